Source: an optimization exercise on an open RTL-to-GDS flow (aim: small area). Production flows keep margins and buffers that such runs may drop.
Where RTL was checked, it was by simulation tests only, not by an equivalence proof against the original.
Runs are listed by start time; runs that overlapped did not see each other's results, and the first one shown may already differ from the original design.
Some runs may be left out. An edit can pass the tests and still lose a function that they never use.
Function not checked in run 1: the RTL went through the layout flow alone.
The clock input has no modelled driver; a real chip could not lean on it and would need a root buffer or a full tree.
No activity file was given, so power comes from the tool's default toggle rates.

==> flow/config.mk <==
export PLATFORM = sky130hd
export DESIGN_NAME = binaryDisplay
export DESIGN_NICKNAME = binaryDisplay
export VERILOG_FILES = /design/flow/design.v
export SDC_FILE = /design/flow/constraint.sdc
export NUM_CORES = 4
export LEC_CHECK = 0
export CAP_MARGIN = 20
export CORE_MARGIN = 2
export CORE_UTILIZATION = 40
export SLEW_MARGIN = 20
==> flow/design.v <==
`timescale 1ns / 1ps
module prescaler(
        clk,
        rst,
        clk_out
    );
    input wire clk;
    input rst;
    output wire clk_out;
    parameter integer FPGA_CLK = 100000000;
    parameter integer LIGHT_CLK = 1000;
    parameter integer clk_context = FPGA_CLK/LIGHT_CLK;
    integer clk_counter;
    reg temp_clk;
    assign clk_out = (clk_counter == (clk_context / 2) - 1) && !temp_clk;
    always @(posedge clk, posedge rst ) begin
        if (rst == 1) begin
            temp_clk <= 0;
            clk_counter <= 0;
        end
        else begin
            if (clk_counter == (clk_context / 2) - 1) begin
                clk_counter <= 0;
                temp_clk <= !temp_clk;
            end
            else 
                clk_counter <= clk_counter + 1;
        end
    end
endmodule
`timescale 1ns / 1ps
module binaryDisplay(
        SW,
        clk,
        reset,
        segmentDisplay,
        an,
        dp
    );
    input [12:0] SW;
    input wire clk;
    input reset;
    output reg [6:0] segmentDisplay;
    output reg [3:0] an;
    output reg dp;
    integer totalVal;
    wire clk_output;
    prescaler #(.LIGHT_CLK(5000000)) PRESCALER (.clk(clk), .rst(reset), .clk_out(clk_output));
    localparam STATE_RESET = 3'b000;
    localparam STATE_BIT_0 = 3'b001;
    localparam STATE_BIT_1 = 3'b010;
    localparam STATE_BIT_2 = 3'b011;
    localparam STATE_BIT_3 = 3'b100;
    localparam STATE_UNUSED_1 = 3'b101;
    localparam STATE_UNUSED_2 = 3'b110;
    localparam STATE_UNUSED_3 = 3'b111;
    reg[2:0] CurrentState;
    reg[2:0] NextState;
    integer onePos;
    integer tenPos;
    integer hundredPos;
    integer thousandPos;
    always @(*) begin
        totalVal = SW;
    end
    always @(posedge clk , posedge reset) begin
        if (reset == 1) begin
            CurrentState <= STATE_RESET;
        end else begin
            CurrentState <= NextState;
        end
    end
    always @(posedge clk, posedge reset) begin
        if (reset == 1) begin
            NextState <= STATE_RESET;
            dp <= 1'b0;
            an <= 4'b0000;
            segmentDisplay <= 7'b000_0000;
        end else if (clk_output) begin
            NextState <= CurrentState;
            case (CurrentState)
                STATE_RESET : begin
                    dp <= 1'b0;
                    an <= 4'b0000;
                    segmentDisplay <= 7'b000_0000;
                    NextState <= STATE_BIT_0;
                end
                STATE_BIT_0 : begin
                    onePos = totalVal % 10;
                    case (onePos)
                        'd0 : segmentDisplay <= 7'b100_0000;
                        'd1 : segmentDisplay <= 7'b111_1001;
                        'd2 : segmentDisplay <= 7'b010_0100;
                        'd3 : segmentDisplay <= 7'b011_0000;
                        'd4 : segmentDisplay <= 7'b001_1001;
                        'd5 : segmentDisplay <= 7'b001_0010;
                        'd6 : segmentDisplay <= 7'b000_0010;
                        'd7 : segmentDisplay <= 7'b111_1000;
                        'd8 : segmentDisplay <= 7'b000_0000;
                        'd9 : segmentDisplay <= 7'b001_0000;
                        default : segmentDisplay <= 7'b000_0000;
                    endcase
                    dp <= 1'b1;
                    an <= 4'b1110;
                    NextState <= STATE_BIT_1;
                end
                STATE_BIT_1 : begin
                    tenPos = (totalVal % 100) / 10;
                    case (tenPos)
                        'd0 : segmentDisplay <= 7'b100_0000;
                        'd1 : segmentDisplay <= 7'b111_1001;
                        'd2 : segmentDisplay <= 7'b010_0100;
                        'd3 : segmentDisplay <= 7'b011_0000;
                        'd4 : segmentDisplay <= 7'b001_1001;
                        'd5 : segmentDisplay <= 7'b001_0010;
                        'd6 : segmentDisplay <= 7'b000_0010;
                        'd7 : segmentDisplay <= 7'b111_1000;
                        'd8 : segmentDisplay <= 7'b000_0000;
                        'd9 : segmentDisplay <= 7'b001_0000;
                        default : segmentDisplay <= 7'b000_0000;
                    endcase
                    dp <= 1'b1;
                    an <= 4'b1101;
                    NextState <= STATE_BIT_2;
                end
                STATE_BIT_2 : begin
                    hundredPos = ((totalVal % 1000) - (totalVal % 100)) / 100;
                    case (hundredPos)
                        'd0 : segmentDisplay <= 7'b100_0000;
                        'd1 : segmentDisplay <= 7'b111_1001;
                        'd2 : segmentDisplay <= 7'b010_0100;
                        'd3 : segmentDisplay <= 7'b011_0000;
                        'd4 : segmentDisplay <= 7'b001_1001;
                        'd5 : segmentDisplay <= 7'b001_0010;
                        'd6 : segmentDisplay <= 7'b000_0010;
                        'd7 : segmentDisplay <= 7'b111_1000;
                        'd8 : segmentDisplay <= 7'b000_0000;
                        'd9 : segmentDisplay <= 7'b001_0000;
                        default : segmentDisplay <= 7'b000_0000;
                    endcase
                    dp <= 1'b1;
                    an <= 4'b1011;
                    NextState <= STATE_BIT_3;
                end
                STATE_BIT_3 : begin
                    thousandPos = (totalVal  - (totalVal % 1000)) / 1000;
                    case (thousandPos)
                        'd0 : segmentDisplay <= 7'b100_0000;
                        'd1 : segmentDisplay <= 7'b111_1001;
                        'd2 : segmentDisplay <= 7'b010_0100;
                        'd3 : segmentDisplay <= 7'b011_0000;
                        'd4 : segmentDisplay <= 7'b001_1001;
                        'd5 : segmentDisplay <= 7'b001_0010;
                        'd6 : segmentDisplay <= 7'b000_0010;
                        'd7 : segmentDisplay <= 7'b111_1000;
                        'd8 : segmentDisplay <= 7'b000_0000;
                        'd9 : segmentDisplay <= 7'b001_0000;
                        default : segmentDisplay <= 7'b000_0000;
                    endcase
                    dp <= 1'b1;
                    an <= 4'b0111;
                    NextState <= STATE_BIT_0;
                end
                STATE_UNUSED_1 : begin
                    NextState <= STATE_RESET;
                end
                STATE_UNUSED_2 : begin
                    NextState <= STATE_RESET;
                end
                STATE_UNUSED_3 : begin
                    NextState <= STATE_RESET;
                end
                default: begin
                    NextState <= STATE_RESET;
                end
            endcase
        end
    end 
endmodule
==> flow/run.sh <==
#!/bin/bash
# synth_recipe.tcl (not shown) runs the flow's synth.tcl, then flattens the netlist and writes it again
# the make line also repeats each setting of config.mk as NAME=value (left out here)
make -C /OpenROAD-flow-scripts/flow DESIGN_CONFIG=/design/flow/config.mk WORK_HOME=/design/flow/orfs CLKGATE_MAP_FILE= SYNTH_SCRIPT=/design/flow/synth_recipe.tcl finish
==> flow/constraint.sdc <==
create_clock -name core_clock -period 50.0 [get_ports {clk}]
set_input_delay 10.0000 -clock core_clock [delete_from_list [all_inputs] [get_ports {clk}]]
set_output_delay 10.0000 -clock core_clock [all_outputs]
set_load 0.01 [all_outputs]
==> results.txt, run 1 <==
By instance count, the cell type seen most on the critical path is sky130_fd_sc_hd__nand2_1. The proportion of layout cells with a drive suffix above 1 is 5.48%. Clock-pin slew was measured on the worst setup and hold paths at 0.07 ns. From synthesis to final layout, the design area changed by 4.82%. The repair_antennas step left the layout with diodes totalling 0. Setup repair after global routing left no endpoint under its margin. The share of synthesized flip-flops with an asynchronous set or reset is 100%. The launch instance of the worst register-to-register path is CurrentState[2]. The worst min-delay path category is reg2reg.

The fmax is 22.2 MHz. The vertical extent of the die came out at 210 um. The worst setup path is captured at a register. The count of buffers inserted at the top-level ports is 26. The launching element of the worst setup path is SW[9]. Dividing the detail-routed via count by the number of cells gives 6.27. The count of endpoints failing hold in the final timing report came out at 0. Among all stages on the critical path, the largest delay is contributed by sky130_fd_sc_hd__a2111oi_0. In this run, post-CTS repair resized a total of 0 instances. The simple logic cell fraction of the synthesized area is 28.5%. The first detailed-routing pass ran for 8 iterations. The detail route stage leaves a number of antenna-violating nets equal to 0. The required arrival time at the worst endpoint is 50.22 ns.

The minimum clock period after layout came out at 45.07 ns. The area fraction in compound gates after synthesis is 35.9%. The summed instance area of the synthesized netlist is 17,000 sq um. The die covers 44,100 sq um. The CTS sink count came out at 51. For this run, the register share of the synthesized area comes to 7.52%.

The via count of the first global-routing pass came out at 17,157. For this run, design rule violations remaining after detail routing come to 0. The synthesized design contains 0 enable-type register cells. Routability-driven placement finished with a final weighted congestion of 0.925. After detailed placement, the total cell area comes to 17,600 sq um. The adder-cell share of the synthesized area is 6.81%. After synthesis the netlist holds a flip-flop and latch count of 51.

Once the clock tree was built, the setup fixing pass inserted 0 buffers. The mean post-synth cell area is 6.81 sq um. The final-report setup violation count came out at 0. After synthesis, the largest family of logic cells by area is compound AO/OA/AOI/OAI gates. The worst clock skew came out at 0.00782 ns. The CTS tree is yes. The number of DRC markers after the initial detailed-route iteration came out at 1,406.

The tool flagged a number of max-cap violations equal to 0. In the final routed layout, each cell accounts on average for 17.2 um. The gate count after technology mapping came out at 2,490.

The sort of element at the start of the critical path is a primary input. The maximum buffer depth of the clock tree is 2. The final-report max-slew violation count is 0. After layout, the worst path uses 90.1% of the clock period.

The wire length of the first global-routing pass is 85.6 mm. The H-tree was split into 2 levels. The largest stage delay on the critical path came out at 0.93 ns.

The clock insertion delay at the later pin of the skew report came out at 0.29 ns. The final global-route overflow total came out at 0. The tightest hold margin came out at 0.374 ns. Clock tree synthesis selected as its root buffer the cell sky130_fd_sc_hd__clkbuf_16. The most used flip-flop cell after synthesis is sky130_fd_sc_hd__dfrtp_1.

The flow ran to the end and the layout has no timing, DRC or antenna violations. The slew at the pin with the worst max-slew slack came out at 1.06 ns. The HPWL after detailed placement is 40.7 mm. The total core area is 41,900 sq um. The total number of vias came out at 18,737. The cell area after layout is 17,800 sq um. The TritonCTS buffer count came out at 5.

The I/O pin total is 27. After the last flow step, the layout net total stands at 2,538. The biggest fanout along the worst timing path is 25. The launch point of the worst hold path is NextState[1]. The maximum number of pins on one net before global-route repair is 52. The effective utilization at floorplan came out at 40.5%. Row generation in the floorplan step produced 75 rows. The die is 210 um wide. The total negative slack came out at 0 ns.

The distinct cell type count after synthesis is 127. The mux share of post-synthesis cell area came out at 4.42%. The data arrival time at the worst-slack endpoint came out at 45.29 ns. The Yosys warning count is 2. The relative slew slack came out at 27.5%.

The critical path in this run is classified as in2reg. The area share of xor/xnor cells in the synthesized design is 12.2%. The number of antenna violations at the first check in global routing came out at 0.

The post-detailed-routing wire length is 51.4 mm. The total track usage is 22.4%. The total of hold buffers inserted after clock tree synthesis is 0.
-- state kept, by name, indices dropped and copies added, names as in the netlist --
signal and cells:
dp 1, segmentDisplay 7, CurrentState 3, an 4, NextState 3, PRESCALER.clk_counter 32, PRESCALER.temp_clk 1
-- layout make-up --
class | count | area (sq um)
Fill cell | 4346 | 24200
Multi-Input combinational cell | 2242 | 14900
Sequential cell | 51 | 1280
Tap cell | 539 | 674
Inverter | 108 | 407
Timing Repair Buffer | 38 | 348
Clock buffer | 6 | 129
Clock inverter | 2 | 12.5
-- cells in the final DEF, fill, tap and decap left out, drive strengths merged, types with 11 or more instances in the layout --
cell type	synthesis	routed
a2111oi	11	11
a31o	11	11
a32oi	12	12
a221oi	16	16
maj3	19	19
and4	13	13
ha	77	77
buf	23	12
dfrtp	51	51
and3	23	23
a22oi	17	17
nand2b	34	34
o21ai	184	184
nor3	80	80
or2	28	28
xnor2	162	162
and2	37	37
a31oi	39	39
or3	28	28
clkdlybuf4s50	0	26
o22ai	28	28
nor4	29	29
o31ai	27	27
inv	106	105
nand3	90	90
a21oi	162	162
xor2	71	71
a21boi	13	13
nand4	30	30
a21o	46	46
nor2b	19	19
a211o	17	17
nand2	279	279
o21a	32	32
o211ai	41	41
mux2	19	19
mux2i	49	49
o2111ai	17	17
nor2	251	251
a211oi	35	35
-- path summary, 6_finish.rpt --
kind / to / slack [ns] / depth (start not counted)
setup / recovery: segmentDisplay[4] / 4.93 / 114
hold / removal: CurrentState[1] / 0.37 / 0
setup reg to reg: segmentDisplay[4] / 45.79 / 14
hold reg to reg: CurrentState[1] / 0.37 / 0
max in group asynchronous: PRESCALER.clk_counter[18] / 39.29 / 2
min in group asynchronous: an[3] / 10.19 / 2
-- critical path: cells and delay by family --
kind / cells / cell delay [ns]
multiplexers: 5 / 2.19
adder cells (fa/ha/maj): 6 / 1.86
AO/OA/AOI/OAI: 53 / 16.90
XOR/XNOR: 8 / 2.90
buffers and inverters: 2 / 1.09
AND/OR/NAND/NOR: 40 / 10.26
-- per-layer routing --
metal | share of wire, % | global-route usage (%) | vias to the layer above | wire (um)
met3 | 4.3 | 1.03 | 74 | 2190
met2 | 48 | 39.5 | 595 | 24600
met5 | 0 | 0 | - | 0
met4 | 2.1 | 5.33 | 0 | 1090
met1 | 46 | 30.2 | 8820 | 23500
li1 | - | - | 9248 | -
-- cells by family (layout without fill, tap and decap cells) --
family                     after synthesis  after routing
adders and majority gates               96             96
buffers and inverters                  203            154
DFF                                     51             51
xor gates and xnor gates               233            233
other                                    2              8
and+or+nand+nor                        991            991
muxes                                   69             69
AOI/OAI and AO/OA                      845            845
-- metrics by stage --
stage | util, % | setup WS, ns | cells
after floorplan | - | 12.05 | 2496
after global placement | 42.0 | 6.16 | 2977
after detailed placement | 42.0 | 5.41 | 2977
after CTS | 42.4 | 5.60 | 2985
after global routing | 42.4 | 1.67 | 2986
final | 42.4 | 4.93 | 2986
-- synthesized netlist by cell type, drive strengths merged, types with 23 or more instances --
cell,number,area [sq um]
and2,37,231
a21oi,162,826
and3,23,144
nand2b,34,213
o21ai,184,943
a31oi,39,272
xor2,71,644
ha,77,963
buf,23,111
or3,28,180
nor3,80,405
inv,106,398
xnor2,162,1430
clkbuf,72,270
dfrtp,51,1280
or2,28,175
o22ai,28,175
a21o,46,347
nor4,29,196
o21a,32,240
nand4,30,188
nand3,90,450
a211oi,35,268
nand2,279,1050
nor2,251,942
mux2i,49,514
o31ai,27,221
o211ai,41,327
Power of run 1 is not shown: default switching activity piles up to over one toggle a cycle in this logic, so the estimate is an artifact.
==> inputs of run 2 (changes only) <==
==> flow/design.v (replaced) <==
module prescaler(
        input wire clk,
        input wire rst,
        output wire clk_out
    );
    reg [4:0] cnt;
    assign clk_out = &cnt;
    always @(posedge clk, posedge rst) begin
        if (rst)
            cnt <= 5'd2;
        else if (clk_out)
            cnt <= 5'd12;
        else
            cnt <= cnt + 5'd1;
    end
endmodule
module binaryDisplay(
        input [12:0] SW,
        input wire clk,
        input reset,
        output [6:0] segmentDisplay,
        output reg [3:0] an,
        output dp
    );
    wire en;
    prescaler PRESCALER (.clk(clk), .rst(reset), .clk_out(en));
    reg [3:0] digit;
    wire [1:0] sel = (an == 4'b1110) ? 2'd1 :
                     (an == 4'b1101) ? 2'd2 :
                     (an == 4'b1011) ? 2'd3 : 2'd0;
    wire [3:0] nd;
    bcd_digit EXT (.SW(SW), .sel(sel), .d(nd));
    always @(posedge clk, posedge reset) begin
        if (reset) begin
            an <= 4'b0000;
            digit <= 4'd8;
        end else if (en) begin
            an <= {an[2] | ~an[3], an[1] | ~an[2], an[0] | ~an[1], an[3]};
            digit <= nd;
        end
    end
    assign dp = an[0] | an[1];
    reg [6:0] seg;
    always @(*) begin
        case (digit)
            4'd0: seg = 7'b100_0000;
            4'd1: seg = 7'b111_1001;
            4'd2: seg = 7'b010_0100;
            4'd3: seg = 7'b011_0000;
            4'd4: seg = 7'b001_1001;
            4'd5: seg = 7'b001_0010;
            4'd6: seg = 7'b000_0010;
            4'd7: seg = 7'b111_1000;
            4'd9: seg = 7'b001_0000;
            default: seg = 7'b000_0000;
        endcase
    end
    assign segmentDisplay = seg;
endmodule
module bcd_digit(input wire [12:0] SW, input wire [1:0] sel, output wire [3:0] d);
  wire new_n20, new_n21, new_n22, new_n23, new_n24, new_n25, new_n26, new_n27, new_n28, new_n29, new_n30, new_n31, new_n32, new_n33, new_n34, new_n35, new_n36, new_n37, new_n38, new_n39, new_n40, new_n41, new_n42, new_n43, new_n44, new_n45, new_n46, new_n47, new_n48, new_n49, new_n50, new_n51, new_n52, new_n53, new_n54, new_n55, new_n56, new_n57, new_n58, new_n59, new_n60, new_n61, new_n62, new_n63, new_n64, new_n65, new_n66, new_n67, new_n68, new_n69, new_n70, new_n71, new_n72, new_n73, new_n74, new_n75, new_n76, new_n77, new_n78, new_n79, new_n80, new_n81, new_n82, new_n83, new_n84, new_n85, new_n86, new_n87, new_n88, new_n89, new_n90, new_n91, new_n92, new_n93, new_n94, new_n95, new_n96, new_n97, new_n98, new_n99, new_n100, new_n101, new_n102, new_n103, new_n104, new_n105, new_n106, new_n107, new_n108, new_n109, new_n110, new_n111, new_n112, new_n113, new_n114, new_n115, new_n116, new_n117, new_n118, new_n119, new_n120, new_n121, new_n122, new_n123, new_n124, new_n125, new_n126, new_n127, new_n128, new_n129, new_n130, new_n131, new_n132, new_n133, new_n134, new_n135, new_n136, new_n137, new_n138, new_n139, new_n140, new_n141, new_n142, new_n143, new_n144, new_n145, new_n146, new_n147, new_n148, new_n149, new_n150, new_n151, new_n152, new_n153, new_n154, new_n155, new_n156, new_n157, new_n158, new_n159, new_n160, new_n161, new_n162, new_n163, new_n164, new_n165, new_n166, new_n167, new_n168, new_n169, new_n170, new_n171, new_n172, new_n173, new_n174, new_n175, new_n176, new_n177, new_n178, new_n179, new_n180, new_n181, new_n182, new_n183, new_n184, new_n185, new_n186, new_n187, new_n188, new_n189, new_n190, new_n191, new_n192, new_n193, new_n194, new_n195, new_n196, new_n197, new_n198, new_n199, new_n200, new_n201, new_n202, new_n203, new_n204, new_n205, new_n206, new_n207, new_n208, new_n209, new_n210, new_n211, new_n212, new_n213, new_n214, new_n215, new_n216, new_n217, new_n218, new_n219, new_n220, new_n221, new_n222, new_n223, new_n224, new_n225, new_n226, new_n228, new_n229, new_n230, new_n231, new_n232, new_n233, new_n234, new_n235, new_n236, new_n237, new_n238, new_n239, new_n240, new_n242, new_n243, new_n244, new_n245, new_n246, new_n247, new_n248, new_n250, new_n251, new_n252, new_n253, new_n254, new_n255, new_n256;
  assign new_n20 = ~SW[2];
  assign new_n21 = ~SW[3];
  assign new_n22 = ~SW[4];
  assign new_n23 = ~SW[10];
  assign new_n24 = ~SW[11];
  assign new_n25 = ~new_n24 & (~new_n23 | ~SW[12]);
  assign new_n26 = ~SW[12]& ~new_n23;
  assign new_n27 = ~new_n25 | (~SW[9]& ~new_n26);
  assign new_n28 = ~new_n27;
  assign new_n29 = ~SW[12];
  assign new_n30 = ~new_n29 & ~SW[10]& ~SW[11];
  assign new_n31 = ~new_n25 & (~new_n30 | ~SW[9]);
  assign new_n32 = ~new_n31 & ~new_n28;
  assign new_n33 = ~SW[8];
  assign new_n34 = ~new_n30 & ~new_n28;
  assign new_n35 = ~SW[9]& ~new_n34;
  assign new_n36 = ~SW[9];
  assign new_n37 = ~new_n28 & ~new_n36 & ~new_n30;
  assign new_n38 = ~new_n37 & ~new_n35;
  assign new_n39 = ~new_n38 | ~new_n33;
  assign new_n40 = ~new_n30 | ~new_n36;
  assign new_n41 = ~new_n29 & (~new_n23 | ~new_n24);
  assign new_n42 = ~new_n26 & (~new_n41 | ~new_n23);
  assign new_n43 = ~new_n40 | (~new_n42 & ~new_n35);
  assign new_n44 = ~new_n39 | ~new_n43;
  assign new_n45 = ~new_n44;
  assign new_n46 = ~new_n32 & ~new_n45;
  assign new_n47 = ~SW[8]& ~new_n46;
  assign new_n48 = ~new_n46;
  assign new_n49 = ~new_n33 & ~new_n48;
  assign new_n50 = ~new_n47 & ~new_n49;
  assign new_n51 = ~new_n50;
  assign new_n52 = ~SW[7]& ~new_n51;
  assign new_n53 = ~new_n52;
  assign new_n54 = ~new_n32;
  assign new_n55 = (~new_n54 & ~new_n39) | (~new_n38 & ~new_n47);
  assign new_n56 = ~new_n53 | ~new_n55;
  assign new_n57 = ~new_n56;
  assign new_n58 = ~new_n54 & (~new_n38 | ~new_n33);
  assign new_n59 = ~new_n44 | (~new_n43 & ~new_n58);
  assign new_n60 = ~new_n59;
  assign new_n61 = ~new_n60 & ~new_n57;
  assign new_n62 = SW[7]| new_n61;
  assign new_n63 = ~new_n61 | ~SW[7];
  assign new_n64 = ~new_n62 | ~new_n63;
  assign new_n65 = ~SW[6]& ~new_n64;
  assign new_n66 = ~new_n65;
  assign new_n67 = ~new_n62 | ~new_n51;
  assign new_n68 = ~new_n67 | (~new_n53 & ~new_n59);
  assign new_n69 = ~new_n66 | ~new_n68;
  assign new_n70 = ~new_n59 & ~new_n52;
  assign new_n71 = ~new_n56 | (~new_n55 & ~new_n70);
  assign new_n72 = ~new_n69 | ~new_n71;
  assign new_n73 = ~new_n72;
  assign new_n74 = SW[6]| new_n73;
  assign new_n75 = ~new_n73 | ~SW[6];
  assign new_n76 = ~new_n74 | ~new_n75;
  assign new_n77 = ~SW[5]& ~new_n76;
  assign new_n78 = ~new_n77;
  assign new_n79 = ~new_n74 | ~new_n64;
  assign new_n80 = ~new_n79 | (~new_n66 & ~new_n71);
  assign new_n81 = ~new_n78 | ~new_n80;
  assign new_n82 = ~new_n71 & ~new_n65;
  assign new_n83 = ~new_n69 | (~new_n68 & ~new_n82);
  assign new_n84 = ~new_n81 | ~new_n83;
  assign new_n85 = ~SW[5]^ new_n84;
  assign new_n86 = ~new_n85 | ~new_n22;
  assign new_n87 = ~new_n84;
  assign new_n88 = ~new_n76 | (~SW[5]& ~new_n87);
  assign new_n89 = ~new_n88 | (~new_n78 & ~new_n83);
  assign new_n90 = ~new_n86 | ~new_n89;
  assign new_n91 = ~new_n83 & ~new_n77;
  assign new_n92 = ~new_n81 | (~new_n80 & ~new_n91);
  assign new_n93 = ~new_n90 | ~new_n92;
  assign new_n94 = ~new_n93;
  assign new_n95 = ~SW[4]& ~new_n94;
  assign new_n96 = ~new_n22 & ~new_n93;
  assign new_n97 = ~new_n96 & ~new_n95;
  assign new_n98 = ~new_n97 | ~new_n21;
  assign new_n99 = (~new_n86 & ~new_n92) | (~new_n85 & ~new_n95);
  assign new_n100 = ~new_n98 | ~new_n99;
  assign new_n101 = ~new_n92 & (~new_n85 | ~new_n22);
  assign new_n102 = ~new_n90 | (~new_n89 & ~new_n101);
  assign new_n103 = ~new_n100 | ~new_n102;
  assign new_n104 = ~new_n103;
  assign new_n105 = ~SW[3]& ~new_n104;
  assign new_n106 = ~new_n21 & ~new_n103;
  assign new_n107 = ~new_n106 & ~new_n105;
  assign new_n108 = ~new_n107 | ~new_n20;
  assign new_n109 = (~new_n98 & ~new_n102) | (~new_n97 & ~new_n105);
  assign new_n110 = ~new_n108 | ~new_n109;
  assign new_n111 = ~new_n102 & (~new_n97 | ~new_n21);
  assign new_n112 = ~new_n100 | (~new_n99 & ~new_n111);
  assign new_n113 = ~new_n110 | ~new_n112;
  assign new_n114 = ~new_n113;
  assign new_n115 = ~SW[2]& ~new_n114;
  assign new_n116 = ~new_n20 & ~new_n113;
  assign new_n117 = ~new_n116 & ~new_n115;
  assign new_n118 = ~new_n117;
  assign new_n119 = ~SW[1]& ~new_n118;
  assign new_n120 = ~new_n119;
  assign new_n121 = (~new_n108 & ~new_n112) | (~new_n107 & ~new_n115);
  assign new_n122 = ~new_n120 | ~new_n121;
  assign new_n123 = ~new_n112 & (~new_n107 | ~new_n20);
  assign new_n124 = ~new_n110 | (~new_n109 & ~new_n123);
  assign new_n125 = ~new_n122 | ~new_n124;
  assign new_n126 = ~sel[0];
  assign new_n127 = ~sel[1]& ~new_n126;
  assign new_n128 = ~new_n125 | ~new_n127;
  assign new_n129 = ~new_n61;
  assign new_n130 = ~new_n41;
  assign new_n131 = ~new_n46 | ~new_n130;
  assign new_n132 = ~new_n131 | (~new_n130 & ~new_n28);
  assign new_n133 = ~new_n61 | ~new_n132;
  assign new_n134 = ~new_n133;
  assign new_n135 = ~new_n41 & ~new_n134;
  assign new_n136 = ~new_n135;
  assign new_n137 = ~new_n31 | ~new_n44 | ~new_n41;
  assign new_n138 = ~new_n137 | (~new_n34 & ~new_n136);
  assign new_n139 = ~new_n138;
  assign new_n140 = ~new_n129 & ~new_n139;
  assign new_n141 = ~new_n61 & ~new_n138;
  assign new_n142 = ~new_n141 & ~new_n140;
  assign new_n143 = ~new_n142 | ~new_n73;
  assign new_n144 = (~new_n129 & ~new_n137) | (~new_n132 & ~new_n140);
  assign new_n145 = ~new_n143 | ~new_n144;
  assign new_n146 = ~new_n145;
  assign new_n147 = ~new_n134 | ~new_n34;
  assign new_n148 = ~new_n130 & (~new_n44 | ~new_n31);
  assign new_n149 = ~new_n148;
  assign new_n150 = ~new_n149 | ~new_n136 | ~new_n147;
  assign new_n151 = ~new_n150;
  assign new_n152 = ~new_n151 & ~new_n146;
  assign new_n153 = ~new_n72 & ~new_n152;
  assign new_n154 = ~new_n146 & ~new_n73 & ~new_n151;
  assign new_n155 = ~new_n154 & ~new_n153;
  assign new_n156 = ~new_n87 | ~new_n155;
  assign new_n157 = (~new_n143 & ~new_n150) | (~new_n142 & ~new_n153);
  assign new_n158 = ~new_n156 | ~new_n157;
  assign new_n159 = ~new_n144 & (~new_n143 | ~new_n151);
  assign new_n160 = ~new_n159 & ~new_n146;
  assign new_n161 = ~new_n160;
  assign new_n162 = ~new_n158 | ~new_n161;
  assign new_n163 = ~new_n162;
  assign new_n164 = ~new_n84 & ~new_n163;
  assign new_n165 = ~new_n87 & ~new_n162;
  assign new_n166 = ~new_n165 & ~new_n164;
  assign new_n167 = ~new_n166 | ~new_n94;
  assign new_n168 = ~new_n157 & (~new_n156 | ~new_n160);
  assign new_n169 = ~new_n168 & (~new_n156 | ~new_n157);
  assign new_n170 = ~new_n169;
  assign new_n171 = (~new_n156 & ~new_n161) | (~new_n155 & ~new_n164);
  assign new_n172 = ~new_n167 | ~new_n171;
  assign new_n173 = ~new_n172 | ~new_n170;
  assign new_n174 = ~new_n173;
  assign new_n175 = ~new_n93 & ~new_n174;
  assign new_n176 = (~new_n167 & ~new_n170) | (~new_n166 & ~new_n175);
  assign new_n177 = ~new_n94 & ~new_n173;
  assign new_n178 = ~new_n177 & ~new_n175;
  assign new_n179 = ~new_n178;
  assign new_n180 = ~new_n103 & ~new_n179;
  assign new_n181 = ~new_n180;
  assign new_n182 = ~new_n181 | ~new_n176;
  assign new_n183 = ~new_n170 & (~new_n166 | ~new_n94);
  assign new_n184 = ~new_n172 | (~new_n171 & ~new_n183);
  assign new_n185 = ~new_n184 & ~new_n180;
  assign new_n186 = ~new_n182 | (~new_n176 & ~new_n185);
  assign new_n187 = ~new_n182 | ~new_n184;
  assign new_n188 = ~new_n187;
  assign new_n189 = ~new_n103 & ~new_n188;
  assign new_n190 = ~new_n104 & ~new_n187;
  assign new_n191 = ~new_n190 & ~new_n189;
  assign new_n192 = ~new_n191 | ~new_n114;
  assign new_n193 = (~new_n181 & ~new_n184) | (~new_n178 & ~new_n189);
  assign new_n194 = ~new_n192 | ~new_n193;
  assign new_n195 = ~new_n194 | ~new_n186;
  assign new_n196 = ~sel[1];
  assign new_n197 = ~sel[0]& ~new_n196;
  assign new_n198 = ~new_n195 | ~new_n197;
  assign new_n199 = ~new_n148 & ~new_n152;
  assign new_n200 = ~new_n138 | (~new_n199 & ~new_n162);
  assign new_n201 = ~new_n149 & ~new_n146;
  assign new_n202 = ~new_n201;
  assign new_n203 = ~new_n202 & ~new_n163;
  assign new_n204 = ~new_n200 | (~new_n138 & ~new_n203);
  assign new_n205 = ~new_n200 | ~new_n202;
  assign new_n206 = new_n163 ^ new_n205;
  assign new_n207 = ~new_n174 | ~new_n206;
  assign new_n208 = ~new_n204;
  assign new_n209 = ~new_n205;
  assign new_n210 = ~new_n199 | (~new_n162 & ~new_n209);
  assign new_n211 = ~new_n210 | (~new_n162 & ~new_n202);
  assign new_n212 = ~new_n207 | ~new_n211;
  assign new_n213 = ~new_n212;
  assign new_n214 = ~new_n208 & ~new_n213;
  assign new_n215 = ~new_n173 & ~new_n214;
  assign new_n216 = (~new_n204 & ~new_n207) | (~new_n206 & ~new_n215);
  assign new_n217 = new_n174 ^ new_n214;
  assign new_n218 = new_n217 | new_n187;
  assign new_n219 = ~new_n218 | ~new_n216;
  assign new_n220 = ~new_n211 & (~new_n207 | ~new_n208);
  assign new_n221 = ~new_n220 & ~new_n213;
  assign new_n222 = ~new_n221;
  assign new_n223 = ~new_n219 | ~new_n222;
  assign new_n224 = ~new_n126 & ~new_n196;
  assign new_n225 = ~sel[0]& ~sel[1];
  assign new_n226 = (~SW[0]| ~new_n225) & (~new_n223 | ~new_n224);
  assign d[0]= ~new_n226 | ~new_n128 | ~new_n198;
  assign new_n228 = ~new_n224;
  assign new_n229 = ~SW[1];
  assign new_n230 = ~new_n125 | ~new_n229;
  assign new_n231 = ~new_n230;
  assign new_n232 = ~new_n229 & ~new_n125;
  assign new_n233 = ~new_n225 | (~new_n232 & ~new_n231);
  assign new_n234 = ~new_n113 & (~new_n194 | ~new_n186);
  assign new_n235 = ~new_n114 & ~new_n195;
  assign new_n236 = ~new_n127 | (~new_n234 & ~new_n235);
  assign new_n237 = ~new_n223 | ~new_n188;
  assign new_n238 = ~new_n222 | ~new_n219 | ~new_n187;
  assign new_n239 = ~new_n237 | ~new_n238;
  assign new_n240 = ~new_n239 | ~new_n197;
  assign d[1]= ~new_n236 | ~new_n240 | ~new_n233 | (~new_n214 & ~new_n228);
  assign new_n242 = (~new_n120 & ~new_n124) | (~new_n117 & ~new_n231);
  assign new_n243 = ~new_n242 | ~new_n225;
  assign new_n244 = (~new_n186 & ~new_n192) | (~new_n191 & ~new_n234);
  assign new_n245 = ~new_n244 | ~new_n127;
  assign new_n246 = ~new_n237 | ~new_n217;
  assign new_n247 = ~new_n246 | (~new_n218 & ~new_n222);
  assign new_n248 = (~new_n205 | ~new_n224) & (~new_n247 | ~new_n197);
  assign d[2]= ~new_n248 | ~new_n243 | ~new_n245;
  assign new_n250 = ~new_n124 & ~new_n119;
  assign new_n251 = ~new_n225 | ~new_n122 | (~new_n121 & ~new_n250);
  assign new_n252 = ~new_n186 & (~new_n191 | ~new_n114);
  assign new_n253 = ~new_n127 | ~new_n194 | (~new_n193 & ~new_n252);
  assign new_n254 = ~new_n216 & (~new_n218 | ~new_n221);
  assign new_n255 = ~new_n219 | ~new_n197;
  assign new_n256 = ~new_n224 | ~new_n146 | ~new_n148;
  assign d[3]= ~new_n253 | ~new_n256 | ~new_n251 | (~new_n254 & ~new_n255);
endmodule
--- a/flow/config.mk
+++ b/flow/config.mk
@@ -5,6 +5,8 @@
 export SDC_FILE = /design/flow/constraint.sdc
 export NUM_CORES = 4
 export LEC_CHECK = 0
+export ABC_AREA = 1
+export ABC_CLOCK_PERIOD_IN_PS = 50000
 export CAP_MARGIN = 20
 export CORE_MARGIN = 2
 export CORE_UTILIZATION = 40
==> run 2 against run 1 <==
- highest routed layer unchanged
- die area fell by 86%
- worst setup slack improved by 29 ns
- fmax rose to 2.7 times the previous value
- via count fell by 89%
- global-route usage fell by 7.0 points
- still clean
- wire length fell by 92%
- critical endpoint is now digit[2]
- final cell count fell by 85%
- clock skew fell by 0.0045 ns
- flip-flop and latch count fell by 38
- synthesized cell count fell by 86%
==> results.txt, run 2 <==
The final period utilization is 33.0%. STA classifies the critical path startpoint as a primary input. The DRC violations left is 0. The post-synthesis to final-layout area growth came out at 17.4%. Data on the critical path is required at its endpoint by 50.14 ns. The leading cell type in the layout, fill and taps excluded is sky130_fd_sc_hd__nand2_1. The proportion of layout cells with a drive suffix above 1 is 24.1%. The combined buffer and inverter count along the critical path is 10.

The count of cells in the finished layout, fillers not included, comes to 450. The gate count after technology mapping came out at 349. The CTS sink count came out at 13. The final global-route overflow total is 0.

The share of synthesized flip-flops with an asynchronous set or reset came out at 100%. The endpoint class of the critical path is a register. The fmax is 60.5 MHz.

Ranked by total cell area, the synthesized netlist is headed by sky130_fd_sc_hd__nand2_1, sky130_fd_sc_hd__ha_1, sky130_fd_sc_hd__dfrtp_1, sky130_fd_sc_hd__inv_1, sky130_fd_sc_hd__nand2_2. The floorplan step defined a die boundary enclosing 6250 sq um. The residual antenna-violating net count after detailed routing is 0. After detailed routing, the total wire length is 4.32 mm. Max-cap violations in this run came to 0.

The worst clock skew is 0.00328 ns. The worst-case IR drop observed on VDD is 0.0267 mV. The count of buffers inserted at the top-level ports is 26. The kind of cell adding the most delay to the critical path is simple AND/OR/NAND/NOR gates. The number of flip-flops and latches in the synthesized netlist is 13.

The number of cells after detailed placement is 446. The maximum buffer depth of the clock tree is 2. The largest single stage delay on the critical path is 0.54 ns. The number of different library cells used by synthesis comes to 36. The critical path is of the in2reg type.

The vias per cell came out at 4.67. The static leakage power is 1.45 nW. The slowest cell on the critical path is sky130_fd_sc_hd__clkdlybuf4s50_1. The effective utilization at floorplan came out at 41.2%. The post-layout utilization of the core is 48.3%.

The final-report max-slew violation count is 0. The count of endpoints failing hold in the final timing report came out at 0. The die is 79.1 um tall. The wire length of the first global-routing pass came out at 8.19 mm.

The detailed router placed 2,103 vias in this run. 27 I/O pins were placed. Detailed placement finished with a half-perimeter wire length of 3.67 mm.

The summed instance area of the synthesized netlist came out at 2250 sq um. The number of flip-flops in the largest register is 5. The clock insertion delay at the later pin of the skew report came out at 0.24 ns.

At the end of routability-driven placement, the weighted congestion stood at 0.813. The initialized floorplan defines 27 standard-cell rows. In the synthesized netlist the dominant register cell turns out to be sky130_fd_sc_hd__dfrtp_1. The total negative slack came out at 0 ns. The largest registers in the layout are PRESCALER.cnt (5), an (4), digit (4). The TritonCTS buffer count is 3.

The mean post-synth cell area is 6.46 sq um. The total track usage came out at 15.4%. The Yosys warning count is 2.

Setup repair after global routing left no endpoint under its margin. The number of antenna violations at the first check in global routing came out at 0. 0 antenna diodes ended up in the layout. In this run, the number of DRC markers left after iteration 0 of detailed routing was 45. PRESCALER.cnt holds more flip-flops than any other register. The commonest cells after synthesis are sky130_fd_sc_hd__nand2_1, sky130_fd_sc_hd__inv_1, sky130_fd_sc_hd__nand2_2. The data arrival time at the worst-slack endpoint is 16.66 ns. The library cells used most frequently in the layout, excluding fill and tap cells, are sky130_fd_sc_hd__nand2_1, sky130_fd_sc_hd__inv_1, sky130_fd_sc_hd__nand2_2, sky130_fd_sc_hd__clkdlybuf4s50_1, sky130_fd_sc_hd__nand3_1.

Of all cell types, the one taking the most synthesized area is sky130_fd_sc_hd__nand2_1. The fraction of the yosys area taken by sequential cells is 14.5%. The layout net count came out at 417.

The total power of the final layout came out at 152 uW. The total core area came out at 5470 sq um. The horizontal die dimension is 79.1 um. Dividing total power by cell area gives a power density of 57.6 nW/um^2.

The tree is rooted in a sky130_fd_sc_hd__clkbuf_8. The run finished with no timing, DRC or antenna violations. At the pin with the least slew margin, the transition time is 0.492 ns. The top cell type's share of synthesized area came out at 14.0%.

The total of hold buffers inserted after clock tree synthesis came out at 0. The min-delay analysis places its worst path in the category reg2reg. The count of flip-flops with a built-in enable after synthesis came out at 0. The most common cell in the synthesized netlist is sky130_fd_sc_hd__nand2_1. The number of gates resized after CTS was 0. After clock tree synthesis, the clock-pin slew on the worst setup and hold paths is 0.05 ns. The relative slew slack is 67.2%.

TritonCTS built the clock tree. The maximum number of pins on one net before global-route repair is 15. After layout, the minimum clock period comes to 16.52 ns.

The H-tree level count came out at 1. The tightest hold margin came out at 0.448 ns. Setup violations remaining at the end of the flow were counted as 0. The via count of the first global-routing pass came to 2,090. The biggest fanout along the worst timing path came out at 5.

The post-detailed-route wirelength per cell is 9.60 um. The number of buffers inserted by post-CTS setup repair is 0. The length of the first detailed-routing pass in iterations is 4.
-- run 2: power by group --
group          leakage, nW  total (mW)  switching, mW  internal, mW
Sequential           0.133      0.0138        0.00166        0.0121
Clock               0.0228     0.00918        0.00356       0.00562
Combinational         1.29       0.130         0.0755        0.0540
-- run 2: cells by family (layout without fill, tap and decap cells) --
family                     after synthesis  after routing  share of synthesized area, %
and+or+nand+nor                        198            198                          47.9
buffers and inverters                   74            103                          12.3
AOI/OAI and AO/OA                       40             40                          12.0
adders and majority gates               23             23                          12.8
DFF                                     13             13                          14.5
xor gates and xnor gates                 1              1                         0.389
-- run 2: worst paths after layout --
| path | from | to | slack, ns | cells past startpoint |
|---|---|---|---|---|
| worst max-delay path | SW[12] | digit[2] | 33.48 | 54 |
| worst min-delay path | PRESCALER.cnt[0] | PRESCALER.cnt[0] | 0.45 | 1 |
| worst max register to register | PRESCALER.cnt[1] | digit[3] | 48.13 | 8 |
| worst min register to register | PRESCALER.cnt[0] | PRESCALER.cnt[0] | 0.45 | 1 |
| max in group asynchronous | reset | PRESCALER.cnt[1] | 39.57 | 2 |
| min in group asynchronous | reset | PRESCALER.cnt[4] | 10.08 | 2 |
-- run 2: final cells by class --
class                   instances  area, sq um
fillers                       576         2830
multi-input cells             262         1650
flip-flops and latches         13          328
inverters                      73          274
repair buffers                 26          260
well taps                      72         90.1
clock buffers                   4         45.0
-- run 2: routing by layer --
| layer | track usage [%] | vias up | wire [um] |
|---|---|---|---|
| met3 | 2.16 | 2 | 117 |
| met4 | 1.72 | 0 | 9 |
| met5 | 0 | - | 0 |
| met2 | 29.4 | 20 | 2120 |
| li1 | - | 1157 | - |
| met1 | 18.7 | 924 | 2070 |
-- run 2: per-stage QoR --
stage                     setup slack (ns)  cell area, sq um
final                                33.48              2650
after global routing                 32.68              2650
after CTS                            33.42              2650
after detailed placement             33.18              2600
after global placement               33.31              2600
after floorplan                      34.39              2250
==> inputs of run 3 (changes only) <==
==> flow/flow/run.sh (new file) <==
#!/bin/bash
# Own layout flow: the standard ORFS flow, with two synthesis changes and
# smaller port buffers.
#  - synthesis is ORFS's synth.tcl (through synth_recipe.tcl, so the registers,
#    their names and cells are the standard synthesis's), but the final ABC
#    mapping uses flow/area.abc (area-oriented restructuring and mapping,
#    no gate upsizing), and the full-adder extraction is off;
#  - the ports are buffered with sky130_fd_sc_hd__buf_1.
set -euo pipefail
W=$PWD
sed "s#\$::env(SCRIPTS_DIR)/synth.tcl#$W/my_synth.tcl#" synth_recipe.tcl > my_synth_recipe.tcl
awk -v s="$W/flow/area.abc" '{print} /synth_preamble.tcl/ {print "set abc_args [lreplace $abc_args 1 1 " s "]"}' \
    "$FLOW_HOME/scripts/synth.tcl" > my_synth.tcl
grep -q "lreplace \$abc_args 1 1" my_synth.tcl
bash standard.sh SYNTH_SCRIPT=$W/my_synth_recipe.tcl ADDER_MAP_FILE= \
    "BUFFER_PORTS_ARGS=-buffer_cell sky130_fd_sc_hd__buf_1" finish > standard.log 2>&1
==> flow/flow/area.abc (new file) <==
strash
dc2
balance
rewrite
refactor
balance
rewrite
rewrite -z
balance
refactor -z
rewrite -z
balance
dc2
dch
map -a
topo
==> flow/standard.sh (new file) <==
#!/bin/bash
# synth_recipe.tcl (not shown) runs the flow's synth.tcl, then flattens the netlist and writes it again
# the make line also repeats each setting of config.mk as NAME=value (left out here)
make -C /OpenROAD-flow-scripts/flow DESIGN_CONFIG=/design/flow/config.mk WORK_HOME=/design/flow/orfs CLKGATE_MAP_FILE= SYNTH_SCRIPT=/design/flow/synth_recipe.tcl "${@:-finish}"
removed: flow/run.sh
==> run 3 against run 2 <==
- still clean
- final cell count down 16%
- sequential share of layout area increased by 5.9 points
- clock skew increased by 0.00076 ns
- synthesized cell count shrank 14%
- critical path type unchanged
- largest power group unchanged
==> results.txt, run 3 <==
The number of flip-flops and latches in the synthesized netlist came out at 13. The DRC violations left came out at 0. The depth of the worst hold-timing path is 1. The final-report setup violation count is 0. The number of rows created at floorplan came out at 22.

By instance count, the leading cell after synthesis is sky130_fd_sc_hd__nor2_1. The biggest fanout along the worst timing path came out at 6. The distinct cell type count after synthesis is 21. The overall die area came out at 4510 sq um. After synthesis the cells add up to 1590 sq um. The setup slack after layout came out at 33.66 ns. The library cells used most frequently in the layout, excluding fill and tap cells, are sky130_fd_sc_hd__nor2_1, sky130_fd_sc_hd__nand2_1, sky130_fd_sc_hd__clkinv_1, sky130_fd_sc_hd__o21ai_0, sky130_fd_sc_hd__buf_1. The number of clock buffers added by TritonCTS is 3. The via count of the first global-routing pass is 1,635. The top cell type's share of synthesized area came out at 17.3%.

Dividing total power by cell area gives a power density of 51.6 nW/um^2. CTS built an H-tree with a depth of 1. Setup repair after global routing left no endpoint under its margin. VDD sags by at most 0.0167 mV. TritonCTS built the clock tree. The placement-stage worst setup slack is 33.41 ns. The register with the most flip-flops in the final layout is PRESCALER.cnt.

The minimum clock period after layout is 16.34 ns. The fmax came out at 61.2 MHz. The number of antenna violations at the first check in global routing was 0. Across every metal layer, demand over resource in global routing totals 17.2%.

The count of endpoints failing hold in the final timing report came out at 0. The share of synthesized flip-flops with an asynchronous set or reset came out at 100%. Clock latency on the worst-skew pair, taken at its later pin, is 0.25 ns.

The total negative slack came out at 0 ns. The leading cell type in the layout, fill and taps excluded is sky130_fd_sc_hd__nor2_1. The vertical extent of the die came out at 67.1 um. The number of cell instances on the worst register-to-register path is 7.

After filler insertion, the fill cell instance count of the layout stands at 445. Across the run, the number of max-cap violations was 0. The last weighted congestion value of the routability-driven placer came out at 0.826. The final-report max-slew violation count is 0. In this run the most critical hold path is launched from PRESCALER.cnt[4].

The residual antenna-violating net count after detailed routing is 0. The number of diodes added for antenna fixing came out at 0. The met2 wire length came out at 1.58 mm. At the pin with the least slew margin, the transition time is 0.801 ns. The I/O pin total is 27. In the final layout, the registers with the most flip-flops are PRESCALER.cnt (5), an (4), digit (4).

For the worst setup path, the data arrival time is 16.50 ns. The fraction of the yosys area taken by sequential cells came out at 20.6%. In this run the horizontal extent of the chip is 67.1 um. The required arrival time at the worst endpoint came out at 50.16 ns. The post-synthesis to final-layout area growth is 12.7%. The final period utilization is 32.7%.

The static leakage power came out at 0.718 nW. After detailed routing, the total wire length is 3.51 mm. The count of flip-flops with a built-in enable after synthesis came out at 0. The number of flip-flops in the largest register came out at 5.

The detailed-routed wire length on met3 is 92 um. The met1 wire length came out at 1.79 mm. In this design, the stage delay of the slowest critical-path cell is 0.31 ns. STA classifies the critical path endpoint as a register. Entering global routing, the biggest net connects 14 pins. The worst register-to-register path begins at PRESCALER.cnt[1].

By startpoint and endpoint, the worst setup path is classified as in2reg. Summed over all instances, the cell type with the most area after synthesis is sky130_fd_sc_hd__dfrtp_1. The gate count after technology mapping is 299. The HPWL after detailed placement is 2.95 mm. The maximum buffer depth of the clock tree came out at 2. The initial utilization of the core area, before any placement, comes to 42.6%. The min-delay analysis places its worst path in the category reg2reg. The run finished with no timing, DRC or antenna violations.

The CTS sink count is 13. The terminating pin of the worst hold path is PRESCALER.cnt[4]. The layout net count came out at 345. For the final database, setup skew stands at 0.00404 ns. For this design, the CTS-stage hold fixing added 0 buffers. The clock slew at the register clock pins of the worst setup and hold paths came out at 0.05 ns. The total overflow left after global routing is 0. The most used flip-flop cell after synthesis is sky130_fd_sc_hd__dfrtp_1. The commonest cells after synthesis are sky130_fd_sc_hd__nor2_1, sky130_fd_sc_hd__nand2_1, sky130_fd_sc_hd__clkinv_1. The wire length of the first global-routing pass is 6.20 mm. Dividing the detail-routed wire length by the instance count gives 9.31 um.

The worst setup path is launched from a primary input. The post-CTS resize count is 0. The length of the first detailed-routing pass in iterations is 4. Summing over every cut layer, the via total after detailed routing is 1,875.

The detailed router finished its first iteration with 74 violations. The number of buffers inserted by post-CTS setup repair is 0. The count of buffers inserted at the top-level ports came out at 26. The setup check on the worst reg-to-reg path leaves a slack of 47.61 ns.

The proportion of layout cells with a drive suffix above 1 is 2.43%. The worst flop-to-flop path endpoint is digit[3]. The Yosys warning count came out at 2.

Ranked by total cell area, the synthesized netlist is headed by sky130_fd_sc_hd__dfrtp_1, sky130_fd_sc_hd__nor2_1, sky130_fd_sc_hd__nand2_1, sky130_fd_sc_hd__clkinv_1, sky130_fd_sc_hd__o21ai_0. The slowest stage of the critical path is the sky130_fd_sc_hd__o21ai_0 cell. In the routed layout, each cell is associated on average with a via count of 4.97. In this run the mean area of a mapped cell was 5.33 sq um. In this run the tightest slew margin relative to its limit is 46.1%. The core region is 3740 sq um. By instance count, the cell type seen most on the critical path is sky130_fd_sc_hd__nor2_1. In this run the top signal layer used is met4.

In this run the clock root is driven by a sky130_fd_sc_hd__clkbuf_8.
[run 3: changes by cell type in the layout (fill, tap and decap cells not counted), sizes merged, moves of 8 or more]
cell	change
a21oi	+8
buf	+26
clkdlybuf4s50	-26
clkinv	+58
ha	-23
inv	-73
nand2	-62
nand3	-31
nor2	+53
o21ai	+13
o22ai	+9
[run 3: cell families after synthesis]
group | synth area share [%]
AND/OR/NAND/NOR | 36.9
AO/OA/AOI/OAI | 26.7
buffers and inverters | 13.7
flip-flops | 20.6
XOR/XNOR | 2.20
[run 3: how the worst max path moves through the flow]
stage          slack, ns  depth (start not counted)        to    from
6_report           33.66                         58  digit[2]  SW[12]
4_1_cts            33.64                         62  digit[2]  SW[12]
3_3_place_gp       33.46                         62  digit[2]  SW[12]
3_5_place_dp       33.41                         62  digit[2]  SW[12]
2_1_floorplan      34.45                         61  digit[2]  SW[12]
5_1_grt            32.34                         61  digit[1]  SW[12]
[run 3: layer usage]
layer	global-route usage, %	vias to the layer above
li1	-	1051
met2	30.2	20
met3	3.38	7
met4	4.08	0
met5	0	-
met1	21.4	797
[run 3: worst max-delay path, delay by kind of cell]
kind | cells | cell delay [ns]
simple gates | 38 | 4.12
buf+inv | 14 | 1.43
compound gates | 6 | 0.95
[run 3: stage by stage]
stage / total power [mW] / utilization [%] / instance area [sq um] / std cells / hold slack (ns)
finish: 0.0927 / 48.0 / 1800 / 377 / 0.473
global route: 0.105 / 48.0 / 1800 / 377 / 0.496
CTS: 0.0927 / 48.0 / 1800 / 377 / 0.475
detailed placement: 0.0830 / 46.8 / 1750 / 373 / 0.464
global placement: 0.0830 / 46.8 / 1750 / 373 / 0.463
floorplan: 0.0700 / - / 1590 / 299 / 0.449
[run 3: report_power, final]
part / switching [mW] / internal [mW] / leakage, nW / total, mW
logic: 0.0465 / 0.0230 / 0.562 / 0.0695
registers: 0.00177 / 0.0121 / 0.133 / 0.0139
clock network: 0.00369 / 0.00563 / 0.0228 / 0.00932
[run 3: layout make-up]
class | instances | area [sq um] | area share (%)
clock buffers | 4 | 45.0 | 2.51
inverters | 58 | 218 | 12.1
multi-input cells | 228 | 1050 | 58.4
flip-flops and latches | 13 | 328 | 18.2
well taps | 48 | 60.1 | 3.34
repair buffers | 26 | 97.6 | 5.43
==> inputs of run 4 (changes only) <==
--- a/flow/config.mk
+++ b/flow/config.mk
@@ -10,4 +10,5 @@
 export CAP_MARGIN = 20
 export CORE_MARGIN = 2
 export CORE_UTILIZATION = 40
+export CTS_BUF_LIST = sky130_fd_sc_hd__clkbuf_2
 export SLEW_MARGIN = 20
==> run 4 against run 3 <==
- hold slack better by 0.0097 ns
- via count is 0.53% lower
- combinational power hardly changed
- critical path type unchanged
- flip-flop and latch count stayed put
- largest cell class unchanged
- still clean on timing, DRC and antenna
- clock power is 42% lower
- wire length is 0.60% lower
==> results.txt, run 4 <==
The smallest clock period supported by the final layout is computed as 16.31 ns. The worst hold path belongs to the class reg2reg. The flow ran to the end and the layout has no timing, DRC or antenna violations. The number of flip-flops in the largest register is 5. The largest registers in the layout are PRESCALER.cnt (5), an (4), digit (4).

Counting flops with an async set or reset pin after synthesis yields a share of 100%. The dominant cell type by area after synthesis is sky130_fd_sc_hd__dfrtp_1. The total core area is 3740 sq um. The number of antenna violations at the first check in global routing is 0.

The distinct cell type count after synthesis is 21. The die covers 4510 sq um. The effective utilization at floorplan came out at 42.6%.

The final global-route overflow total came out at 0. Global routing used 17.1% of the available tracks across all layers. From bottom edge to top edge, the die measures 67.1 um. The number of rows created at floorplan is 22. The design internal power came out at 37.1 uW. The post-detailed-routing wire length came out at 3.49 mm.

For the pin with the worst max-slew slack, the measured transition is 0.803 ns. The library cell used most frequently in the layout, excluding fill and tap cells, is sky130_fd_sc_hd__nor2_1. The critical path contains buffers and inverters numbering 14 combined. The post-CTS resize count came out at 0. The final-report max-slew violation count is 0. The count of endpoints failing hold in the final timing report is 0. The Yosys warning count came out at 2. Setup repair after global routing left no endpoint under its margin.

The fmax came out at 61.3 MHz. The total negative slack is 0 ns. The H-tree level count is 1.

The number of setup buffers added after CTS is 0. The static leakage power is 0.712 nW. Entering global routing, the biggest net connects 14 pins.

Among all stages on the critical path, the largest delay is contributed by sky130_fd_sc_hd__o21ai_0. Pin placement for this block handled 27 I/O pins. In this run the clock root is driven by a sky130_fd_sc_hd__clkbuf_2. The gate count after technology mapping came out at 299. Measured along the x axis, the die boundary spans 67.1 um. In this run the deepest clock path goes through 2 buffers. The average instance in the mapped netlist occupies 5.33 sq um. The highest layer used for signal routing is met4. The switching component of the power is 51.6 uW. The HPWL after detailed placement is 2.95 mm. The worst setup path is launched from a primary input. The sequential fraction of design power came out at 15.6%. After detailed routing, the average wire length per cell comes to 9.25 um.

The CTS tree is yes. The TritonCTS buffer count came out at 3. The critical path is of the in2reg type. The top cell type's share of synthesized area is 17.3%. The area after detailed placement is 1750 sq um. The clock power share came out at 6.1%. The final period utilization came out at 32.6%.

The relative slew slack is 46.0%. The areal power density over the cells came out at 50.1 nW/um^2. The wire length of the first global-routing pass is 6.22 mm. The cell area after layout came out at 1770 sq um. The worst clock skew is 0.00442 ns. The last weighted congestion value of the routability-driven placer came out at 0.826. STA classifies the critical path endpoint as a register. The final-report setup violation count came out at 0. Once layout is complete, the utilization of the core stands at 47.3%. By instance count, the cell type seen most on the critical path is sky130_fd_sc_hd__nor2_1. The number of fill cells in the layout came out at 449. The kind of cell adding the most delay to the critical path is simple AND/OR/NAND/NOR gates. The count of max-cap constraint violations came out at 0.

The number of DRC markers after the initial detailed-route iteration is 75. Of all nets on the critical path, the largest fanout is 6. The via count of the first global-routing pass is 1,648. Leaving out fill and tap cells, the most frequent cells in the layout are sky130_fd_sc_hd__nor2_1, sky130_fd_sc_hd__nand2_1, sky130_fd_sc_hd__clkinv_1, sky130_fd_sc_hd__o21ai_0, sky130_fd_sc_hd__buf_1. The proportion of layout cells with a drive suffix above 1 is 2.74%. The relative contribution of combinational cells to total power came out at 78.3%. The fraction of the yosys area taken by sequential cells came out at 20.6%. The switching share of power came out at 58.1%. The summed instance area of the synthesized netlist is 1590 sq um. The met2 wire length came out at 1.59 mm. For this run, the detailed router's first-pass iteration total came to 4. Data on the critical path is required at its endpoint by 50.19 ns. The CTS sink count is 13. Among all flip-flop cells after synthesis, the most frequent one is sky130_fd_sc_hd__dfrtp_1.

In the post-synthesis netlist, the cell with the most instances is sky130_fd_sc_hd__nor2_1. By area the synthesized netlist is led by sky130_fd_sc_hd__dfrtp_1, sky130_fd_sc_hd__nor2_1, sky130_fd_sc_hd__nand2_1, sky130_fd_sc_hd__clkinv_1, sky130_fd_sc_hd__o21ai_0. The met1 wire length came out at 1.81 mm.

The residual antenna-violating net count after detailed routing came out at 0. The number of flip-flops and latches in the synthesized netlist is 13. For the worst setup path, the data arrival time is 16.51 ns. The commonest cells after synthesis are sky130_fd_sc_hd__nor2_1, sky130_fd_sc_hd__nand2_1, sky130_fd_sc_hd__clkinv_1. Summing over every cut layer, the via total after detailed routing is 1,865. After clock tree synthesis, the clock-pin slew on the worst setup and hold paths is 0.12 ns. The highest ir drop seen on vdd is 0.0167 mV. The number of diodes added for antenna fixing is 0. The clock insertion delay at the later pin of the skew report came out at 0.27 ns. For this run, design rule violations remaining after detail routing come to 0. Detailed routing placed a total of 78 um of wire on met3. The count of buffers inserted at the top-level ports is 26.

Counting flops with a built-in enable in the synthesized netlist gives 0. The layout net count came out at 345. The total of hold buffers inserted after clock tree synthesis is 0.

The largest stage delay on the critical path came out at 0.31 ns. After detailed routing, the number of vias per cell comes to 4.95. The post-synthesis to final-layout area growth is 11.1%. The register with the highest flop count is PRESCALER.cnt.
[run 4: path summary, 6_finish.rpt]
check                                  from               end  slack (ns)  cells after the start
max                                  SW[12]          digit[2]       33.69                     58
min                        PRESCALER.cnt[4]  PRESCALER.cnt[4]        0.48                      1
max reg2reg                PRESCALER.cnt[1]          digit[3]       47.60                      7
min reg2reg                PRESCALER.cnt[4]  PRESCALER.cnt[4]        0.48                      1
max in group asynchronous             reset  PRESCALER.cnt[1]       40.08                      2
min in group asynchronous             reset          digit[0]        9.63                      2
[run 4: power groups by stage]
stage | logic [mW] | registers (mW) | clock network, mW
global placement | 0.0690 | 0.0140 | 0
finish | 0.0695 | 0.0138 | 0.00539
global route | 0.0812 | 0.0140 | 0.00612
floorplan | 0.0564 | 0.0136 | 0
detailed placement | 0.0691 | 0.0140 | 0
CTS | 0.0694 | 0.0137 | 0.00567
[run 4: cell type report]
cell class / count / area [sq um] / area share (%)
clock buffer: 4 / 20.0 / 1.13
inverter: 58 / 218 / 12.3
multi-input combinational: 228 / 1050 / 59.2
sequential: 13 / 328 / 18.5
tap: 48 / 60.1 / 3.39
timing repair buffer: 26 / 97.6 / 5.51
[run 4: cells by family after synthesis]
logic type / Yosys count / synth area share, %
xor+xnor: 4 / 2.20
buf+inv: 58 / 13.7
compound gates: 75 / 26.7
flops: 13 / 20.6
simple gates: 149 / 36.9
[run 4: per-layer routing]
layer  vias up  track usage, %
li1       1051               -
met1       793            21.5
met2        19            30.4
met3         2            3.38
met4         0            2.55
met5         -               0
[run 4: stage by stage]
stage | hold slack [ns] | std cells | total power [mW] | worst slack (ns)
detailed placement | 0.464 | 373 | 0.0830 | 33.41
finish | 0.483 | 377 | 0.0887 | 33.69
global placement | 0.463 | 373 | 0.0830 | 33.46
global route | 0.507 | 377 | 0.101 | 32.40
CTS | 0.485 | 377 | 0.0888 | 33.68
floorplan | 0.449 | 299 | 0.0700 | 34.45
==> inputs of run 5 (changes only) <==
--- a/flow/config.mk
+++ b/flow/config.mk
@@ -10,5 +10,5 @@
 export CAP_MARGIN = 20
 export CORE_MARGIN = 2
 export CORE_UTILIZATION = 40
-export CTS_BUF_LIST = sky130_fd_sc_hd__clkbuf_2
+export CTS_BUF_LIST = sky130_fd_sc_hd__clkbuf_4
 export SLEW_MARGIN = 20
==> run 5 against run 4 <==
- sequential power is essentially flat
- worst setup slack improved by 0.0064 ns
- fmax about the same
- critical path type unchanged
- still clean
- clock power is 28% higher
- clock skew down 0.00095 ns
- sequential share of layout area shrank 0.10 points
- combinational power is essentially flat
- power grew 1.7%
- synthesized cell count unchanged
- final area up 0.56%
- critical endpoint unchanged
==> results.txt, run 5 <==
The run finished with no timing, DRC or antenna violations. Once layout is complete, the cells apart from fillers number 377. The type of the worst setup path is in2reg. Relative to the synthesized area, the layout overhead comes to 11.8%. The last weighted congestion value of the routability-driven placer is 0.826. The via count of the first global-routing pass came out at 1,636. The mean post-synth cell area is 5.33 sq um. Summing every instance area after synthesis gives 1590 sq um.

Measured along the x axis, the die boundary spans 67.1 um. The final global-route overflow total came out at 0. The depth of the worst hold-timing path came out at 1. Summed over all nets, the half-perimeter wirelength after detailed placement is 2.95 mm. The sort of element at the start of the critical path is a primary input. The post-layout utilization of the core came out at 47.6%.

The maximum number of pins on one net before global-route repair came out at 14. The leading cell type in the layout, fill and taps excluded is sky130_fd_sc_hd__nor2_1. The die covers 4510 sq um. After the first detailed-routing iteration, the DRC count stood at 68. Of the cells placed in the final design, the portion with a size suffix greater than 1 is 2.74%.

The vertical extent of the die came out at 67.1 um. Summed over all cells, the static leakage comes to 0.714 nW. The CTS sink count came out at 13.

CTS placed an instance of sky130_fd_sc_hd__clkbuf_4 at the clock tree root. The share of synthesized flip-flops with an asynchronous set or reset is 100%. The routed layout has 1,875 vias.

In the routed design, unresolved DRC markers number 0. The final-report max-slew violation count came out at 0. The worst clock skew is 0.00347 ns. Setup repair after global routing left no endpoint under its margin. After synthesis, the largest area contributor takes up 17.3% of total cell area.

The areal power density over the cells came out at 50.7 nW/um^2. The fraction of the yosys area taken by sequential cells is 20.6%. The layout has 447 filler cells.

The clock slew at the register clock pins of the worst setup and hold paths is 0.08 ns. The slew at the pin with the worst max-slew slack came out at 0.802 ns. The count of endpoints failing hold in the final timing report came out at 0. The fmax came out at 61.3 MHz.

The count of max-cap constraint violations is 0. The length of the first detailed-routing pass in iterations came out at 4. Counting I/O delays and the setup requirement, the final critical path takes 16.31 ns. The gate count after technology mapping came out at 299. The placement-stage worst setup slack came out at 33.41 ns.

The number of buffers inserted by post-CTS setup repair is 0. In this run, post-CTS hold repair placed 0 buffers. The TritonCTS buffer count came out at 3. The highest ir drop seen on vdd came out at 0.0167 mV.

The I/O pin total came out at 27. After synthesis, the most frequently instantiated cells are sky130_fd_sc_hd__nor2_1, sky130_fd_sc_hd__nand2_1, sky130_fd_sc_hd__clkinv_1. The H-tree level count is 1.

After floorplanning, the core was divided into 22 placement rows. The maximum buffer depth of the clock tree came out at 2. The total negative slack came out at 0 ns. The layout net count came out at 345. The number of cells after detailed placement is 373. In the layout the commonest cells are sky130_fd_sc_hd__nor2_1, sky130_fd_sc_hd__nand2_1, sky130_fd_sc_hd__clkinv_1, sky130_fd_sc_hd__o21ai_0, sky130_fd_sc_hd__buf_1.

The distinct cell type count after synthesis is 21. The required arrival time at the worst endpoint came out at 50.19 ns. Counting flops per register, the top entry is PRESCALER.cnt. Among the stages of the critical path, the cell type that occurs most often is sky130_fd_sc_hd__nor2_1. The repair_antennas step left the layout with diodes totalling 0.

For this block, the routed nets add up to 3.48 mm of wire. The count of flip-flops with a built-in enable after synthesis came out at 0. The largest stage delay on the critical path came out at 0.31 ns.

The first global-routing pass estimated 6.16 mm of wire. For the worst setup path, the data arrival time is 16.50 ns. The Yosys warning count is 2.

The total track usage is 16.8%. Headroom to the max-slew limit came out at 46.0%. For this run, the leading register cell type out of synthesis is sky130_fd_sc_hd__dfrtp_1. The slowest cell on the critical path is sky130_fd_sc_hd__o21ai_0. The final period utilization came out at 32.6%.

The clock insertion delay at the later pin of the skew report came out at 0.27 ns. By area the synthesized netlist is led by sky130_fd_sc_hd__dfrtp_1, sky130_fd_sc_hd__nor2_1, sky130_fd_sc_hd__nand2_1, sky130_fd_sc_hd__clkinv_1, sky130_fd_sc_hd__o21ai_0. The effective utilization at floorplan is 42.6%. The total core area came out at 3740 sq um. In this run the worst path has a maximum fanout of 6. The total power of the final layout is 90.3 uW. Dividing the detail-routed wire length by the instance count gives 9.23 um. The largest registers in the layout are PRESCALER.cnt (5), an (4), digit (4). In this run the tool buffered the top-level ports with 26 buffer cells. Summed over all instances, the cell type with the most area after synthesis is sky130_fd_sc_hd__dfrtp_1.

In this run, post-CTS repair resized a total of 0 instances. The residual antenna-violating net count after detailed routing is 0. The number of flip-flops and latches in the synthesized netlist is 13. The CTS tree is yes.

The number of cell instances on the worst register-to-register path is 7. The final-report setup violation count came out at 0. The vias per cell came out at 4.97. The worst min-delay path category is reg2reg. The number of flip-flops in the largest register came out at 5. The worst setup path is captured at a register. The setup slack after layout is 33.69 ns.

The number of antenna violations at the first check in global routing came out at 0. In the post-synthesis netlist, the cell with the most instances is sky130_fd_sc_hd__nor2_1.
-- run 5: path summary, 6_finish.rpt --
kind                       slack [ns]               end        startpoint
min in group asynchronous        9.64          digit[0]             reset
min                              0.48  PRESCALER.cnt[4]  PRESCALER.cnt[4]
max reg2reg                     47.62          digit[3]  PRESCALER.cnt[1]
max                             33.69          digit[2]            SW[12]
min reg2reg                      0.48  PRESCALER.cnt[4]  PRESCALER.cnt[4]
max in group asynchronous       40.07  PRESCALER.cnt[1]             reset
-- run 5: where the power goes --
| part | internal [mW] | switching [mW] | leakage [nW] |
|---|---|---|---|
| logic | 0.0230 | 0.0465 | 0.562 |
| registers | 0.0121 | 0.00177 | 0.133 |
| clock network | 0.00364 | 0.00329 | 0.0184 |
| total | 0.0387 | 0.0516 | 0.714 |
-- run 5: layout make-up --
| type | count | area [sq um] | share of cell area, % |
|---|---|---|---|
| Tap cell | 48 | 60.1 | 3.37 |
| Sequential cell | 13 | 328 | 18.4 |
| Clock buffer | 4 | 30.0 | 1.69 |
| Inverter | 58 | 218 | 12.2 |
| Multi-Input combinational cell | 228 | 1050 | 58.8 |
| Timing Repair Buffer | 26 | 97.6 | 5.48 |
-- run 5: per-layer routing --
layer,GRT usage (%),part of all wire (%)
met1,21.4,51
met2,30.2,46
met3,3.38,2.4
met4,1.79,0.40
met5,0,0
-- run 5: cell families (layout without fill, tap and decap cells) --
| group | count (synthesis) | count (layout) | synth area share [%] |
|---|---|---|---|
| buffers and inverters | 58 | 88 | 13.7 |
| XOR/XNOR | 4 | 4 | 2.20 |
| AO/OA/AOI/OAI | 75 | 75 | 26.7 |
| AND/OR/NAND/NOR | 149 | 149 | 36.9 |
| flip-flops | 13 | 13 | 20.6 |
-- run 5: metrics by stage --
step	hold WS (ns)	instance area, sq um
after detailed placement	0.464	1750
after global placement	0.463	1750
final	0.476	1780
after global routing	0.500	1780
after floorplan	0.449	1590
after CTS	0.479	1780
-- run 5: worst max-delay path: cells and delay by family --
| family | cells | cell delay (ns) |
|---|---|---|
| and+or+nand+nor | 38 | 4.12 |
| buffers and inverters | 14 | 1.43 |
| AOI/OAI and AO/OA | 6 | 0.95 |
==> inputs of run 6 (changes only) <==
--- a/flow/design.v
+++ b/flow/design.v
@@ -3,15 +3,14 @@
         input wire rst,
         output wire clk_out
     );
-    reg [4:0] cnt;
-    assign clk_out = &cnt;
+    reg [4:0] sr;
+    wire fb = sr[4] ? ~sr[2] : (sr[2] & ~sr[3]);
+    assign clk_out = ~|sr[3:0];
     always @(posedge clk, posedge rst) begin
         if (rst)
-            cnt <= 5'd2;
-        else if (clk_out)
-            cnt <= 5'd12;
+            sr <= 5'b10001;
         else
-            cnt <= cnt + 5'd1;
+            sr <= {sr[3:0], fb};
     end
 endmodule
 module binaryDisplay(
@@ -19,43 +18,40 @@
         input wire clk,
         input reset,
         output [6:0] segmentDisplay,
-        output reg [3:0] an,
+        output [3:0] an,
         output dp
     );
     wire en;
     prescaler PRESCALER (.clk(clk), .rst(reset), .clk_out(en));
+    reg [1:0] sel;
+    reg on;
     reg [3:0] digit;
-    wire [1:0] sel = (an == 4'b1110) ? 2'd1 :
-                     (an == 4'b1101) ? 2'd2 :
-                     (an == 4'b1011) ? 2'd3 : 2'd0;
     wire [3:0] nd;
     bcd_digit EXT (.SW(SW), .sel(sel), .d(nd));
     always @(posedge clk, posedge reset) begin
         if (reset) begin
-            an <= 4'b0000;
-            digit <= 4'd8;
+            sel <= 2'd3;
+            on <= 1'b0;
         end else if (en) begin
-            an <= {an[2] | ~an[3], an[1] | ~an[2], an[0] | ~an[1], an[3]};
-            digit <= nd;
+            sel <= sel + 2'd1;
+            if (sel == 2'd0)
+                on <= 1'b1;
         end
     end
-    assign dp = an[0] | an[1];
-    reg [6:0] seg;
-    always @(*) begin
-        case (digit)
-            4'd0: seg = 7'b100_0000;
-            4'd1: seg = 7'b111_1001;
-            4'd2: seg = 7'b010_0100;
-            4'd3: seg = 7'b011_0000;
-            4'd4: seg = 7'b001_1001;
-            4'd5: seg = 7'b001_0010;
-            4'd6: seg = 7'b000_0010;
-            4'd7: seg = 7'b111_1000;
-            4'd9: seg = 7'b001_0000;
-            default: seg = 7'b000_0000;
-        endcase
+    always @(posedge clk) begin
+        if (en)
+            digit <= nd;
     end
-    assign segmentDisplay = seg;
+    assign dp = on;
+    assign an = {on & (sel != 2'd0), on & (sel != 2'd3),
+                 on & (sel != 2'd2), on & (sel != 2'd1)};
+    assign segmentDisplay[0] = on & ((digit == 4'd1) | (digit == 4'd4) | (digit == 4'd12));
+    assign segmentDisplay[1] = on & ((digit == 4'd5) | (digit == 4'd6) | (digit == 4'd13) | (digit == 4'd14));
+    assign segmentDisplay[2] = on & ((digit == 4'd2) | (digit == 4'd10));
+    assign segmentDisplay[3] = on & ((digit == 4'd1) | (digit == 4'd4) | (digit == 4'd7) | (digit == 4'd12) | (digit == 4'd15));
+    assign segmentDisplay[4] = on & ((digit == 4'd1) | (digit == 4'd3) | (digit == 4'd4) | (digit == 4'd5) | (digit == 4'd7) | (digit == 4'd9) | (digit == 4'd11) | (digit == 4'd12) | (digit == 4'd13) | (digit == 4'd15));
+    assign segmentDisplay[5] = on & ((digit == 4'd1) | (digit == 4'd2) | (digit == 4'd3) | (digit == 4'd7) | (digit == 4'd11) | (digit == 4'd15));
+    assign segmentDisplay[6] = on & ((digit == 4'd0) | (digit == 4'd1) | (digit == 4'd7) | (digit == 4'd10) | (digit == 4'd11) | (digit == 4'd15));
 endmodule
 module bcd_digit(input wire [12:0] SW, input wire [1:0] sel, output wire [3:0] d);
   wire new_n20, new_n21, new_n22, new_n23, new_n24, new_n25, new_n26, new_n27, new_n28, new_n29, new_n30, new_n31, new_n32, new_n33, new_n34, new_n35, new_n36, new_n37, new_n38, new_n39, new_n40, new_n41, new_n42, new_n43, new_n44, new_n45, new_n46, new_n47, new_n48, new_n49, new_n50, new_n51, new_n52, new_n53, new_n54, new_n55, new_n56, new_n57, new_n58, new_n59, new_n60, new_n61, new_n62, new_n63, new_n64, new_n65, new_n66, new_n67, new_n68, new_n69, new_n70, new_n71, new_n72, new_n73, new_n74, new_n75, new_n76, new_n77, new_n78, new_n79, new_n80, new_n81, new_n82, new_n83, new_n84, new_n85, new_n86, new_n87, new_n88, new_n89, new_n90, new_n91, new_n92, new_n93, new_n94, new_n95, new_n96, new_n97, new_n98, new_n99, new_n100, new_n101, new_n102, new_n103, new_n104, new_n105, new_n106, new_n107, new_n108, new_n109, new_n110, new_n111, new_n112, new_n113, new_n114, new_n115, new_n116, new_n117, new_n118, new_n119, new_n120, new_n121, new_n122, new_n123, new_n124, new_n125, new_n126, new_n127, new_n128, new_n129, new_n130, new_n131, new_n132, new_n133, new_n134, new_n135, new_n136, new_n137, new_n138, new_n139, new_n140, new_n141, new_n142, new_n143, new_n144, new_n145, new_n146, new_n147, new_n148, new_n149, new_n150, new_n151, new_n152, new_n153, new_n154, new_n155, new_n156, new_n157, new_n158, new_n159, new_n160, new_n161, new_n162, new_n163, new_n164, new_n165, new_n166, new_n167, new_n168, new_n169, new_n170, new_n171, new_n172, new_n173, new_n174, new_n175, new_n176, new_n177, new_n178, new_n179, new_n180, new_n181, new_n182, new_n183, new_n184, new_n185, new_n186, new_n187, new_n188, new_n189, new_n190, new_n191, new_n192, new_n193, new_n194, new_n195, new_n196, new_n197, new_n198, new_n199, new_n200, new_n201, new_n202, new_n203, new_n204, new_n205, new_n206, new_n207, new_n208, new_n209, new_n210, new_n211, new_n212, new_n213, new_n214, new_n215, new_n216, new_n217, new_n218, new_n219, new_n220, new_n221, new_n222, new_n223, new_n224, new_n225, new_n226, new_n228, new_n229, new_n230, new_n231, new_n232, new_n233, new_n234, new_n235, new_n236, new_n237, new_n238, new_n239, new_n240, new_n242, new_n243, new_n244, new_n245, new_n246, new_n247, new_n248, new_n250, new_n251, new_n252, new_n253, new_n254, new_n255, new_n256;
==> run 6 against run 5 <==
- hold slack got worse by 0.10 ns
- combinational power grew 5.0%
- via count is 6.2% lower
- synthesized cell count decreased by 4.3%
- global-route usage is 0.24 points lower
- die area decreased by 4.3%
- final cell count shrank 3.2%
- wire length fell by 5.0%
- largest cell class unchanged
==> results.txt, run 6 <==
The library cell used most frequently in the layout, excluding fill and tap cells, is sky130_fd_sc_hd__nor2_1. sky130_fd_sc_hd__nor2_1 is the most common cell in the netlist. The number of cells after detailed placement is 361. In the finished design, the share of the clock period the worst path needs comes to 33.3%.

In this run the cell area of the synthesized design comes to 1520 sq um. The CTS tree is yes. The biggest fanout along the worst timing path is 6.

The total of hold buffers inserted after clock tree synthesis is 0. The number of rows created at floorplan is 22. In the layout the commonest cells are sky130_fd_sc_hd__nor2_1, sky130_fd_sc_hd__nand2_1, sky130_fd_sc_hd__clkinv_1, sky130_fd_sc_hd__o21ai_0, sky130_fd_sc_hd__buf_1. The share of synthesized flip-flops with an asynchronous set or reset is 66.7%.

For the worst-skew pair, the clock arrives at the later sink with an insertion delay of 0.27 ns. VDD sags by at most 0.0161 mV. The critical path in this run is classified as in2reg. The area share of xor/xnor cells in the synthesized design is 1.73%. The areal power density over the cells is 54.4 nW/um^2. The flow ran to the end and the layout has no timing, DRC or antenna violations. A synthesized cell averages 5.32 sq um.

The register with the most flip-flops in the final layout is PRESCALER.sr. The sort of element at the start of the critical path is a primary input. At the worst endpoint, the arrival time is 16.65 ns. For the pin with the worst max-slew slack, the measured transition is 0.417 ns.

The worst min-delay path category is reg2reg. At the placement stage, the worst setup path has a slack of 33.07 ns. The final-report max-slew violation count came out at 0. The tightest hold margin came out at 0.374 ns. After synthesis, the most frequently instantiated cells are sky130_fd_sc_hd__nor2_1, sky130_fd_sc_hd__nand2_1, sky130_fd_sc_hd__clkinv_1. Synthesis produced a netlist whose cell count is 286.

Summing internal, switching and leakage power gives 93.2 uW. The count of max-cap constraint violations came out at 0. Summed over all instances, the cell type with the most area after synthesis is sky130_fd_sc_hd__nor2_1.

The largest registers in the layout are PRESCALER.sr (5), digit (4), sel (2). The die is 65.7 um tall. Setup violations remaining at the end of the flow were counted as 0. The Yosys step of the flow raised 2 warnings.

The post-CTS resize count came out at 0. Summed over all nets, the half-perimeter wirelength after detailed placement is 2.85 mm. For the finished layout, the period the worst path requires is 16.63 ns. The master cell of the clock root buffer is sky130_fd_sc_hd__clkbuf_4. The number of flip-flops and latches in the synthesized netlist came out at 12. The number of antenna violations at the first check in global routing is 0. STA classifies the critical path endpoint as a register. The H-tree level count is 1. Measured against its own limit, the worst slew margin works out to 71.9%.

The distinct cell type count after synthesis came out at 23. The number of DRC markers after the initial detailed-route iteration came out at 71. By instance count, the cell type seen most on the critical path is sky130_fd_sc_hd__nor2_1. The maximum buffer depth of the clock tree came out at 2. The clock arrives with 0.00507 ns of skew. Entering global routing, the biggest net connects 9 pins. The largest individual stage delay along the critical path comes from the cell sky130_fd_sc_hd__o21ai_0. The effective utilization at floorplan came out at 41.5%.

The TritonCTS buffer count is 3. Sorting the synthesized cells by area gives the leading types as sky130_fd_sc_hd__nor2_1, sky130_fd_sc_hd__nand2_1, sky130_fd_sc_hd__clkinv_1, sky130_fd_sc_hd__o21ai_0, sky130_fd_sc_hd__edfxtp_1. Among all flip-flop cells after synthesis, the most frequent one is sky130_fd_sc_hd__edfxtp_1. The total number of vias came out at 1,759. Relative to the synthesized area, the layout overhead comes to 12.6%. The number of standard cells in the final layout excluding fillers came out at 365. The layout net count came out at 333. The required arrival time at the worst endpoint is 50.01 ns.

The simple logic cell fraction of the synthesized area came out at 39.8%. The register with the most flip-flops in the layout has 5 of them. The top cell type's share of synthesized area is 18.8%. After detailed routing, the total wire length is 3.31 mm. The mux share of post-synthesis cell area came out at 0%.

Setup repair after global routing left no endpoint under its margin. Pin placement for this block handled 27 I/O pins. The DRC violations left came out at 0. The adder-cell share of the synthesized area came out at 0%.

The count of flip-flops with a built-in enable after synthesis is 4. The fmax came out at 60.1 MHz. In this run the remaining antenna-violating nets after routing total 0. The post-detailed-route wirelength per cell is 9.06 um. After synthesis, the largest family of logic cells by area is simple AND/OR/NAND/NOR gates. The static leakage power is 0.705 nW. The proportion of layout cells with a drive suffix above 1 is 4.10%. The wire length of the first global-routing pass came out at 5.88 mm.

The largest stage delay on the critical path came out at 0.35 ns. Measured along the x axis, the die boundary spans 65.7 um. The total negative slack came out at 0 ns. The layout has 428 filler cells. The share of the Yosys chip area taken by registers is 21.4%.

The final global-route overflow total is 0. The synthesized netlist devotes 23.5% of its cell area to compound gates. In this run the post-CTS setup repair buffer count came out at 0. The via count of the first global-routing pass came to 1,511. The last weighted congestion value of the routability-driven placer came out at 0.752. The total track usage is 16.6%. The overall die area came out at 4310 sq um.

The tree built by TritonCTS fans out to 12 sinks. The clock slew at the register clock pins of the worst setup and hold paths is 0.07 ns. The reg2reg setup slack is 48.48 ns. The setup slack after layout is 33.37 ns. The first detailed-routing pass ran for 4 iterations.

The count of buffers inserted at the top-level ports is 26. The repair_antennas step left the layout with diodes totalling 0. The floorplan step defined a core boundary enclosing 3660 sq um. The vias per cell came out at 4.82.

The count of endpoints failing hold in the final timing report came out at 0.
## run 6: worst max-delay path: cells and delay by family
family	cells	cell delay, ns
compound gates	6	0.88
buf+inv	16	1.60
simple gates	39	4.17
## run 6: layout make-up
cell class | instances | area (sq um) | area share (%)
multi-input cells | 219 | 988 | 57.7
repair buffers | 27 | 105 | 6.14
well taps | 48 | 60.1 | 3.51
flip-flops and latches | 12 | 325 | 19.0
clock inverters | 1 | 3.75 | 0.219
inverters | 55 | 206 | 12.1
clock buffers | 3 | 22.5 | 1.32
## run 6: routing by layer
metal	track usage (%)	share of wire [%]
met4	0.521	0.36
met5	0	0
met3	3.94	3.6
met2	29.9	46
met1	21.1	50
## run 6: power by group
group | switching [mW] | total, mW | internal [mW] | leakage (nW)
Sequential | 0.000982 | 0.0143 | 0.0133 | 0.136
Clock | 0.00301 | 0.00589 | 0.00289 | 0.0154
Combinational | 0.0473 | 0.0730 | 0.0257 | 0.554
## run 6: final timing paths
check,from,to,cells after the start
max in group asynchronous,reset,sel[0],2
min in group asynchronous,reset,on,2
worst max-delay path,SW[12],digit[2],61
worst min-delay path,PRESCALER.sr[1],PRESCALER.sr[2],0
worst min register to register,PRESCALER.sr[1],PRESCALER.sr[2],0
worst max register to register,sel[0],digit[0],4
## run 6: cell families (layout without fill, tap and decap cells)
group / count (synthesis) / after routing
AOI/OAI and AO/OA: 62 / 62
xor gates and xnor gates: 3 / 3
buffers and inverters: 55 / 86
DFF: 12 / 12
and+or+nand+nor: 154 / 154
## run 6: metrics by stage
step	utilization, %	instance area [sq um]
detailed placement	46.0	1690
finish	46.8	1710
global placement	46.0	1690
CTS	46.8	1710
floorplan	-	1520
global route	46.8	1710
==> inputs of run 7 (changes only) <==
--- a/flow/flow/area.abc
+++ b/flow/flow/area.abc
@@ -12,5 +12,5 @@
 balance
 dc2
 dch
-map -a
+amap
 topo
==> run 7 against run 6 <==
- hold slack gained 0.012 ns
- flip-flop and latch count unchanged
- power shrank 1.3%
- sequential power is essentially flat
- clock skew grew 0.0011 ns
- non-clock buffer count decreased by 1
- via count decreased by 6.1%
- clock-buffer cell count did not move
- core utilization shrank 0.54 points
- worst setup slack got worse by 0.62 ns
- wire length is 1.2% lower
- synthesized cell count decreased by 11%
- critical endpoint unchanged
- largest cell class unchanged
- highest routed layer unchanged
==> results.txt, run 7 <==
The final period utilization came out at 34.5%. In this run the biggest area consumer among cell types represents 24.6% of the synthesized area. The fmax is 58.0 MHz. The most used flip-flop cell after synthesis is sky130_fd_sc_hd__edfxtp_1. At the worst endpoint, the required time is 50.07 ns. The distinct cell type count after synthesis is 29. The tree is rooted in a sky130_fd_sc_hd__clkbuf_4. For this run, the detailed router's first-pass iteration total came to 4. In the post-synthesis netlist, the biggest area contributors are sky130_fd_sc_hd__nor2_1, sky130_fd_sc_hd__a21oi_1, sky130_fd_sc_hd__clkinv_1, sky130_fd_sc_hd__edfxtp_1, sky130_fd_sc_hd__dfstp_2.

The largest total area in the synthesized netlist belongs to sky130_fd_sc_hd__nor2_1. In the final layout, the share of cells above drive strength 1 is 2.46%. The number of rows created at floorplan came out at 22. The relative slew slack is 36.0%. The post-detailed-routing wire length is 3.27 mm. The slew at the pin with the worst max-slew slack is 0.952 ns. The cell count after synthesis came out at 255. The final-report max-slew violation count came out at 0. The data arrival time at the worst-slack endpoint came out at 17.32 ns. The flow ran to the end and the layout has no timing, DRC or antenna violations. The maximum number of pins on one net before global-route repair is 9. Setup repair after global routing left no endpoint under its margin. Counting stages on the worst path, the most repeated cell is sky130_fd_sc_hd__nor2_1. The largest stage delay on the critical path came out at 0.26 ns. For this design, the slowest cell found on the critical path is sky130_fd_sc_hd__nor2_1.

The static leakage power is 0.611 nW. In this run the post-CTS setup repair buffer count came out at 0. Post-CTS repair changed the size of 0 cells. The largest registers in the layout are PRESCALER.sr (5), digit (4), sel (2). Buffers inserted during clock tree synthesis total 3. The most instantiated library cell after synthesis is sky130_fd_sc_hd__nor2_1. The share of synthesized flip-flops with an asynchronous set or reset came out at 66.7%. Setup violations remaining at the end of the flow were counted as 0. The number of flip-flops and latches in the synthesized netlist came out at 12. In this design, the largest share of critical-path delay is due to simple AND/OR/NAND/NOR gates. The layout net count is 301. The wire length of the first global-routing pass came out at 5.55 mm.

The HPWL after detailed placement is 2.78 mm. On the final layout, the worst clock skew is 0.00612 ns. The number of diodes added for antenna fixing came out at 0. Counting I/O delays and the setup requirement, the final critical path takes 17.25 ns. The total negative slack came out at 0 ns. The floorplan step defined a die boundary enclosing 4210 sq um.

The register with the most flip-flops in the layout has 5 of them. The residual antenna-violating net count after detailed routing came out at 0. The clock insertion delay at the later pin of the skew report is 0.27 ns. The type of the worst setup path is in2reg.

After detailed routing, the average wire length per cell comes to 9.81 um. The last weighted congestion value of the routability-driven placer is 0.822. The Yosys step of the flow raised 2 warnings.

The summed instance area of the synthesized netlist is 1480 sq um. The die is 64.9 um tall. The mean post-synth cell area came out at 5.81 sq um. The sort of element at the start of the critical path is a primary input. The die is 64.9 um wide. For this configuration, the core starts out at a cell density of 41.1%.

The areal power density over the cells is 55.2 nW/um^2. The top cell types in the final layout, fill and taps aside, are sky130_fd_sc_hd__nor2_1, sky130_fd_sc_hd__a21oi_1, sky130_fd_sc_hd__clkinv_1, sky130_fd_sc_hd__buf_1. The commonest cells after synthesis are sky130_fd_sc_hd__nor2_1, sky130_fd_sc_hd__a21oi_1, sky130_fd_sc_hd__clkinv_1. The CTS sink count is 12. After detailed routing, the number of vias per cell comes to 4.96. Clock-pin slew was measured on the worst setup and hold paths at 0.07 ns. In this run, synthesis inferred 4 flip-flops with an integrated enable. After the first detailed-routing iteration, the DRC count stood at 66. Hold repair after CTS inserted 0 buffers. After routing the design area is 1670 sq um. The combined buffer and inverter count along the critical path is 2.

The via count of the first global-routing pass is 1,360. The tool flagged a number of max-cap violations equal to 0. The H-tree level count is 1. The worst min-delay path category is reg2reg.

More flip-flops sit in one register than any other, and that register is PRESCALER.sr. The maximum buffer depth of the clock tree is 2. The CTS tree is yes. The biggest fanout along the worst timing path is 5. The total number of vias came out at 1,651. The final global-route overflow total is 0. 27 I/O pins were placed. Leaving out fill and tap cells, the most frequent cell in the layout is sky130_fd_sc_hd__nor2_1. The area after detailed placement came out at 1640 sq um. The highest ir drop seen on vdd is 0.0290 mV. The area growth from synthesis to layout is 12.4%. The number of antenna violations at the first check in global routing is 0. For this run, the total global-route usage over all layers was measured as 15.6%.

The DRC violations left came out at 0. The fraction of the yosys area taken by sequential cells came out at 21.9%. The count of buffers inserted at the top-level ports is 26. The total core area is 3610 sq um. The count of endpoints failing hold in the final timing report came out at 0. STA classifies the critical path endpoint as a register.
-- run 7: cell type report --
cell class                      instances  area, sq um
Clock buffer                            3         22.5
Clock inverter                          1         3.75
Fill cell                             415         1940
Inverter                               33          124
Multi-Input combinational cell        210         1030
Sequential cell                        12          325
Tap cell                               48         60.1
Timing Repair Buffer                   26         97.6
-- run 7: metal layers --
| metal | part of all wire, % | track usage, % | vias to the layer above | wire length [um] |
|---|---|---|---|---|
| li1 | - | - | 935 | - |
| met1 | 54 | 23.5 | 683 | 1770 |
| met2 | 42 | 25.3 | 31 | 1370 |
| met3 | 3.2 | 0.521 | 2 | 106 |
| met4 | 0.43 | 2.39 | 0 | 14 |
| met5 | 0 | 0 | - | 0 |
-- run 7: cell families after synthesis --
group,count (synthesis),share of synthesized area [%]
AOI/OAI and AO/OA,76,32.0
DFF,12,21.9
and+or+nand+nor,134,37.7
buffers and inverters,33,8.35
-- run 7: where the power goes --
group | internal [mW] | switching, mW | leakage, nW | total, mW
sequential | 0.0133 | 0.00106 | 0.136 | 0.0143
clock | 0.00288 | 0.00293 | 0.0154 | 0.00581
combinational | 0.0258 | 0.0460 | 0.459 | 0.0718
-- run 7: through the flow --
step | instances | setup WS (ns) | hold slack, ns | total power, mW | util (%)
after detailed placement | 329 | 32.49 | 0.381 | 0.0860 | 45.5
after global routing | 333 | 31.57 | 0.411 | 0.104 | 46.2
after global placement | 329 | 32.56 | 0.359 | 0.0858 | 45.5
after CTS | 333 | 32.70 | 0.386 | 0.0921 | 46.2
final | 333 | 32.75 | 0.386 | 0.0919 | 46.2
after floorplan | 255 | 33.76 | 0.355 | 0.0722 | -
-- run 7: final timing paths --
path / from / to / slack, ns / cells past startpoint
hold reg to reg: PRESCALER.sr[1] / PRESCALER.sr[2] / 0.39 / 0
setup reg to reg: PRESCALER.sr[3] / sel[1] / 48.11 / 4
setup / recovery: SW[11] / digit[2] / 32.75 / 48
hold / removal: PRESCALER.sr[1] / PRESCALER.sr[2] / 0.39 / 0
min in group asynchronous: reset / PRESCALER.sr[3] / 9.60 / 2
max in group asynchronous: reset / sel[1] / 40.16 / 2
==> inputs of run 8 (changes only) <==
--- a/flow/config.mk
+++ b/flow/config.mk
@@ -11,4 +11,6 @@
 export CORE_MARGIN = 2
 export CORE_UTILIZATION = 40
 export CTS_BUF_LIST = sky130_fd_sc_hd__clkbuf_4
+export CTS_CLUSTER_DIAMETER = 200
+export CTS_CLUSTER_SIZE = 30
 export SLEW_MARGIN = 20
==> run 8 against run 7 <==
- still clean
- core utilization stayed put
- hold slack did not move
- critical path depth did not move
- clock power is essentially flat
- global-route usage unchanged
- fmax unchanged
- critical endpoint unchanged
- highest routed layer unchanged
==> results.txt, run 8 <==
The number of hold buffers added after CTS was 0. By area the synthesized netlist is led by sky130_fd_sc_hd__nor2_1, sky130_fd_sc_hd__a21oi_1, sky130_fd_sc_hd__clkinv_1, sky130_fd_sc_hd__edfxtp_1, sky130_fd_sc_hd__dfstp_2. Averaged over all synthesized cells, the footprint is 5.81 sq um. The Yosys warning count is 2. The worst clock skew is 0.00612 ns.

The number of antenna violations at the first check in global routing is 0. Sorting the synthesized cells by how often they occur yields sky130_fd_sc_hd__nor2_1, sky130_fd_sc_hd__a21oi_1, sky130_fd_sc_hd__clkinv_1. The proportion of layout cells with a drive suffix above 1 is 2.46%. The most frequent cell on the critical path is sky130_fd_sc_hd__nor2_1. The total power of the final layout is 91.9 uW. STA classifies the critical path endpoint as a register. In the layout the commonest cells are sky130_fd_sc_hd__nor2_1, sky130_fd_sc_hd__a21oi_1, sky130_fd_sc_hd__clkinv_1, sky130_fd_sc_hd__buf_1. The fmax came out at 58.0 MHz. Setup repair after global routing left no endpoint under its margin. The most common cell in the synthesized netlist is sky130_fd_sc_hd__nor2_1. The number of buffers inserted by post-CTS setup repair is 0. The largest registers in the layout are PRESCALER.sr (5), digit (4), sel (2). In this run the worst path has a maximum fanout of 5. The tightest min-delay check is of the reg2reg type. The combined buffer and inverter count along the critical path came out at 2. The top cell type's share of synthesized area is 24.6%. STA puts the critical path data required time at 50.07 ns.

The via count of the first global-routing pass is 1,360. STA puts the critical path data arrival time at 17.32 ns. The overall die area is 4210 sq um. The slew at the pin with the worst max-slew slack is 0.952 ns. Clock latency on the worst-skew pair, taken at its later pin, is 0.27 ns. The highest ir drop seen on vdd came out at 0.0290 mV. Leaving out fill and tap cells, the most frequent cell in the layout is sky130_fd_sc_hd__nor2_1. The maximum number of pins on one net before global-route repair came out at 9. Headroom to the max-slew limit came out at 36.0%.

The total core area is 3610 sq um. The summed instance area of the synthesized netlist is 1480 sq um. The post-detailed-routing wire length is 3.27 mm. The detailed router placed 1,651 vias in this run.

Dividing the detail-routed wire length by the instance count gives 9.81 um. The DRC violations left came out at 0. The run finished with no timing, DRC or antenna violations. The register with the most flip-flops in the layout has 5 of them.

The type of the worst setup path is in2reg. The share of synthesized flip-flops with an asynchronous set or reset came out at 66.7%. The count of max-cap constraint violations is 0. The number of DRC markers after the initial detailed-route iteration came out at 66.

The final layout contains 301 nets. The number of diodes added for antenna fixing came out at 0. The clock period could shrink to 17.25 ns. The synthesized design spends more area on one cell type than any other, namely sky130_fd_sc_hd__nor2_1. The horizontal die dimension is 64.9 um. OpenSTA, run right after detailed placement, puts the worst setup slack at 32.49 ns. The HPWL after detailed placement came out at 2.78 mm.

On the critical path, the stage with the largest delay is an instance of sky130_fd_sc_hd__nor2_1. The final-report setup violation count is 0. The number of standard cells in the final layout excluding fillers is 333.

The distinct cell type count after synthesis is 29. The final period utilization came out at 34.5%. The effective utilization at floorplan is 41.1%. The areal power density over the cells is 55.2 nW/um^2. The register with the highest flop count is PRESCALER.sr. The final-report max-slew violation count came out at 0.

For this run, the detailed router's first-pass iteration total came to 4. Summing the sequential cell areas from Yosys gives 21.9% of the chip area. The final global-route overflow total is 0. The count of endpoints failing hold in the final timing report is 0. The total track usage is 15.6%. The I/O pin total came out at 27. The post-CTS resize count is 0. Summed over all cells, the static leakage comes to 0.611 nW. The setup slack after layout came out at 32.75 ns. Clock-pin slew was measured on the worst setup and hold paths at 0.07 ns. The gate count after technology mapping came out at 255. After floorplanning, the core was divided into 22 placement rows. The clock net in this run drives a total of 12 sinks.

The largest stage delay on the critical path came out at 0.26 ns. The residual antenna-violating net count after detailed routing came out at 0. The root buffer cell chosen for the clock tree is sky130_fd_sc_hd__clkbuf_4. In this run, CTS created clock tree buffers numbering 3. The number of flip-flops and latches in the synthesized netlist is 12. The vertical extent of the die is 64.9 um. The wire length of the first global-routing pass is 5.55 mm. The total negative slack is 0 ns. The post-synthesis to final-layout area growth came out at 12.4%.

The number of cells after detailed placement came out at 329. STA classifies the critical path startpoint as a primary input. The kind of cell adding the most delay to the critical path is simple AND/OR/NAND/NOR gates. The count of buffers inserted at the top-level ports came out at 26.

TritonCTS built the clock tree. After detailed routing, the number of vias per cell comes to 4.96. The H-tree level count is 1. Counting along the longest clock path gives a buffer depth of 2. The most used flip-flop cell after synthesis is sky130_fd_sc_hd__edfxtp_1. The last weighted congestion value of the routability-driven placer came out at 0.822. The count of flip-flops with a built-in enable after synthesis came out at 4.
run 8: metal layers:
layer  global-route usage [%]  part of all wire, %  vias up  routed length (um)
li1                         -                    -      935                   -
met1                     23.5                   54      683                1770
met2                     25.3                   42       31                1370
met3                    0.521                  3.2        2                 106
met4                     2.39                 0.43        0                  14
met5                        0                    0        -                   0
run 8: cell families after synthesis:
family | share of synthesized area (%)
and+or+nand+nor | 37.7
AOI/OAI and AO/OA | 32.0
buffers and inverters | 8.35
DFF | 21.9
run 8: area by class of cell:
type                       instances  area, sq um
fill                             415         1940
multi-input combinational        210         1030
sequential                        12          325
inverter                          33          124
timing repair buffer              26         97.6
tap                               48         60.1
clock buffer                       3         22.5
clock inverter                     1         3.75
run 8: power breakdown:
part / total, mW / internal [mW] / switching (mW)
logic: 0.0718 / 0.0258 / 0.0460
clock network: 0.00581 / 0.00288 / 0.00293
registers: 0.0143 / 0.0133 / 0.00106
run 8: through the flow:
stage | util, % | cell area, sq um | hold slack, ns
global route | 46.2 | 1670 | 0.411
CTS | 46.2 | 1670 | 0.386
floorplan | - | 1480 | 0.355
finish | 46.2 | 1670 | 0.386
detailed placement | 45.5 | 1640 | 0.381
global placement | 45.5 | 1640 | 0.359
run 8: final timing paths:
path                                         to  cells after the start       startpoint  slack [ns]
worst max-delay path                   digit[2]                     48           SW[11]       32.75
worst min-delay path            PRESCALER.sr[2]                      0  PRESCALER.sr[1]        0.39
worst max register to register           sel[1]                      4  PRESCALER.sr[3]       48.11
worst min register to register  PRESCALER.sr[2]                      0  PRESCALER.sr[1]        0.39
max in group asynchronous                sel[1]                      2            reset       40.16
min in group asynchronous       PRESCALER.sr[3]                      2            reset        9.60
==> inputs of run 9 (changes only) <==
--- a/flow/config.mk
+++ b/flow/config.mk
@@ -10,7 +10,7 @@
 export CAP_MARGIN = 20
 export CORE_MARGIN = 2
 export CORE_UTILIZATION = 40
-export CTS_BUF_LIST = sky130_fd_sc_hd__clkbuf_4
+export CTS_BUF_LIST = sky130_fd_sc_hd__clkbuf_8
 export CTS_CLUSTER_DIAMETER = 200
 export CTS_CLUSTER_SIZE = 30
 export SLEW_MARGIN = 20
==> run 9 against run 8 <==
- die area is the same
- non-clock buffer count is the same
- final cell count is the same
- hold slack lost 0.0045 ns
- first-iteration DRC count is the same
- power grew 4.8%
- clock power grew 76%
- sequential share of layout area shrank 0.33 points
- critical path type unchanged
- largest power group unchanged
==> results.txt, run 9 <==
The run finished with no timing, DRC or antenna violations. The areal power density over the cells came out at 56.8 nW/um^2. sky130_fd_sc_hd__nor2_1 is the most common cell in the netlist. The combined buffer and inverter count along the critical path came out at 2. The worst-case IR drop observed on VDD is 0.0291 mV.

The total power of the final layout is 96.4 uW. The clock slew at the register clock pins of the worst setup and hold paths is 0.05 ns. The count of endpoints failing hold in the final timing report is 0. For this block, the initial DRC count from the detailed router was 66. TritonCTS built the clock tree. For this design the static power due to leakage is 0.624 nW. The last weighted congestion value of the routability-driven placer came out at 0.822. Hold timing on the final database bottoms out at a slack of 0.381 ns.

For this run, the share of the core covered by cells in the final layout is 47.0%. The minimum clock period after layout came out at 17.29 ns. The final-report max-slew violation count came to 0. The post-CTS resize count is 0. The number of hold buffers added after CTS was 0.

The count of buffers inserted at the top-level ports came out at 26. For this design the top-level I/O count stands at 27. The maximum buffer depth of the clock tree is 2.

The largest registers in the layout are PRESCALER.sr (5), digit (4), sel (2). The top cell types in the final layout, fill and taps aside, are sky130_fd_sc_hd__nor2_1, sky130_fd_sc_hd__a21oi_1, sky130_fd_sc_hd__clkinv_1, sky130_fd_sc_hd__buf_1. The synthesized design contains 12 register bits.

The horizontal die dimension is 64.9 um. The setup slack after layout is 32.71 ns. The slowest cell on the critical path is sky130_fd_sc_hd__nor2_1. The mean post-synth cell area is 5.81 sq um. Counting every sink on the clock net gives 12. The fmax came out at 57.9 MHz. The proportion of layout cells with a drive suffix above 1 came out at 2.81%. The worst clock skew came out at 0.00557 ns. The post-detailed-route wirelength per cell is 9.85 um. The worst min-delay path category is reg2reg.

The data arrival time at the worst-slack endpoint is 17.33 ns. The biggest fanout along the worst timing path came out at 5. The number of flip-flops in the largest register came out at 5. The length of the first detailed-routing pass in iterations is 4. The DRC violations left came out at 0. The total number of vias came out at 1,653. The initial utilization of the core area, before any placement, comes to 41.1%.

In the synthesized netlist the async set-or-reset flop fraction comes to 66.7%. The final period utilization is 34.6%. The top cell type's share of synthesized area is 24.6%. The number of rows created at floorplan came out at 22. The summed instance area of the synthesized netlist is 1480 sq um.

The total negative slack came out at 0 ns. After detailed routing, the total wire length is 3.28 mm. The number of diodes added for antenna fixing came out at 0. The clock insertion delay at the later pin of the skew report is 0.24 ns. The largest stage delay on the critical path came out at 0.26 ns.

The kind of cell adding the most delay to the critical path is simple AND/OR/NAND/NOR gates. The TritonCTS buffer count is 3. The maximum number of pins on one net before global-route repair is 9. After global routing the overflow that remains totals 0. For the worst setup path, the data required time is 50.04 ns. The core region is 3610 sq um. The count of nets left with antenna violations once routing finished came out at 0. The post-synthesis to final-layout area growth came out at 14.3%. The relative slew slack is 36.2%.

The H-tree level count came out at 1. Max-cap violations in this run came to 0. The number of buffers inserted by post-CTS setup repair is 0. The most frequent cell on the critical path is sky130_fd_sc_hd__nor2_1. Counting flops per register, the top entry is PRESCALER.sr. The number of antenna violations at the first check in global routing was 0. The total track usage came out at 15.8%.

In the synthesized netlist the dominant register cell turns out to be sky130_fd_sc_hd__edfxtp_1. The fraction of the yosys area taken by sequential cells came out at 21.9%. The critical path is of the in2reg type. OpenSTA, run right after detailed placement, puts the worst setup slack at 32.49 ns. The vertical extent of the die came out at 64.9 um. The layout net count came out at 301. The vias per cell is 4.96. STA classifies the critical path endpoint as a register. The slew at the pin with the worst max-slew slack is 0.948 ns. The Yosys warning count came out at 2.

STA classifies the critical path startpoint as a primary input. The number of fill cells in the layout is 410. Leaving out fill and tap cells, the most frequent cell in the layout is sky130_fd_sc_hd__nor2_1. Sorting the synthesized cells by area gives the leading types as sky130_fd_sc_hd__nor2_1, sky130_fd_sc_hd__a21oi_1, sky130_fd_sc_hd__clkinv_1, sky130_fd_sc_hd__edfxtp_1, sky130_fd_sc_hd__dfstp_2. The overall die area came out at 4210 sq um. The via count of the first global-routing pass is 1,357. The distinct cell type count after synthesis is 29. Synthesis produced 255 cells. The final-report setup violation count came out at 0.

The HPWL after detailed placement is 2.78 mm. In this run, synthesis inferred 4 flip-flops with an integrated enable. Setup repair after global routing left no endpoint under its margin. The dominant cell type by area after synthesis is sky130_fd_sc_hd__nor2_1. The master cell of the clock root buffer is sky130_fd_sc_hd__clkbuf_8. The wire length of the first global-routing pass is 5.56 mm. Counting instances in the post-synthesis netlist gives the leading cell types as sky130_fd_sc_hd__nor2_1, sky130_fd_sc_hd__a21oi_1, sky130_fd_sc_hd__clkinv_1.
[run 9: cell counts after synthesis]
Identical to the previous run, type by type.
[run 9: routing by layer]
| metal | vias to the layer above | track usage, % | routed length, um |
|---|---|---|---|
| met5 | - | 0 | 0 |
| met1 | 683 | 23.5 | 1780 |
| met2 | 33 | 25.3 | 1380 |
| li1 | 935 | - | - |
| met3 | 2 | 1.04 | 109 |
| met4 | 0 | 2.39 | 12 |
[run 9: layout make-up]
cell class | count | area, sq um | share of cell area, %
Multi-Input combinational cell | 210 | 1030 | 61.0
Clock buffer | 4 | 55.1 | 3.25
Inverter | 33 | 124 | 7.31
Timing Repair Buffer | 26 | 97.6 | 5.76
Tap cell | 48 | 60.1 | 3.54
Sequential cell | 12 | 325 | 19.2
[run 9: per-stage QoR]
| stage | cell area, sq um | instances |
|---|---|---|
| after floorplan | 1480 | 255 |
| after global placement | 1640 | 329 |
| after detailed placement | 1640 | 329 |
| after CTS | 1700 | 333 |
| after global routing | 1700 | 333 |
| final | 1700 | 333 |
[run 9: cell families (layout without fill, tap and decap cells)]
family	count (synthesis)	count (layout)	share of synthesized area (%)
AOI/OAI and AO/OA	76	76	32.0
buffers and inverters	33	63	8.35
DFF	12	12	21.9
and+or+nand+nor	134	134	37.7
[run 9: report_power, final]
part / switching (mW) / internal, mW / leakage, nW
Clock: 0.00324 / 0.00693 / 0.0288
Sequential: 0.00105 / 0.0133 / 0.136
Combinational: 0.0461 / 0.0258 / 0.459
[run 9: worst register-to-register path, delay by kind of cell (launching register included)]
family / cells / cell delay, ns
AOI/OAI and AO/OA: 1 / 0.09
buffers and inverters: 1 / 0.31
DFF: 1 / 0.39
and+or+nand+nor: 2 / 1.01
[run 9: worst paths after layout]
| check | start | to | slack (ns) | depth (start not counted) |
|---|---|---|---|---|
| max | SW[11] | digit[2] | 32.71 | 48 |
| min | PRESCALER.sr[1] | PRESCALER.sr[2] | 0.38 | 0 |
| max reg2reg | PRESCALER.sr[3] | sel[1] | 48.12 | 4 |
| min reg2reg | PRESCALER.sr[1] | PRESCALER.sr[2] | 0.38 | 0 |
| max in group asynchronous | reset | sel[1] | 40.12 | 2 |
| min in group asynchronous | reset | PRESCALER.sr[3] | 9.63 | 2 |
==> inputs of run 10 (changes only) <==
==> flow/design.v (replaced) <==
module prescaler(
        input wire clk,
        input wire rst,
        output wire clk_out
    );
    reg [4:0] sr;
    wire fb = sr[4] ? ~sr[2] : (sr[2] & ~sr[3]);
    assign clk_out = ~|sr[3:0];
    always @(posedge clk, posedge rst) begin
        if (rst)
            sr <= 5'b10001;
        else
            sr <= {sr[3:0], fb};
    end
endmodule
module binaryDisplay(
        input [12:0] SW,
        input wire clk,
        input reset,
        output [6:0] segmentDisplay,
        output [3:0] an,
        output dp
    );
    wire en;
    prescaler PRESCALER (.clk(clk), .rst(reset), .clk_out(en));
    reg [1:0] sel;
    reg on;
    reg [3:0] digit;
    wire [3:0] nd;
    bcd_digit EXT (.SW(SW), .sel(sel), .d(nd));
    always @(posedge clk, posedge reset) begin
        if (reset) begin
            sel <= 2'd3;
            on <= 1'b0;
        end else if (en) begin
            sel <= sel + 2'd1;
            if (sel == 2'd0)
                on <= 1'b1;
        end
    end
    always @(posedge clk) begin
        if (en)
            digit <= nd;
    end
    assign dp = on;
    assign an = {on & (sel != 2'd0), on & (sel != 2'd3),
                 on & (sel != 2'd2), on & (sel != 2'd1)};
    assign segmentDisplay[0] = on & ((digit == 4'd1) | (digit == 4'd4) | (digit == 4'd12));
    assign segmentDisplay[1] = on & ((digit == 4'd5) | (digit == 4'd6) | (digit == 4'd13) | (digit == 4'd14));
    assign segmentDisplay[2] = on & ((digit == 4'd2) | (digit == 4'd10));
    assign segmentDisplay[3] = on & ((digit == 4'd1) | (digit == 4'd4) | (digit == 4'd7) | (digit == 4'd12) | (digit == 4'd15));
    assign segmentDisplay[4] = on & ((digit == 4'd1) | (digit == 4'd3) | (digit == 4'd4) | (digit == 4'd5) | (digit == 4'd7) | (digit == 4'd9) | (digit == 4'd11) | (digit == 4'd12) | (digit == 4'd13) | (digit == 4'd15));
    assign segmentDisplay[5] = on & ((digit == 4'd1) | (digit == 4'd2) | (digit == 4'd3) | (digit == 4'd7) | (digit == 4'd11) | (digit == 4'd15));
    assign segmentDisplay[6] = on & ((digit == 4'd0) | (digit == 4'd1) | (digit == 4'd7) | (digit == 4'd10) | (digit == 4'd11) | (digit == 4'd15));
endmodule
module bcd_digit(input wire [12:0] SW, input wire [1:0] sel, output wire [3:0] d);
  wire new_n20, new_n21, new_n22, new_n23, new_n24, new_n25, new_n26, new_n27, new_n28, new_n29, new_n30, new_n31, new_n32, new_n33, new_n34, new_n35, new_n36, new_n37, new_n38, new_n39, new_n40, new_n41, new_n42, new_n43, new_n44, new_n45, new_n46, new_n47, new_n48, new_n49, new_n50, new_n51, new_n52, new_n53, new_n54, new_n55, new_n56, new_n57, new_n58, new_n59, new_n60, new_n61, new_n62, new_n63, new_n64, new_n65, new_n66, new_n67, new_n68, new_n69, new_n70, new_n71, new_n72, new_n73, new_n74, new_n75, new_n76, new_n77, new_n78, new_n79, new_n80, new_n81, new_n82, new_n83, new_n84, new_n85, new_n86, new_n87, new_n88, new_n89, new_n90, new_n91, new_n92, new_n93, new_n94, new_n95, new_n96, new_n97, new_n98, new_n99, new_n100, new_n101, new_n102, new_n103, new_n104, new_n105, new_n106, new_n107, new_n108, new_n109, new_n110, new_n111, new_n112, new_n113, new_n114, new_n115, new_n116, new_n117, new_n118, new_n119, new_n120, new_n121, new_n122, new_n123, new_n124, new_n125, new_n126, new_n127, new_n128, new_n129, new_n130, new_n131, new_n132, new_n133, new_n134, new_n135, new_n136, new_n137, new_n138, new_n139, new_n140, new_n141, new_n142, new_n143, new_n144, new_n145, new_n146, new_n147, new_n148, new_n149, new_n150, new_n151, new_n152, new_n153, new_n154, new_n155, new_n156, new_n157, new_n158, new_n159, new_n160, new_n161, new_n162, new_n163, new_n164, new_n165, new_n166, new_n168, new_n169, new_n170, new_n171, new_n172, new_n173, new_n174, new_n175, new_n177, new_n178, new_n179, new_n180, new_n181, new_n182, new_n183, new_n184, new_n185, new_n186, new_n187, new_n188, new_n189, new_n190, new_n192, new_n193, new_n194, new_n195, new_n196, new_n197, new_n198, new_n199, new_n200, new_n201;
  assign new_n20 = ~SW[2];
  assign new_n21 = ~SW[3];
  assign new_n22 = ~SW[4];
  assign new_n23 = ~SW[6];
  assign new_n24 = ~SW[9];
  assign new_n25 = ~SW[12];
  assign new_n26 = ~sel[0]| ~sel[1];
  assign new_n27 = ~SW[12]| (~SW[10]& ~SW[11]);
  assign new_n28 = ~new_n27;
  assign new_n29 = ~new_n25 & ~SW[10]& ~SW[11];
  assign new_n30 = SW[10]| ~new_n24;
  assign new_n31 = ~new_n29 & (~SW[11]| ~new_n25 | ~new_n30);
  assign new_n32 = ~new_n31;
  assign new_n33 = ~new_n28 & (~new_n24 | ~new_n32);
  assign new_n34 = ~SW[10]& ~new_n33;
  assign new_n35 = ~SW[12]| ~SW[9]| ~SW[10]| ~SW[11];
  assign new_n36 = ~new_n31 | ~new_n35;
  assign new_n37 = SW[11]& new_n31 & new_n35;
  assign new_n38 = (~SW[10]& ~new_n33) | (~new_n29 & ~new_n37);
  assign new_n39 = ~new_n34 & (~SW[10]| ~new_n33);
  assign new_n40 = (~SW[9]& ~new_n31) | (~new_n24 & ~new_n36);
  assign new_n41 = ~new_n40;
  assign new_n42 = ~SW[8]& ~new_n40;
  assign new_n43 = ~new_n38 | (~new_n39 & ~new_n42);
  assign new_n44 = ~new_n43;
  assign new_n45 = ~new_n36 & ~new_n27 & ~new_n43;
  assign new_n46 = ~new_n45;
  assign new_n47 = ~SW[7]& (~SW[8]| ~new_n39);
  assign new_n48 = ~SW[8]& ~new_n39;
  assign new_n49 = ~new_n47 & ~new_n41 & ~new_n48;
  assign new_n50 = ~new_n41 | ~new_n48;
  assign new_n51 = ~new_n38 | ~new_n50;
  assign new_n52 = ~new_n49 & ~new_n51;
  assign new_n53 = ~new_n52;
  assign new_n54 = ~new_n44 | (~SW[7]& ~new_n52);
  assign new_n55 = new_n54 & (SW[7]| new_n38);
  assign new_n56 = ~SW[8]| ~new_n55;
  assign new_n57 = ~new_n54 | ~new_n56;
  assign new_n58 = ~new_n41 & ~new_n53;
  assign new_n59 = ~new_n57 | (~new_n51 & ~new_n58);
  assign new_n60 = ~new_n56 | (~SW[8]& ~new_n55);
  assign new_n61 = ~SW[7]| ~new_n52;
  assign new_n62 = ~new_n61 | (~SW[7]& ~new_n52);
  assign new_n63 = ~SW[6]& ~new_n62;
  assign new_n64 = ~new_n59 | (~new_n60 & ~new_n63);
  assign new_n65 = ~new_n64;
  assign new_n66 = ~new_n35 | (~new_n28 & ~new_n44);
  assign new_n67 = ~new_n66;
  assign new_n68 = ~new_n66 | (~new_n53 & ~new_n64);
  assign new_n69 = ~new_n31 & (~new_n44 | ~new_n52);
  assign new_n70 = ~new_n69 & (~new_n31 | ~new_n68);
  assign new_n71 = ~new_n45 & ~new_n70;
  assign new_n72 = ~new_n64 | ~new_n66 | ~new_n32 | ~new_n53;
  assign new_n73 = ~new_n71 | ~new_n72;
  assign new_n74 = ~new_n27 & ~new_n68;
  assign new_n75 = ~new_n45 & ~new_n69;
  assign new_n76 = ~new_n75;
  assign new_n77 = ~new_n65 | (~new_n45 & ~new_n70);
  assign new_n78 = ~new_n75 | ~new_n77;
  assign new_n79 = ~new_n78 | (~new_n46 & ~new_n64);
  assign new_n80 = new_n79 | ~new_n53;
  assign new_n81 = ~new_n52 | ~new_n79;
  assign new_n82 = ~new_n80 | ~new_n81;
  assign new_n83 = ~new_n82;
  assign new_n84 = ~new_n23 & SW[5];
  assign new_n85 = ~new_n62 | (~SW[5]& ~SW[6]) | (~new_n60 & ~new_n84);
  assign new_n86 = ~new_n85 | ~new_n59 | (~SW[6]& ~new_n62 & ~new_n60);
  assign new_n87 = ~new_n86;
  assign new_n88 = ~new_n77 | (~new_n65 & ~new_n73);
  assign new_n89 = ~new_n88;
  assign new_n90 = ~new_n86 & ~new_n88;
  assign new_n91 = (~new_n78 | ~new_n80) & (~new_n67 | ~new_n71) & (~new_n66 | ~new_n73);
  assign new_n92 = ~new_n91;
  assign new_n93 = ~new_n92 | (~new_n82 & ~new_n90);
  assign new_n94 = ~new_n76 | ~new_n93;
  assign new_n95 = ~new_n74 & (~new_n27 | ~new_n72 | ~new_n94);
  assign new_n96 = ~new_n95;
  assign new_n97 = ~new_n93 & ~new_n96;
  assign new_n98 = ~new_n74 & ~new_n97;
  assign new_n99 = new_n73 | new_n98;
  assign new_n100 = ~new_n73 | ~new_n98;
  assign new_n101 = ~new_n99 | ~new_n100;
  assign new_n102 = ~SW[5]& ~new_n87;
  assign new_n103 = ~new_n64 & ~new_n102;
  assign new_n104 = (~new_n64 & ~new_n102) | (~SW[5]& ~new_n59);
  assign new_n105 = ~new_n23 & ~new_n104;
  assign new_n106 = ~new_n85 | (~new_n62 & ~new_n86) | (~new_n103 & ~new_n105);
  assign new_n107 = new_n105 | (new_n23 & new_n104);
  assign new_n108 = ~new_n102 & (~SW[5]| ~new_n87);
  assign new_n109 = ~new_n108;
  assign new_n110 = ~SW[4]& ~new_n109;
  assign new_n111 = ~new_n106 | (~new_n107 & ~new_n110);
  assign new_n112 = ~new_n111;
  assign new_n113 = ~new_n112 | (~new_n83 & ~new_n87);
  assign new_n114 = ~new_n113 | (~new_n82 & ~new_n86);
  assign new_n115 = ~new_n114;
  assign new_n116 = ~new_n91 & (~new_n83 | ~new_n87 | ~new_n89);
  assign new_n117 = ~new_n116 | (~new_n89 & ~new_n114);
  assign new_n118 = ~new_n117;
  assign new_n119 = ~new_n97 & (~new_n93 | ~new_n96);
  assign new_n120 = ~new_n119;
  assign new_n121 = new_n101 & (new_n117 | new_n120);
  assign new_n122 = ~new_n93 & (~new_n112 | ~new_n117);
  assign new_n123 = new_n122 | (~new_n92 & ~new_n111);
  assign new_n124 = ~new_n87 & ~new_n123;
  assign new_n125 = ~new_n116 | (~new_n89 & ~new_n115);
  assign new_n126 = ~new_n125 | (~new_n122 & ~new_n124);
  assign new_n127 = new_n124 | (new_n87 & new_n123);
  assign new_n128 = ~new_n106 | (~SW[4]& ~new_n109 & ~new_n107);
  assign new_n129 = ~new_n107 & (~SW[3]| ~SW[4]);
  assign new_n130 = ~new_n108 & ~new_n129 & (~new_n21 | ~new_n22);
  assign new_n131 = ~new_n128 & ~new_n130;
  assign new_n132 = ~new_n131;
  assign new_n133 = (~new_n111 & ~new_n118) | (~new_n112 & ~new_n117);
  assign new_n134 = ~new_n132 & ~new_n133;
  assign new_n135 = ~new_n126 | (~new_n127 & ~new_n134);
  assign new_n136 = ~new_n118 & ~new_n119;
  assign new_n137 = ~new_n101 & ~new_n136 & (~new_n120 | ~new_n135);
  assign new_n138 = ~new_n99 | (~new_n76 & ~new_n95) | (~new_n75 & ~new_n96);
  assign new_n139 = ~new_n138 | (~new_n121 & ~new_n137);
  assign new_n140 = ~new_n139 & (~new_n101 | ~new_n136 | ~new_n135);
  assign new_n141 = sel[0]| ~sel[1];
  assign new_n142 = ~new_n126 | (~new_n132 & ~new_n133 & ~new_n127);
  assign new_n143 = ~new_n112 | (~SW[3]& ~new_n131);
  assign new_n144 = ~new_n143 | (~SW[3]& ~new_n106);
  assign new_n145 = new_n144 | ~SW[4];
  assign new_n146 = ~new_n130 & (~new_n143 | ~new_n145);
  assign new_n147 = ~new_n146 | (~new_n109 & ~new_n128);
  assign new_n148 = ~new_n22 | ~new_n144;
  assign new_n149 = ~new_n145 | ~new_n148;
  assign new_n150 = (~SW[3]& ~new_n131) | (~new_n21 & ~new_n132);
  assign new_n151 = ~SW[2]& ~new_n150;
  assign new_n152 = ~new_n147 | (~new_n149 & ~new_n151);
  assign new_n153 = ~new_n152;
  assign new_n154 = ~new_n135 & (~new_n131 | ~new_n153);
  assign new_n155 = ~new_n127 & ~new_n131 & ~new_n153;
  assign new_n156 = ~new_n133 | (~new_n154 & ~new_n155);
  assign new_n157 = ~new_n142 & new_n156;
  assign new_n158 = ~new_n141 & ~new_n157;
  assign new_n159 = sel[1]| ~sel[0];
  assign new_n160 = ~new_n147 | (~SW[2]& ~new_n150 & ~new_n149);
  assign new_n161 = ~new_n20 & SW[1];
  assign new_n162 = ~new_n150 | (~new_n149 & ~new_n161) | (~SW[1]& ~SW[2]);
  assign new_n163 = ~new_n160 & new_n162;
  assign new_n164 = ~sel[0]& ~sel[1];
  assign new_n165 = ~new_n164;
  assign new_n166 = ~new_n158 & (~SW[0]| ~new_n164);
  assign d[0]= ~new_n166 | (~new_n26 & ~new_n140) | (~new_n159 & ~new_n163);
  assign new_n168 = ~new_n135 & new_n139;
  assign new_n169 = ~new_n168 & (~new_n135 | ~new_n140);
  assign new_n170 = ~new_n152 & ~new_n157;
  assign new_n171 = ~new_n170 & (~new_n152 | ~new_n157);
  assign new_n172 = ~new_n121 & new_n138;
  assign new_n173 = ~SW[1]& ~new_n163;
  assign new_n174 = ~new_n173 & (~SW[1]| ~new_n163);
  assign new_n175 = (new_n159 | new_n171) & (new_n165 | new_n174);
  assign d[1]= ~new_n175 | (~new_n141 & ~new_n169) | (~new_n26 & ~new_n172);
  assign new_n177 = ~new_n135 & ~new_n170;
  assign new_n178 = ~new_n177 & (~new_n135 | ~new_n170);
  assign new_n179 = ~new_n132 & ~new_n178;
  assign new_n180 = ~new_n131 & new_n178;
  assign new_n181 = ~new_n168 & new_n172;
  assign new_n182 = new_n181 | (~new_n135 & ~new_n138);
  assign new_n183 = ~new_n118 & ~new_n182;
  assign new_n184 = ~new_n141 & ~new_n183 & (~new_n118 | ~new_n182);
  assign new_n185 = ~new_n152 & ~new_n173;
  assign new_n186 = (~new_n152 & ~new_n173) | (~SW[1]& ~new_n147);
  assign new_n187 = ~SW[2]& new_n186;
  assign new_n188 = ~new_n20 & ~new_n186;
  assign new_n189 = (~new_n165 & ~new_n188 & ~new_n187) | (~new_n26 & ~new_n96);
  assign new_n190 = ~new_n184 & ~new_n189;
  assign d[2]= ~new_n190 | (~new_n179 & ~new_n180 & ~new_n159);
  assign new_n192 = ~new_n181 & ~new_n183;
  assign new_n193 = ~new_n119 & ~new_n140;
  assign new_n194 = ~new_n120 & ~new_n139;
  assign new_n195 = ~new_n177 & ~new_n180;
  assign new_n196 = ~new_n133 & ~new_n142;
  assign new_n197 = new_n156 & ~new_n195 & ~new_n159 & ~new_n196;
  assign new_n198 = new_n162 & new_n164 & (new_n150 | new_n160);
  assign new_n199 = ~new_n198 | (~new_n185 & ~new_n188);
  assign new_n200 = ~new_n199 | (~new_n27 & ~new_n68 & ~new_n26);
  assign new_n201 = ~new_n197 & ~new_n200;
  assign d[3]= ~new_n201 | (~new_n141 & ~new_n194 & ~new_n193 & ~new_n192);
endmodule
--- a/flow/flow/area.abc
+++ b/flow/flow/area.abc
@@ -11,6 +11,10 @@
 rewrite -z
 balance
 dc2
+&get -n
+&deepsyn -T 240
+&put
+dc2
 dch
 amap
 topo
--- a/flow/config.mk
+++ b/flow/config.mk
@@ -10,7 +10,5 @@
 export CAP_MARGIN = 20
 export CORE_MARGIN = 2
 export CORE_UTILIZATION = 40
-export CTS_BUF_LIST = sky130_fd_sc_hd__clkbuf_8
-export CTS_CLUSTER_DIAMETER = 200
-export CTS_CLUSTER_SIZE = 30
+export CTS_BUF_LIST = sky130_fd_sc_hd__clkbuf_4
 export SLEW_MARGIN = 20
==> run 10 against run 9 <==
- highest routed layer unchanged
- power fell by 49%
- synthesized cell count fell by 7.1%
- clock skew fell by 0.0026 ns
- via count rose by 0.60%
- final cell count fell by 6.0%
- die area fell by 6.8%
- first-iteration DRC count fell by 12%
==> results.txt, run 10 <==
The fraction of the yosys area taken by sequential cells came out at 23.7%. Among the stages of the critical path, the cell type that occurs most often is sky130_fd_sc_hd__nor2_1. The largest stage delay on the critical path came out at 0.49 ns. The synthesized design contains 12 register bits. Data arrives at the worst endpoint at 15.33 ns. The last weighted congestion value of the routability-driven placer is 0.872. The areal power density over the cells is 31.6 nW/um^2.

The number of DRC markers after the initial detailed-route iteration came out at 58. In this run the remaining antenna-violating nets after routing total 0. The CTS sink count is 12.

The highest ir drop seen on vdd came out at 0.0160 mV. The H-tree level count is 1. The synthesized netlist occupies a cell area of 1380 sq um. The worst setup path is launched from a primary input. The synthesized netlist devotes 0% of its cell area to adder and majority cells. The HPWL after detailed placement is 2.76 mm. The count of endpoints failing hold in the final timing report came out at 0.

Setup repair after global routing left no endpoint under its margin. TritonCTS built the clock tree. The synthesized netlist devotes 33.8% of its cell area to compound gates. The launch instance of the worst register-to-register path is PRESCALER.sr[3]. Static timing analysis puts the maximum clock frequency at 65.3 MHz. The number of diodes added for antenna fixing came out at 0.

The relative slew slack is 35.7%. The overall die area came out at 3920 sq um. The worst register-to-register path ends at sel[1].

The vias per cell came out at 5.31. The number of cell instances on the worst register-to-register path came out at 5. The number of buffers inserted by post-CTS setup repair came out at 0. The share of synthesized flip-flops with an asynchronous set or reset came out at 66.7%. The post-synthesis to final-layout area growth came out at 13.2%. Summing all non-filler instances in the final layout gives an area of 1560 sq um.

Measured along the x axis, the die boundary spans 62.6 um. The mux share of post-synthesis cell area came out at 0%. The tree is rooted in a sky130_fd_sc_hd__clkbuf_4.

The TritonCTS buffer count is 3. The required arrival time at the worst endpoint is 50.03 ns. The proportion of layout cells with a drive suffix above 1 is 2.62%.

The maximum number of pins on one net before global-route repair is 11. The area of combinational cells with multiple inputs came out at 892 sq um. The register with the most flip-flops in the layout has 5 of them. The register with the highest flop count is PRESCALER.sr. The met3 capacity usage during global routing came out at 3.60%.

Summing the areas of all and, or, nand and nor instances in the mapped netlist gives 31.1% of the synthesized area. The library cells used most frequently in the layout, excluding fill and tap cells, are sky130_fd_sc_hd__nor2_1, sky130_fd_sc_hd__clkinv_1, sky130_fd_sc_hd__o21ai_0, sky130_fd_sc_hd__buf_1, sky130_fd_sc_hd__nand2_1. The number of standard cells in the final layout excluding fillers is 313. The total core area is 3310 sq um.

The I/O pin total is 27. The number of rows created at floorplan is 21. The slowest cell on the critical path is sky130_fd_sc_hd__a211oi_1. The total of hold buffers inserted after clock tree synthesis is 0. The distinct cell type count after synthesis came out at 24. STA classifies the critical path endpoint as a register. In the global route stage, met1 resource usage came out at 25.7%. By area, the combinational part of the netlist is dominated by compound AO/OA/AOI/OAI gates. The total number of vias is 1,663. sky130_fd_sc_hd__nor2_1 takes more of the synthesized area than any other cell. The worst register-to-register path has a setup slack of 48.09 ns.

The met2 usage is 25.8%. By area the synthesized netlist is led by sky130_fd_sc_hd__nor2_1, sky130_fd_sc_hd__clkinv_1, sky130_fd_sc_hd__o21ai_0, sky130_fd_sc_hd__edfxtp_1, sky130_fd_sc_hd__a21oi_1. The number of antenna violations at the first check in global routing is 0. The mean post-synth cell area is 5.80 sq um. The flow ran to the end and the layout has no timing, DRC or antenna violations.

The layout net count came out at 283. The first detailed-routing pass ran for 4 iterations. The minimum clock period after layout is 15.31 ns. The total negative slack is 0 ns.

The final-report setup violation count came out at 0. In this run the deepest clock path goes through 2 buffers. The analysis attributes to cell leakage a power of 0.560 nW. The final critical path takes up 30.6% of the cycle. The clock insertion delay at the later pin of the skew report came out at 0.27 ns. The peak-usage layer in the global routing report is met2. The via count of the first global-routing pass is 1,354. The most critical setup path has its startpoint at SW[12]. The clock slew at the register clock pins of the worst setup and hold paths is 0.07 ns. The total track usage is 17.2%.

The vertical extent of the die is 62.6 um. Power comes to 49.2 uW. In the routed design, unresolved DRC markers number 0. The Yosys warning count is 2. The slew at the pin with the worst max-slew slack is 0.955 ns. The effective utilization at floorplan is 41.5%. The post-detailed-route wirelength per cell is 10.6 um.

The setup path with the least slack is of type in2reg. The area after detailed placement came out at 1530 sq um. The final-report max-slew violation count came out at 0.

The worst clock skew is 0.00299 ns. The post-CTS resize count came out at 0. The area share of xor/xnor cells in the synthesized design came out at 0%. The library cell used most frequently in the layout, excluding fill and tap cells, is sky130_fd_sc_hd__nor2_1.

Ranked by instance count, the synthesized netlist is headed by sky130_fd_sc_hd__nor2_1, sky130_fd_sc_hd__clkinv_1, sky130_fd_sc_hd__o21ai_0. The most critical setup path has its endpoint at digit[1]. The most instantiated library cell after synthesis is sky130_fd_sc_hd__nor2_1.

The count of max-cap constraint violations is 0. The number of fill cells in the layout came out at 354. Wires add up to 3.32 mm.

The gate count after technology mapping came out at 237. Summed over its instances, the top area cell type makes up 15.8% of the synthesized netlist area. The worst hold path belongs to the class reg2reg. The final global-route overflow total came out at 0. The tightest hold margin came out at 0.382 ns.

The most used flip-flop cell after synthesis is sky130_fd_sc_hd__edfxtp_1. The count of buffers inserted at the top-level ports is 26. In the final layout, the registers with the most flip-flops are PRESCALER.sr (5), digit (4), sel (2). Along the worst path, the maximum fanout reaches 7. The count of flip-flops with a built-in enable after synthesis came out at 4. The area taken by flip-flops and latches came out at 325 sq um. The number of cells after detailed placement came out at 309. The wire length of the first global-routing pass is 5.67 mm.
==> run 10: cell count changes in the layout (fill, tap and decap cells not counted), moves of 6 or more <==
cell and change:
sky130_fd_sc_hd__nor3_1 +8, sky130_fd_sc_hd__o21ai_0 +26, sky130_fd_sc_hd__clkinv_1 +10, sky130_fd_sc_hd__nand2_1 +12, sky130_fd_sc_hd__o21a_1 -6, sky130_fd_sc_hd__nor2_1 -39
sky130_fd_sc_hd__a21oi_1 -18, sky130_fd_sc_hd__nor2b_1 -9
==> run 10: worst min path at each step <==
stage / start / cells after the start / to / slack (ns)
2_1_floorplan: PRESCALER.sr[1] / 0 / PRESCALER.sr[2] / 0.36
3_3_place_gp: PRESCALER.sr[1] / 0 / PRESCALER.sr[2] / 0.37
3_5_place_dp: PRESCALER.sr[1] / 0 / PRESCALER.sr[2] / 0.36
4_1_cts: PRESCALER.sr[1] / 0 / PRESCALER.sr[2] / 0.38
5_1_grt: PRESCALER.sr[1] / 0 / PRESCALER.sr[2] / 0.40
6_report: PRESCALER.sr[1] / 0 / PRESCALER.sr[2] / 0.38
==> run 10: metrics by stage <==
step | setup WS, ns | util (%)
global route | 33.61 | 47.0
CTS | 34.74 | 47.0
finish | 34.69 | 47.0
floorplan | 35.67 | -
global placement | 34.47 | 46.2
detailed placement | 34.50 | 46.2
==> run 10: critical path, delay by kind of cell <==
| family | cells | cell delay, ns |
|---|---|---|
| compound gates | 9 | 2.31 |
| buf+inv | 8 | 1.18 |
| simple gates | 12 | 1.86 |
==> run 10: power by group <==
group | switching, mW | internal, mW | leakage, nW
combinational | 0.0199 | 0.0105 | 0.408
clock | 0.00310 | 0.00288 | 0.0154
sequential | 0.00104 | 0.0118 | 0.136
==> run 10: cell families after synthesis <==
kind of cell	Yosys count
and+or+nand+nor	104
buffers and inverters	42
DFF	12
AOI/OAI and AO/OA	79
==> run 10: per-layer routing <==
| metal | share of wire (%) | up-vias |
|---|---|---|
| li1 | - | 894 |
| met1 | 51 | 719 |
| met2 | 43 | 46 |
| met3 | 5.0 | 4 |
| met4 | 0.84 | 0 |
| met5 | 0 | - |
==> run 10: cell type report <==
| cell class | count | share of cell area (%) |
|---|---|---|
| Inverter | 42 | 10.1 |
| Tap cell | 46 | 3.70 |
| Clock inverter | 1 | 0.241 |
| Clock buffer | 3 | 1.45 |
| Sequential cell | 12 | 20.9 |
| Timing Repair Buffer | 26 | 6.27 |
| Multi-Input combinational cell | 183 | 57.3 |
==> inputs of run 11 (changes only) <==
==> flow/design.v: back to that of run 6 <==
--- a/flow/flow/run.sh
+++ b/flow/flow/run.sh
@@ -13,4 +13,4 @@
     "$FLOW_HOME/scripts/synth.tcl" > my_synth.tcl
 grep -q "lreplace \$abc_args 1 1" my_synth.tcl
 bash standard.sh SYNTH_SCRIPT=$W/my_synth_recipe.tcl ADDER_MAP_FILE= \
-    "BUFFER_PORTS_ARGS=-buffer_cell sky130_fd_sc_hd__buf_1" finish > standard.log 2>&1
+    "BUFFER_PORTS_ARGS=-buffer_cell sky130_fd_sc_hd__buf_1" "CTS_ARGS=-buf_list sky130_fd_sc_hd__clkbuf_4 -repair_clock_nets" finish > standard.log 2>&1
==> flow/flow/area.abc (replaced) <==
strash
dc2
balance
rewrite
refactor
balance
rewrite
rewrite -z
balance
refactor -z
rewrite -z
balance
dc2
dch
amap
topo
==> run 11 against run 10 <==
- synthesized area is 7.8% higher
- worst setup slack worse by 1.9 ns
- clock skew is 0.0031 ns higher
- still clean on timing, DRC and antenna
- critical endpoint is now digit[2]
- clock power is 3% lower
- global-route usage is 1.5 points lower
==> results.txt, run 11 <==
The slew at the pin with the worst max-slew slack is 0.952 ns. The total core area came out at 3610 sq um. Setup repair after global routing left no endpoint under its margin. The largest family of logic cells by synthesized area is simple AND/OR/NAND/NOR gates. The launch instance of the worst register-to-register path is PRESCALER.sr[3].

The maximum buffer depth of the clock tree is 2. The count of endpoints failing hold in the final timing report came out at 0. The total of hold buffers inserted after clock tree synthesis came out at 0. The clock slew at the register clock pins of the worst setup and hold paths came out at 0.07 ns. For this run, the post-layout net count is 301. The kind of cell adding the most delay to the critical path is simple AND/OR/NAND/NOR gates. The area share of xor/xnor cells in the synthesized design is 0%. The endpoint class of the critical path is a register. The worst hold path begins at PRESCALER.sr[1]. The tightest hold margin came out at 0.386 ns. The floorplan step defined a die boundary enclosing 4210 sq um. The clock insertion delay at the later pin of the skew report is 0.27 ns. The worst register-to-register path has a depth of 4. The simple logic cell fraction of the synthesized area is 37.7%. Of the post-synthesis cell area, the part taken by muxes is 0%.

The root buffer cell chosen for the clock tree is sky130_fd_sc_hd__clkbuf_4. The number of buffers inserted by post-CTS setup repair came out at 0. The TritonCTS buffer count is 3.

The depth of the worst hold-timing path came out at 0. The wire length of the first global-routing pass is 5.55 mm. The number of antenna violations at the first check in global routing is 0. In the final layout, the registers with the most flip-flops are PRESCALER.sr (5), digit (4), sel (2). Summing every instance area after synthesis gives 1480 sq um. The placement-stage worst setup slack is 32.49 ns. For this run, the leading register cell type out of synthesis is sky130_fd_sc_hd__edfxtp_1. The worst hold path terminates at PRESCALER.sr[2]. The Yosys warning count came out at 2. The H-tree level count came out at 1. sky130_fd_sc_hd__nor2_1 takes more of the synthesized area than any other cell.

Max-cap violations in this run came to 0. After synthesis, the cell types taking the most area are sky130_fd_sc_hd__nor2_1, sky130_fd_sc_hd__a21oi_1, sky130_fd_sc_hd__clkinv_1, sky130_fd_sc_hd__edfxtp_1, sky130_fd_sc_hd__dfstp_2. The number of DRC markers after the initial detailed-route iteration is 66.

The library cells used most frequently in the layout, excluding fill and tap cells, are sky130_fd_sc_hd__nor2_1, sky130_fd_sc_hd__a21oi_1, sky130_fd_sc_hd__clkinv_1, sky130_fd_sc_hd__buf_1. The effective utilization at floorplan is 41.1%. The residual antenna-violating net count after detailed routing is 0.

The required arrival time at the worst endpoint came out at 50.07 ns. The last weighted congestion value of the routability-driven placer came out at 0.822. From left edge to right edge, the die measures 64.9 um. The CTS sink count is 12.

By startpoint and endpoint, the worst setup path is classified as in2reg. The CTS tree is yes. The most instantiated library cell after synthesis is sky130_fd_sc_hd__nor2_1.

The worst clock skew is 0.00612 ns. Headroom to the max-slew limit came out at 36.0%. Sorting the synthesized cells by how often they occur yields sky130_fd_sc_hd__nor2_1, sky130_fd_sc_hd__a21oi_1, sky130_fd_sc_hd__clkinv_1. The highest ir drop seen on vdd came out at 0.0290 mV. The synthesized design devotes to its leading area cell type 24.6% of total area.

Global routing finished with a remaining overflow of 0. For this run, the slowest stage of the critical path takes 0.26 ns. The mean post-synth cell area came out at 5.81 sq um. The worst setup path is launched from a primary input. The areal power density over the cells is 55.2 nW/um^2. The fmax is 58.0 MHz. The adder-cell share of the synthesized area is 0%. The met3 capacity usage during global routing came out at 0.521%. The area fraction in compound gates after synthesis is 32.0%. The share of synthesized flip-flops with an asynchronous set or reset came out at 66.7%. Synthesis instantiated 29 different standard cells from the library.

The gate count after technology mapping is 255. The cell that appears most often on the critical path is sky130_fd_sc_hd__nor2_1. For the finished layout, the period the worst path requires is 17.25 ns. The number of rows created at floorplan came out at 22. The post-synthesis to final-layout area growth came out at 12.4%. The length of the first detailed-routing pass in iterations is 4. The vias per cell came out at 4.96. The combined buffer and inverter count along the critical path is 2.

The post-CTS resize count came out at 0. The total track usage came out at 15.6%. The proportion of layout cells with a drive suffix above 1 is 2.46%. The number of flip-flops in the largest register is 5. The final-report max-slew violation count is 0. The fraction of the yosys area taken by sequential cells is 21.9%. In this run the vertical extent of the chip is 64.9 um. The flow ran to the end and the layout has no timing, DRC or antenna violations. The worst min-delay path category is reg2reg. The final-report setup violation count is 0. The maximum number of pins on one net before global-route repair is 9. The area taken by flip-flops and latches came out at 325 sq um. In this run the critical register-to-register path is captured at sel[1]. The repair_antennas step left the layout with diodes totalling 0.

During placement, the flow inserted port buffers numbering 26. The synthesized design contains 4 enable-type register cells. The biggest fanout along the worst timing path is 5.

The met2 usage came out at 25.3%. The peak-usage layer in the global routing report is met2. The post-detailed-route wirelength per cell is 9.81 um. The slowest cell on the critical path is sky130_fd_sc_hd__nor2_1.

The number of fill cells in the layout came out at 415. The via count of the first global-routing pass is 1,360. Summed over all cells, the static leakage comes to 0.611 nW. The setup slack after layout is 32.75 ns.

The area of combinational cells with multiple inputs is 1030 sq um. The DRC violations left came out at 0. The data arrival time at the worst-slack endpoint came out at 17.32 ns. The total negative slack came out at 0 ns. The routed layout has 1,651 vias. The final period utilization came out at 34.5%. The reg2reg setup slack came out at 48.11 ns. The post-detailed-routing wire length came out at 3.27 mm. Global routing consumed, on the met1 layer, 23.5% of the routing resources.

The library cell used most frequently in the layout, excluding fill and tap cells, is sky130_fd_sc_hd__nor2_1. Once detailed placement completed, the half-perimeter wirelength came to 2.78 mm. The synthesized design contains 12 register bits.

Ranked by flip-flop count, first place goes to PRESCALER.sr. The I/O pin total is 27.
-- run 11: cell types whose count changed in the layout (fill, tap and decap cells not counted), moves of 6 or more --
cell                       delta
sky130_fd_sc_hd__o21a_1       +6
sky130_fd_sc_hd__clkinv_1     -9
sky130_fd_sc_hd__nand2_1     -12
sky130_fd_sc_hd__a21oi_1     +18
sky130_fd_sc_hd__nor2_1      +39
sky130_fd_sc_hd__nor2b_1      +9
sky130_fd_sc_hd__nor3_1       -8
sky130_fd_sc_hd__o21ai_0     -26
-- run 11: routing by layer --
layer / vias up / share of wire [%]
met2: 31 / 42
met5: - / 0
met3: 2 / 3.2
met4: 0 / 0.43
met1: 683 / 54
li1: 935 / -
-- run 11: final cells by class --
class                   count  share of cell area, %
well taps                  48                   3.60
clock buffers               3                   1.35
repair buffers             26                   5.86
clock inverters             1                  0.225
flip-flops and latches     12                   19.5
multi-input cells         210                   62.0
inverters                  33                   7.43
-- run 11: report_power, final --
part	leakage (nW)	switching, mW	total [mW]	internal [mW]
logic	0.459	0.0460	0.0718	0.0258
clock network	0.0154	0.00293	0.00581	0.00288
registers	0.136	0.00106	0.0143	0.0133
-- run 11: kinds of logic after synthesis --
group	Yosys count
buffers and inverters	33
DFF	12
AOI/OAI and AO/OA	76
and+or+nand+nor	134
-- run 11: worst max path at each step --
stage / endpoint / cells past startpoint / startpoint
6_report: digit[2] / 48 / SW[11]
4_1_cts: digit[2] / 49 / SW[11]
5_1_grt: digit[1] / 49 / SW[11]
3_3_place_gp: digit[1] / 49 / SW[11]
2_1_floorplan: digit[1] / 48 / SW[11]
3_5_place_dp: digit[2] / 49 / SW[11]
-- run 11: per-stage QoR --
step                util (%)  instance area (sq um)  total power [mW]  instances
global route            46.2                   1670             0.104        333
floorplan                  -                   1480            0.0722        255
finish                  46.2                   1670            0.0919        333
global placement        45.5                   1640            0.0858        329
CTS                     46.2                   1670            0.0921        333
detailed placement      45.5                   1640            0.0860        329
==> inputs of run 12 (changes only) <==
==> flow/design.v (replaced) <==
module prescaler(
        input wire clk,
        input wire rst,
        output wire clk_out
    );
    reg [4:0] sr;
    wire fb = sr[4] ? ~sr[2] : (sr[2] & ~sr[3]);
    assign clk_out = ~|sr[3:0];
    always @(posedge clk, posedge rst) begin
        if (rst)
            sr <= 5'b10001;
        else
            sr <= {sr[3:0], fb};
    end
endmodule
module binaryDisplay(
        input [12:0] SW,
        input wire clk,
        input reset,
        output [6:0] segmentDisplay,
        output [3:0] an,
        output dp
    );
    wire en;
    prescaler PRESCALER (.clk(clk), .rst(reset), .clk_out(en));
    reg [1:0] sel;
    reg on;
    reg [3:0] digit;
    wire [3:0] nd;
    bcd_digit EXT (.SW(SW), .sel(sel), .en(en), .digit(digit), .d(nd));
    always @(posedge clk, posedge reset) begin
        if (reset) begin
            sel <= 2'd3;
            on <= 1'b0;
        end else if (en) begin
            sel <= sel + 2'd1;
            if (sel == 2'd0)
                on <= 1'b1;
        end
    end
    always @(posedge clk) begin
        digit <= nd;
    end
    assign dp = on;
    assign an = {on & (sel != 2'd0), on & (sel != 2'd3),
                 on & (sel != 2'd2), on & (sel != 2'd1)};
    assign segmentDisplay[0] = on & ((digit == 4'd1) | (digit == 4'd4) | (digit == 4'd12));
    assign segmentDisplay[1] = on & ((digit == 4'd5) | (digit == 4'd6) | (digit == 4'd13) | (digit == 4'd14));
    assign segmentDisplay[2] = on & ((digit == 4'd2) | (digit == 4'd10));
    assign segmentDisplay[3] = on & ((digit == 4'd1) | (digit == 4'd4) | (digit == 4'd7) | (digit == 4'd12) | (digit == 4'd15));
    assign segmentDisplay[4] = on & ((digit == 4'd1) | (digit == 4'd3) | (digit == 4'd4) | (digit == 4'd5) | (digit == 4'd7) | (digit == 4'd9) | (digit == 4'd11) | (digit == 4'd12) | (digit == 4'd13) | (digit == 4'd15));
    assign segmentDisplay[5] = on & ((digit == 4'd1) | (digit == 4'd2) | (digit == 4'd3) | (digit == 4'd7) | (digit == 4'd11) | (digit == 4'd15));
    assign segmentDisplay[6] = on & ((digit == 4'd0) | (digit == 4'd1) | (digit == 4'd7) | (digit == 4'd10) | (digit == 4'd11) | (digit == 4'd15));
endmodule
module bcd_digit(input wire [12:0] SW, input wire [1:0] sel, input wire [3:0] digit, input wire en, output wire [3:0] d);
  wire new_n25, new_n26, new_n27, new_n28, new_n29, new_n30, new_n31, new_n32, new_n33, new_n34, new_n35, new_n36, new_n37, new_n38, new_n39, new_n40, new_n41, new_n42, new_n43, new_n44, new_n45, new_n46, new_n47, new_n48, new_n49, new_n50, new_n51, new_n52, new_n53, new_n54, new_n55, new_n56, new_n57, new_n58, new_n59, new_n60, new_n61, new_n62, new_n63, new_n64, new_n65, new_n66, new_n67, new_n68, new_n69, new_n70, new_n71, new_n72, new_n73, new_n74, new_n75, new_n76, new_n77, new_n78, new_n79, new_n80, new_n81, new_n82, new_n83, new_n84, new_n85, new_n86, new_n87, new_n88, new_n89, new_n90, new_n91, new_n92, new_n93, new_n94, new_n95, new_n96, new_n97, new_n98, new_n99, new_n100, new_n101, new_n102, new_n103, new_n104, new_n105, new_n106, new_n107, new_n108, new_n109, new_n110, new_n111, new_n112, new_n113, new_n114, new_n115, new_n116, new_n117, new_n118, new_n119, new_n120, new_n121, new_n122, new_n123, new_n124, new_n125, new_n126, new_n127, new_n128, new_n129, new_n130, new_n131, new_n132, new_n133, new_n134, new_n135, new_n136, new_n137, new_n138, new_n139, new_n140, new_n141, new_n142, new_n143, new_n144, new_n145, new_n146, new_n147, new_n148, new_n149, new_n150, new_n151, new_n152, new_n153, new_n154, new_n155, new_n156, new_n157, new_n158, new_n159, new_n160, new_n161, new_n162, new_n163, new_n164, new_n165, new_n166, new_n167, new_n168, new_n169, new_n171, new_n172, new_n173, new_n174, new_n176, new_n177, new_n178, new_n179, new_n180, new_n182, new_n183, new_n184;
  assign new_n25 = ~SW[2];
  assign new_n26 = ~SW[8];
  assign new_n27 = ~SW[10];
  assign new_n28 = ~SW[11];
  assign new_n29 = ~SW[12];
  assign new_n30 = ~sel[0];
  assign new_n31 = ~sel[1];
  assign new_n32 = ~en;
  assign new_n33 = ~digit[1];
  assign new_n34 = ~digit[2];
  assign new_n35 = ~new_n28 & ~new_n29;
  assign new_n36 = ~new_n35 | (~SW[8]& ~SW[9]& ~SW[10]);
  assign new_n37 = ~new_n36;
  assign new_n38 = ~new_n26 | ~new_n37;
  assign new_n39 = ~SW[9]& ~SW[8]& ~new_n28 & ~new_n29;
  assign new_n40 = (~SW[9]| ~new_n38) & (~SW[10]| ~new_n39);
  assign new_n41 = ~new_n40;
  assign new_n42 = ~new_n38 | (~new_n26 & ~new_n35);
  assign new_n43 = ~new_n41 & ~SW[7]& ~new_n42;
  assign new_n44 = new_n43 | new_n27 | new_n39;
  assign new_n45 = ~new_n44 & ~new_n28 & ~new_n37;
  assign new_n46 = ~new_n45 & (~SW[12]| ~new_n36);
  assign new_n47 = ~SW[7]& ~new_n46;
  assign new_n48 = ~new_n47;
  assign new_n49 = ~new_n42 & ~new_n48;
  assign new_n50 = ~new_n49;
  assign new_n51 = (~new_n41 & ~new_n50) | (~new_n40 & ~new_n49);
  assign new_n52 = SW[7]& new_n46;
  assign new_n53 = ~new_n47 & ~new_n52;
  assign new_n54 = ~new_n53;
  assign new_n55 = new_n54 | SW[6]| new_n42;
  assign new_n56 = ~new_n44 & ~new_n46;
  assign new_n57 = (new_n29 | new_n37 | new_n43) & (new_n27 | new_n39);
  assign new_n58 = ~new_n56 & ~new_n57;
  assign new_n59 = ~new_n55 | ~new_n51 | ~new_n58;
  assign new_n60 = ~new_n59;
  assign new_n61 = ~new_n56 & (~SW[11]| ~new_n36);
  assign new_n62 = ~new_n45 & ~new_n61;
  assign new_n63 = ~new_n60 & ~new_n62;
  assign new_n64 = ~SW[6]& ~new_n63;
  assign new_n65 = SW[6]& new_n63;
  assign new_n66 = ~new_n64 & ~new_n65;
  assign new_n67 = ~new_n66;
  assign new_n68 = new_n51 & new_n55 & new_n62;
  assign new_n69 = ~new_n59 | (~new_n58 & ~new_n68);
  assign new_n70 = ~new_n48 | ~new_n42 | (~SW[6]& ~new_n63 & ~new_n52);
  assign new_n71 = ~new_n70 | ~new_n50 | (~new_n45 & ~new_n61 & ~new_n55);
  assign new_n72 = ~new_n71;
  assign new_n73 = ~SW[5]& ~new_n54 & ~new_n67;
  assign new_n74 = ~new_n72 & ~new_n73;
  assign new_n75 = ~new_n51 & (~new_n55 | ~new_n62);
  assign new_n76 = new_n60 | new_n68 | new_n75;
  assign new_n77 = ~new_n76 & ~new_n72 & ~new_n73;
  assign new_n78 = ~new_n77 & new_n69;
  assign new_n79 = SW[5]| new_n78;
  assign new_n80 = SW[5]& new_n78;
  assign new_n81 = ~new_n69 & ~new_n73;
  assign new_n82 = ~new_n71 | ~new_n81;
  assign new_n83 = ~new_n82 | (~new_n74 & ~new_n76);
  assign new_n84 = new_n80 | ~new_n79;
  assign new_n85 = ~SW[4]& ~new_n67 & ~new_n84;
  assign new_n86 = ~new_n82 | (~new_n71 & ~new_n81);
  assign new_n87 = ~new_n77 & ~new_n86;
  assign new_n88 = (~SW[6]& ~new_n63) | (~new_n65 & ~new_n79);
  assign new_n89 = ~new_n53 & ~new_n88;
  assign new_n90 = ~new_n89 & (~new_n53 | ~new_n88);
  assign new_n91 = ~new_n90 & ~new_n85 & ~new_n77 & ~new_n86;
  assign new_n92 = ~new_n83 & ~new_n91;
  assign new_n93 = ~SW[4]& ~new_n92;
  assign new_n94 = ~new_n93;
  assign new_n95 = ~new_n79 | (~new_n80 & ~new_n94);
  assign new_n96 = ~new_n66 | ~new_n95;
  assign new_n97 = ~new_n96 | (~new_n66 & ~new_n95);
  assign new_n98 = ~new_n93 & (~SW[4]| ~new_n92);
  assign new_n99 = ~new_n98;
  assign new_n100 = ~new_n84 & ~SW[3]& ~new_n99;
  assign new_n101 = new_n85 | ~new_n83;
  assign new_n102 = ~new_n90 & ~new_n101;
  assign new_n103 = ~new_n102 & ~new_n91 & (~new_n90 | ~new_n101);
  assign new_n104 = ~new_n97 | new_n100 | ~new_n103;
  assign new_n105 = ~new_n87 & ~new_n102;
  assign new_n106 = ~new_n104 | (~new_n91 & ~new_n105);
  assign new_n107 = ~new_n106;
  assign new_n108 = ~SW[3]& ~new_n107;
  assign new_n109 = ~new_n108 & (~SW[3]| ~new_n107);
  assign new_n110 = ~new_n25 | ~new_n109;
  assign new_n111 = ~new_n100 & ~new_n107;
  assign new_n112 = ~new_n97 | ~new_n111;
  assign new_n113 = ~new_n112;
  assign new_n114 = ~new_n104 | (~new_n103 & ~new_n113);
  assign new_n115 = ~new_n98 | ~new_n108;
  assign new_n116 = ~new_n84 & (~new_n94 | ~new_n115);
  assign new_n117 = ~new_n116 & (~new_n94 | ~new_n115 | ~new_n84);
  assign new_n118 = ~new_n117;
  assign new_n119 = ~new_n99 & ~new_n110;
  assign new_n120 = ~new_n112 | (~new_n97 & ~new_n111);
  assign new_n121 = ~new_n119 & ~new_n117 & ~new_n120;
  assign new_n122 = ~new_n121 & new_n114;
  assign new_n123 = ~new_n110 & ~new_n122;
  assign new_n124 = new_n115 & (new_n98 | new_n108);
  assign new_n125 = ~new_n123 & ~new_n124;
  assign new_n126 = ~new_n114 & ~new_n99 & ~new_n110;
  assign new_n127 = ~new_n125 & ~sel[1]& ~new_n126;
  assign new_n128 = ~new_n127 & (~sel[1]| ~new_n63);
  assign new_n129 = ~new_n128;
  assign new_n130 = ~SW[2]& ~new_n122;
  assign new_n131 = ~new_n109 & ~new_n130;
  assign new_n132 = ~new_n131 & ~sel[1]& ~new_n123;
  assign new_n133 = ~new_n132 & (~sel[1]| ~new_n78);
  assign new_n134 = ~sel[1]& ~new_n121;
  assign new_n135 = ~new_n114 & ~new_n119;
  assign new_n136 = ~new_n118 | ~new_n135;
  assign new_n137 = ~new_n120 | ~new_n136;
  assign new_n138 = (~sel[1]| ~new_n37) & (~new_n134 | ~new_n137);
  assign new_n139 = ~new_n136 | (~new_n118 & ~new_n135);
  assign new_n140 = (~sel[1]& ~new_n121 & ~new_n139) | (~new_n31 & ~new_n46);
  assign new_n141 = ~new_n138 & ~new_n128 & ~new_n140;
  assign new_n142 = new_n138 & (new_n128 | new_n133);
  assign new_n143 = ~new_n140 & ~new_n141;
  assign new_n144 = ~new_n141 & (~new_n140 | ~new_n142);
  assign new_n145 = ~new_n144;
  assign new_n146 = ~new_n133 & ~new_n144;
  assign new_n147 = new_n138 | (~new_n128 & ~new_n140);
  assign new_n148 = ~new_n147 | (~new_n133 & ~new_n144);
  assign new_n149 = ~new_n129 | ~new_n148;
  assign new_n150 = new_n149 & (new_n129 | new_n148);
  assign new_n151 = ~new_n25 & new_n122;
  assign new_n152 = ~new_n31 | (~new_n130 & ~new_n151);
  assign new_n153 = ~new_n152 | (~new_n31 & ~new_n92);
  assign new_n154 = ~new_n153;
  assign new_n155 = (~new_n31 & ~new_n106) | (~SW[1]& ~sel[1]);
  assign new_n156 = ~new_n155;
  assign new_n157 = ~new_n150 & (~new_n153 | ~new_n156);
  assign new_n158 = ~new_n146 & (~new_n133 | ~new_n144);
  assign new_n159 = ~new_n158;
  assign new_n160 = ~new_n158 & ~new_n157 & (~new_n154 | ~new_n155);
  assign new_n161 = ~new_n153 & ~new_n159;
  assign new_n162 = ~new_n142 & ~new_n143;
  assign new_n163 = ~new_n149 | ~new_n162;
  assign new_n164 = ~new_n163 | (~new_n153 & ~new_n159 & ~new_n150);
  assign new_n165 = ~new_n160 & ~new_n164;
  assign new_n166 = ~sel[1]| ~new_n122;
  assign new_n167 = SW[0]| ~new_n31;
  assign new_n168 = ~new_n32 & (~new_n30 | ~new_n167 | ~new_n166);
  assign new_n169 = ~new_n168 | (~new_n30 & ~new_n165);
  assign d[0]= new_n169 & (en | digit[0]);
  assign new_n171 = ~new_n156 & ~new_n165;
  assign new_n172 = ~new_n171 & ~sel[0]& (~new_n156 | ~new_n165);
  assign new_n173 = ~new_n163 | (~new_n150 & ~new_n161);
  assign new_n174 = ~new_n30 & ~new_n173;
  assign d[1]= (~new_n32 & ~new_n174 & ~new_n172) | (~en & ~new_n33);
  assign new_n176 = ~new_n171 & ~new_n173;
  assign new_n177 = (~new_n171 & ~new_n173) | (~new_n156 & ~new_n163);
  assign new_n178 = ~new_n154 & ~new_n177;
  assign new_n179 = ~new_n178 & (~new_n154 | ~new_n177);
  assign new_n180 = ~en | (~new_n30 & ~new_n145) | (~sel[0]& ~new_n179);
  assign d[2]= ~new_n180 | (~en & ~new_n34);
  assign new_n182 = ~new_n176 & ~new_n178;
  assign new_n183 = ~sel[0]& ~new_n160 & ~new_n182 & (~new_n158 | ~new_n165);
  assign new_n184 = ~new_n30 & ~new_n147;
  assign d[3]= (new_n32 | new_n184 | new_n183) & (en | digit[3]);
endmodule
--- a/flow/flow/run.sh
+++ b/flow/flow/run.sh
@@ -13,4 +13,4 @@
     "$FLOW_HOME/scripts/synth.tcl" > my_synth.tcl
 grep -q "lreplace \$abc_args 1 1" my_synth.tcl
 bash standard.sh SYNTH_SCRIPT=$W/my_synth_recipe.tcl ADDER_MAP_FILE= \
-    "BUFFER_PORTS_ARGS=-buffer_cell sky130_fd_sc_hd__buf_1" "CTS_ARGS=-buf_list sky130_fd_sc_hd__clkbuf_4 -repair_clock_nets" finish > standard.log 2>&1
+    "BUFFER_PORTS_ARGS=-buffer_cell sky130_fd_sc_hd__buf_1" finish > standard.log 2>&1
--- a/flow/flow/area.abc
+++ b/flow/flow/area.abc
@@ -11,6 +11,10 @@
 rewrite -z
 balance
 dc2
+&get -n
+&deepsyn -T 240
+&put
+dc2
 dch
 amap
 topo
--- a/flow/config.mk
+++ b/flow/config.mk
@@ -9,6 +9,6 @@
 export ABC_CLOCK_PERIOD_IN_PS = 50000
 export CAP_MARGIN = 20
 export CORE_MARGIN = 2
-export CORE_UTILIZATION = 40
+export CORE_UTILIZATION = 20
 export CTS_BUF_LIST = sky130_fd_sc_hd__clkbuf_4
 export SLEW_MARGIN = 20
==> run 12 against run 11 <==
- synthesized area is 16% lower
- via count down 11%
- flip-flop and latch count unchanged
- power down 8.6%
- critical path depth rose by 15
- clock power increased by 2%
- final area decreased by 12%
- register-to-register slack worse by 1.8 ns
- largest cell class unchanged
==> results.txt, run 12 <==
Counting flops per register, the top entry is PRESCALER.sr. The distinct cell type count after synthesis came out at 30. For this run, the post-layout net count is 261. The proportion of layout cells with a drive suffix above 1 came out at 3.27%. The total track usage came out at 8.78%. Wires add up to 2.96 mm. In this run the count of I/O pins placed on the die edge is 27.

The last weighted congestion value of the routability-driven placer is 0.791. Summed over all cells, the static leakage comes to 0.531 nW. The master cell of the clock root buffer is sky130_fd_sc_hd__clkbuf_4.

The critical path is of the in2reg type. The minimum clock period after layout came out at 20.03 ns. The number of flip-flops in the largest register came out at 5. Setup total negative slack on the finished layout was measured at 0 ns. The worst clock skew came out at 0.000363 ns. The overall die area came out at 6880 sq um. The number of rows created at floorplan came out at 28. The H-tree level count came out at 1.

The fmax came out at 49.9 MHz. The maximum buffer depth of the clock tree is 2. The data arrival time at the worst-slack endpoint came out at 20.22 ns.

The peak-usage layer in the global routing report is met2. Counting flops and latches in the post-synthesis netlist gives 12. The number of cells after detailed placement came out at 316. By area the synthesized netlist is led by sky130_fd_sc_hd__nor2_1, sky130_fd_sc_hd__a21oi_1, sky130_fd_sc_hd__clkinv_1, sky130_fd_sc_hd__dfstp_2, sky130_fd_sc_hd__dfrtp_1. Entering global routing, the biggest net connects 12 pins. The summed instance area of the synthesized netlist came out at 1250 sq um.

The total number of vias came out at 1,470. The TritonCTS buffer count came out at 3. Sorting the synthesized cells by how often they occur yields sky130_fd_sc_hd__nor2_1, sky130_fd_sc_hd__clkinv_1, sky130_fd_sc_hd__a21oi_1. The post-synthesis to final-layout area growth is 18.1%. STA classifies the critical path endpoint as a register. After clock tree synthesis, the repair step resized 0 gates. The biggest fanout along the worst timing path is 5. For met3 alone, demand over resource in global routing was 1.19%.

The clock insertion delay at the later pin of the skew report came out at 0.26 ns. The gate count after technology mapping came out at 214. The effective utilization at floorplan came out at 20.8%. The number of antenna violations at the first check in global routing is 0. The met2 usage is 14.8%. The highest ir drop seen on vdd is 0.0162 mV. The die is 83.0 um tall. The path class of the tightest hold or removal check is reg2reg. Setup repair after global routing left no endpoint under its margin. Summing the sequential cell areas from Yosys gives 22.9% of the chip area. The number of diodes added for antenna fixing is 0.

The slew at the pin with the worst max-slew slack is 0.466 ns. Yosys instantiated no cell more often than sky130_fd_sc_hd__nor2_1. In the final layout, the registers with the most flip-flops are PRESCALER.sr (5), digit (4), sel (2). The share of synthesized flip-flops with an asynchronous set or reset came out at 66.7%. TritonCTS built the clock tree. The cell that appears most often on the critical path is sky130_fd_sc_hd__nor2_1. The post-detailed-route wirelength per cell is 9.25 um. The final-report max-slew violation count was 0. After clock tree synthesis, the clock-pin slew on the worst setup and hold paths is 0.07 ns. The count of endpoints failing hold in the final timing report is 0. Once layout is complete, the utilization of the core stands at 24.6%. The count of max-cap constraint violations came out at 0.

The horizontal die dimension came out at 83.0 um. The required arrival time at the worst endpoint came out at 50.19 ns. Among all flip-flop cells after synthesis, the most frequent one is sky130_fd_sc_hd__dfxtp_1. The number of buffers inserted by post-CTS setup repair is 0. The final period utilization came out at 40.1%. The wire length of the first global-routing pass is 5.30 mm.

The length of the first detailed-routing pass in iterations is 4. The CTS sink count came out at 12. The count of flip-flops with a built-in enable after synthesis is 0. For this design, the CTS-stage hold fixing added 0 buffers. For this block, the initial DRC count from the detailed router was 54. The slowest cell on the critical path is sky130_fd_sc_hd__o22ai_1.

The worst setup path is launched from a primary input. In this design, the stage delay of the slowest critical-path cell is 0.36 ns. The total core area is 5990 sq um. The via count of the first global-routing pass is 1,237. Once layout is complete, the cells apart from fillers number 320. The top cell type's share of synthesized area is 16.2%.

In the layout the commonest cells are sky130_fd_sc_hd__nor2_1, sky130_fd_sc_hd__clkinv_1, sky130_fd_sc_hd__a21oi_1, sky130_fd_sc_hd__buf_1, sky130_fd_sc_hd__o21ai_0. The relative slew slack came out at 68.6%. The mean post-synth cell area is 5.83 sq um.

The total overflow left after global routing is 0. The count of buffers inserted at the top-level ports came out at 26. Yosys printed 2 warnings.

The leading cell type in the layout, fill and taps excluded is sky130_fd_sc_hd__nor2_1. The fraction of met1 tracks used by global routing is 11.8%. Power spread over the standard cell area amounts to 57.0 nW/um^2. The vias per cell is 4.59. The HPWL after detailed placement came out at 2.53 mm. The run finished with no timing, DRC or antenna violations. Setup violations remaining at the end of the flow were counted as 0. The residual antenna-violating net count after detailed routing came out at 0. The synthesized design spends more area on one cell type than any other, namely sky130_fd_sc_hd__nor2_1. The DRC violations left is 0.
[run 12: cell types whose count changed after synthesis, moves of 3 or more]
cell	previous run	this run
sky130_fd_sc_hd__edfxtp_1	4	0
sky130_fd_sc_hd__nand2_1	11	17
sky130_fd_sc_hd__o21a_1	9	6
sky130_fd_sc_hd__dfxtp_1	0	4
sky130_fd_sc_hd__o21ai_0	5	20
sky130_fd_sc_hd__nor2b_1	11	2
sky130_fd_sc_hd__nor3_1	6	12
sky130_fd_sc_hd__nand2b_1	4	0
sky130_fd_sc_hd__o31a_1	4	0
sky130_fd_sc_hd__o22ai_1	2	5
sky130_fd_sc_hd__nor2_1	97	54
sky130_fd_sc_hd__a21oi_1	39	26
[run 12: where the power goes]
group | switching (mW) | internal [mW]
registers | 0.00131 | 0.0114
clock network | 0.00303 | 0.00288
logic | 0.0400 | 0.0253
total | 0.0444 | 0.0396
[run 12: logic make-up (layout without fill, tap and decap cells)]
logic type	count (synthesis)	in the layout	synth area share (%)
buf+inv	34	65	10.2
compound gates	73	73	34.9
flops	12	12	22.9
simple gates	95	95	32.0
[run 12: cell type report]
class	instances	area, sq um
multi-input cells	168	835
fillers	678	4520
repair buffers	27	105
clock inverters	1	3.75
flip-flops and latches	12	285
inverters	34	128
well taps	75	93.8
clock buffers	3	22.5
[run 12: final timing paths]
| kind | from | end | slack, ns | cells past startpoint |
|---|---|---|---|---|
| max | SW[12] | digit[3] | 29.97 | 63 |
| min | PRESCALER.sr[1] | PRESCALER.sr[2] | 0.40 | 0 |
| max reg2reg | sel[1] | digit[3] | 46.32 | 19 |
| min reg2reg | PRESCALER.sr[1] | PRESCALER.sr[2] | 0.40 | 0 |
| max in group asynchronous | reset | PRESCALER.sr[4] | 40.16 | 2 |
| min in group asynchronous | reset | on | 9.60 | 2 |
[run 12: routing by layer]
metal / share of wire (%) / vias to the layer above
li1: - / 807
met1: 51 / 646
met2: 47 / 15
met3: 1.2 / 2
met4: 0.68 / 0
met5: 0 / -
[run 12: worst max-delay path: cells and delay by family]
kind / cells / cell delay, ns
and+or+nand+nor: 34 / 5.30
AOI/OAI and AO/OA: 19 / 3.67
buffers and inverters: 10 / 1.24
[run 12: stage by stage]
step | setup WS (ns) | area [sq um] | power (mW) | hold slack (ns)
after floorplan | 31.36 | 1250 | 0.0659 | 0.355
final | 29.97 | 1470 | 0.0840 | 0.398
after global routing | 28.23 | 1470 | 0.0952 | 0.400
after detailed placement | 29.67 | 1450 | 0.0777 | 0.369
after global placement | 29.79 | 1450 | 0.0767 | 0.369
after CTS | 29.91 | 1470 | 0.0839 | 0.403
==> inputs of run 13 (changes only) <==
==> flow/design.v (replaced) <==
module prescaler(
        input wire clk,
        input wire rst,
        output wire clk_out
    );
    reg [4:0] sr;
    wire fb = sr[4] ? ~sr[2] : (sr[2] & ~sr[3]);
    assign clk_out = ~|sr[3:0];
    always @(posedge clk, posedge rst) begin
        if (rst)
            sr <= 5'b10001;
        else
            sr <= {sr[3:0], fb};
    end
endmodule
module binaryDisplay(
        input [12:0] SW,
        input wire clk,
        input reset,
        output [6:0] segmentDisplay,
        output [3:0] an,
        output dp
    );
    wire en;
    prescaler PRESCALER (.clk(clk), .rst(reset), .clk_out(en));
    reg [1:0] sel;
    reg on;
    reg [3:0] digit;
    wire [3:0] nd;
    bcd_digit EXT (.SW(SW), .sel(sel), .d(nd));
    always @(posedge clk, posedge reset) begin
        if (reset) begin
            sel <= 2'd3;
            on <= 1'b0;
        end else if (en) begin
            sel <= sel + 2'd1;
            if (sel == 2'd0)
                on <= 1'b1;
        end
    end
    always @(posedge clk) begin
        if (en)
            digit <= nd;
    end
    assign dp = on;
    assign an = {on & (sel != 2'd0), on & (sel != 2'd3),
                 on & (sel != 2'd2), on & (sel != 2'd1)};
    assign segmentDisplay[0] = on & ((digit == 4'd1) | (digit == 4'd4) | (digit == 4'd12));
    assign segmentDisplay[1] = on & ((digit == 4'd5) | (digit == 4'd6) | (digit == 4'd13) | (digit == 4'd14));
    assign segmentDisplay[2] = on & ((digit == 4'd2) | (digit == 4'd10));
    assign segmentDisplay[3] = on & ((digit == 4'd1) | (digit == 4'd4) | (digit == 4'd7) | (digit == 4'd12) | (digit == 4'd15));
    assign segmentDisplay[4] = on & ((digit == 4'd1) | (digit == 4'd3) | (digit == 4'd4) | (digit == 4'd5) | (digit == 4'd7) | (digit == 4'd9) | (digit == 4'd11) | (digit == 4'd12) | (digit == 4'd13) | (digit == 4'd15));
    assign segmentDisplay[5] = on & ((digit == 4'd1) | (digit == 4'd2) | (digit == 4'd3) | (digit == 4'd7) | (digit == 4'd11) | (digit == 4'd15));
    assign segmentDisplay[6] = on & ((digit == 4'd0) | (digit == 4'd1) | (digit == 4'd7) | (digit == 4'd10) | (digit == 4'd11) | (digit == 4'd15));
endmodule
module bcd_digit(input wire [12:0] SW, input wire [1:0] sel, output wire [3:0] d);
  wire new_n20, new_n21, new_n22, new_n23, new_n24, new_n25, new_n26, new_n27, new_n28, new_n29, new_n30, new_n31, new_n32, new_n33, new_n34, new_n35, new_n36, new_n37, new_n38, new_n39, new_n40, new_n41, new_n42, new_n43, new_n44, new_n45, new_n46, new_n47, new_n48, new_n49, new_n50, new_n51, new_n52, new_n53, new_n54, new_n55, new_n56, new_n57, new_n58, new_n59, new_n60, new_n61, new_n62, new_n63, new_n64, new_n65, new_n66, new_n67, new_n68, new_n69, new_n70, new_n71, new_n72, new_n73, new_n74, new_n75, new_n76, new_n77, new_n78, new_n79, new_n80, new_n81, new_n82, new_n83, new_n84, new_n85, new_n86, new_n87, new_n88, new_n89, new_n90, new_n91, new_n92, new_n93, new_n94, new_n95, new_n96, new_n97, new_n98, new_n99, new_n100, new_n101, new_n102, new_n103, new_n104, new_n105, new_n106, new_n107, new_n108, new_n109, new_n110, new_n111, new_n112, new_n113, new_n114, new_n115, new_n116, new_n117, new_n118, new_n119, new_n120, new_n121, new_n122, new_n123, new_n124, new_n125, new_n126, new_n127, new_n128, new_n129, new_n130, new_n131, new_n132, new_n133, new_n134, new_n135, new_n136, new_n137, new_n138, new_n139, new_n140, new_n141, new_n142, new_n143, new_n144, new_n145, new_n146, new_n147, new_n148, new_n149, new_n150, new_n151, new_n152, new_n153, new_n154, new_n155, new_n156, new_n158, new_n159, new_n160, new_n162, new_n163, new_n164, new_n165, new_n167, new_n168;
  assign new_n20 = ~SW[5];
  assign new_n21 = ~SW[7];
  assign new_n22 = ~SW[11];
  assign new_n23 = ~sel[0];
  assign new_n24 = ~sel[1];
  assign new_n25 = ~SW[10]& ~SW[8]& ~SW[9];
  assign new_n26 = ~SW[11]| ~SW[12];
  assign new_n27 = ~new_n25 & ~new_n26;
  assign new_n28 = ~new_n27;
  assign new_n29 = ~SW[8]& ~new_n28;
  assign new_n30 = ~new_n29;
  assign new_n31 = ~new_n29 & (~SW[8]| ~new_n26);
  assign new_n32 = ~new_n31;
  assign new_n33 = ~SW[12]| (~new_n22 & ~new_n25);
  assign new_n34 = ~new_n26 & ~SW[8]& ~SW[9];
  assign new_n35 = (~SW[9]| ~new_n30) & (~SW[10]| ~new_n34);
  assign new_n36 = ~new_n35 | ~new_n21 | ~new_n31;
  assign new_n37 = ~new_n22 & ~new_n27;
  assign new_n38 = ~new_n34 & SW[10];
  assign new_n39 = ~new_n36 | ~new_n37 | ~new_n38;
  assign new_n40 = ~new_n33 | ~new_n39;
  assign new_n41 = ~new_n21 | ~new_n40;
  assign new_n42 = ~new_n41 | (~new_n21 & ~new_n40);
  assign new_n43 = ~SW[6]& ~new_n42;
  assign new_n44 = ~new_n31 | ~new_n43;
  assign new_n45 = ~new_n32 & ~new_n41;
  assign new_n46 = (~new_n35 & ~new_n45) | (~new_n33 & ~new_n36);
  assign new_n47 = ~new_n44 | ~new_n46;
  assign new_n48 = ~new_n33 & (~new_n21 | ~new_n31 | ~new_n35);
  assign new_n49 = ~new_n38 & ~new_n48;
  assign new_n50 = new_n38 & new_n48;
  assign new_n51 = ~new_n49 & ~new_n50;
  assign new_n52 = ~new_n39 | ~new_n51;
  assign new_n53 = ~new_n52;
  assign new_n54 = ~new_n47 & ~new_n52;
  assign new_n55 = ~new_n39 | (~new_n37 & ~new_n50);
  assign new_n56 = ~new_n54 & new_n55;
  assign new_n57 = ~SW[6]& ~new_n56;
  assign new_n58 = new_n57 | (SW[6]& new_n56);
  assign new_n59 = ~new_n47 & ~new_n55;
  assign new_n60 = (~new_n47 & ~new_n52) | (~new_n53 & ~new_n59);
  assign new_n61 = ~new_n58 & ~SW[5]& ~new_n42;
  assign new_n62 = ~new_n56 & (~new_n31 | ~new_n43);
  assign new_n63 = ~new_n44 & ~new_n55;
  assign new_n64 = ~new_n45 & ~new_n63 & (~new_n32 | ~new_n41);
  assign new_n65 = ~new_n64 & (~new_n43 | ~new_n62);
  assign new_n66 = ~new_n61 & new_n65;
  assign new_n67 = ~new_n66;
  assign new_n68 = ~new_n54 & ~new_n59;
  assign new_n69 = ~new_n68 | (~new_n46 & ~new_n62);
  assign new_n70 = ~new_n67 & ~new_n69;
  assign new_n71 = ~new_n60 | (~new_n67 & ~new_n69);
  assign new_n72 = ~new_n20 | ~new_n71;
  assign new_n73 = ~new_n58 & ~new_n72;
  assign new_n74 = ~new_n73 & (~new_n58 | ~new_n72);
  assign new_n75 = ~new_n72 | (~new_n20 & ~new_n71);
  assign new_n76 = ~new_n60 & ~new_n61;
  assign new_n77 = (~new_n60 & ~new_n67) | (~new_n66 & ~new_n69);
  assign new_n78 = ~new_n57 & ~new_n73;
  assign new_n79 = ~new_n42 & ~new_n78;
  assign new_n80 = ~new_n79 & (~new_n42 | ~new_n78);
  assign new_n81 = ~new_n58 & ~SW[4]& ~new_n75;
  assign new_n82 = ~new_n65 & ~new_n76;
  assign new_n83 = ~new_n70 & ~new_n82 & (~new_n65 | ~new_n76);
  assign new_n84 = new_n83 & ~new_n81 & ~new_n80;
  assign new_n85 = ~new_n77 & ~new_n84;
  assign new_n86 = ~new_n85 & ~SW[4]& ~new_n75;
  assign new_n87 = ~new_n74 & ~new_n86;
  assign new_n88 = ~new_n87 & (~new_n74 | ~new_n86);
  assign new_n89 = ~SW[4]& ~new_n85;
  assign new_n90 = ~new_n89 & (~SW[4]| ~new_n85);
  assign new_n91 = ~new_n90;
  assign new_n92 = ~new_n75 & ~SW[3]& ~new_n91;
  assign new_n93 = new_n81 | ~new_n77;
  assign new_n94 = ~new_n80 & ~new_n93;
  assign new_n95 = ~new_n94 & ~new_n84 & (~new_n80 | ~new_n93);
  assign new_n96 = new_n95 & ~new_n88 & ~new_n92;
  assign new_n97 = ~new_n83 & ~new_n94;
  assign new_n98 = ~new_n84 & ~new_n97;
  assign new_n99 = ~new_n96 & ~new_n98;
  assign new_n100 = ~SW[3]& ~new_n99;
  assign new_n101 = ~new_n100 & (~SW[3]| ~new_n99);
  assign new_n102 = SW[2]| ~new_n101;
  assign new_n103 = ~new_n88 & ~new_n92 & ~new_n84 & ~new_n97;
  assign new_n104 = ~new_n95 & ~new_n103;
  assign new_n105 = ~new_n96 & ~new_n104;
  assign new_n106 = ~new_n90 | ~new_n100;
  assign new_n107 = ~new_n106 | (~SW[4]& ~new_n85);
  assign new_n108 = ~new_n75 | ~new_n107;
  assign new_n109 = ~new_n108 | (~new_n75 & ~new_n107);
  assign new_n110 = new_n88 & (new_n84 | new_n97 | new_n92);
  assign new_n111 = ~new_n96 & ~new_n103 & ~new_n110;
  assign new_n112 = ~new_n111 | (~new_n91 & ~new_n102);
  assign new_n113 = ~new_n109 & ~new_n112;
  assign new_n114 = ~new_n105 & ~new_n113;
  assign new_n115 = ~new_n102 & ~new_n114;
  assign new_n116 = ~new_n106 | (~new_n90 & ~new_n100);
  assign new_n117 = new_n115 & new_n116;
  assign new_n118 = ~new_n115 & ~new_n116;
  assign new_n119 = (~sel[1]& ~new_n118 & ~new_n117) | (~new_n24 & ~new_n56);
  assign new_n120 = ~new_n119;
  assign new_n121 = ~SW[2]& ~new_n114;
  assign new_n122 = ~new_n101 & ~new_n121;
  assign new_n123 = (sel[1]| new_n115 | new_n122) & (new_n24 | new_n71);
  assign new_n124 = ~sel[1]& ~new_n113;
  assign new_n125 = ~new_n105 | (~new_n91 & ~new_n102);
  assign new_n126 = ~new_n109 & ~new_n125;
  assign new_n127 = ~new_n126 & (~new_n109 | ~new_n125);
  assign new_n128 = (sel[1]& new_n40) | (new_n124 & new_n127);
  assign new_n129 = ~new_n124 | (~new_n111 & ~new_n126);
  assign new_n130 = new_n129 & (new_n24 | new_n28);
  assign new_n131 = ~new_n130 & ~new_n119 & ~new_n128;
  assign new_n132 = new_n130 & (new_n119 | new_n123);
  assign new_n133 = ~new_n131 & (~new_n128 | ~new_n132);
  assign new_n134 = new_n130 | (~new_n119 & ~new_n128);
  assign new_n135 = ~new_n134 | (~new_n123 & ~new_n133);
  assign new_n136 = ~new_n120 | ~new_n135;
  assign new_n137 = ~new_n136 | (~new_n120 & ~new_n135);
  assign new_n138 = ~new_n137;
  assign new_n139 = ~new_n123 | ~new_n133;
  assign new_n140 = ~new_n139 | (~new_n123 & ~new_n133);
  assign new_n141 = ~new_n121 & (~SW[2]| ~new_n114);
  assign new_n142 = (~sel[1]| ~new_n85) & (~new_n24 | ~new_n141);
  assign new_n143 = ~new_n142;
  assign new_n144 = ~new_n140 & ~new_n142;
  assign new_n145 = ~new_n137 | ~new_n144;
  assign new_n146 = ~new_n132 & (~new_n120 | ~new_n135);
  assign new_n147 = ~new_n146 | (~new_n128 & ~new_n131);
  assign new_n148 = ~new_n145 | ~new_n147;
  assign new_n149 = ~SW[1]& ~sel[1];
  assign new_n150 = ~new_n149 & (~sel[1]| ~new_n99);
  assign new_n151 = ~new_n150;
  assign new_n152 = ~new_n143 & ~new_n151;
  assign new_n153 = ~new_n140 | (~new_n142 & ~new_n150) | (~new_n138 & ~new_n152);
  assign new_n154 = new_n153 & new_n145 & new_n147;
  assign new_n155 = ~new_n24 & ~new_n114;
  assign new_n156 = ~new_n155 & (~SW[0]| ~new_n24);
  assign d[0]= (~sel[0]& ~new_n156) | (~new_n23 & ~new_n154);
  assign new_n158 = ~new_n147 | (~new_n138 & ~new_n144);
  assign new_n159 = ~new_n151 & new_n154;
  assign new_n160 = ~new_n150 & ~new_n154;
  assign d[1]= (sel[0]| new_n159 | new_n160) & (new_n23 | new_n158);
  assign new_n162 = ~new_n158 & ~new_n160;
  assign new_n163 = ~new_n162 & (~new_n158 | ~new_n160);
  assign new_n164 = ~new_n143 & new_n163;
  assign new_n165 = ~new_n142 & ~new_n163;
  assign d[2]= (~sel[0]& ~new_n165 & ~new_n164) | (~new_n23 & ~new_n133);
  assign new_n167 = new_n23 & new_n153 & (new_n140 | new_n148);
  assign new_n168 = ~new_n167 | (~new_n162 & ~new_n164);
  assign d[3]= ~new_n168 | (~new_n23 & ~new_n134);
endmodule
==> run 13 against run 12 <==
- via count down 11%
- sequential power up 12%
- final cell count down 10%
- clock power up about 10%
- sequential share of layout area up 4.2 points
- clock skew up 0.0053 ns
- wire length down 6.5%
- flip-flop and latch count unchanged
- worst setup slack better by 1.8 ns
- synthesized cell count down 13%
- clock-buffer cell count up 1
- critical endpoint is now digit[3]
- largest power group unchanged
==> results.txt, run 13 <==
The via count of the first global-routing pass came to 1,174. Ranked by total cell area, the synthesized netlist is headed by sky130_fd_sc_hd__nor2_1, sky130_fd_sc_hd__a21oi_1, sky130_fd_sc_hd__edfxtp_1, sky130_fd_sc_hd__o21ai_0, sky130_fd_sc_hd__dfstp_2. Across the whole layout, storage elements account for 325 sq um. Fill cells in the final layout number 648.

The last weighted congestion value of the routability-driven placer is 0.798. The residual antenna-violating net count after detailed routing is 0. The launch instance of the worst register-to-register path is sel[1]. The number of antenna violations at the first check in global routing came out at 0. The total of hold buffers inserted after clock tree synthesis came out at 0. In this run the core area contains 27 standard-cell rows. The total track usage came out at 8.99%. The number of flip-flops in the largest register is 5. The number of flip-flops and latches in the synthesized netlist is 12. The mapped netlist covers 1160 sq um. The most frequent cell on the critical path is sky130_fd_sc_hd__nor2_1. More flip-flops sit in one register than any other, and that register is PRESCALER.sr. The mean post-synth cell area came out at 6.23 sq um. The static leakage power came out at 0.495 nW.

The minimum clock period after layout came out at 18.23 ns. The number of diodes added for antenna fixing came out at 0. Dividing the detail-routed wire length by the instance count gives 9.60 um. The vertical extent of the die is 80.1 um. The total number of vias is 1,315. The reg2reg setup slack came out at 47.04 ns. Setup repair after global routing left no endpoint under its margin. The CTS sink count is 12.

In the layout the commonest cells are sky130_fd_sc_hd__nor2_1, sky130_fd_sc_hd__buf_1, sky130_fd_sc_hd__a21oi_1, sky130_fd_sc_hd__o21ai_0, sky130_fd_sc_hd__clkinv_1. For the worst flop-to-flop path, the logic depth is 11. The count of buffers inserted at the top-level ports is 26.

At the end of the flow, the number of nets in the layout was 232. Adding up every negative setup slack in the final design gives 0 ns. For this design the top-level I/O count stands at 27. The post-synthesis to final-layout area growth is 19.3%. The depth of the worst hold-timing path came out at 0.

In this run the deepest clock path goes through 2 buffers. Hold is met by 0.398 ns. The wire length of the first global-routing pass came out at 4.76 mm. The fmax came out at 54.8 MHz. Of all cell types, the one taking the most synthesized area is sky130_fd_sc_hd__nor2_1.

The launch point of the worst hold path is PRESCALER.sr[1]. The post-CTS resize count is 0. The number of DRC markers after the initial detailed-route iteration is 76. Synthesis produced a netlist whose cell count is 186. The critical path is of the in2reg type.

The clock insertion delay at the later pin of the skew report is 0.27 ns. The final-report setup violation count is 0. The area of combinational cells with multiple inputs came out at 757 sq um. The Yosys warning count is 2.

The maximum number of pins on one net before global-route repair came out at 11. STA puts the critical path data required time at 50.02 ns. The TritonCTS buffer count is 3. The HPWL after detailed placement is 2.35 mm.

The count of endpoints failing hold in the final timing report is 0. Post-CTS timing repair inserted 0 buffers for setup. In this run the worst hold path is classified as reg2reg. The share of the Yosys chip area taken by registers is 28.1%. The relative slew slack came out at 53.8%. The share of synthesized flip-flops with an asynchronous set or reset is 66.7%.

The biggest fanout along the worst timing path came out at 5. The DRC violations left is 0. The run finished with no timing, DRC or antenna violations. For this run the aggregate overflow at the end of global routing stands at 0. The most used flip-flop cell after synthesis is sky130_fd_sc_hd__edfxtp_1. The highest ir drop seen on vdd came out at 0.0149 mV. The count of flip-flops with a built-in enable after synthesis is 4. The final-report max-slew violation count came out at 0. The proportion of layout cells with a drive suffix above 1 is 4.17%. The worst hold path terminates at PRESCALER.sr[2]. The number of different library cells used by synthesis comes to 30. The vias per cell came out at 4.57. The top cell type's share of synthesized area is 13.6%. In the final layout, the registers with the most flip-flops are PRESCALER.sr (5), digit (4), sel (2). The sort of element at the start of the critical path is a primary input. TritonCTS built the clock tree.

The master cell of the clock root buffer is sky130_fd_sc_hd__clkbuf_4. The slew at the pin with the worst max-slew slack is 0.687 ns. The H-tree level count is 1.

The data arrival time at the worst-slack endpoint came out at 18.25 ns. The worst setup path is captured at a register. In this run the horizontal extent of the chip is 80.1 um. The worst clock skew is 0.00568 ns. For this block, the routed nets add up to 2.77 mm of wire.

The slowest cell on the critical path is sky130_fd_sc_hd__o311ai_0. Leaving out fill and tap cells, the most frequent cell in the layout is sky130_fd_sc_hd__nor2_1. The clock slew at the register clock pins of the worst setup and hold paths came out at 0.07 ns. By count the netlist is led by sky130_fd_sc_hd__nor2_1, sky130_fd_sc_hd__a21oi_1, sky130_fd_sc_hd__o21ai_0. Across the run, the number of max-cap violations was 0. The final period utilization came out at 36.5%. For this configuration, the core starts out at a cell density of 20.9%. Dividing total power by cell area gives a power density of 49.2 nW/um^2.

The most instantiated library cell after synthesis is sky130_fd_sc_hd__nor2_1. The total core area came out at 5540 sq um. The largest stage delay on the critical path is 0.57 ns. The overall die area is 6420 sq um. The worst flop-to-flop path endpoint is digit[3]. The length of the first detailed-routing pass in iterations is 4.
[run 13: area by class of cell]
type                            instances  area share (%)
Tap cell                               72            6.52
Clock buffer                            4            2.17
Timing Repair Buffer                   26            7.06
Sequential cell                        12            23.5
Inverter                               22            5.97
Multi-Input combinational cell        152            54.8
[run 13: routing by layer]
layer | vias up | GRT usage [%] | routed length [um] | part of all wire [%]
met1 | 582 | 10.6 | 1330 | 48
met3 | 2 | 1.01 | 39 | 1.4
li1 | 716 | - | - | -
met4 | 0 | 2.54 | 8 | 0.29
met2 | 15 | 16.9 | 1390 | 50
met5 | - | 0 | 0 | 0
[run 13: worst max-delay path by stage]
stage,end,from,slack (ns),cells past startpoint
2_1_floorplan,digit[3],SW[9],32.91,47
4_1_cts,digit[3],SW[8],31.75,44
3_5_place_dp,digit[3],SW[8],31.52,48
6_report,digit[3],SW[8],31.77,44
5_1_grt,digit[3],SW[9],30.27,48
3_3_place_gp,digit[3],SW[8],31.63,44
[run 13: power by group]
part / switching, mW / total [mW] / internal [mW]
sequential: 0.00101 / 0.0142 / 0.0132
combinational: 0.0294 / 0.0472 / 0.0178
clock: 0.00289 / 0.00652 / 0.00363
[run 13: worst max-delay path, delay by kind of cell]
kind | cells | cell delay, ns
buffers and inverters | 4 | 0.43
AND/OR/NAND/NOR | 18 | 3.04
AO/OA/AOI/OAI | 22 | 4.75
[run 13: cells by family after synthesis]
family,Yosys count,synth area share [%]
flip-flops,12,28.1
AO/OA/AOI/OAI,67,32.8
AND/OR/NAND/NOR,84,31.2
buffers and inverters,22,7.13
XOR/XNOR,1,0.756
[run 13: stage by stage]
stage          power [mW]  area, sq um  setup WS [ns]  util (%)  cells
2_1_floorplan      0.0521         1160          32.91         -    186
3_5_place_dp       0.0615         1350          31.52      24.3    284
4_1_cts            0.0683         1380          31.75      24.8    288
5_1_grt            0.0771         1380          30.27      25.0    288
6_report           0.0680         1380          31.77      25.0    288
3_3_place_gp       0.0609         1350          31.63      24.3    284
==> inputs of run 14 (changes only) <==
==> flow/design.v: back to that of run 12 <==
==> flow/flow/run.sh (replaced) <==
#!/bin/bash
# Own layout flow: the standard ORFS flow, with two synthesis changes and
# smaller port buffers.
#  - synthesis is ORFS's synth.tcl (through synth_recipe.tcl, so the registers,
#    their names and cells are the standard synthesis's), but the final ABC
#    mapping uses flow/area.abc (area-oriented restructuring and mapping,
#    no gate upsizing), and the full-adder extraction is off;
#  - the ports are buffered with sky130_fd_sc_hd__buf_1;
#  - after CTS, the clock tree's leaf buffers are folded into its root
#    buffer (flow/fixcts.tcl): one clkbuf_4 drives the dozen flip-flops.
set -euo pipefail
W=$PWD
sed "s#\$::env(SCRIPTS_DIR)/synth.tcl#$W/my_synth.tcl#" synth_recipe.tcl > my_synth_recipe.tcl
awk -v s="$W/flow/area.abc" '{print} /synth_preamble.tcl/ {print "set abc_args [lreplace $abc_args 1 1 " s "]"}' \
    "$FLOW_HOME/scripts/synth.tcl" > my_synth.tcl
grep -q "lreplace \$abc_args 1 1" my_synth.tcl
ARGS=(SYNTH_SCRIPT=$W/my_synth_recipe.tcl ADDER_MAP_FILE=
      "BUFFER_PORTS_ARGS=-buffer_cell sky130_fd_sc_hd__buf_1"
      "CTS_ARGS=-sink_clustering_enable -repair_clock_nets -buf_list sky130_fd_sc_hd__clkbuf_4 -dont_use_dummy_load")
bash standard.sh "${ARGS[@]}" cts > standard_to_cts.log 2>&1
R=$W/orfs/results/$FLOW_PLATFORM/binaryDisplay/base
IN_ODB=$R/4_cts.odb OUT_ODB=$R/4_cts.odb openroad -no_init -exit flow/fixcts.tcl > fixcts.log 2>&1
bash standard.sh "${ARGS[@]}" finish > standard_finish.log 2>&1
==> flow/flow/fixcts.tcl (new file) <==
# Collapse CTS's two-level clock tree into its root buffer: every clock sink
# of a leaf buffer is moved to the root buffer's output net, then the leaf
# buffers are removed. The root buffer (a clkbuf_4) then drives all the
# flip-flops, so the clock port still drives only that one buffer.
# Usage: IN_ODB=... OUT_ODB=... openroad -exit fixcts.tcl
read_db $::env(IN_ODB)
set block [ord::get_db_block]
set clk [$block findNet clk]
set root ""
foreach it [$clk getITerms] {
  if {[$it isInputSignal]} {
    set inst [$it getInst]
    if {[string match "*clkbuf*" [[$inst getMaster] getName]]} { set root $inst }
  }
}
if {$root == ""} { puts "no root clock buffer"; exit 1 }
set rootout ""
foreach it [$root getITerms] { if {[$it isOutputSignal]} { set rootout [$it getNet] } }
puts "root [$root getName] drives [$rootout getName]"
set leaves {}
foreach it [$rootout getITerms] {
  set inst [$it getInst]
  if {$inst != $root && [string match "*clkbuf*" [[$inst getMaster] getName]]} { lappend leaves $inst }
}
foreach leaf $leaves {
  set lout ""
  foreach it [$leaf getITerms] { if {[$it isOutputSignal]} { set lout [$it getNet] } }
  set sinks {}
  foreach it [$lout getITerms] { if {[$it getInst] != $leaf} { lappend sinks $it } }
  foreach it $sinks { $it disconnect; $it connect $rootout }
  puts "leaf [$leaf getName]: moved [llength $sinks] sinks"
  odb::dbInst_destroy $leaf
  odb::dbNet_destroy $lout
}
write_db $::env(OUT_ODB)
==> run 14 against run 13 <==
- clock-buffer cell count shrank 3
- non-clock buffer count is 1 higher
- synthesized cell count increased by 15%
- final cell count is 10% higher
- die area grew 7.3%
- combinational power rose by 39%
- still clean
- first-iteration DRC count up 16%
- worst setup slack got worse by 1.9 ns
- flip-flop and latch count stayed put
- synthesized area increased by 7.7%
==> results.txt, run 14 <==
The reg2reg setup slack came out at 46.32 ns. The flow ran to the end and the layout has no timing, DRC or antenna violations. The initial utilization of the core area, before any placement, comes to 20.8%. The mean post-synth cell area came out at 5.83 sq um. The cell that appears most often on the critical path is sky130_fd_sc_hd__nor2_1. The Yosys warning count is 2. Of all nets on the critical path, the largest fanout is 5. The worst clock skew is 0.000979 ns. The I/O pin total came out at 27.

The number of flip-flops in the largest register came out at 5. The synthesized netlist occupies a cell area of 1250 sq um. The wire length of the first global-routing pass is 5.26 mm. The clock insertion delay at the later pin of the skew report is 0.17 ns. The fraction of the yosys area taken by sequential cells came out at 22.9%. The highest layer touched by signal routing is met4.

For the final routed database, the setup TNS stands at 0 ns. The largest registers in the layout are PRESCALER.sr (5), digit (4), sel (2). The required arrival time at the worst endpoint is 50.11 ns. The number of DRC markers after the initial detailed-route iteration is 88. The worst path uses 40.3% of the clock period. The total of hold buffers inserted after clock tree synthesis came out at 0. The total number of vias came out at 1,468. The switching share of power is 53.8%. The share of synthesized flip-flops with an asynchronous set or reset is 66.7%. The design internal power came out at 37.7 uW. The switching component of the power is 43.9 uW. Leaving out fill and tap cells, the most frequent cell in the layout is sky130_fd_sc_hd__nor2_1. The post-detailed-routing wire length came out at 2.94 mm. The HPWL after detailed placement is 2.53 mm. The via count of the first global-routing pass came out at 1,220.

The data arrival time at the worst-slack endpoint came out at 20.24 ns. The final-report max-slew violation count was 0. The vias per cell came out at 4.63. The count of endpoints failing hold in the final timing report came out at 0. The fmax came out at 49.7 MHz. The launch instance of the worst register-to-register path is sel[1]. The share of synthesized area in the top cell type comes to 16.2%. The region available for standard cell placement spans 5990 sq um. The met1 wire length came out at 1.48 mm. The largest stage delay on the critical path is 0.36 ns. The DRC violations left is 0. Counting every sink on the clock net gives 12. Entering global routing, the biggest net connects 13 pins.

sky130_fd_sc_hd__nor2_1 is the most common cell in the netlist. The number of antenna violations at the first check in global routing is 0. Detailed routing placed a total of 43 um of wire on met3. The slowest stage of the critical path is the sky130_fd_sc_hd__o22ai_1 cell. The commonest cells after synthesis are sky130_fd_sc_hd__nor2_1, sky130_fd_sc_hd__clkinv_1, sky130_fd_sc_hd__a21oi_1. During placement, the flow inserted port buffers numbering 26. The distinct cell type count after synthesis is 30. In this run the static leakage power is 0.520 nW. The layout net count came out at 259. The library cells used most frequently in the layout, excluding fill and tap cells, are sky130_fd_sc_hd__nor2_1, sky130_fd_sc_hd__clkinv_1, sky130_fd_sc_hd__a21oi_1, sky130_fd_sc_hd__buf_1, sky130_fd_sc_hd__o21ai_0. The critical path in this run is classified as in2reg.

The launching element of the worst setup path is SW[12]. The detail route stage leaves a number of antenna-violating nets equal to 0. The number of standard cells in the final layout excluding fillers came out at 317. The dominant cell type by area after synthesis is sky130_fd_sc_hd__nor2_1.

By area the synthesized netlist is led by sky130_fd_sc_hd__nor2_1, sky130_fd_sc_hd__a21oi_1, sky130_fd_sc_hd__clkinv_1, sky130_fd_sc_hd__dfstp_2, sky130_fd_sc_hd__dfrtp_1. The slew at the pin with the worst max-slew slack is 0.466 ns. The post-CTS resize count came out at 0.

The overall die area came out at 6880 sq um. The clock power share came out at 3.9%. The proportion of layout cells with a drive suffix above 1 came out at 2.48%. The number of flip-flops and latches in the synthesized netlist came out at 12. The areal power density over the cells came out at 56.1 nW/um^2. The final global-route overflow total is 0. Combinational logic burns 80.5% of the power. Post-CTS timing repair inserted 0 buffers for setup.

The number of diodes added for antenna fixing is 0. The count of max-cap constraint violations came out at 0. The worst-case IR drop observed on VDD is 0.0165 mV. Setup violations remaining at the end of the flow were counted as 0.

The number of cells after detailed placement came out at 316. The endpoint class of the critical path is a register. The minimum clock period after layout is 20.13 ns. In this run the worst hold path is classified as reg2reg. The horizontal die dimension is 83.0 um. In the final routed layout, each cell accounts on average for 9.29 um. The relative slew slack came out at 68.6%.

The startpoint identified for the worst hold timing path is PRESCALER.sr[1]. Ranked by flip-flop count, first place goes to PRESCALER.sr. The met2 wire length came out at 1.40 mm. From bottom edge to top edge, the die measures 83.0 um. The last weighted congestion value of the routability-driven placer came out at 0.791. The gate count after technology mapping came out at 214. STA classifies the critical path startpoint as a primary input. The number of fill cells in the layout is 679. The number of rows created at floorplan came out at 28.

The sequential fraction of design power came out at 15.6%. For this run, the leading register cell type out of synthesis is sky130_fd_sc_hd__dfxtp_1. The count of flip-flops with a built-in enable after synthesis is 0. The clock slew at the register clock pins of the worst setup and hold paths is 0.11 ns.

Counting instances, the worst hold path has a depth of 0. Setup repair after global routing left no endpoint under its margin. For the worst flop-to-flop path, the logic depth is 19. The first detailed-routing pass ran for 4 iterations.

The total track usage is 9.18%. From synthesis to final layout, the design area changed by 16.5%.
[run 14: stage by stage]
step	power, mW	worst slack (ns)	utilization, %	area (sq um)	hold slack [ns]
5_1_grt	0.0926	28.14	24.3	1450	0.416
2_1_floorplan	0.0659	31.36	-	1250	0.355
6_report	0.0816	29.87	24.3	1450	0.408
4_1_cts	0.0836	29.91	24.5	1470	0.393
3_5_place_dp	0.0777	29.67	24.1	1450	0.369
3_3_place_gp	0.0767	29.79	24.1	1450	0.369
[run 14: cell families after synthesis]
| group | count (synthesis) | synth area share (%) |
|---|---|---|
| AOI/OAI and AO/OA | 73 | 34.9 |
| and+or+nand+nor | 95 | 32.0 |
| DFF | 12 | 22.9 |
| buffers and inverters | 34 | 10.2 |
[run 14: power by group through the flow]
stage	Combinational (mW)	Sequential, mW	Clock [mW]
detailed placement	0.0647	0.0130	0
floorplan	0.0533	0.0125	0
CTS	0.0650	0.0128	0.00580
finish	0.0657	0.0127	0.00321
global route	0.0756	0.0130	0.00394
global placement	0.0638	0.0130	0
[run 14: final cells by class]
type | instances | area [sq um] | area share [%]
Timing Repair Buffer | 27 | 105 | 7.23
Clock buffer | 1 | 7.51 | 0.516
Sequential cell | 12 | 285 | 19.6
Tap cell | 75 | 93.8 | 6.45
Inverter | 34 | 128 | 8.78
Multi-Input combinational cell | 168 | 835 | 57.4
[run 14: routing by layer]
layer | GRT usage (%) | up-vias
met1 | 13.1 | 647
met5 | 0 | -
li1 | - | 803
met3 | 0.696 | 2
met2 | 15.2 | 16
met4 | 1.64 | 0
[run 14: worst paths after layout]
check	end
min in group asynchronous	PRESCALER.sr[3]
min reg2reg	PRESCALER.sr[2]
min	PRESCALER.sr[2]
max in group asynchronous	sel[0]
max	digit[3]
max reg2reg	digit[3]
[run 14: critical path: cells and delay by family]
family,cells,cell delay (ns)
AND/OR/NAND/NOR,34,5.32
AO/OA/AOI/OAI,19,3.68
buffers and inverters,10,1.24
==> inputs of run 15 (changes only) <==
==> flow/design.v (replaced) <==
module prescaler(
        input wire clk,
        input wire rst,
        output wire clk_out
    );
    reg [4:0] sr;
    wire fb = sr[4] ? ~sr[2] : (sr[2] & ~sr[3]);
    assign clk_out = ~|sr[3:0];
    always @(posedge clk, posedge rst) begin
        if (rst)
            sr <= 5'b10001;
        else
            sr <= {sr[3:0], fb};
    end
endmodule
module binaryDisplay(
        input [12:0] SW,
        input wire clk,
        input reset,
        output [6:0] segmentDisplay,
        output [3:0] an,
        output dp
    );
    wire en;
    prescaler PRESCALER (.clk(clk), .rst(reset), .clk_out(en));
    reg [1:0] sel;
    reg on;
    reg [3:0] digit;
    wire [3:0] nd;
    bcd_digit EXT (.SW(SW), .sel(sel), .en(en), .digit(digit), .d(nd));
    always @(posedge clk, posedge reset) begin
        if (reset) begin
            sel <= 2'd3;
            on <= 1'b0;
        end else if (en) begin
            sel <= sel + 2'd1;
            if (sel == 2'd0)
                on <= 1'b1;
        end
    end
    always @(posedge clk) begin
        digit <= nd;
    end
    assign dp = on;
    assign an = {on & (sel != 2'd0), on & (sel != 2'd3),
                 on & (sel != 2'd2), on & (sel != 2'd1)};
    assign segmentDisplay[0] = on & ((digit == 4'd1) | (digit == 4'd4) | (digit == 4'd12));
    assign segmentDisplay[1] = on & ((digit == 4'd5) | (digit == 4'd6) | (digit == 4'd13) | (digit == 4'd14));
    assign segmentDisplay[2] = on & ((digit == 4'd2) | (digit == 4'd10));
    assign segmentDisplay[3] = on & ((digit == 4'd1) | (digit == 4'd4) | (digit == 4'd7) | (digit == 4'd12) | (digit == 4'd15));
    assign segmentDisplay[4] = on & ((digit == 4'd1) | (digit == 4'd3) | (digit == 4'd4) | (digit == 4'd5) | (digit == 4'd7) | (digit == 4'd9) | (digit == 4'd11) | (digit == 4'd12) | (digit == 4'd13) | (digit == 4'd15));
    assign segmentDisplay[5] = on & ((digit == 4'd1) | (digit == 4'd2) | (digit == 4'd3) | (digit == 4'd7) | (digit == 4'd11) | (digit == 4'd15));
    assign segmentDisplay[6] = on & ((digit == 4'd0) | (digit == 4'd1) | (digit == 4'd7) | (digit == 4'd10) | (digit == 4'd11) | (digit == 4'd15));
endmodule
module bcd_digit(input wire [12:0] SW, input wire [1:0] sel, input wire [3:0] digit, input wire en, output wire [3:0] d);
  wire new_n25, new_n26, new_n27, new_n28, new_n29, new_n30, new_n31, new_n32, new_n33, new_n34, new_n35, new_n36, new_n37, new_n38, new_n39, new_n40, new_n41, new_n42, new_n43, new_n44, new_n45, new_n46, new_n47, new_n48, new_n49, new_n50, new_n51, new_n52, new_n53, new_n54, new_n55, new_n56, new_n57, new_n58, new_n59, new_n60, new_n61, new_n62, new_n63, new_n64, new_n65, new_n66, new_n67, new_n68, new_n69, new_n70, new_n71, new_n72, new_n73, new_n74, new_n75, new_n76, new_n77, new_n78, new_n79, new_n80, new_n81, new_n82, new_n83, new_n84, new_n85, new_n86, new_n87, new_n88, new_n89, new_n90, new_n91, new_n92, new_n93, new_n94, new_n95, new_n96, new_n97, new_n98, new_n99, new_n100, new_n101, new_n102, new_n103, new_n104, new_n105, new_n106, new_n107, new_n108, new_n109, new_n110, new_n111, new_n112, new_n113, new_n114, new_n115, new_n116, new_n117, new_n118, new_n119, new_n120, new_n121, new_n122, new_n123, new_n124, new_n125, new_n126, new_n127, new_n128, new_n129, new_n130, new_n131, new_n132, new_n133, new_n134, new_n135, new_n136, new_n137, new_n138, new_n139, new_n140, new_n141, new_n142, new_n143, new_n144, new_n145, new_n146, new_n147, new_n148, new_n149, new_n150, new_n151, new_n152, new_n153, new_n154, new_n155, new_n156, new_n157, new_n158, new_n160, new_n161, new_n162, new_n163, new_n164, new_n165, new_n167, new_n168, new_n169, new_n170, new_n171, new_n173, new_n174, new_n175;
  assign new_n25 = ~SW[4];
  assign new_n26 = ~SW[5];
  assign new_n27 = ~SW[7];
  assign new_n28 = ~SW[8];
  assign new_n29 = ~SW[9];
  assign new_n30 = ~SW[10];
  assign new_n31 = ~sel[1];
  assign new_n32 = ~en;
  assign new_n33 = ~SW[11]| (~SW[8]& ~SW[9]& ~SW[10]);
  assign new_n34 = ~new_n33 & SW[12];
  assign new_n35 = ~new_n34;
  assign new_n36 = ~new_n27 | ~new_n28 | ~new_n29;
  assign new_n37 = ~SW[12]& (~SW[10]| ~SW[11]| ~new_n36);
  assign new_n38 = ~new_n34 & ~new_n37;
  assign new_n39 = ~new_n38;
  assign new_n40 = ~new_n30 & ~new_n39;
  assign new_n41 = (SW[11]| new_n40) & (new_n33 | new_n37);
  assign new_n42 = ~new_n40 & (~new_n30 | ~new_n39);
  assign new_n43 = ~SW[6]& ~SW[7];
  assign new_n44 = ~new_n43 & (~new_n28 | ~SW[12]);
  assign new_n45 = ~SW[6]| ~SW[7];
  assign new_n46 = ~SW[11]& (~new_n28 | ~new_n45);
  assign new_n47 = ~SW[9]| ~new_n42 | (~new_n44 & ~new_n46);
  assign new_n48 = ~new_n41 & new_n47;
  assign new_n49 = ~SW[6]& ~new_n48;
  assign new_n50 = ~new_n49;
  assign new_n51 = ~new_n27 & ~new_n38;
  assign new_n52 = ~new_n35 | (~SW[7]& ~new_n39) | (~new_n50 & ~new_n51);
  assign new_n53 = ~new_n28 | ~new_n52;
  assign new_n54 = ~new_n53;
  assign new_n55 = ~new_n29 & ~new_n48;
  assign new_n56 = (~new_n29 & ~new_n48) | (~SW[9]& ~new_n41);
  assign new_n57 = ~new_n54 | ~new_n56;
  assign new_n58 = ~new_n57;
  assign new_n59 = ~new_n57 | (~new_n54 & ~new_n56);
  assign new_n60 = ~new_n53 | (~new_n28 & ~new_n52);
  assign new_n61 = ~new_n60;
  assign new_n62 = ~SW[6]| ~new_n48;
  assign new_n63 = ~new_n50 | ~new_n62;
  assign new_n64 = ~new_n51 & (~new_n27 | ~new_n38);
  assign new_n65 = ~new_n26 | ~new_n64;
  assign new_n66 = ~new_n63 & ~new_n65;
  assign new_n67 = ~new_n61 & ~new_n66;
  assign new_n68 = ~new_n59 | ~new_n67;
  assign new_n69 = ~new_n47 | (~new_n42 & ~new_n55);
  assign new_n70 = ~new_n68 | (~new_n58 & ~new_n69);
  assign new_n71 = ~new_n26 | ~new_n70;
  assign new_n72 = ~new_n26 & ~new_n70;
  assign new_n73 = ~new_n71 | (~new_n26 & ~new_n70);
  assign new_n74 = ~new_n49 & (~new_n26 | ~new_n70 | ~new_n62);
  assign new_n75 = ~new_n64 & ~new_n74;
  assign new_n76 = ~new_n75 & (~new_n64 | ~new_n74);
  assign new_n77 = ~new_n76;
  assign new_n78 = ~SW[4]& ~new_n63 & ~new_n73;
  assign new_n79 = ~new_n66 & ~new_n69;
  assign new_n80 = ~new_n61 & ~new_n66 & ~new_n69;
  assign new_n81 = ~new_n68 | (~new_n60 & ~new_n79);
  assign new_n82 = ~new_n80 & ~new_n81;
  assign new_n83 = ~new_n77 & ~new_n78 & ~new_n80 & ~new_n81;
  assign new_n84 = ~new_n83;
  assign new_n85 = ~new_n68 | (~new_n59 & ~new_n80);
  assign new_n86 = ~new_n84 | ~new_n85;
  assign new_n87 = ~new_n25 | ~new_n86;
  assign new_n88 = ~new_n78 & ~new_n85;
  assign new_n89 = ~new_n77 & ~new_n78 & ~new_n85;
  assign new_n90 = ~new_n84 | (~new_n82 & ~new_n89);
  assign new_n91 = ~new_n71 | (~new_n72 & ~new_n87);
  assign new_n92 = ~new_n63 | ~new_n91;
  assign new_n93 = ~new_n92 | (~new_n63 & ~new_n91);
  assign new_n94 = ~new_n87 | (~new_n25 & ~new_n86);
  assign new_n95 = ~SW[3]& ~new_n73 & ~new_n94;
  assign new_n96 = ~new_n83 & ~new_n89;
  assign new_n97 = ~new_n96 | (~new_n76 & ~new_n88);
  assign new_n98 = new_n90 & (new_n95 | new_n97 | new_n93);
  assign new_n99 = ~SW[3]& ~new_n98;
  assign new_n100 = ~new_n87 | (~SW[3]& ~new_n98);
  assign new_n101 = ~new_n100 | (~new_n25 & ~new_n86);
  assign new_n102 = ~new_n73 & ~new_n101;
  assign new_n103 = ~new_n102 & (~new_n73 | ~new_n101);
  assign new_n104 = ~new_n93 | (~new_n90 & ~new_n95);
  assign new_n105 = ~new_n93 & ~new_n98;
  assign new_n106 = ~new_n104 | (~new_n93 & ~new_n98 & ~new_n95);
  assign new_n107 = ~new_n106;
  assign new_n108 = ~new_n99 & (~SW[3]| ~new_n98);
  assign new_n109 = ~new_n108;
  assign new_n110 = ~SW[2]& ~new_n94 & ~new_n109;
  assign new_n111 = ~new_n103 & ~new_n106 & ~new_n110;
  assign new_n112 = ~sel[1]& ~new_n111;
  assign new_n113 = ~new_n97 & ~new_n105;
  assign new_n114 = ~new_n113 & (~new_n97 | ~new_n105);
  assign new_n115 = ~new_n103 & ~new_n110 & ~new_n114;
  assign new_n116 = ~new_n112 | (~new_n107 & ~new_n115);
  assign new_n117 = ~new_n116 | (~new_n31 & ~new_n35);
  assign new_n118 = ~new_n111 & new_n114;
  assign new_n119 = ~SW[2]& ~new_n118;
  assign new_n120 = ~new_n109 & ~SW[2]& ~new_n118;
  assign new_n121 = ~new_n99 & ~new_n120;
  assign new_n122 = ~new_n94 | ~new_n121;
  assign new_n123 = ~new_n122 | (~new_n94 & ~new_n121);
  assign new_n124 = ~sel[1]| ~new_n48;
  assign new_n125 = ~new_n124 | (~sel[1]& ~new_n123);
  assign new_n126 = ~new_n117 | ~new_n125;
  assign new_n127 = ~new_n126;
  assign new_n128 = new_n103 & (new_n110 | new_n114);
  assign new_n129 = ~new_n115 & ~new_n128;
  assign new_n130 = (~sel[1]| ~new_n38) & (~new_n112 | ~new_n129);
  assign new_n131 = ~new_n130;
  assign new_n132 = ~new_n108 & ~new_n119;
  assign new_n133 = (~sel[1]& ~new_n120 & ~new_n132) | (~new_n31 & ~new_n70);
  assign new_n134 = ~new_n131 | ~new_n133;
  assign new_n135 = ~new_n134 | (~new_n131 & ~new_n133);
  assign new_n136 = ~new_n127 & ~new_n135;
  assign new_n137 = ~new_n117 & ~new_n125;
  assign new_n138 = ~new_n127 & ~new_n137;
  assign new_n139 = ~new_n134 | ~new_n138;
  assign new_n140 = ~new_n139 | (~new_n134 & ~new_n138);
  assign new_n141 = SW[2]& new_n118;
  assign new_n142 = (~sel[1]& ~new_n119 & ~new_n141) | (~new_n31 & ~new_n86);
  assign new_n143 = ~new_n142 | (~new_n136 & ~new_n140);
  assign new_n144 = ~new_n140 & ~new_n142;
  assign new_n145 = ~new_n144 & new_n143;
  assign new_n146 = ~new_n136 & ~new_n145;
  assign new_n147 = ~SW[1]| ~new_n31;
  assign new_n148 = ~new_n147 | (~new_n31 & ~new_n98);
  assign new_n149 = ~new_n32 & (~new_n146 | ~new_n148);
  assign new_n150 = ~new_n149;
  assign new_n151 = ~new_n134 | ~new_n137;
  assign new_n152 = ~new_n143 & ~new_n151;
  assign new_n153 = new_n143 | ~new_n126;
  assign new_n154 = ~new_n152 & (~new_n135 | ~new_n151 | ~new_n153);
  assign new_n155 = ~new_n31 & ~new_n118;
  assign new_n156 = sel[0]| ~en;
  assign new_n157 = ~sel[1]& SW[0];
  assign new_n158 = (~new_n156 & ~new_n157 & ~new_n155) | (~en & ~digit[0]);
  assign d[0]= ~new_n158 & (~sel[0]| ~new_n154 | ~new_n149);
  assign new_n160 = ~new_n156 | (~en & ~digit[1]);
  assign new_n161 = ~new_n148 & ~new_n154;
  assign new_n162 = ~new_n161 & (~new_n148 | ~new_n154);
  assign new_n163 = ~new_n160 | (~new_n150 & ~new_n162);
  assign new_n164 = ~sel[0]| (~new_n136 & ~new_n140);
  assign new_n165 = ~new_n32 & ~new_n164;
  assign d[1]= new_n163 & (new_n32 | new_n164 | new_n144);
  assign new_n167 = ~new_n145 & ~new_n161;
  assign new_n168 = ~sel[0]& ~new_n167 & (~new_n145 | ~new_n161);
  assign new_n169 = ~new_n164 & ~new_n127 & ~new_n130;
  assign new_n170 = new_n127 & sel[0]& new_n130;
  assign new_n171 = new_n168 | new_n169 | new_n32 | new_n170;
  assign d[2]= new_n171 & (en | digit[2]);
  assign new_n173 = ~new_n146 & ~new_n152;
  assign new_n174 = ~new_n156 & ~new_n173;
  assign new_n175 = (~new_n32 | ~digit[3]) & (~new_n117 | ~new_n165) & (~new_n162 | ~new_n174);
  assign d[3]= ~new_n175;
endmodule
--- a/flow/flow/run.sh
+++ b/flow/flow/run.sh
@@ -3,8 +3,9 @@
 # smaller port buffers.
 #  - synthesis is ORFS's synth.tcl (through synth_recipe.tcl, so the registers,
 #    their names and cells are the standard synthesis's), but the final ABC
-#    mapping uses flow/area.abc (area-oriented restructuring and mapping,
-#    no gate upsizing), and the full-adder extraction is off;
+#    mapping uses flow/area.abc (a light script: structural choices and
+#    area mapping, no gate upsizing; the RTL's gate equations are already
+#    optimised), and the full-adder extraction is off;
 #  - the ports are buffered with sky130_fd_sc_hd__buf_1;
 #  - after CTS, the clock tree's leaf buffers are folded into its root
 #    buffer (flow/fixcts.tcl): one clkbuf_4 drives the dozen flip-flops.
==> flow/flow/area.abc (replaced) <==
strash
dch
amap
topo
--- a/flow/config.mk
+++ b/flow/config.mk
@@ -9,6 +9,6 @@
 export ABC_CLOCK_PERIOD_IN_PS = 50000
 export CAP_MARGIN = 20
 export CORE_MARGIN = 2
-export CORE_UTILIZATION = 20
+export CORE_UTILIZATION = 30
 export CTS_BUF_LIST = sky130_fd_sc_hd__clkbuf_4
 export SLEW_MARGIN = 20
==> run 15 against run 14 <==
- critical path depth shrank 15
- via count shrank 4.8%
- sequential share of layout area grew 1.5 points
- critical path type unchanged
- synthesized cell count shrank 8.4%
- first-iteration DRC count shrank 1.1%
==> results.txt, run 15 <==
The final-report setup violation count came out at 0. The via count of the first global-routing pass is 1,145. The total track usage is 14.0%. The last weighted congestion value of the routability-driven placer is 0.846.

By count the netlist is led by sky130_fd_sc_hd__nor2_1, sky130_fd_sc_hd__clkinv_1, sky130_fd_sc_hd__o21ai_0. The highest ir drop seen on vdd is 0.0127 mV. The number of standard cells in the final layout excluding fillers is 272. The length of the first detailed-routing pass in iterations is 5.

The most used flip-flop cell after synthesis is sky130_fd_sc_hd__dfxtp_1. Summed over all failing endpoints, the final setup total negative slack is 0 ns. The number of cells after detailed placement came out at 271. Across the run, the number of max-cap violations was 0. Sorting the synthesized cells by area gives the leading types as sky130_fd_sc_hd__nor2_1, sky130_fd_sc_hd__o21ai_0, sky130_fd_sc_hd__clkinv_1, sky130_fd_sc_hd__dfstp_2, sky130_fd_sc_hd__dfrtp_1. The number of flip-flops in the largest register is 5.

STA classifies the critical path startpoint as a primary input. Clock skew on the completed layout was measured at 0.000603 ns. The reg2reg setup slack is 46.74 ns. Global routing consumed, on the met3 layer, 0.676% of the routing resources. Summing the areas of all fa, ha and maj instances in the mapped netlist gives 0% of the synthesized area.

In this run the worst setup path begins at SW[9]. The share of synthesized area in the top cell type comes to 14.7%. The largest stage delay on the critical path came out at 0.33 ns. The post-detailed-routing wire length is 2.85 mm.

The count of buffers inserted at the top-level ports came out at 26. The fraction of met1 tracks used by global routing came out at 20.5%. The overall die area came out at 4430 sq um. The number of rows created at floorplan is 22.

The relative slew slack came out at 61.8%. The number of antenna diodes in the final layout is 0. At the placement stage, the worst setup path has a slack of 32.03 ns.

The HPWL after detailed placement is 2.39 mm. The distinct cell type count after synthesis came out at 28. The wire length of the first global-routing pass is 4.89 mm. Summed over all instances, the cell type with the most area after synthesis is sky130_fd_sc_hd__nor2_1. The final global-route overflow total is 0. The effective utilization at floorplan came out at 31.6%. The core region is 3720 sq um.

The Yosys warning count came out at 2. The number of DRC markers after the initial detailed-route iteration came out at 87. After synthesis, the largest family of logic cells by area is compound AO/OA/AOI/OAI gates.

From bottom edge to top edge, the die measures 66.6 um. The endpoint identified for the worst register-to-register timing path is digit[2]. The post-layout utilization of the core is 36.3%.

The area fraction in compound gates after synthesis came out at 36.4%. The post-synthesis to final-layout area growth is 14.7%. Once the clock tree was built, the resizer swapped 0 gates to a different size. The critical path is of the in2reg type.

The setup slack after layout came out at 32.14 ns. The count of endpoints failing hold in the final timing report came out at 0. The slew at the pin with the worst max-slew slack is 0.567 ns. The DRC violations left is 0. The tightest hold margin came out at 0.390 ns. The register with the most flip-flops in the final layout is PRESCALER.sr.

The flow ran to the end and the layout has no timing, DRC or antenna violations. The simple logic cell fraction of the synthesized area is 30.0%. The residual antenna-violating net count after detailed routing came out at 0. Derived from the worst setup path, the maximum achievable clock frequency is 56.0 MHz. The average instance in the mapped netlist occupies 5.99 sq um. After routing the design area is 1350 sq um. The final-report max-slew violation count is 0.

The areal power density over the cells is 47.5 nW/um^2. The library cell used most frequently in the layout, excluding fill and tap cells, is sky130_fd_sc_hd__nor2_1. After synthesis the cells add up to 1170 sq um. The area share of xor/xnor cells in the synthesized design is 0%. The fraction of the yosys area taken by sequential cells came out at 24.3%.

The most critical setup path has its endpoint at digit[2]. Total power for the finished layout comes to 64.1 uW. The data arrival time at the worst-slack endpoint is 17.93 ns. The count of flip-flops with a built-in enable after synthesis is 0. Clock-pin slew was measured on the worst setup and hold paths at 0.11 ns. Counting cells, the worst reg-to-reg path comes to 12. The final route contains 1,398 vias.

The mux share of post-synthesis cell area came out at 0%. The proportion of layout cells with a drive suffix above 1 is 2.68%. The largest registers in the layout are PRESCALER.sr (5), digit (4), sel (2). Entering global routing, the biggest net connects 13 pins.

After detailed placement, the total cell area comes to 1340 sq um. STA classifies the critical path endpoint as a register. The total of hold buffers inserted after clock tree synthesis came out at 0.

The worst min-delay path category is reg2reg. By instance count, the cell type seen most on the critical path is sky130_fd_sc_hd__nor2_1. The minimum clock period after layout is 17.86 ns.

The peak-usage layer in the global routing report is met2. For this run, asynchronously set or reset flops after synthesis account for 66.7%. The most instantiated library cell after synthesis is sky130_fd_sc_hd__nor2_1. The I/O pin total is 27. The gate count after technology mapping came out at 196. In the routed layout, each cell is associated on average with a via count of 5.14.

Along the worst path, the maximum fanout reaches 5. Setup repair after global routing left no endpoint under its margin. Leaving out fill and tap cells, the most frequent cells in the layout are sky130_fd_sc_hd__nor2_1, sky130_fd_sc_hd__clkinv_1, sky130_fd_sc_hd__o21ai_0, sky130_fd_sc_hd__buf_1, sky130_fd_sc_hd__nand2_1. The met2 usage came out at 24.1%. The final period utilization came out at 35.7%. Counting flops and latches in the post-synthesis netlist gives 12. The post-detailed-route wirelength per cell is 10.5 um. The clock insertion delay at the later pin of the skew report is 0.17 ns. From left edge to right edge, the die measures 66.6 um. The clock net in this run drives a total of 12 sinks. The layout net count came out at 241.

The number of antenna violations at the first check in global routing came out at 0. The number of buffers inserted by post-CTS setup repair came out at 0. The static leakage power came out at 0.481 nW. At the worst endpoint, the required time is 50.07 ns. The slowest stage of the critical path is the sky130_fd_sc_hd__o31ai_1 cell. The launch instance of the worst register-to-register path is sel[1].
-- run 15: layout make-up --
cell class	instances	area (sq um)
sequential	12	285
timing repair buffer	27	105
tap	48	60.1
fill	432	2370
multi-input combinational	155	781
inverter	29	109
clock buffer	1	7.51
-- run 15: worst min path at each step --
stage / from / to / cells past startpoint
2_1_floorplan: PRESCALER.sr[1] / PRESCALER.sr[2] / 0
3_3_place_gp: PRESCALER.sr[1] / PRESCALER.sr[2] / 0
3_5_place_dp: PRESCALER.sr[1] / PRESCALER.sr[2] / 0
4_1_cts: PRESCALER.sr[1] / PRESCALER.sr[2] / 0
5_1_grt: PRESCALER.sr[1] / PRESCALER.sr[2] / 0
6_report: PRESCALER.sr[1] / PRESCALER.sr[2] / 0
-- run 15: report_power, final --
part	switching (mW)	total (mW)	internal [mW]
logic	0.0303	0.0482	0.0179
clock network	0.00212	0.00309	0.000962
registers	0.00149	0.0128	0.0113
-- run 15: logic make-up (layout without fill, tap and decap cells) --
kind of cell	count (synthesis)	count (layout)
simple gates	85	85
compound gates	70	70
buf+inv	29	57
flops	12	12
-- run 15: worst max-delay path: cells and delay by family --
kind	cells	cell delay, ns
AOI/OAI and AO/OA	20	3.74
buffers and inverters	6	0.83
and+or+nand+nor	22	3.35
-- run 15: routing by layer --
metal	vias to the layer above	share of wire [%]
met5	-	0
met4	0	0
met3	0	4.8
met2	41	42
met1	593	53
li1	764	-

==> static timing again, ports no longer ideal <==
The results above use ideal ports. As a check the final layouts listed here were re-extracted and re-timed, cells and wires unchanged. Step 1: set_driving_cell puts a clkbuf_16 on clk and a buf_2 on each other input, an assumption about the parent block. Step 2, shift: input delay + t, output delay - t, t = (earliest + latest rising clock arrival at the registers) / 2. This alone moves slack from input paths to output paths. a / b / c = ideal / step 1 / step 2; a / b = the first two.
run	shift t [ns]	slack for setup (ns)	worst setup path after step 2
run 1	0.317	4.932 / 4.941 / 4.625	input to register
run 2	0.260	33.479 / 33.475 / 33.215	input to register
run 3	0.265	33.661 / 33.660 / 33.395	input to register
run 4	0.283	33.685 / 33.681 / 33.398	input to register
run 5	0.288	33.692 / 33.686 / 33.398	input to register
run 6	0.283	33.368 / 33.363 / 33.080	input to register
run 7	0.278	32.748 / 32.741 / 32.463	input to register
run 8	0.278	32.748 / 32.741 / 32.463	input to register
run 9	0.251	32.714 / 32.711 / 32.460	input to register
run 10	0.283	34.694 / 34.691 / 34.408	input to register
run 11	0.278	32.748 / 32.741 / 32.463	input to register
run 12	0.284	29.969 / 29.968 / 29.684	input to register
run 13	0.280	31.767 / 31.764 / 31.484	input to register
run 14	0.190	29.871 / 29.869 / 29.679	input to register
run 15	0.179	32.139 / 32.131 / 31.951	input to register
After both steps setup and hold are still met in every run listed. The setup slack of run 1, which loses most, moves by +0.009 ns with the drivers and by -0.307 ns with both steps.
